This is an optimization exercise on Yosys and OpenROAD, whose aim is small area, not a production implementation.
RTL that was checked went through simulation tests only; none was proved equivalent to the original.
The runs stand in the order in which they began. Some may have run side by side, so a run need not build on the results above it, and the first need not be the original design.
Not every run is shown, and edits may drop behaviour that the tests do not exercise.
Only the layout flow was run in runs 5 to 7; the RTL was not checked for function there.

### config.mk
export PLATFORM = sky130hd
export DESIGN_NAME = top
export DESIGN_NICKNAME = top
export VERILOG_FILES = /design/flow/design.v
export SDC_FILE = /design/flow/constraint.sdc
export NUM_CORES = 4
export LEC_CHECK = 0
export CAP_MARGIN = 20
export CORE_MARGIN = 2
export CORE_UTILIZATION = 40
export SLEW_MARGIN = 20
### constraint.sdc
create_clock -name core_clock -period 10.0 [get_ports {CLK}]
set_input_delay 2.0000 -clock core_clock [delete_from_list [all_inputs] [get_ports {CLK}]]
set_output_delay 2.0000 -clock core_clock [all_outputs]
set_load 0.01 [all_outputs]
### design.v
`timescale 1ns / 1ps
module top(
    input CLK               ,
    input RST_N             ,
    input  SCL              ,
    input  SDA              ,
    output SDA_OUT          ,
    output OUT_EN           ,
    input [7:0] RO_ONE      ,
    input [7:0] RO_TWO      ,
    output [31:0] EFUSE_OUT ,
    output [7:0] CTRL_ONE       ,
    output [7:0] CTRL_TWO       ,
    output [7:0] CTRL_THREE     ,
    output VDD5V                , 
    input  Q                    ,
    output PGENB                ,
    output STROBE               ,
    output NR                   ,
    output [31:0] WE                    
    );
    assign VDD5V = 1'b1;
    wire efuse_bypass     ;
    wire efuse_write      ;
	wire efuse_multiple_en ;
    wire [31:0] efuse_in  ;
    wire write              ;
    wire read               ;
    wire ack                ;
    wire wr_done            ;
    wire rd_done            ;
    wire [31:0] data_in     ;
    wire [31:0] data_out    ;
    wire rst_n_s            ;
    wire clk_div_r          ;
    clk_div  #(.DIV_CLK(1)) 
        u_clk_div(
        .clk        (CLK        ),
        .rst_n      (rst_n_s    ),
        .clk_div_r  (clk_div_r  )
        );
    sync_async_reset u_sync_async_reset(
        .clk    (CLK    ),
        .rst_n  (RST_N  ),
        .rst_n_s(rst_n_s)
   );
    main_state_machine u_main_state_machine(
        .clk            (CLK        )  ,
        .rst_n          (rst_n_s    )  ,
        .efuse_write    (efuse_write)  ,
        .efuse_in       (efuse_in   )  ,
        .efuse_out      (EFUSE_OUT  )  ,
        .efuse_bypass   (efuse_bypass) ,
        .efuse_multiple_en (efuse_multiple_en),  
        .write          (write      )  ,
        .read           (read       )  ,
        .ack            (ack        )  ,
        .data_write     (data_in    )  ,
        .data_read      (data_out   )  ,
        .wr_done        (wr_done    )  ,
        .rd_done        (rd_done    )
    );
    efuse_controller u_efuse_controller(
        .clk_div2   (CLK        ),
        .ce         (~clk_div_r ),
        .rst_n      (rst_n_s    ),
        .wr         (write      ),
        .rd         (read       ),
        .ack        (ack        ),
        .data_in    (data_in    ),
        .data_out   (data_out   ),
        .wr_done    (wr_done    ),
        .rd_done    (rd_done    ),
        .pgenb      (PGENB      ),
        .strobe     (STROBE     ),
        .nr         (NR         ),
        .q          (Q          ),
        .we         (WE         )
    );
    i2c u_i2c(
        .clk           (CLK                 ),
        .reset_n       (rst_n_s             ),
        .efuse_write    (efuse_write        ),
        .efuse_bypass   (efuse_bypass       ),
		.efuse_multiple_en (efuse_multiple_en) ,  
        .efuse_out      (EFUSE_OUT          ),
        .efuse_in       (efuse_in           ),
        .RO_ONE         (RO_ONE             ),
        .RO_TWO         (RO_TWO             ),
        .CTRL_ONE      (CTRL_ONE             ),
        .CTRL_TWO      (CTRL_TWO             ),
        .CTRL_THREE    (CTRL_THREE           ),
        .scl            (SCL                ),
        .sda            (SDA                ),
        .sda_out        (SDA_OUT            ),
        .sda_out_en     (OUT_EN             )
    );
endmodule
`timescale 1ns / 1ps
module clk_div #(parameter DIV_CLK = 1)(
    input clk           ,
    input rst_n         ,
    output reg clk_div_r
    );
    reg [2:0] cnt;
    always @(posedge clk or negedge rst_n) begin
        if(!rst_n)
            cnt <= 3'd0;
        else if(cnt==DIV_CLK-1 )
            cnt <= 3'd0;
        else
            cnt <= cnt + 3'b1;
    end
    always @(posedge clk or negedge rst_n) begin
        if(!rst_n)
            clk_div_r <= 1'b1;
        else if(cnt==DIV_CLK-1 )
            clk_div_r <= ~clk_div_r;
    end
endmodule
`timescale 1ns / 1ps
module sync_async_reset(
    input clk           ,
    input rst_n         ,
    output reg rst_n_s
    );
    reg mid_rst;
    always @(posedge clk or negedge rst_n) begin
        if(!rst_n) begin
            rst_n_s <= 1'b0     ;
            mid_rst <= 1'b0     ;
        end
        else begin
            mid_rst <= 1'b1     ;
            rst_n_s <= mid_rst  ;
        end        
    end
endmodule
`timescale 1ns / 1ps
module main_state_machine(
    input clk           ,
    input rst_n         , 
    input efuse_bypass        ,
    output reg [31:0] efuse_out,
    input efuse_write       ,
	input efuse_multiple_en ,   
    input [31:0] efuse_in   ,
    output reg [31:0] data_write,
    output reg ack              ,
    output reg write            ,
    output reg read             ,
    input wr_done               ,
    input rd_done               ,
    input [31:0] data_read    
    );
    localparam READ = 2'b00;
    localparam WAIT = 2'b01;
    localparam PGM  = 2'b10;
    reg [1:0] state_c;
    reg [1:0] state_n;
    reg efuse_write_d0;
    wire efuse_write_up;
    always @(posedge clk or negedge rst_n) begin
        if(!rst_n)
            state_c <= READ;
        else 
            state_c <= state_n;
    end
    always @(*) begin
        case(state_c)
            READ:   if(rd_done)
                        state_n = WAIT;
                    else    
                        state_n = state_c;
            WAIT:   if((efuse_write_up)&&((efuse_out==32'd0) || efuse_multiple_en))  
                        state_n = PGM;
                    else    
                        state_n = state_c;
            PGM:    if(wr_done)
                        state_n = READ;
                    else    
                        state_n = state_c;
            default:state_n = READ;
        endcase
    end
    always @(posedge clk or negedge rst_n) begin
        if(!rst_n)
            efuse_write_d0 <= 1'b0;
        else 
            efuse_write_d0 <= efuse_write;
    end
    assign efuse_write_up = (efuse_write)&&(!efuse_write_d0);
    always @(posedge clk or negedge rst_n) begin
        if(!rst_n)
            read <= 1'b0;
        else if(rd_done)
            read <= 1'b0;
        else if(state_c == READ)
            read <= 1'b1;
        else 
            read <= 1'b0;
    end
    always @(posedge clk or negedge rst_n) begin
        if(!rst_n)
            write <= 1'b0;
        else if(state_n == PGM)begin
                write <= 1'b1;
        end
        else if(wr_done)
            write <= 1'b0;
        else 
            write <= 1'b0; 
    end
    always @(posedge clk or negedge rst_n) begin
        if(!rst_n)
            efuse_out <= 32'd0;
        else if (efuse_bypass)
            efuse_out <= efuse_in;
        else if(rd_done) begin       
            efuse_out <= data_read;
        end
        else    
            efuse_out <= efuse_out;
    end
    always @(posedge clk or negedge rst_n)begin
        if(!rst_n)
            ack <= 1'b0;
        else if(rd_done)
            ack <= 1'b1;
        else if(wr_done)
            ack <= 1'b1;
        else 
            ack <= 1'b0; 
    end
    always @(posedge clk or negedge rst_n) begin
        if(!rst_n)
            data_write <= 32'd0;
        else if(efuse_write)
            data_write <= (efuse_in & (~ efuse_out)) ;  
        else 
            data_write <= data_write; 
    end
endmodule
`timescale 1ns / 1ps
module efuse_controller #(parameter M=32) (
    input rst_n ,
    input clk_div2,
    input ce    ,    
    input wr    ,
    input rd    ,
    input ack   ,
    input [M-1:0] data_in       ,
    output  reg [M-1:0] data_out,
    input  q,
    output reg pgenb,
    output reg nr,
    output reg strobe,
    output reg [M-1:0] we,
    output reg rd_done,
    output reg wr_done
    );
    reg [M-1:0] temp            ;
    reg [M-1:0] we_d0           ;
    reg [M-1:0] data_out_temp   ;
    reg [1:0] state_c           ;
    reg [1:0] state_n           ;
    reg [4:0] cnt_t_pgm         ;  
    reg [4:0] cnt_pgm           ;
    reg [4:0] cnt_read          ;
    reg strobe_d0   ;
    wire we_rise    ;
    wire strobe_fall;
    localparam WAIT = 2'b00 ;
    localparam READ = 2'b01 ;
    localparam PGM  = 2'b10 ;
    always @(posedge clk_div2 or negedge rst_n) begin
        if(!rst_n)
            state_c <= WAIT   ;
        else if(!ce) begin end  
        else
            state_c <= state_n;
    end
    always @(*) begin
        case(state_c)
            WAIT:begin
                if(rd)
                    state_n = READ;
                else if(wr)
                    state_n = PGM;
                else
                    state_n = state_c;
            end
            READ:begin
                if(rd_done)
                    state_n = WAIT;
                else
                    state_n = state_c;
            end
            PGM:begin
                if(wr_done)
                    state_n = WAIT;
                else 
                    state_n = state_c;
            end
            default:state_n = WAIT;
        endcase
    end
    always @(*) begin
        case(state_c)
            WAIT:begin
                pgenb = 1'b1;
                nr    = 1'b0;
            end
            READ:begin
                pgenb = 1'b1;
                nr    = 1'b1;
            end
            PGM:begin
                pgenb = 1'b0;
                nr    = 1'b0;
            end
            default:begin
                pgenb = 1'b1;               
                nr    = 1'b0;           
            end
        endcase
    end
    always @(posedge clk_div2 or negedge rst_n) begin
        if(!rst_n)
            strobe <= 1'b0;
        else if(!ce) begin end  
        else if(state_c==READ)begin
            if(cnt_t_pgm=='d0&&we!='d0)
                strobe <= 1'b1;
            else if(cnt_t_pgm=='d1)
                strobe <= 1'b1;
            else 
                strobe <= 1'b0; 
        end
        else if(state_c==PGM)begin
            if(we_rise)
                strobe <= 1'b1;
            else if(cnt_t_pgm =='d19)
                strobe <= 1'b0;            
        end
        else
            strobe <= 1'b0;
    end
    always @(posedge clk_div2 or negedge rst_n) begin
        if(!rst_n)begin
            data_out <= 'd0;
        end
        else if(!ce) begin end  
        else if((cnt_read == 'd31)&&(strobe_fall))
            data_out <= data_out_temp;
        else 
            data_out <= data_out;
    end
    always @(posedge clk_div2 or negedge rst_n) begin
        if(!rst_n)begin
            strobe_d0 <= 1'b0;
        end
        else if(!ce) begin end  
        else begin
            strobe_d0 <= strobe;
        end
    end
    always @(posedge clk_div2 or negedge rst_n) begin
        if(!rst_n)begin
            we_d0 <= 'd0;
        end
        else if(!ce) begin end  
        else
            we_d0 <= we;
    end
    assign we_rise = (we!='d0&&we_d0 =='d0);
    assign strobe_fall = (!strobe && strobe_d0);
    always @(posedge clk_div2 or negedge rst_n) begin
        if(!rst_n)begin
            cnt_pgm <=0;
        end
        else if(!ce) begin end  
        else if(state_c == PGM) begin
            if(cnt_pgm == 5'd31) begin
                if(strobe_fall)
                    cnt_pgm <=0;
                else if(data_in[cnt_pgm]==0)
                    cnt_pgm <=0;
            end 
            else if(state_n == WAIT)
                cnt_pgm <=0;
            else if(data_in[cnt_pgm]==0)
                cnt_pgm <= cnt_pgm +1;
            else if(strobe_fall)
                cnt_pgm <= cnt_pgm +1;
            else 
                cnt_pgm <= cnt_pgm;
        end
    end
    wire sign_cnt_t_pgm;
    assign sign_cnt_t_pgm = (cnt_t_pgm==5'd4)?1'b1:1'b0;
    always @(posedge clk_div2 or negedge rst_n) begin
        if(!rst_n)
            cnt_t_pgm <=0;
        else if(!ce) begin end  
        else if(state_c == PGM&&we!='d0)
            if(cnt_t_pgm=='d19)
                cnt_t_pgm <= 'd0;
            else if(strobe)
                cnt_t_pgm <= cnt_t_pgm+1;
            else
                cnt_t_pgm<=0;
        else if(state_c == READ)begin
            if(sign_cnt_t_pgm)
                cnt_t_pgm <= 'd0;
            else
                cnt_t_pgm <= cnt_t_pgm + 'd1;
        end
        else 
            cnt_t_pgm <= 'd0;
    end
    always @(posedge clk_div2 or negedge rst_n) begin
        if(!rst_n)begin
            wr_done <= 0;
        end
        else if(!ce) begin end  
        else if(cnt_pgm == 5'd31)begin
            if(strobe_fall)
                wr_done <= 1'b1;
            else if(data_in[cnt_pgm]==1'b0)
                wr_done <= 1'b1; 
            else
                wr_done <= 0 ;
        end        
        else if(ack)begin
            wr_done <= 0;
        end
        else 
            wr_done <= 0;
    end
      always @(posedge clk_div2 or negedge rst_n) begin
        if(!rst_n)
            rd_done <= 0;
        else if(!ce) begin end  
        else if(state_c == READ)begin
            if(cnt_read == 5'd31&&strobe_fall)
                rd_done <= 1'b1; 
            else 
                rd_done <= 1'b0;
        end
        else if(ack)begin
             rd_done <= 0;
        end
    end
    always @(posedge clk_div2 or negedge rst_n) begin
        if(!rst_n)
            data_out_temp<= 'd0;
        else if(!ce) begin end  
        else if(state_c == WAIT)
            data_out_temp<= 'd0;
        else if(state_c==READ&&cnt_t_pgm=='d2)
            data_out_temp[cnt_read] <= q;
        else
            data_out_temp <= data_out_temp;
    end
    always @(posedge clk_div2 or negedge rst_n) begin
        if(!rst_n)begin
            cnt_read <= 0;
        end
        else if(!ce) begin end  
        else if(state_c==READ)begin
            if((cnt_read == 5'd31)&&(strobe_fall))
                cnt_read <= 'd0;
            else if(cnt_t_pgm=='d3)
                cnt_read <= cnt_read +1;
            else 
                cnt_read <= cnt_read;
        end
    end
    always @(posedge clk_div2 or negedge rst_n) begin
        if(!rst_n)
            we <= 'd0;
        else if(!ce) begin end  
        else if(state_n == READ && we == 'd0)   
            we <= temp;        
        else if(state_c == READ)begin
            if(cnt_t_pgm=='d3)
                we <= 'd0;
            else if(cnt_t_pgm == 'd4)
                we <= temp;
            else 
                we <= we;
        end
        else if(state_c==PGM)begin
            if(strobe_fall)
                we <= 'd0;
            else
                we <= temp & data_in; 
        end
    end
    always @(posedge clk_div2 or negedge rst_n) begin
        if(!rst_n)
            temp <= 'd1;
        else if(!ce) begin end  
        else if( state_c==READ&&cnt_t_pgm=='d3)
            temp <= temp<<1;                    
        else if(cnt_t_pgm=='d19) 
            temp <= temp<<1;
        else if(state_c == PGM && !data_in[cnt_pgm])
            temp <= temp<<1;
        else if(state_c == WAIT)
            temp <= 'd1;
        else
            temp <= temp;
    end
endmodule
`timescale 1ns/1ps
module i2c  (
    input clk                   ,       
    input reset_n               ,
    input  [31:0] efuse_out     ,
    output [31:0] efuse_in      ,
    output efuse_bypass         ,
    output efuse_write          ,
    output  efuse_multiple_en ,   
    input [7:0] RO_ONE         ,
    input [7:0] RO_TWO         ,
    output [7:0] CTRL_ONE       ,
    output [7:0] CTRL_TWO       ,
    output [7:0] CTRL_THREE     ,
    input scl                   ,
    input sda                   ,
    output reg sda_out          ,
    output reg sda_out_en
    );
    parameter I2C_IDLE = 0      ;
    parameter I2C_WORK = 1      ;
    parameter MAX_REGS = 14     ;
    parameter  [6:0] i2c_slave_addr = 7'b1010101; 
    parameter  [7:0] in_reg6    = 8'b0 ;
    parameter  [7:0] in_reg7    = 8'b0 ;
    parameter  [7:0] in_reg8    = 8'b0 ;
    parameter  [7:0] in_reg9    = 8'hff ;
    parameter  [7:0] in_reg10   = 8'b0 ;
    parameter  [7:0] in_reg11   = 8'b0 ;
    parameter  [7:0] in_reg12   = 8'b0 ;
    parameter  [7:0] in_reg13   = 8'b0 ;
    wire  [7:0] EFUSE_IN_ONE  ;
    wire  [7:0] EFUSE_IN_TWO  ;
    wire  [7:0] EFUSE_IN_THREE;
    wire  [7:0] EFUSE_IN_FOUR ;
    wire  [7:0] EFUSE_CTRL    ;
    wire [7:0] read_data            ;        
    reg [7:0] myregs[0:MAX_REGS-1]  ; 
    reg [7:0] addr                  ;                 
    reg [4:0] i                     ;
    reg [7:0] j                     ;
    reg [7:0] slave_addr            ;
    reg [7:0] data                  ;
    reg state                       ;
    reg n_state                     ;
    reg i2c_start       ;
    reg i2c_stop        ;
    reg scl_rise        ;
    reg scl_fall        ;
    reg i2c_set         ;
    reg i2c_get         ;
    reg slave_addr_match;
    reg scl_in, sda_in  ;
    reg scl_old, sda_old; 
    wire time_out       ;
    assign EFUSE_IN_ONE     = myregs[2] ;
    assign EFUSE_IN_TWO     = myregs[3] ;
    assign EFUSE_IN_THREE   = myregs[4];
    assign EFUSE_IN_FOUR    = myregs[5];
    assign EFUSE_CTRL       = myregs[6];
    assign CTRL_ONE         = myregs[7];
    assign CTRL_TWO         = myregs[8];
    assign CTRL_THREE       = myregs[9];
    assign read_data = (addr < MAX_REGS) ? myregs[addr[3:0]] : 8'd0;    
    assign time_out = (j >= 8'd250) ? 1'b1 : 1'b0;     
    assign efuse_in = {EFUSE_IN_FOUR,EFUSE_IN_THREE,EFUSE_IN_TWO,EFUSE_IN_ONE};
    assign efuse_write  = EFUSE_CTRL[0];
    assign efuse_bypass = EFUSE_CTRL[1];
	assign efuse_multiple_en = EFUSE_CTRL[2];  
    always @(posedge clk or negedge reset_n)begin
        if(!reset_n) begin
            state <= I2C_IDLE;
        end
        else begin
            state <= n_state;
        end
    end
    always @(*) begin
        n_state = state;
        case(state)
            I2C_IDLE:begin
                if(i2c_start == 1'b1)
                    n_state = I2C_WORK;
                else
                    n_state = state;
            end
            I2C_WORK:begin
                if(i2c_stop == 1'b1)
                    n_state = I2C_IDLE;
                else if ((scl_fall == 1'b1)&&(i==5'd17 && slave_addr_match && i2c_get))
                    n_state = I2C_IDLE;
                else if ((scl_fall == 1'b1)&&(i==5'd27 && slave_addr_match && i2c_get))
                    n_state = I2C_IDLE;
                else
                    n_state = state ;
            end        
            default: n_state = I2C_IDLE;
        endcase
    end
    always @(posedge clk or negedge reset_n) begin
        if (!reset_n) begin
                myregs[0]  <= 8'd0     ;
                myregs[1]  <= 8'd0     ;
                myregs[2]  <= 8'd0     ;
                myregs[3]  <= 8'd0     ;
                myregs[4]  <= 8'd0     ;
                myregs[5]  <= 8'd0     ;
                myregs[6]  <= in_reg6  ;
                myregs[7]  <= in_reg7  ;
                myregs[8]  <= in_reg8  ;
                myregs[9]  <= in_reg9  ;
                myregs[10] <= in_reg10 ;
                myregs[11] <= in_reg11 ;
                myregs[12] <= in_reg12 ;
                myregs[13] <= in_reg13 ;
        end
        else begin
            myregs[0] <= RO_ONE             ;
            myregs[1] <= RO_TWO             ;            
            myregs[10] <= efuse_out[7:0]     ;
            myregs[11] <= efuse_out[15:8]    ;            
            myregs[12] <= efuse_out[23:16]   ;
            myregs[13] <= efuse_out[31:24]   ;
           if((state==I2C_WORK)&&(scl_fall == 1'b1)&&(i==5'd26) && (i2c_set))begin        
                case(addr) 
                    8'd2 :  myregs[2]  <= data;
                    8'd3 :  myregs[3]  <= data;
                    8'd4 :  myregs[4]  <= data;
                    8'd5 :  myregs[5]  <= data;
                    8'd6 :  myregs[6]  <= data;
                    8'd7 :  myregs[7]  <= data;
                    8'd8 :  myregs[8]  <= data;
                    8'd9 :  myregs[9]  <= data;
                endcase				    
           end        
        end  
    end
    always @(posedge clk or negedge reset_n)begin
        if (reset_n == 1'b0) begin
            scl_in <= 1'b0; 
            sda_in <= 1'b0;
        end
        else begin
            scl_in <= scl;
            sda_in <= sda;
        end
    end
    always @(posedge clk or negedge reset_n)begin
        if (reset_n == 1'b0) begin
            scl_old <= 1'b0; 
            sda_old <= 1'b0;
        end
        else begin
            scl_old <= scl_in; 
            sda_old <= sda_in;
        end
    end
    always @(*) begin
        if(scl_old==1'b1 && scl_in ==1'b1 && sda_old ==1'b1 && sda_in == 1'b0) 
            i2c_start = 1'b1; 
        else 
            i2c_start = 1'b0;
        if(scl_old==1'b1 && scl_in ==1'b1 && sda_old ==1'b0 && sda_in == 1'b1) 
            i2c_stop = 1'b1; 
        else 
            i2c_stop = 1'b0;
        if(scl_old == 1'b0 && scl_in == 1'b1) 
            scl_rise = 1'b1; 
        else 
            scl_rise = 1'b0;
        if(scl_old == 1'b1 && scl_in == 1'b0) 
            scl_fall = 1'b1; 
        else 
            scl_fall = 1'b0;
    end
    always @(*) begin
        if (slave_addr[7:1] == i2c_slave_addr) 
            slave_addr_match = 1'b1; 
        else 
            slave_addr_match = 1'b0;
        if (slave_addr_match && slave_addr[0] == 1'b1)  
            i2c_get = 1'b1; 
        else 
            i2c_get = 1'b0;
        if (slave_addr_match && slave_addr[0] == 1'b0)  
            i2c_set = 1'b1; 
        else 
            i2c_set = 1'b0;
    end
    always @(posedge clk or negedge reset_n)begin
        if(!reset_n)begin
            i <= 5'd0;
        end
        else begin
            if(state==I2C_WORK)begin
                if (i2c_stop == 1'b1)
                    i <= 5'd0;
                else if(i2c_start == 1'b1)
                    i <= 5'd0;
                else if (scl_rise == 1'b1)begin
                    if ( i<5'd30 )
                        i <= i + 5'd1;
                end
                else if ((scl_fall == 1'b1)&&(i==5'd17 && slave_addr_match && i2c_get)) 
                    i <= 5'd0;
                else if ((scl_fall == 1'b1)&&(i==5'd27 && slave_addr_match && i2c_get)) 
                    i <= 5'd0;
            end
            else if(state==I2C_IDLE)begin
                i <= 5'd0;
                if (i2c_start == 1'b1)
                    i <= 5'd0;
            end
        end
    end
    always @(posedge clk or negedge reset_n)begin
        if(!reset_n) begin
            j <= 8'd0;
        end
        else begin
            if( state==I2C_IDLE)
                j <= 8'd0;
            else if( state==I2C_WORK)begin
                if (i2c_start == 1'b1)
                    j <= 8'd0;
                else if (scl_fall == 1'b1)
                    j <= 8'd0;
                else
                    j <= j+8'd1;
            end
        end
    end
    always @(posedge clk or negedge reset_n) begin
        if(!reset_n)begin
            sda_out <= 1'b0;
        end
        else begin
            if(state==I2C_IDLE)
                sda_out <= 1'b1;
            else if( state==I2C_WORK)begin
                if (i2c_stop == 1'b1)
                    sda_out <= 1'b1;
                else if (i2c_start == 1'b1)
                    sda_out <= 1'b1;
                else if (scl_fall == 1'b1)begin
                    if (i==5'd8 && slave_addr_match)
                        sda_out <= 1'b0;
                    else if (i==5'd17 && slave_addr_match && i2c_set)
                        sda_out <= 1'b0;
                    else if (i==5'd26 && slave_addr_match && i2c_set)
                        sda_out <= 1'b0;
                    else if (i==5'd9 && i2c_get)
                        sda_out    <= read_data[7];
                    else if (i==5'd10 && i2c_get)
                        sda_out    <= read_data[6];
                    else if (i==5'd11 && i2c_get)
                        sda_out    <= read_data[5];
                    else if (i==5'd12 && i2c_get)
                        sda_out    <= read_data[4];
                    else if (i==5'd13 && i2c_get)
                        sda_out    <= read_data[3];
                    else if (i==5'd14 && i2c_get)
                        sda_out    <= read_data[2];
                    else if (i==5'd15 && i2c_get)
                        sda_out    <= read_data[1];
                    else if (i==5'd16 && i2c_get)
                        sda_out    <= read_data[0];
                    else if (i==5'd17 && slave_addr_match && i2c_get)
                        sda_out <= 1'b1;
                    else if (i==5'd27 && slave_addr_match && i2c_set)
                        sda_out <= 1'b1;
                end              
            end      
        end
    end
    always @(posedge clk or negedge reset_n) begin
        if(!reset_n)begin
            data <= 8'd0;    
        end
        else begin
            if(state==I2C_WORK)begin
                if ((scl_rise == 1'b1)&&(i>5'd17) && (i<5'd26)&&(i2c_get==0) )
                    data <= {data[6:0], sda_in};   
            end
        end
    end
    always @(posedge clk or negedge reset_n) begin
        if(!reset_n)begin
            addr <= 8'd0;    
        end
        else begin
            if(state==I2C_WORK)begin
                if ((scl_rise == 1'b1)&&(i>5'd8) && (i<5'd17)&&(i2c_get==0) )
                    addr <= {addr[6:0], sda_in};   
            end    
        end
    end
    always @(posedge clk or negedge reset_n) begin
        if(!reset_n)begin
            slave_addr <= 8'd0;  
        end
        else begin
            if(state==I2C_WORK)begin
                if (i2c_stop == 1'b1) 
                    slave_addr <= 8'd0;
                else if (i2c_start == 1'b1)
                    slave_addr <= 8'd0;
                else if (scl_rise == 1'b1)begin
                    if(i<5'd8)begin
                        slave_addr <= {slave_addr[6:0], sda_in};
                    end
                end
                else if (scl_fall == 1'b1)begin
                    if (i==5'd17 && slave_addr_match && i2c_get)
                        slave_addr <= 8'd0;
                    else if (i==5'd27 && slave_addr_match && i2c_set)
                        slave_addr <= 8'd0;        
                end  
            end
        end
    end
    always @(posedge clk or negedge reset_n) begin
        if(!reset_n)begin
            sda_out_en <= 1'b0;
        end
        else begin
            if( state==I2C_WORK)begin           
                if (i2c_stop == 1'b1)
                    sda_out_en <= 1'b0;
                else if (i2c_start == 1'b1)
                    sda_out_en <= 1'b0;
                else if (scl_fall == 1'b1)begin
                    if (i==5'd8 && slave_addr_match)
                        sda_out_en <= 1'b1;
                    else if (i==5'd17 && slave_addr_match && i2c_set)
                        sda_out_en <= 1'b1;
                    else if (i==5'd26 && slave_addr_match && i2c_set)
                        sda_out_en <= 1'b1;
                    else if (i==5'd9 && i2c_get)
                        sda_out_en <= 1'b1;
                    else if (i==5'd10 && i2c_get)
                        sda_out_en <= 1'b1;
                    else if (i==5'd11 && i2c_get)
                        sda_out_en <= 1'b1;
                    else if (i==5'd12 && i2c_get)
                        sda_out_en <= 1'b1;
                    else if (i==5'd13 && i2c_get)
                        sda_out_en <= 1'b1;
                    else if (i==5'd14 && i2c_get)
                        sda_out_en <= 1'b1;
                    else if (i==5'd15 && i2c_get)
                        sda_out_en <= 1'b1;
                    else if (i==5'd16 && i2c_get)
                        sda_out_en <= 1'b1;
                    else if (i==5'd17 && slave_addr_match && i2c_get)
                        sda_out_en <= 1'b0;
                    else if (i==5'd27 && slave_addr_match && i2c_set)
                        sda_out_en <= 1'b0;
                    else 
                        sda_out_en <= 1'b0;
                end
                else if (sda_out_en && time_out)  
                    sda_out_en <= 1'b0;     
            end
        end
    end
endmodule
### run.sh
#!/bin/bash
# synth_recipe.tcl (not shown) runs the flow's synth.tcl, then flattens the netlist and writes it again
# the make line also repeats each setting of config.mk as NAME=value (left out here)
make -C /OpenROAD-flow-scripts/flow DESIGN_CONFIG=/design/flow/config.mk WORK_HOME=/design/flow/orfs CLKGATE_MAP_FILE= SYNTH_SCRIPT=/design/flow/synth_recipe.tcl finish
==> results of run 1 <==
[per-layer routing]
metal	vias up	share of wire [%]	track usage, %
met4	2	2.4	5.928
met1	6876	47	31.93
met5	-	0.021	0
met2	386	46	33.27
li1	6234	-	-
met3	81	5.0	3.821
[final timing paths]
kind / endpoint / slack (ps) / cells after the start
max: NR / 5890 / 3
max in group asynchronous: u_i2c.myregs[3][2]$_DFFE_PN0P_ / 7370 / 2
min reg2reg: u_sync_async_reset.rst_n_s$_DFF_PN0_ / 350 / 0
min in group asynchronous: u_i2c.myregs[1][2]$_DFF_PN0_ / 440 / 0
max reg2reg: u_i2c.myregs[4][7]$_DFFE_PN0P_ / 6610 / 6
min: u_sync_async_reset.rst_n_s$_DFF_PN0_ / 350 / 0
[worst max-delay path: stages, from the launching register on]
cell and delay (ps):
dfrtp_1 480, nand2b_1 190, clkinv_1 280, clkdlybuf4s50_1 590
[registers in the layout, indices dropped and copies added, names as in the netlist, 8 cells and up]
name	count
u_efuse_controller.data_out	32
u_efuse_controller.data_out_temp	32
u_efuse_controller.temp	32
u_efuse_controller.we	32
u_efuse_controller.we_d0	32
u_i2c.addr	8
u_i2c.data	8
u_i2c.j	8
u_i2c.myregs	112
u_i2c.slave_addr	8
u_main_state_machine.data_write	32
u_main_state_machine.efuse_out	32
[cell type report]
class	count	share of cell area, %
flip-flops and latches	413	47.11
multi-input cells	1073	34.74
repair buffers	132	5.869
clock buffers	60	5.659
well taps	607	3.456
inverters	99	1.691
clock inverters	21	1.480
[per-stage QoR]
stage / setup WS (ps) / area [um^2] / hold slack (ps) / utilization [%]
6_report: 5888 / 21980 / 347.2 / 47.41
5_1_grt: 5758 / 21980 / 356.8 / 47.41
4_1_cts: 5888 / 21970 / 350.9 / 47.40
3_5_place_dp: 6438 / 20400 / 337.0 / 44.02
3_3_place_gp: 6452 / 20390 / 336.3 / 43.99
2_1_floorplan: 3273 / 18710 / 331.1 / -
[cell families (layout without fill, tap and decap cells)]
group | count (synthesis) | count (layout) | share of synthesized area (%)
mux | 212 | 212 | 13.03
compound gates | 422 | 422 | 14.26
buf+inv | 196 | 312 | 4.074
other cells | 1 | 2 | 0.02005
fa+ha+maj | 23 | 23 | 1.539
flops | 413 | 413 | 55.33
xor+xnor | 17 | 17 | 0.7961
simple gates | 397 | 397 | 10.95
[synthesized netlist by cell type (all sizes together) (10+ instances only)]
master	count	area share (%)
dfstp	10	1.4
o21ai	167	4.5
clkbuf	70	1.4
nor3	16	0.54
inv	98	2.0
nand2b	19	0.64
a31oi	28	0.94
nand4	14	0.47
nor2b	11	0.37
nor4	33	1.1
a22o	35	1.6
nand3b	35	1.4
mux4	10	1.2
nand2	138	2.8
mux2	152	9.2
nor2	61	1.3
ha	23	1.5
o31ai	39	1.6
nand3	32	0.86
dfrtp	403	54
buf	27	0.68
a21oi	69	1.8
mux2i	50	2.7
==> summary.txt, run 1 <==
Placement
  • Cells after DPL: ~2300
  • Port Buffers: 113
  • RePlAce Congestion: 0.8694
  • DPL Wire Length: about 36 mm

STA
  • Final hold violation count: 0
  • Fin crit share: between 40% and 50%
  • Final setup vio count: 0
  • Rel. slew slack: 27.66%
  • Clock skew: 30.59 ps
  • Fmax: 243.2 MHz
  • Max-slew violations: 0
  • RSZ-0062 raised after global routing: false
  • Total Neg Setup Slack: 0 ps
  • Final worst path period need: slightly above 4000 ps
  • Worst-Margin Slew: between 1000 and 1500 ps

Drt
  • Wire per inst: approximately 22 um
  • Drt pass-1 iters: 5
  • Vias per cell: 5.646
  • Final ANT Viol Nets: 0
  • # DRC: 0
  • Initial DRC count: 1297
  • Post-Route WL: 52.11 mm
  • DR vias: 13580

Logic synthesis
  • Mapped Area: roughly 19000 um^2
  • Seq/Total Area, Yosys: 55.33%
  • Ys flop type: dfrtp_1
  • EDFF count, synth: 0
  • Synth Area per Inst: about 11 um^2
  • Async SR Flop Fraction: 100.0%
  • Synth warn: 6
  • Post-synthesis cell type count: 74
  • #FFs+latches synth: around 410
  • Syn Inst Count: 1681

Run
  • Max Cap Viol: 0

Setup path
  • R2r startpoint: u_i2c.slave_addr[4]$_DFFE_PN0P_
  • CP Class: flip-flop to output port
  • Critical Path Source: u_efuse_controller.state_c[1]$_DFFE_PN0N_
  • CP Data Required Time: 8000 ps
  • CP Launch Type: flip-flop
  • Worst-path fanout max: 9
  • CP arrival: 2110 ps
  • Crit. End Element: output port

Final layout
  • Layout fillers: 4245
  • Area grow syn2layout: 17.51%
  • Most common cell after layout, fill and taps aside: dfrtp_1
  • Share of layout cells above drive strength 1: between 15 and 20%
  • Antenna cell count: 0
  • Fin nets: 1809
  • Layout Cells excl Fill: 2405
  • Multi-input logic area: around 7600 um^2
  • Most frequent cells in the layout: dfrtp_1 (400), o21ai_0 (166), mux2_2 (152)
  • Storage cell area: 10350 um^2

Die
  • Die Span Y: 220.2 um
  • Die area: 48500 um^2
  • Core Rows: 79
  • # IOs: between 100 and 150
  • Chip Width: 220.2 um
  • Starting Density: 40.34%
  • Core region area: 46360 um^2

Status
  • Run status: complete, no violations

Clocking
  • Worst-case clock buffer depth: 3
  • CTS root buffer: clkbuf_16
  • CTS tree: done
  • Clk sinks: 413
  • Postcts setup bufs: 0
  • CTS Buf Count: 46
  • # resized after CTS: 0
  • Max H-tree Level: 2
  • Clock transition at path regs: approximately 60 ps
  • Hold-fix buffers at CTS: 0
  • Clock latency (worst-skew pair): 580 ps

Worst hold path
  • HP Start: u_sync_async_reset.mid_rst$_DFF_PN0_
  • Min-Delay Path Class: flip-flop to flip-flop

Global route
  • Tot GR Track Use: 21.77%
  • Antenna violations before repair: 1
  • Grt ovf: 0
  • Vias in the first global route: 13170
  • First-pass GRT wire length: around 80 mm
  • Pin count of the biggest net entering global routing: around 140
Power of run 1 is not shown: the default activity estimate is doubtful for this run.
==> inputs of run 2 (changes only) <==
==> design.v (replaced) <==
`timescale 1ns / 1ps
module top(
    input CLK               ,
    input RST_N             ,
    input  SCL              ,
    input  SDA              ,
    output SDA_OUT          ,
    output OUT_EN           ,
    input [7:0] RO_ONE      ,
    input [7:0] RO_TWO      ,
    output [31:0] EFUSE_OUT ,
    output [7:0] CTRL_ONE       ,
    output [7:0] CTRL_TWO       ,
    output [7:0] CTRL_THREE     ,
    output VDD5V                ,
    input  Q                    ,
    output PGENB                ,
    output STROBE               ,
    output NR                   ,
    output [31:0] WE
    );
    assign VDD5V = 1'b1;
    wire efuse_bypass     ;
    wire efuse_write      ;
    wire efuse_multiple_en ;
    wire [31:0] efuse_in  ;
    wire write              ;
    wire read               ;
    wire wr_done            ;
    wire rd_done            ;
    wire dshift             ;
    wire [31:0] data_in     ;
    wire rst_n_s            ;
    wire clk_div_r          ;
    clk_div u_clk_div(
        .clk        (CLK        ),
        .rst_n      (rst_n_s    ),
        .clk_div_r  (clk_div_r  )
        );
    sync_async_reset u_sync_async_reset(
        .clk    (CLK    ),
        .rst_n  (RST_N  ),
        .rst_n_s(rst_n_s)
   );
    main_state_machine u_main_state_machine(
        .clk            (CLK        )  ,
        .rst_n          (rst_n_s    )  ,
        .efuse_write    (efuse_write)  ,
        .efuse_in       (efuse_in   )  ,
        .efuse_out      (EFUSE_OUT  )  ,
        .efuse_bypass   (efuse_bypass) ,
        .efuse_multiple_en (efuse_multiple_en),
        .write          (write      )  ,
        .read           (read       )  ,
        .data_write     (data_in    )  ,
        .dshift         (dshift     )  ,
        .q              (Q          )  ,
        .wr_done        (wr_done    )  ,
        .rd_done        (rd_done    )
    );
    efuse_controller u_efuse_controller(
        .clk        (CLK        ),
        .ce         (~clk_div_r ),
        .rst_n      (rst_n_s    ),
        .wr         (write      ),
        .rd         (read       ),
        .data_in    (data_in    ),
        .dshift     (dshift     ),
        .wr_done    (wr_done    ),
        .rd_done    (rd_done    ),
        .pgenb      (PGENB      ),
        .strobe     (STROBE     ),
        .nr         (NR         ),
        .we         (WE         )
    );
    i2c u_i2c(
        .clk           (CLK                 ),
        .reset_n       (rst_n_s             ),
        .efuse_write    (efuse_write        ),
        .efuse_bypass   (efuse_bypass       ),
        .efuse_multiple_en (efuse_multiple_en) ,
        .efuse_out      (EFUSE_OUT          ),
        .efuse_in       (efuse_in           ),
        .RO_ONE         (RO_ONE             ),
        .RO_TWO         (RO_TWO             ),
        .CTRL_ONE      (CTRL_ONE             ),
        .CTRL_TWO      (CTRL_TWO             ),
        .CTRL_THREE    (CTRL_THREE           ),
        .scl            (SCL                ),
        .sda            (SDA                ),
        .sda_out        (SDA_OUT            ),
        .sda_out_en     (OUT_EN             )
    );
endmodule
`timescale 1ns / 1ps
module clk_div (
    input clk           ,
    input rst_n         ,
    output reg clk_div_r
    );
    always @(posedge clk or negedge rst_n) begin
        if(!rst_n)
            clk_div_r <= 1'b1;
        else
            clk_div_r <= ~clk_div_r;
    end
endmodule
`timescale 1ns / 1ps
module sync_async_reset(
    input clk           ,
    input rst_n         ,
    output reg rst_n_s
    );
    reg mid_rst;
    always @(posedge clk or negedge rst_n) begin
        if(!rst_n) begin
            rst_n_s <= 1'b0     ;
            mid_rst <= 1'b0     ;
        end
        else begin
            mid_rst <= 1'b1     ;
            rst_n_s <= mid_rst  ;
        end
    end
endmodule
`timescale 1ns / 1ps
module main_state_machine(
    input clk           ,
    input rst_n         ,
    input efuse_bypass        ,
    output reg [31:0] efuse_out,
    input efuse_write       ,
    input efuse_multiple_en ,
    input [31:0] efuse_in   ,
    output reg [31:0] data_write,
    output reg write            ,
    output reg read             ,
    input  dshift               ,
    input  q                    ,
    input wr_done               ,
    input rd_done
    );
    localparam READ = 2'b00;
    localparam WAIT = 2'b01;
    localparam PGM  = 2'b10;
    reg [1:0] state_c;
    reg [1:0] state_n;
    reg efuse_write_d0;
    wire efuse_write_up = efuse_write & ~efuse_write_d0;
    always @(posedge clk or negedge rst_n) begin
        if(!rst_n)
            state_c <= READ;
        else
            state_c <= state_n;
    end
    always @(*) begin
        case(state_c)
            READ:   state_n = rd_done ? WAIT : READ;
            WAIT:   state_n = (efuse_write_up && ((efuse_out==32'd0) || efuse_multiple_en)) ? PGM : WAIT;
            PGM:    state_n = wr_done ? READ : PGM;
            default:state_n = READ;
        endcase
    end
    always @(posedge clk or negedge rst_n) begin
        if(!rst_n) begin
            efuse_write_d0 <= 1'b0;
            read  <= 1'b0;
            write <= 1'b0;
        end else begin
            efuse_write_d0 <= efuse_write;
            read  <= !rd_done && (state_c == READ);
            write <= (state_n == PGM);
        end
    end
    always @(posedge clk or negedge rst_n) begin
        if(!rst_n)
            efuse_out <= 32'd0;
        else if (efuse_bypass)
            efuse_out <= efuse_in;
        else if(rd_done)
            efuse_out <= data_write;
    end
    always @(posedge clk or negedge rst_n) begin
        if(!rst_n)
            data_write <= 32'd0;
        else if(dshift)
            data_write <= {q, data_write[31:1]};
        else if(efuse_write && state_c != READ)
            data_write <= efuse_in & ~efuse_out;
    end
endmodule
`timescale 1ns / 1ps
module efuse_controller (
    input rst_n ,
    input clk   ,
    input ce    ,
    input wr    ,
    input rd    ,
    input [31:0] data_in,
    output dshift,           
    output reg pgenb,
    output reg nr,
    output reg strobe,
    output [31:0] we,
    output reg rd_done,
    output reg wr_done
    );
    localparam WAIT = 2'b00 ;
    localparam READ = 2'b01 ;
    localparam PGM  = 2'b10 ;
    localparam [5:0] ZERO = 6'd32;
    reg [1:0] state_c   ;
    reg [1:0] state_n   ;
    reg [5:0] temp      ;
    reg [5:0] we_i      ;
    reg we_nz_d0        ;
    reg strobe_d0       ;
    reg [4:0] cnt_t_pgm ;
    reg [4:0] cnt_pgm   ;
    reg [4:0] cnt_read  ;
    wire we_nz       = ~we_i[5];
    wire we_rise     = we_nz & ~we_nz_d0;
    wire strobe_fall = ~strobe & strobe_d0;
    wire din_p       = data_in[cnt_pgm];
    wire din_t       = ~temp[5] & data_in[temp[4:0]];
    wire [5:0] temp_sh = temp[5] ? temp : temp + 6'd1;
    wire st_wait = (state_c == WAIT);
    wire st_read = (state_c == READ);
    wire st_pgm  = (state_c == PGM);
    genvar k;
    generate for (k = 0; k < 32; k = k + 1) begin : g_we
        assign we[k] = (we_i == k);
    end endgenerate
    assign dshift = ce & st_read & (cnt_t_pgm == 5'd2);
    always @(posedge clk or negedge rst_n) begin
        if(!rst_n)
            state_c <= WAIT;
        else if(ce)
            state_c <= state_n;
    end
    always @(*) begin
        case(state_c)
            WAIT:    state_n = rd ? READ : (wr ? PGM : WAIT);
            READ:    state_n = rd_done ? WAIT : READ;
            PGM:     state_n = wr_done ? WAIT : PGM;
            default: state_n = WAIT;
        endcase
    end
    always @(*) begin
        case(state_c)
            READ:    begin pgenb = 1'b1; nr = 1'b1; end
            PGM:     begin pgenb = 1'b0; nr = 1'b0; end
            default: begin pgenb = 1'b1; nr = 1'b0; end
        endcase
    end
    always @(posedge clk or negedge rst_n) begin
        if(!rst_n)
            strobe <= 1'b0;
        else if(ce) begin
            if(st_read)
                strobe <= (cnt_t_pgm == 5'd0 && we_nz) || (cnt_t_pgm == 5'd1);
            else if(st_pgm) begin
                if(we_rise)
                    strobe <= 1'b1;
                else if(cnt_t_pgm == 5'd19)
                    strobe <= 1'b0;
            end
            else
                strobe <= 1'b0;
        end
    end
    always @(posedge clk or negedge rst_n) begin
        if(!rst_n) begin
            strobe_d0 <= 1'b0;
            we_nz_d0  <= 1'b0;
        end
        else if(ce) begin
            strobe_d0 <= strobe;
            we_nz_d0  <= we_nz;
        end
    end
    always @(posedge clk or negedge rst_n) begin
        if(!rst_n)
            cnt_pgm <= 5'd0;
        else if(ce && st_pgm) begin
            if(cnt_pgm == 5'd31) begin
                if(strobe_fall || !din_p)
                    cnt_pgm <= 5'd0;
            end
            else if(state_n == WAIT)
                cnt_pgm <= 5'd0;
            else if(!din_p || strobe_fall)
                cnt_pgm <= cnt_pgm + 5'd1;
        end
    end
    always @(posedge clk or negedge rst_n) begin
        if(!rst_n)
            cnt_t_pgm <= 5'd0;
        else if(ce) begin
            if(st_pgm && we_nz) begin
                if(cnt_t_pgm == 5'd19)
                    cnt_t_pgm <= 5'd0;
                else if(strobe)
                    cnt_t_pgm <= cnt_t_pgm + 5'd1;
                else
                    cnt_t_pgm <= 5'd0;
            end
            else if(st_read)
                cnt_t_pgm <= (cnt_t_pgm == 5'd4) ? 5'd0 : cnt_t_pgm + 5'd1;
            else
                cnt_t_pgm <= 5'd0;
        end
    end
    always @(posedge clk or negedge rst_n) begin
        if(!rst_n) begin
            wr_done <= 1'b0;
            rd_done <= 1'b0;
        end
        else if(ce) begin
            wr_done <= (cnt_pgm == 5'd31) && (strobe_fall || !din_p);
            rd_done <= st_read && (cnt_read == 5'd31) && strobe_fall;
        end
    end
    always @(posedge clk or negedge rst_n) begin
        if(!rst_n)
            cnt_read <= 5'd0;
        else if(ce && st_read) begin
            if((cnt_read == 5'd31) && strobe_fall)
                cnt_read <= 5'd0;
            else if(cnt_t_pgm == 5'd3)
                cnt_read <= cnt_read + 5'd1;
        end
    end
    always @(posedge clk or negedge rst_n) begin
        if(!rst_n)
            we_i <= ZERO;
        else if(ce) begin
            if(state_n == READ && !we_nz)
                we_i <= temp;
            else if(st_read) begin
                if(cnt_t_pgm == 5'd3)
                    we_i <= ZERO;
                else if(cnt_t_pgm == 5'd4)
                    we_i <= temp;
            end
            else if(st_pgm)
                we_i <= (strobe_fall || !din_t) ? ZERO : temp;
        end
    end
    always @(posedge clk or negedge rst_n) begin
        if(!rst_n)
            temp <= 6'd0;
        else if(ce) begin
            if(st_read && cnt_t_pgm == 5'd3)
                temp <= temp_sh;
            else if(cnt_t_pgm == 5'd19)
                temp <= temp_sh;
            else if(st_pgm && !din_p)
                temp <= temp_sh;
            else if(st_wait)
                temp <= 6'd0;
        end
    end
endmodule
`timescale 1ns/1ps
module i2c  (
    input clk                   ,
    input reset_n               ,
    input  [31:0] efuse_out     ,
    output [31:0] efuse_in      ,
    output efuse_bypass         ,
    output efuse_write          ,
    output efuse_multiple_en    ,
    input [7:0] RO_ONE          ,
    input [7:0] RO_TWO          ,
    output [7:0] CTRL_ONE       ,
    output [7:0] CTRL_TWO       ,
    output [7:0] CTRL_THREE     ,
    input scl                   ,
    input sda                   ,
    output reg sda_out          ,
    output reg sda_out_en
    );
    localparam I2C_IDLE = 1'b0;
    localparam I2C_WORK = 1'b1;
    reg [7:0] reg2, reg3, reg4, reg5, reg6, reg7, reg8, reg9;
    reg [7:0] addr      ;
    reg [7:0] data      ;
    reg [4:0] i         ;
    reg [4:0] i_n       ;
    reg [7:0] j         ;
    reg state           ;
    reg n_state         ;
    reg amatch          ;
    reg arw             ;
    reg rbit            ;
    reg scl_in, sda_in  ;
    reg scl_old, sda_old;
    wire i2c_start = scl_old & scl_in & sda_old & ~sda_in;
    wire i2c_stop  = scl_old & scl_in & ~sda_old & sda_in;
    wire scl_rise  = ~scl_old & scl_in;
    wire scl_fall  = scl_old & ~scl_in;
    wire work      = (state == I2C_WORK);
    wire i2c_get   = amatch & arw;
    wire i2c_set   = amatch & ~arw;
    wire time_out  = (j >= 8'd250);
    wire i_rd      = (i >= 5'd9) && (i <= 5'd16);
    assign efuse_in          = {reg5, reg4, reg3, reg2};
    assign efuse_write       = reg6[0];
    assign efuse_bypass      = reg6[1];
    assign efuse_multiple_en = reg6[2];
    assign CTRL_ONE          = reg7;
    assign CTRL_TWO          = reg8;
    assign CTRL_THREE        = reg9;
    reg [7:0] rsrc;
    always @(*) begin
        case(addr)
            8'd0:  rsrc = RO_ONE;
            8'd1:  rsrc = RO_TWO;
            8'd2:  rsrc = reg2;
            8'd3:  rsrc = reg3;
            8'd4:  rsrc = reg4;
            8'd5:  rsrc = reg5;
            8'd6:  rsrc = reg6;
            8'd7:  rsrc = reg7;
            8'd8:  rsrc = reg8;
            8'd9:  rsrc = reg9;
            8'd10: rsrc = efuse_out[7:0];
            8'd11: rsrc = efuse_out[15:8];
            8'd12: rsrc = efuse_out[23:16];
            8'd13: rsrc = efuse_out[31:24];
            default: rsrc = 8'd0;
        endcase
    end
    always @(posedge clk or negedge reset_n) begin
        if(!reset_n)
            rbit <= 1'b0;
        else
            rbit <= rsrc[3'd0 - i_n[2:0]];
    end
    always @(*) begin
        n_state = state;
        if(!work) begin
            if(i2c_start) n_state = I2C_WORK;
        end
        else if(i2c_stop)
            n_state = I2C_IDLE;
        else if(scl_fall && i == 5'd17 && i2c_get)
            n_state = I2C_IDLE;
    end
    always @(*) begin
        i_n = i;
        if(!work)
            i_n = 5'd0;
        else if(i2c_stop || i2c_start)
            i_n = 5'd0;
        else if(scl_rise) begin
            if(i < 5'd30) i_n = i + 5'd1;
        end
        else if(scl_fall && i == 5'd17 && i2c_get)
            i_n = 5'd0;
    end
    always @(posedge clk or negedge reset_n) begin
        if(!reset_n) begin
            state <= I2C_IDLE;
            i     <= 5'd0;
        end else begin
            state <= n_state;
            i     <= i_n;
        end
    end
    always @(posedge clk or negedge reset_n) begin
        if (!reset_n) begin
            reg2 <= 8'd0;
            reg3 <= 8'd0;
            reg4 <= 8'd0;
            reg5 <= 8'd0;
            reg6 <= 8'd0;
            reg7 <= 8'd0;
            reg8 <= 8'd0;
            reg9 <= 8'hff;
        end
        else if(work && scl_fall && (i == 5'd26) && i2c_set) begin
            case(addr)
                8'd2 :  reg2 <= data;
                8'd3 :  reg3 <= data;
                8'd4 :  reg4 <= data;
                8'd5 :  reg5 <= data;
                8'd6 :  reg6 <= data;
                8'd7 :  reg7 <= data;
                8'd8 :  reg8 <= data;
                8'd9 :  reg9 <= data;
                default: ;
            endcase
        end
    end
    always @(posedge clk or negedge reset_n)begin
        if (reset_n == 1'b0) begin
            scl_in  <= 1'b0;
            sda_in  <= 1'b0;
            scl_old <= 1'b0;
            sda_old <= 1'b0;
        end
        else begin
            scl_in  <= scl;
            sda_in  <= sda;
            scl_old <= scl_in;
            sda_old <= sda_in;
        end
    end
    always @(posedge clk or negedge reset_n)begin
        if(!reset_n)
            j <= 8'd0;
        else if(!work || i2c_start || scl_fall)
            j <= 8'd0;
        else
            j <= j + 8'd1;
    end
    always @(posedge clk or negedge reset_n) begin
        if(!reset_n)begin
            sda_out <= 1'b0;
        end
        else if(!work || i2c_stop || i2c_start)
            sda_out <= 1'b1;
        else if(scl_fall) begin
            if (i == 5'd8 && amatch)
                sda_out <= 1'b0;
            else if ((i == 5'd17 || i == 5'd26) && i2c_set)
                sda_out <= 1'b0;
            else if (i_rd && i2c_get)
                sda_out <= rbit;
            else if (i == 5'd17 && i2c_get)
                sda_out <= 1'b1;
            else if (i == 5'd27 && i2c_set)
                sda_out <= 1'b1;
        end
    end
    always @(posedge clk or negedge reset_n) begin
        if(!reset_n)
            data <= 8'd0;
        else if(work && scl_rise && (i > 5'd17) && (i < 5'd26) && !i2c_get)
            data <= {data[6:0], sda_in};
    end
    always @(posedge clk or negedge reset_n) begin
        if(!reset_n)
            addr <= 8'd0;
        else if(work && scl_rise && i_rd && !i2c_get)
            addr <= {addr[6:0], sda_in};
    end
    always @(posedge clk or negedge reset_n) begin
        if(!reset_n) begin
            amatch <= 1'b1;
            arw    <= 1'b0;
        end
        else if(work) begin
            if (i2c_stop || i2c_start)
                amatch <= 1'b1;
            else if (scl_rise) begin
                if (i < 5'd7)
                    amatch <= amatch & (sda_in == ~i[0]);
                else if (i == 5'd7)
                    arw <= sda_in;
            end
            else if (scl_fall) begin
                if (i == 5'd17 && i2c_get)
                    amatch <= 1'b1;
                else if (i == 5'd27 && i2c_set)
                    amatch <= 1'b0;
            end
        end
    end
    always @(posedge clk or negedge reset_n) begin
        if(!reset_n)
            sda_out_en <= 1'b0;
        else if(work) begin
            if (i2c_stop || i2c_start)
                sda_out_en <= 1'b0;
            else if (scl_fall)
                sda_out_en <= (i == 5'd8 && amatch) ||
                              ((i == 5'd17 || i == 5'd26) && i2c_set) ||
                              (i_rd && i2c_get);
            else if (sda_out_en && time_out)
                sda_out_en <= 1'b0;
        end
    end
endmodule
==> run 2 against run 1 <==
  * Synthesized cell count down 30%
  * Clock skew up 0.84 ps
  * Wire length down 34%
  * First-iteration DRC count down 37%
==> summary.txt, run 2 <==
STA
  • Fin worst setup slack: 5970 ps (was 5888 ps)
  • Total Neg Setup Slack: 0 ps (unchanged)
  • Hold Slack: 347.9 ps (was 347.2 ps)
  • Rel. slew slack: 35.39% (was 27.66%)
  • Clock skew: 31.43 ps (was 30.59 ps)
  • Final setup vio count: 0 (unchanged)
  • Max-slew violations: 0 (unchanged)
  • Final hold violation count: 0 (unchanged)
  • Fin crit share: 40.30% (was 41.12%)
  • RSZ-0062 raised after global routing: false (unchanged)
  • Final worst path period need: 4030 ps (was 4112 ps)
  • Fmax: 248.2 MHz (was 243.2 MHz)
  • Worst-Margin Slew: 969.2 ps (was 1081 ps)

Setup path
  • CP Launch Type: flip-flop (unchanged)
  • Max stage delay cell, worst path: clkdlybuf4s50_1 (unchanged)
  • Worst-path fanout max: 13 (was 9)
  • Cell family with most CP delay: buffers and inverters (unchanged)
  • CP cell instances: nand2b_1 > inv_1 > clkdlybuf4s50_1 (was nand2b_1 > clkinv_1 > clkdlybuf4s50_1)
  • CP Class: flip-flop to output port (unchanged)
  • CP Data Required Time: 8000 ps (about the same)
  • Crit. End Element: output port (unchanged)
  • Worst path bufs/invs: 2 (unchanged)
  • CP peak stage delay: 550 ps (was 590 ps)
  • CP arrival: 2030 ps (was 2110 ps)

Die
  • Core region area: 28630 um^2 (was 46360 um^2)
  • Core Rows: 62 (was 79)
  • Chip Width: 174.1 um (was 220.2 um)
  • # IOs: 115 (unchanged)
  • Die area: 30320 um^2 (was 48500 um^2)
  • Starting Density: 40.44% (was 40.34%)
  • Die Span Y: 174.1 um (was 220.2 um)

Placement
  • Cells after DPL: 1614 (was 2324)
  • Pre-CTS WS: 6275 ps (was 6438 ps)
  • RePlAce Congestion: 0.8919 (was 0.8694)
  • DPL Wire Length: 23.78 mm (was 36.35 mm)
  • Port Buffers: 113 (unchanged)

Final layout
  • Fin nets: 1293 (was 1809)
  • Most common cell after layout, fill and taps aside: dfrtp_1 (unchanged)
  • Layout Cells excl Fill: 1660 (was 2405)
  • Area grow syn2layout: 19.31% (was 17.51%)
  • Most frequent cells in the layout: dfrtp_1 (196), nand2_1 (143), clkdlybuf4s50_1 (113) (was dfrtp_1 (400), o21ai_0 (166), mux2_2 (152))
  • Antenna cell count: 0 (unchanged)
  • Share of layout cells above drive strength 1: 14.73% (was 16.02%)
  • Regs by FF count: u_main_state_machine.data_write x32, u_main_state_machine.efuse_out x32

Global route
  • Pin count of the biggest net entering global routing: 149 (was 139)
  • Vias in the first global route: 9250 (was 13170)
  • Tot GR Track Use: 22.56% (was 21.77%)
  • Antenna violations before repair: 0 (was 1)
  • Grt ovf: 0 (unchanged)
  • First-pass GRT wire length: 54.03 mm (was 80.72 mm)

Logic synthesis
  • Synth Area per Inst: 9.802 um^2 (was 11.13 um^2)
  • Post-synthesis mux area share: 16.75% (was 13.03%)
  • Leading area contributor after synthesis: dfrtp_1 (unchanged)
  • Most numerous cell in the Yosys netlist: dfrtp_1 (unchanged)
  • Syn Inst Count: 1181 (was 1681)
  • Ys flop type: dfrtp_1 (unchanged)
  • Largest family of logic cells by synthesized area: simple AND/OR/NAND/NOR gates (was compound AO/OA/AOI/OAI gates)
  • Post-synthesis cell type count: 84 (was 74)
  • Seq/Total Area, Yosys: 45.30% (was 55.33%)
  • Synth warn: 5 (was 6)
  • Mapped Area: 11580 um^2 (was 18700 um^2)
  • Async SR Flop Fraction: 100.0% (unchanged)
  • #FFs+latches synth: 209 (was 413)
  • Post-synth top area share: 42.80% (was 53.92%)
  • Top area cells in the synthesized netlist: dfrtp_1 (43%), mux2_2 (9.1%), mux2i_1 (5.3%) (was dfrtp_1 (54%), mux2_2 (9.2%), o21ai_0 (4.4%))
  • Synth cell count leaders: dfrtp_1 (198), nand2_1 (143), o21ai_0 (103) (was dfrtp_1 (403), o21ai_0 (166), mux2_2 (152))
  • Synth Area in Compound Gates: 14.08% (was 14.26%)
  • EDFF count, synth: 0 (unchanged)
  • Adder-cell share of the synthesized area: 1.621% (was 1.539%)
  • Xor/xnor cell area share of the yosys netlist: 0.8323% (was 0.7961%)
  • Post-Synth Simple-Gate Area: 17.77% (was 10.95%)

Clocking
  • CTS tree: done (unchanged)
  • Hold-fix buffers at CTS: 0 (unchanged)
  • Clk sinks: 209 (was 413)
  • Max H-tree Level: 1 (was 2)
  • Clock transition at path regs: 60 ps (about the same)
  • # resized after CTS: 0 (unchanged)
  • Clock latency (worst-skew pair): 540 ps (was 580 ps)
  • Postcts setup bufs: 0 (unchanged)
  • Worst-case clock buffer depth: 3 (unchanged)
  • CTS Buf Count: 25 (was 46)
  • CTS root buffer: clkbuf_16 (unchanged)

Drt
  • Post-Route WL: 34.45 mm (was 52.11 mm)
  • Final ANT Viol Nets: 0 (unchanged)
  • DR vias: 9504 (was 13580)
  • Wire per inst: 20.75 um (was 21.67 um)
  • Initial DRC count: 811 (was 1297)
  • Drt pass-1 iters: 7 (was 5)
  • # DRC: 0 (unchanged)
  • Vias per cell: 5.725 (was 5.646)

Status
  • Run status: complete, no violations (unchanged)

Worst hold path
  • Min-Delay Path Class: flip-flop to flip-flop (unchanged)

Run
  • Max Cap Viol: 0 (unchanged)
[run 2: final timing paths]
path | start | end | slack (ps) | cells after the start
max | u_efuse_controller.state_c[0]$_DFFE_PN0N_ | NR | 5970 | 3
min | u_sync_async_reset.mid_rst$_DFF_PN0_ | u_sync_async_reset.rst_n_s$_DFF_PN0_ | 350 | 0
max reg2reg | u_i2c.i[1]$_DFF_PN0_ | u_i2c.rbit$_DFF_PN0_ | 6760 | 14
min reg2reg | u_sync_async_reset.mid_rst$_DFF_PN0_ | u_sync_async_reset.rst_n_s$_DFF_PN0_ | 350 | 0
max in group asynchronous | RST_N | u_sync_async_reset.rst_n_s$_DFF_PN0_ | 8220 | 1
min in group asynchronous | u_sync_async_reset.rst_n_s$_DFF_PN0_ | u_main_state_machine.data_write[30]$_DFFE_PN0P_ | 430 | 0
[run 2: cells by family (layout without fill, tap and decap cells)]
group / Yosys count / count (layout)
buffers and inverters: 98 / 192
multiplexers: 168 / 168
XOR/XNOR: 11 / 11
AO/OA/AOI/OAI: 262 / 262
flip-flops: 209 / 209
other: 1 / 2
adder cells (fa/ha/maj): 15 / 15
AND/OR/NAND/NOR: 417 / 417
[run 2: final cells by class]
cell class	count	area, um^2
Fill cell	2710	14810
Multi-Input combinational cell	875	5927
Sequential cell	209	5249
Timing Repair Buffer	124	1226
Clock buffer	38	724.4
Tap cell	384	480.5
Clock inverter	8	122.6
Inverter	22	82.58
[run 2: metrics by stage]
stage          area, um^2  utilization [%]
6_report            13810            48.25
2_1_floorplan       11580                -
5_1_grt             13810            48.25
4_1_cts             13810            48.25
3_3_place_gp        12960            45.29
3_5_place_dp        12960            45.29
[run 2: metal layers]
metal,share of wire [%],global-route usage [%],vias to the layer above
li1,-,-,4449
met1,47,32.44,4666
met2,44,34.31,315
met3,6.2,3.784,74
met4,3.2,8.193,0
met5,0,0,-
Power of run 2 is not shown: the default activity estimate is doubtful for this run.
==> inputs of run 3 (changes only) <==
--- a/config.mk
+++ b/config.mk
@@ -5,7 +5,9 @@
 export SDC_FILE = /design/flow/constraint.sdc
 export NUM_CORES = 4
 export LEC_CHECK = 0
+export ABC_AREA = 1
 export CAP_MARGIN = 20
 export CORE_MARGIN = 2
 export CORE_UTILIZATION = 40
+export CTS_BUF_LIST = sky130_fd_sc_hd__clkbuf_4
 export SLEW_MARGIN = 20
==> run 3 against run 2 <==
  * Non-clock buffer count down 5
  * Still clean
  * Setup slack got worse by 300 ps
  * Wire length rose by 4.3%
==> summary.txt, run 3 <==
Status
  • Run status: complete, no violations (unchanged)

Logic synthesis
  • Syn Inst Count: 1500 (was 1181)
  • Top area cells in the synthesized netlist: dfrtp_1 (44%), nand2_1 (11%), nand3_1 (7.6%) (was dfrtp_1 (43%), mux2_2 (9.1%), mux2i_1 (5.3%))
  • Leading area contributor after synthesis: dfrtp_1 (unchanged)
  • EDFF count, synth: 0 (unchanged)
  • Synth cell count leaders: nand2_1 (330), dfrtp_1 (198), nor2_1 (188) (was dfrtp_1 (198), nand2_1 (143), o21ai_0 (103))
  • Synth Area per Inst: 7.518 um^2 (was 9.802 um^2)
  • Most numerous cell in the Yosys netlist: nand2_1 (was dfrtp_1)
  • Synth warn: 5 (unchanged)
  • Post-synth top area share: 43.94% (was 42.80%)
  • Post-synthesis cell type count: 39 (was 84)
  • Seq/Total Area, Yosys: 46.50% (was 45.30%)
  • #FFs+latches synth: 209 (unchanged)
  • Mapped Area: 11280 um^2 (was 11580 um^2)
  • Async SR Flop Fraction: 100.0% (unchanged)
  • Ys flop type: dfrtp_1 (unchanged)

Setup path
  • CP peak stage delay: 580 ps (was 550 ps)
  • CP cell instances: inv_1 > nand2_1 > nor2_1 > clkdlybuf4s50_1 (was nand2b_1 > inv_1 > clkdlybuf4s50_1)
  • CP Class: flip-flop to output port (unchanged)
  • Worst-path fanout max: 16 (was 13)
  • Max stage delay cell, worst path: dfstp_2 (was clkdlybuf4s50_1)
  • CP arrival: 2330 ps (was 2030 ps)
  • Crit. End Element: output port (unchanged)
  • CP Launch Type: flip-flop (unchanged)
  • CP Data Required Time: 8000 ps (about the same)

STA
  • Final setup vio count: 0 (unchanged)
  • Rel. slew slack: 31.84% (was 35.39%)
  • Max-slew violations: 0 (unchanged)
  • Fin crit share: 43.27% (was 40.30%)
  • Final hold violation count: 0 (unchanged)
  • Total Neg Setup Slack: 0 ps (unchanged)
  • Fmax: 231.1 MHz (was 248.2 MHz)
  • Worst-Margin Slew: 1022 ps (was 969.2 ps)
  • RSZ-0062 raised after global routing: false (unchanged)
  • Final worst path period need: 4327 ps (was 4030 ps)
  • Clock skew: 53.41 ps (was 31.43 ps)

Final layout
  • Area grow syn2layout: 19.28% (was 19.31%)
  • Most frequent cells in the layout: nand2_1 (330), dfrtp_1 (197), nor2_1 (186) (was dfrtp_1 (196), nand2_1 (143), clkdlybuf4s50_1 (113))
  • Share of layout cells above drive strength 1: 7.323% (was 14.73%)
  • Regs by FF count: u_main_state_machine.data_write x32, u_main_state_machine.efuse_out x32 (unchanged)
  • Fin nets: 1656 (was 1293)
  • Most common cell after layout, fill and taps aside: nand2_1 (was dfrtp_1)

Global route
  • Tot GR Track Use: 24.46% (was 22.56%)
  • Vias in the first global route: 10010 (was 9250)
  • Grt ovf: 0 (unchanged)
  • First-pass GRT wire length: 56.02 mm (was 54.03 mm)
  • Pin count of the biggest net entering global routing: 177 (was 149)
  • Antenna violations before repair: 1 (was 0)

Clocking
  • CTS tree: done (unchanged)
  • CTS root buffer: clkbuf_4 (was clkbuf_16)
  • Hold-fix buffers at CTS: 0 (unchanged)
  • Max H-tree Level: 2 (was 1)
  • Postcts setup bufs: 0 (unchanged)
  • # resized after CTS: 0 (unchanged)
  • Clk sinks: 209 (unchanged)
  • Clock latency (worst-skew pair): 700 ps (was 540 ps)
  • CTS Buf Count: 58 (was 25)
  • Worst-case clock buffer depth: 3 (unchanged)
  • Clock transition at path regs: 60 ps (about the same)

Placement
  • DPL Wire Length: 25.74 mm (was 23.78 mm)
  • RePlAce Congestion: 0.9073 (was 0.8919)
  • Port Buffers: 113 (unchanged)

Drt
  • Final ANT Viol Nets: 0 (unchanged)
  • Vias per cell: 5.403 (was 5.725)
  • Metal3 WL: 2.957 mm (was 2.137 mm)
  • Detail Route met2 WL: 15.00 mm (was 15.10 mm)
  • Wire per inst: 17.57 um (was 20.75 um)
  • # DRC: 0 (unchanged)
  • Met1 wire length: 17.29 mm (was 16.09 mm)
  • DR top layer: met4 (unchanged)
  • Drt pass-1 iters: 6 (was 7)
  • DR vias: 11050 (was 9504)
  • Initial DRC count: 1066 (was 811)
  • Post-Route WL: 35.94 mm (was 34.45 mm)

Die
  • # IOs: 115 (unchanged)
  • Core Rows: 61 (was 62)
  • Die Span Y: 171.9 um (was 174.1 um)
  • Die area: 29550 um^2 (was 30320 um^2)
  • Starting Density: 40.59% (was 40.44%)
  • Chip Width: 171.9 um (was 174.1 um)
  • Core region area: 27780 um^2 (was 28630 um^2)

Worst hold path
  • Min-Delay Path Class: flip-flop to asynchronous set/reset pin (was flip-flop to flip-flop)

Run
  • Max Cap Viol: 0 (unchanged)
## run 3: cell types whose count changed in the layout (fill, tap and decap cells not counted), sizes merged, moves of 53 or more
| cell | before | now |
|---|---|---|
| nand2 | 147 | 330 |
| inv | 23 | 163 |
| nand3 | 32 | 171 |
| nor2 | 91 | 188 |
| mux2 | 96 | 0 |
| mux2i | 61 | 2 |
| o21ai | 103 | 161 |
| clkbuf | 38 | 91 |
## run 3: logic make-up after synthesis
logic type | after synthesis | share of synthesized area (%)
AO/OA/AOI/OAI | 290 | 14.95
XOR/XNOR | 8 | 0.6213
adder cells (fa/ha/maj) | 15 | 1.664
buffers and inverters | 223 | 7.733
flip-flops | 209 | 46.50
multiplexers | 2 | 0.1775
other | 1 | 0.03325
AND/OR/NAND/NOR | 752 | 28.33
## run 3: critical path: cells and delay by family, from the launching register on
family / cells / cell delay [ps]
DFF: 1 / 580
buffers and inverters: 2 / 590
and+or+nand+nor: 2 / 490
## run 3: final timing paths
check	start	endpoint	slack, ps	cells after the start
max reg2reg	u_efuse_controller.cnt_pgm[0]$_DFFE_PN0P_	u_efuse_controller.temp[0]$_DFFE_PN0P_	7100	14
min	u_sync_async_reset.rst_n_s$_DFF_PN0_	u_main_state_machine.state_c[0]$_DFF_PN0_	280	0
max	u_efuse_controller.we_i[5]$_DFFE_PN1P_	WE[24]	5670	4
min in group core_clock	u_sync_async_reset.mid_rst$_DFF_PN0_	u_sync_async_reset.rst_n_s$_DFF_PN0_	350	0
min reg2reg	u_sync_async_reset.rst_n_s$_DFF_PN0_	u_main_state_machine.state_c[0]$_DFF_PN0_	280	0
max in group asynchronous	RST_N	u_sync_async_reset.rst_n_s$_DFF_PN0_	8360	1
## run 3: final cells by class
class / instances / area, um^2
diodes: 1 / 2.502
clock buffers: 91 / 683.2
clock inverters: 15 / 62.56
fillers: 2838 / 14330
inverters: 163 / 611.8
multi-input cells: 1069 / 5182
flip-flops and latches: 209 / 5248
well taps: 378 / 473.0
repair buffers: 119 / 1189
## run 3: metal layers
| layer | global-route usage [%] | up-vias |
|---|---|---|
| met1 | 37.64 | 5251 |
| met2 | 34.26 | 429 |
| met4 | 7.600 | 0 |
| li1 | - | 5316 |
| met3 | 4.921 | 54 |
| met5 | 0 | - |
## run 3: through the flow
step           utilization, %  instance area (um^2)  std cells  hold slack [ps]  setup slack (ps)
4_1_cts                 48.41                 13450       2044            305.7              5622
3_3_place_gp            45.73                 12700       1938            285.9              6417
5_1_grt                 48.42                 13450       2045            324.3              5519
6_report                48.42                 13450       2045            275.9              5673
3_5_place_dp            45.73                 12700       1938            295.4              6343
2_1_floorplan               -                 11280       1501            331.2              3764
Power of run 3 is not shown: the default activity estimate is doubtful for this run.
==> inputs of run 4 (changes only) <==
--- a/config.mk
+++ b/config.mk
@@ -9,5 +9,6 @@
 export CAP_MARGIN = 20
 export CORE_MARGIN = 2
 export CORE_UTILIZATION = 40
-export CTS_BUF_LIST = sky130_fd_sc_hd__clkbuf_4
+export CTS_BUF_LIST = sky130_fd_sc_hd__clkbuf_8
+export CTS_CLUSTER_SIZE = 30
 export SLEW_MARGIN = 20
==> run 4 against run 3 <==
  * First-iteration DRC count rose by 12%
  * Sequential cell count did not move
  * Maximum frequency rose by 3.4%
  * Clock skew fell by 20 ps
  * Critical path type unchanged
  * Final area barely moved
  * Register-to-register slack improved by 40 ps
  * Synthesized area did not move
==> summary.txt, run 4 <==
Status
  • Run status: complete, no violations (unchanged)

Setup path
  • Max stage delay cell, worst path: dfstp_2 (unchanged)
  • Crit. End Element: output port (unchanged)
  • Worst-path fanout max: 16 (unchanged)
  • Register-to-register setup slack: 7140 ps (was 7100 ps)
  • Cell family with most CP delay: buffers and inverters (unchanged)
  • Worst path bufs/invs: 2 (unchanged)
  • Capture point of the worst reg-to-reg path: u_efuse_controller.temp[0]$_DFFE_PN0P_ (unchanged)
  • CP Launch Type: flip-flop (unchanged)
  • FF-to-FF path depth: 14 (unchanged)
  • CP arrival: 2190 ps (was 2330 ps)
  • R2r startpoint: u_efuse_controller.cnt_pgm[0]$_DFFE_PN0P_ (unchanged)
  • CP Class: flip-flop to output port (unchanged)
  • CP peak stage delay: 580 ps (about the same)
  • CP Data Required Time: 8000 ps (about the same)
  • CP cell instances: inv_1 > nand2_1 > nor2_1 > clkdlybuf4s50_1 (unchanged)

Clocking
  • # resized after CTS: 0 (unchanged)
  • Clk sinks: 209 (unchanged)
  • Hold-fix buffers at CTS: 0 (unchanged)
  • Max H-tree Level: 2 (unchanged)
  • Postcts setup bufs: 0 (unchanged)
  • Worst-case clock buffer depth: 3 (unchanged)
  • CTS root buffer: clkbuf_8 (was clkbuf_4)
  • Clock transition at path regs: 50 ps (was 60 ps)
  • CTS tree: done (unchanged)
  • Clock latency (worst-skew pair): 550 ps (was 700 ps)
  • CTS Buf Count: 39 (was 58)

Global route
  • Antenna violations before repair: 0 (was 1)
  • Grt ovf: 0 (unchanged)
  • First-pass GRT wire length: 55.39 mm (was 56.02 mm)
  • Tot GR Track Use: 24.23% (was 24.46%)
  • Pin count of the biggest net entering global routing: 177 (unchanged)
  • Vias in the first global route: 9810 (was 10010)

Logic synthesis
  • Post-Synth Simple-Gate Area: 28.33% (unchanged)
  • Mapped Area: 11280 um^2 (unchanged)
  • Most numerous cell in the Yosys netlist: nand2_1 (unchanged)
  • Seq/Total Area, Yosys: 46.50% (unchanged)
  • EDFF count, synth: 0 (unchanged)
  • Post-synthesis cell type count: 39 (unchanged)
  • Synth Area in Compound Gates: 14.95% (unchanged)
  • Syn Inst Count: 1500 (unchanged)
  • Leading area contributor after synthesis: dfrtp_1 (unchanged)
  • Top area cells in the synthesized netlist: dfrtp_1 (44%), nand2_1 (11%), nand3_1 (7.6%) (unchanged)
  • Synth cell count leaders: nand2_1 (330), dfrtp_1 (198), nor2_1 (188) (unchanged)
  • Largest family of logic cells by synthesized area: simple AND/OR/NAND/NOR gates (unchanged)
  • #FFs+latches synth: 209 (unchanged)
  • Post-synthesis mux area share: 0.1775% (unchanged)
  • Synth Area per Inst: 7.518 um^2 (unchanged)
  • Post-synth top area share: 43.94% (unchanged)
  • Adder-cell share of the synthesized area: 1.664% (unchanged)
  • Async SR Flop Fraction: 100.0% (unchanged)
  • Synth warn: 5 (unchanged)
  • Xor/xnor cell area share of the yosys netlist: 0.6213% (unchanged)
  • Ys flop type: dfrtp_1 (unchanged)

Worst hold path
  • Min-Delay Path Class: flip-flop to asynchronous set/reset pin (unchanged)

Drt
  • # DRC: 0 (unchanged)
  • Initial DRC count: 1191 (was 1066)
  • Final ANT Viol Nets: 0 (unchanged)
  • Vias per cell: 5.439 (was 5.403)
  • Post-Route WL: 35.64 mm (was 35.94 mm)
  • Wire per inst: 17.78 um (was 17.57 um)
  • Drt pass-1 iters: 6 (unchanged)
  • DR vias: 10910 (was 11050)

STA
  • Final worst path period need: 4186 ps (was 4327 ps)
  • Final hold violation count: 0 (unchanged)
  • Fmax: 238.9 MHz (was 231.1 MHz)
  • Worst-Margin Slew: 1036 ps (was 1022 ps)
  • Max-slew violations: 0 (unchanged)
  • RSZ-0062 raised after global routing: false (unchanged)
  • Fin crit share: 41.86% (was 43.27%)
  • Total Neg Setup Slack: 0 ps (unchanged)
  • Clock skew: 33.87 ps (was 53.41 ps)
  • Rel. slew slack: 30.96% (was 31.84%)
  • Final setup vio count: 0 (unchanged)

Die
  • Die Span Y: 171.9 um (unchanged)
  • Die area: 29550 um^2 (unchanged)
  • Core Rows: 61 (unchanged)
  • Starting Density: 40.59% (unchanged)
  • Chip Width: 171.9 um (unchanged)
  • # IOs: 115 (unchanged)
  • Core region area: 27780 um^2 (unchanged)

Run
  • Max Cap Viol: 0 (unchanged)

Placement
  • Port Buffers: 113 (unchanged)
  • RePlAce Congestion: 0.9073 (unchanged)
  • DPL Wire Length: 25.74 mm (unchanged)

Final layout
  • Layout fillers: 2806 (was 2838)
  • Area grow syn2layout: 19.39% (was 19.28%)
  • Fin nets: 1637 (was 1656)
  • Antenna cell count: 0 (was 1)
  • Multi-input logic area: 5182 um^2 (unchanged)
  • Most common cell after layout, fill and taps aside: nand2_1 (unchanged)
  • Storage cell area: 5248 um^2 (unchanged)
  • Share of layout cells above drive strength 1: 4.856% (was 7.323%)
  • Most frequent cells in the layout: nand2_1 (330), dfrtp_1 (197), nor2_1 (186) (unchanged)
  • Regs by FF count: u_main_state_machine.data_write x32, u_main_state_machine.efuse_out x32 (unchanged)
## run 4: stage by stage
stage	worst slack (ps)	utilization [%]	instances	area, um^2	hold slack [ps]
after floorplan	3764	-	1501	11280	331.2
after global placement	6417	45.73	1938	12700	285.9
after detailed placement	6343	45.73	1938	12700	295.4
after CTS	5774	48.46	2005	13460	294.6
after global routing	5665	48.46	2005	13460	320.0
final	5814	48.46	2005	13460	269.9
## run 4: worst max-delay path by stage
stage / endpoint / cells past startpoint / slack (ps) / start
6_report: WE[24] / 4 / 5810 / u_efuse_controller.we_i[5]$_DFFE_PN1P_
5_1_grt: WE[23] / 4 / 5670 / u_efuse_controller.we_i[5]$_DFFE_PN1P_
4_1_cts: WE[24] / 4 / 5770 / u_efuse_controller.we_i[5]$_DFFE_PN1P_
3_5_place_dp: WE[24] / 4 / 6340 / u_efuse_controller.we_i[5]$_DFFE_PN1P_
3_3_place_gp: WE[30] / 4 / 6420 / u_efuse_controller.we_i[5]$_DFFE_PN1P_
2_1_floorplan: u_efuse_controller.cnt_pgm[0]$_DFFE_PN0P_ / 0 / 3760 / u_sync_async_reset.rst_n_s$_DFF_PN0_
## run 4: per-layer routing
layer | routed length, um | part of all wire [%] | global-route usage (%)
met5 | 0 | 0 | 0
met4 | 673 | 1.9 | 6.102
met3 | 3322 | 9.3 | 5.402
met2 | 14750 | 41 | 33.94
met1 | 16890 | 47 | 37.53
## run 4: cell type report
type                       count  area share (%)
clock buffer                  47           4.804
tap                          378           3.513
multi-input combinational   1069           38.49
inverter                     163           4.544
clock inverter                20          0.8456
sequential                   209           38.97
timing repair buffer         119           8.828
## run 4: logic make-up (layout without fill, tap and decap cells)
logic type / Yosys count / after routing
and+or+nand+nor: 752 / 752
AOI/OAI and AO/OA: 290 / 290
buffers and inverters: 223 / 349
DFF: 209 / 209
adders and majority gates: 15 / 15
xor gates and xnor gates: 8 / 8
muxes: 2 / 2
other: 1 / 2
Power of run 4 is not shown: the default activity estimate is doubtful for this run.
==> inputs of run 5 (changes only) <==
--- a/design.v
+++ b/design.v
@@ -133,8 +133,8 @@
     input efuse_multiple_en ,
     input [31:0] efuse_in   ,
     output reg [31:0] data_write,
-    output reg write            ,
-    output reg read             ,
+    output write                ,
+    output read                 ,
     input  dshift               ,
     input  q                    ,
     input wr_done               ,
@@ -162,16 +162,13 @@
         endcase
     end
     always @(posedge clk or negedge rst_n) begin
-        if(!rst_n) begin
+        if(!rst_n)
             efuse_write_d0 <= 1'b0;
-            read  <= 1'b0;
-            write <= 1'b0;
-        end else begin
+        else
             efuse_write_d0 <= efuse_write;
-            read  <= !rd_done && (state_c == READ);
-            write <= (state_n == PGM);
-        end
     end
+    assign write = (state_c == PGM);
+    assign read  = (state_c == READ) && !wr_done;
     always @(posedge clk or negedge rst_n) begin
         if(!rst_n)
             efuse_out <= 32'd0;
@@ -552,21 +549,13 @@
             amatch <= 1'b1;
             arw    <= 1'b0;
         end
-        else if(work) begin
-            if (i2c_stop || i2c_start)
-                amatch <= 1'b1;
-            else if (scl_rise) begin
-                if (i < 5'd7)
-                    amatch <= amatch & (sda_in == ~i[0]);
-                else if (i == 5'd7)
-                    arw <= sda_in;
-            end
-            else if (scl_fall) begin
-                if (i == 5'd17 && i2c_get)
-                    amatch <= 1'b1;
-                else if (i == 5'd27 && i2c_set)
-                    amatch <= 1'b0;
-            end
+        else if (!work || i2c_stop || i2c_start)
+            amatch <= 1'b1;
+        else if (scl_rise) begin
+            if (i < 5'd7)
+                amatch <= amatch & (sda_in == ~i[0]);
+            else if (i == 5'd7)
+                arw <= sda_in;
         end
     end
     always @(posedge clk or negedge reset_n) begin
==> flow/run.sh (new file) <==
#!/bin/bash
# Standard ORFS layout with smaller port buffers and a clock tree without
# dummy loads; everything else (synthesis included) is standard.sh.
set -euo pipefail
export BUFFER_PORTS_ARGS="-buffer_cell sky130_fd_sc_hd__buf_1"
export CTS_ARGS="-sink_clustering_enable -repair_clock_nets -buf_list {sky130_fd_sc_hd__clkbuf_4 sky130_fd_sc_hd__clkbuf_8} -dont_use_dummy_load"
bash standard.sh > standard.log 2>&1
==> standard.sh (new file) <==
#!/bin/bash
# synth_recipe.tcl (not shown) runs the flow's synth.tcl, then flattens the netlist and writes it again
# the make line also repeats each setting of config.mk as NAME=value (left out here)
make -C /OpenROAD-flow-scripts/flow DESIGN_CONFIG=/design/flow/config.mk WORK_HOME=/design/flow/orfs CLKGATE_MAP_FILE= SYNTH_SCRIPT=/design/flow/synth_recipe.tcl "${@:-finish}"
--- a/config.mk
+++ b/config.mk
@@ -9,6 +9,4 @@
 export CAP_MARGIN = 20
 export CORE_MARGIN = 2
 export CORE_UTILIZATION = 40
-export CTS_BUF_LIST = sky130_fd_sc_hd__clkbuf_8
-export CTS_CLUSTER_SIZE = 30
 export SLEW_MARGIN = 20
removed: run.sh
==> run 5 against run 4 <==
  * Still clean on timing, DRC and antenna
  * Sequential share of layout area grew 2.3 points
  * Utilization down 3.4 points
  * Clock-buffer cell count down 7
  * Setup slack gained 400 ps
  * Sequential cell count decreased by 2
  * Maximum frequency up 11%
  * First-iteration DRC count shrank 4.6%
  * Highest routed layer unchanged
==> summary.txt, run 5 <==
Status
  • Run status: complete, no violations (unchanged)

Clocking
  • Worst-case clock buffer depth: 3 (unchanged)
  • Clk sinks: 207 (was 209)
  • Postcts setup bufs: 0 (unchanged)
  • Hold-fix buffers at CTS: 0 (unchanged)
  • Clock transition at path regs: 50 ps (about the same)
  • CTS tree: done (unchanged)
  • Clock latency (worst-skew pair): 540 ps (was 550 ps)
  • CTS Buf Count: 40 (was 39)
  • # resized after CTS: 0 (unchanged)
  • Max H-tree Level: 2 (unchanged)
  • CTS root buffer: clkbuf_8 (unchanged)

STA
  • Worst-Margin Slew: 1106 ps (was 1036 ps)
  • Rel. slew slack: 26.20% (was 30.96%)
  • Final worst path period need: 3785 ps (was 4186 ps)
  • Hold Slack: 344.2 ps (was 269.9 ps)
  • Fmax: 264.2 MHz (was 238.9 MHz)
  • Fin crit share: 37.85% (was 41.86%)
  • RSZ-0062 raised after global routing: false (unchanged)
  • Final setup vio count: 0 (unchanged)
  • Max-slew violations: 0 (unchanged)
  • Clock skew: 37.60 ps (was 33.87 ps)
  • Total Neg Setup Slack: 0 ps (unchanged)
  • Final hold violation count: 0 (unchanged)

Worst hold path
  • Hold Path Stages: 0
  • Min-Delay Path Class: flip-flop to flip-flop (was flip-flop to asynchronous set/reset pin)
  • Worst Hold End: u_sync_async_reset.rst_n_s$_DFF_PN0_
  • HP Start: u_sync_async_reset.mid_rst$_DFF_PN0_

Logic synthesis
  • Mapped Area: 11390 um^2 (was 11280 um^2)
  • Leading area contributor after synthesis: dfrtp_1 (unchanged)
  • Top area cells in the synthesized netlist: dfrtp_1 (43%), nand2_1 (11%), nand3_1 (7.7%) (was dfrtp_1 (44%), nand2_1 (11%), nand3_1 (7.6%))
  • Post-synthesis cell type count: 49 (was 39)
  • Ys flop type: dfrtp_1 (unchanged)
  • Syn Inst Count: 1478 (was 1500)
  • Synth cell count leaders: nand2_1 (347), dfrtp_1 (196), nand3_1 (176) (was nand2_1 (330), dfrtp_1 (198), nor2_1 (188))
  • Post-synth top area share: 43.06% (was 43.94%)
  • Most numerous cell in the Yosys netlist: nand2_1 (unchanged)
  • Synth Area per Inst: 7.706 um^2 (was 7.518 um^2)
  • Synth warn: 5 (unchanged)
  • Seq/Total Area, Yosys: 45.60% (was 46.50%)
  • #FFs+latches synth: 207 (was 209)
  • Async SR Flop Fraction: 100.0% (unchanged)
  • EDFF count, synth: 0 (unchanged)

Final layout
  • Most common cell after layout, fill and taps aside: nand2_1 (unchanged)
  • Final Cell Area: 12590 um^2 (was 13460 um^2)
  • Regs by FF count: u_main_state_machine.data_write x32, u_main_state_machine.efuse_out x32 (unchanged)
  • Share of layout cells above drive strength 1: 6.139% (was 4.856%)
  • Most frequent cells in the layout: nand2_1 (347), dfrtp_1 (195), nand3_1 (176) (was nand2_1 (330), dfrtp_1 (197), nor2_1 (186))
  • Fin nets: 1618 (was 1637)
  • Area grow syn2layout: 10.57% (was 19.39%)
  • Antenna cell count: 0 (unchanged)
  • Layout Cells excl Fill: 1958 (was 2005)

Global route
  • First-pass GRT wire length: 55.22 mm (was 55.39 mm)
  • Vias in the first global route: 9932 (was 9810)
  • Grt ovf: 0 (unchanged)
  • Pin count of the biggest net entering global routing: 139 (was 177)
  • Tot GR Track Use: 22.89% (was 24.23%)
  • Antenna violations before repair: 0 (unchanged)

Drt
  • Drt pass-1 iters: 5 (was 6)
  • Post-Route WL: 34.76 mm (was 35.64 mm)
  • DR top layer: met4 (unchanged)
  • Vias per cell: 5.491 (was 5.439)
  • Initial DRC count: 1136 (was 1191)
  • # DRC: 0 (unchanged)
  • Final ANT Viol Nets: 0 (unchanged)
  • Wire per inst: 17.75 um (was 17.78 um)
  • Metal3 WL: 2.550 mm (was 3.322 mm)
  • Detail Route met2 WL: 14.81 mm (was 14.75 mm)
  • Met1 wire length: 16.58 mm (was 16.89 mm)
  • DR vias: 10750 (was 10910)

Placement
  • DPL Wire Length: 24.69 mm (was 25.74 mm)
  • RePlAce Congestion: 0.9053 (was 0.9073)
  • Port Buffers: 113 (unchanged)
  • Cells after DPL: 1918 (was 1938)
  • DP Area: 12040 um^2 (was 12700 um^2)

Die
  • Die area: 29840 um^2 (was 29550 um^2)
  • Chip Width: 172.7 um (was 171.9 um)
  • # IOs: 115 (unchanged)
  • Core Rows: 61 (unchanged)
  • Core region area: 27930 um^2 (was 27780 um^2)
  • Starting Density: 40.77% (was 40.59%)
  • Die Span Y: 172.7 um (was 171.9 um)

Setup path
  • Critical Path Source: u_efuse_controller.we_i[5]$_DFFE_PN1P_ (unchanged)
  • CP cell instances: inv_1 > nand2_1 > nor2_1 > buf_1 (was inv_1 > nand2_1 > nor2_1 > clkdlybuf4s50_1)
  • CP Data Required Time: 8000 ps (about the same)
  • CP Launch Type: flip-flop (unchanged)
  • CP peak stage delay: 590 ps (was 580 ps)
  • Worst-path fanout max: 16 (unchanged)
  • Register-to-register setup slack: 7210 ps (was 7140 ps)
  • Capture point of the worst reg-to-reg path: u_main_state_machine.data_write[23]$_DFFE_PN0P_ (was u_efuse_controller.temp[0]$_DFFE_PN0P_)
  • CP Class: flip-flop to output port (unchanged)
  • R2r startpoint: u_i2c.reg6[0]$_DFFE_PN0P_ (was u_efuse_controller.cnt_pgm[0]$_DFFE_PN0P_)
  • Max stage delay cell, worst path: dfstp_2 (unchanged)
  • FF-to-FF path depth: 5 (was 14)
  • CP arrival: 1780 ps (was 2190 ps)
  • Crit. End Element: output port (unchanged)

Run
  • Max Cap Viol: 0 (unchanged)
## run 5: cell types whose count changed after synthesis, moves of 9 or more
cell	previous run	this run
a21oi_1	37	26
a31oi_1	30	7
buf_6	0	9
nand2_1	330	347
nand4_1	42	60
nor2_1	188	164
o211ai_1	11	1
o21ai_0	160	88
o21ai_1	1	24
o221ai_1	0	29
## run 5: metrics by stage
stage / worst slack (ps) / utilization (%)
floorplan: 3824 / -
global placement: 6805 / 43.11
detailed placement: 6765 / 43.11
CTS: 6215 / 45.08
global route: 6080 / 45.08
finish: 6215 / 45.08
## run 5: layout make-up
cell class                 count  area [um^2]
clock buffer                  40        550.5
timing repair buffer         119        481.7
tap                          378        473.0
inverter                     176        660.6
fill                        2868        15340
multi-input combinational   1038         5230
sequential                   207         5197
## run 5: worst max-delay path by stage
stage,to,slack (ps),depth (start not counted)
finish,WE[21],6220,4
global route,WE[31],6080,4
CTS,WE[30],6220,4
detailed placement,WE[30],6770,4
global placement,WE[16],6810,4
floorplan,u_efuse_controller.cnt_pgm[0]$_DFFE_PN0P_,3820,0
## run 5: layer usage
metal / track usage, % / vias to the layer above
li1: - / 5174
met1: 34.97 / 5102
met2: 33.43 / 416
met3: 3.716 / 59
met4: 6.285 / 0
met5: 0 / -
## run 5: logic make-up (layout without fill, tap and decap cells)
family	after synthesis	in the layout	share of synthesized area, %
flip-flops	207	207	45.60
buffers and inverters	234	335	8.558
adder cells (fa/ha/maj)	15	15	1.648
AND/OR/NAND/NOR	784	784	30.66
XOR/XNOR	4	4	0.3076
other	1	2	0.03292
AO/OA/AOI/OAI	232	232	13.11
multiplexers	1	1	0.08789
## run 5: critical path, delay by kind of cell, from the launching register on
family	cells	cell delay (ps)
flip-flops	1	590
AND/OR/NAND/NOR	2	480
buffers and inverters	2	210
Power of run 5 is not shown: the default activity estimate is doubtful for this run.
==> inputs of run 6 (changes only) <==
==> flow/run.sh (replaced) <==
#!/bin/bash
# The standard layout (standard.sh) with three changes:
#  - synthesis maps logic with an area-only ABC script (flow/abc_area2.script);
#    everything else in synthesis, flip-flop mapping included, is unchanged
#  - port buffers use buf_1
#  - the clock tree uses clkbuf_8 with larger sink clusters and no dummy loads
set -euo pipefail
here=$(pwd)
export MY_ABC_SCRIPT=$here/flow/abc_area2.script
export BUFFER_PORTS_ARGS="-buffer_cell sky130_fd_sc_hd__buf_1"
export CTS_ARGS="-sink_clustering_enable -repair_clock_nets -buf_list {sky130_fd_sc_hd__clkbuf_8} -sink_clustering_size 12 -sink_clustering_max_diameter 50 -dont_use_dummy_load"
sed "s|SYNTH_SCRIPT=[^ ]*|SYNTH_SCRIPT=$here/flow/my_synth.tcl|" standard.sh > my_standard.sh
grep -q "SYNTH_SCRIPT=$here/flow/my_synth.tcl" my_standard.sh
bash my_standard.sh > standard.log 2>&1
==> flow/abc_area2.script (new file) <==
strash
dch
map -a
strash
dch
map -a
topo
==> flow/my_synth.tcl (new file) <==
proc synth {args} { yosys synth -nofsm -noshare {*}$args }
proc abc {args} {
  if {[info exists ::env(MY_ABC_SCRIPT)]} {
    set i [lsearch -exact $args -script]
    if {$i >= 0} { set args [lreplace $args $i [expr {$i+1}] -script $::env(MY_ABC_SCRIPT)] }
  }
  puts "abc args: $args"
  yosys abc {*}$args
}
source $::env(SCRIPTS_DIR)/synth.tcl
# left out here: clear keep_hierarchy, flatten, clean up, hide names made inside functions, write 1_2_yosys.v
--- a/config.mk
+++ b/config.mk
@@ -8,5 +8,6 @@
 export ABC_AREA = 1
 export CAP_MARGIN = 20
 export CORE_MARGIN = 2
-export CORE_UTILIZATION = 40
+export CORE_UTILIZATION = 55
+export PLACE_DENSITY = 0.7
 export SLEW_MARGIN = 20
==> run 6 against run 5 <==
  * Non-clock buffer count rose by 2
  * Via count shrank 8.9%
  * Hold slack lost 90 ps
==> summary.txt, run 6 <==
Drt
  • Initial DRC count: 1002 (was 1136)
  • Drt pass-1 iters: 6 (was 5)
  • DR vias: 9794 (was 10750)
  • # DRC: 0 (unchanged)
  • Final ANT Viol Nets: 0 (unchanged)
  • Vias per cell: 6.270 (was 5.491)
  • Post-Route WL: 31.98 mm (was 34.76 mm)
  • Wire per inst: 20.47 um (was 17.75 um)

Setup path
  • Max stage delay cell, worst path: dfstp_2 (unchanged)
  • Cell family with most CP delay: flip-flops (unchanged)
  • Register-to-register setup slack: 6530 ps (was 7210 ps)
  • CP Class: flip-flop to output port (unchanged)
  • CP Data Required Time: 8000 ps (about the same)
  • CP peak stage delay: 560 ps (was 590 ps)
  • Crit. End Element: output port (unchanged)
  • Worst-path fanout max: 16 (unchanged)
  • CP arrival: 1940 ps (was 1780 ps)
  • CP Launch Type: flip-flop (unchanged)
  • Worst path bufs/invs: 2 (unchanged)
  • CP cell instances: clkinv_1 > nand2_1 > nor2_1 > buf_1 (was inv_1 > nand2_1 > nor2_1 > buf_1)

STA
  • Final hold violation count: 0 (unchanged)
  • Worst-Margin Slew: 918.4 ps (was 1106 ps)
  • Rel. slew slack: 38.78% (was 26.20%)
  • Final worst path period need: 3939 ps (was 3785 ps)
  • Max-slew violations: 0 (unchanged)
  • Clock skew: 60.59 ps (was 37.60 ps)
  • Final setup vio count: 0 (unchanged)
  • Total Neg Setup Slack: 0 ps (unchanged)
  • Fin crit share: 39.39% (was 37.85%)
  • RSZ-0062 raised after global routing: false (unchanged)
  • Fmax: 253.9 MHz (was 264.2 MHz)

Logic synthesis
  • #FFs+latches synth: 207 (unchanged)
  • Most numerous cell in the Yosys netlist: dfrtp_1 (was nand2_1)
  • Synth Area per Inst: 8.561 um^2 (was 7.706 um^2)
  • Synth cell count leaders: dfrtp_1 (196), nand2_1 (167), clkinv_1 (163) (was nand2_1 (347), dfrtp_1 (196), nand3_1 (176))
  • Post-synthesis cell type count: 37 (was 49)
  • Mapped Area: 10160 um^2 (was 11390 um^2)
  • Seq/Total Area, Yosys: 51.11% (was 45.60%)
  • EDFF count, synth: 0 (unchanged)
  • Post-synth top area share: 48.26% (was 43.06%)
  • Synth warn: 5 (unchanged)
  • Ys flop type: dfrtp_1 (unchanged)
  • Syn Inst Count: 1187 (was 1478)
  • Top area cells in the synthesized netlist: dfrtp_1 (48%), o21ai_0 (6.7%), nand2_1 (6.2%) (was dfrtp_1 (43%), nand2_1 (11%), nand3_1 (7.7%))
  • Leading area contributor after synthesis: dfrtp_1 (unchanged)
  • Async SR Flop Fraction: 100.0% (unchanged)

Die
  • Die Span Y: 139.9 um (was 172.7 um)
  • Core Rows: 49 (was 61)
  • Chip Width: 139.9 um (was 172.7 um)
  • Core region area: 18020 um^2 (was 27930 um^2)
  • Starting Density: 56.38% (was 40.77%)
  • # IOs: 115 (unchanged)
  • Die area: 19580 um^2 (was 29840 um^2)

Clocking
  • Clk sinks: 207 (unchanged)
  • Clock latency (worst-skew pair): 560 ps (was 540 ps)
  • Clock transition at path regs: 80 ps (was 50 ps)
  • CTS tree: done (unchanged)
  • Hold-fix buffers at CTS: 0 (unchanged)
  • Max H-tree Level: 1 (was 2)
  • Worst-case clock buffer depth: 3 (unchanged)
  • CTS Buf Count: 25 (was 40)
  • Postcts setup bufs: 0 (unchanged)
  • CTS root buffer: clkbuf_8 (unchanged)
  • # resized after CTS: 0 (unchanged)

Global route
  • Pin count of the biggest net entering global routing: 73 (was 139)
  • First-pass GRT wire length: 50.98 mm (was 55.22 mm)
  • Grt ovf: 0 (unchanged)
  • Antenna violations before repair: 0 (unchanged)
  • Vias in the first global route: 9064 (was 9932)
  • Tot GR Track Use: 32.93% (was 22.89%)

Final layout
  • Regs by FF count: u_main_state_machine.data_write x32, u_main_state_machine.efuse_out x32 (unchanged)
  • Area grow syn2layout: 11.06% (was 10.57%)
  • Antenna cell count: 0 (unchanged)
  • Share of layout cells above drive strength 1: 3.901% (was 6.139%)
  • Most common cell after layout, fill and taps aside: dfrtp_1 (was nand2_1)
  • Fin nets: 1371 (was 1618)
  • Most frequent cells in the layout: dfrtp_1 (195), nand2_1 (166), clkinv_1 (162) (was nand2_1 (347), dfrtp_1 (195), nand3_1 (176))

Placement
  • DPL Wire Length: 23.61 mm (was 24.69 mm)
  • Port Buffers: 113 (unchanged)
  • RePlAce Congestion: 1.013 (was 0.9053)

Status
  • Run status: complete, no violations (unchanged)

Worst hold path
  • Min-Delay Path Class: flip-flop to asynchronous set/reset pin (was flip-flop to flip-flop)

Run
  • Max Cap Viol: 0 (unchanged)
==> run 6: cells by family (layout without fill, tap and decap cells) <==
logic type	Yosys count	after routing	synth area share (%)
other	1	2	0.03690
buffers and inverters	164	309	6.095
DFF	207	207	51.11
xor gates and xnor gates	5	5	0.4309
adders and majority gates	15	15	1.847
and+or+nand+nor	406	406	16.84
AOI/OAI and AO/OA	389	389	23.64
==> run 6: worst register-to-register path: stages (launching register included) <==
cell      delay [ps]
dfrtp_1          400
clkinv_1         140
ha_1             240
clkinv_1          50
nor2_1            30
nand3_1           80
buf_4            340
clkinv_1         270
nor2_1           440
clkinv_1         860
o221ai_1         500
==> run 6: through the flow <==
stage          util (%)  setup WS (ps)  cells  hold slack (ps)  area, um^2
6_report          62.61           6061   1562            254.0       11290
5_1_grt           62.61           5912   1562            295.8       11290
4_1_cts           62.60           6066   1562            268.0       11280
3_5_place_dp      60.69           6664   1537            260.3       10940
3_3_place_gp      60.69           6646   1537            258.1       10940
2_1_floorplan         -           3824   1188            331.2       10170
==> run 6: final timing paths <==
| check | from | end | cells past startpoint |
|---|---|---|---|
| max | u_efuse_controller.we_i[5]$_DFFE_PN1P_ | WE[18] | 4 |
| min | u_sync_async_reset.rst_n_s$_DFF_PN0_ | u_main_state_machine.efuse_out[2]$_DFFE_PN0P_ | 0 |
| max reg2reg | u_efuse_controller.cnt_t_pgm[0]$_DFFE_PN0N_ | u_main_state_machine.data_write[3]$_DFFE_PN0P_ | 10 |
| min reg2reg | u_sync_async_reset.rst_n_s$_DFF_PN0_ | u_main_state_machine.efuse_out[2]$_DFFE_PN0P_ | 0 |
| max in group asynchronous | u_sync_async_reset.rst_n_s$_DFF_PN0_ | u_i2c.addr[2]$_DFFE_PN0P_ | 2 |
| min in group core_clock | u_sync_async_reset.mid_rst$_DFF_PN0_ | u_sync_async_reset.rst_n_s$_DFF_PN0_ | 0 |
==> run 6: final cells by class <==
| type | instances | area (um^2) |
|---|---|---|
| Clock buffer | 25 | 344.1 |
| Fill cell | 1616 | 6739 |
| Inverter | 163 | 611.8 |
| Multi-Input combinational cell | 817 | 4362 |
| Sequential cell | 207 | 5197 |
| Tap cell | 229 | 286.5 |
| Timing Repair Buffer | 121 | 484.2 |
==> run 6: metal layers <==
layer  share of wire, %  up-vias  track usage [%]
met3                9.5      100            5.299
met1                 44     4610            49.30
met4                5.1        0            15.32
met5                  0        -                0
li1                   -     4547                -
met2                 42      537            47.24
Power of run 6 is not shown: the default activity estimate is doubtful for this run.
==> inputs of run 7 (changes only) <==
--- a/flow/run.sh
+++ b/flow/run.sh
@@ -8,7 +8,7 @@
 here=$(pwd)
 export MY_ABC_SCRIPT=$here/flow/abc_area2.script
 export BUFFER_PORTS_ARGS="-buffer_cell sky130_fd_sc_hd__buf_1"
-export CTS_ARGS="-sink_clustering_enable -repair_clock_nets -buf_list {sky130_fd_sc_hd__clkbuf_8} -sink_clustering_size 12 -sink_clustering_max_diameter 50 -dont_use_dummy_load"
+export CTS_ARGS="-sink_clustering_enable -repair_clock_nets -buf_list {sky130_fd_sc_hd__clkbuf_8} -sink_clustering_size 12 -sink_clustering_max_diameter 60 -dont_use_dummy_load"
 sed "s|SYNTH_SCRIPT=[^ ]*|SYNTH_SCRIPT=$here/flow/my_synth.tcl|" standard.sh > my_standard.sh
 grep -q "SYNTH_SCRIPT=$here/flow/my_synth.tcl" my_standard.sh
 bash my_standard.sh > standard.log 2>&1
--- a/config.mk
+++ b/config.mk
@@ -8,6 +8,5 @@
 export ABC_AREA = 1
 export CAP_MARGIN = 20
 export CORE_MARGIN = 2
-export CORE_UTILIZATION = 55
-export PLACE_DENSITY = 0.7
+export CORE_UTILIZATION = 40
 export SLEW_MARGIN = 20
==> run 7 against run 6 <==
  * Non-clock buffer count shrank 1
  * Hold slack better by 100 ps
  * Final cell count is 6.3% higher
  * First-iteration DRC count fell by 15%
  * Register-to-register slack is essentially flat
  * Global-route usage decreased by 7.8 points
  * Synthesized cell count did not move
  * Highest routed layer unchanged
  * Utilization decreased by 17 points
==> summary.txt, run 7 <==
Status
  • Run status: complete, no violations (unchanged)

Drt
  • Post-Route WL: 33.53 mm (was 31.98 mm)
  • # DRC: 0 (unchanged)
  • Final ANT Viol Nets: 0 (unchanged)
  • Wire per inst: 20.20 um (was 20.47 um)
  • Vias per cell: 5.798 (was 6.270)
  • DR vias: 9624 (was 9794)
  • Initial DRC count: 852 (was 1002)
  • Drt pass-1 iters: 5 (was 6)

Run
  • Max Cap Viol: 0 (unchanged)

Setup path
  • Capture point of the worst reg-to-reg path: u_main_state_machine.data_write[5]$_DFFE_PN0P_ (was u_main_state_machine.data_write[3]$_DFFE_PN0P_)
  • CP Data Required Time: 8000 ps (about the same)
  • Worst setup path end: WE[26] (was WE[18])
  • Critical Path Source: u_efuse_controller.we_i[5]$_DFFE_PN1P_ (unchanged)
  • CP Class: flip-flop to output port (unchanged)
  • CP arrival: 1950 ps (was 1940 ps)
  • Register-to-register setup slack: 6540 ps (was 6530 ps)
  • Worst path bufs/invs: 2 (unchanged)
  • Worst-path fanout max: 16 (unchanged)
  • CP Launch Type: flip-flop (unchanged)
  • Crit. End Element: output port (unchanged)
  • R2r startpoint: u_efuse_controller.cnt_t_pgm[0]$_DFFE_PN0N_ (unchanged)
  • Crit path depth: 4 (unchanged)
  • Max stage delay cell, worst path: dfstp_2 (unchanged)
  • CP cell instances: clkinv_1 > nand2_1 > nor2_1 > buf_1 (unchanged)
  • CP peak stage delay: 560 ps (about the same)
  • Cell family with most CP delay: flip-flops (unchanged)
  • FF-to-FF path depth: 10 (unchanged)

Logic synthesis
  • Syn Inst Count: 1187 (unchanged)
  • Seq/Total Area, Yosys: 51.11% (unchanged)
  • Post-synth top area share: 48.26% (unchanged)
  • Async SR Flop Fraction: 100.0% (unchanged)
  • Top area cells in the synthesized netlist: dfrtp_1 (48%), o21ai_0 (6.7%), nand2_1 (6.2%) (unchanged)
  • Most numerous cell in the Yosys netlist: dfrtp_1 (unchanged)
  • Post-synthesis cell type count: 37 (unchanged)
  • Mapped Area: 10160 um^2 (unchanged)
  • Synth cell count leaders: dfrtp_1 (196), nand2_1 (167), clkinv_1 (163) (unchanged)
  • Synth Area per Inst: 8.561 um^2 (unchanged)
  • Ys flop type: dfrtp_1 (unchanged)
  • #FFs+latches synth: 207 (unchanged)
  • Leading area contributor after synthesis: dfrtp_1 (unchanged)
  • EDFF count, synth: 0 (unchanged)
  • Synth warn: 5 (unchanged)

Global route
  • Antenna violations before repair: 0 (unchanged)
  • Pin count of the biggest net entering global routing: 80 (was 73)
  • Tot GR Track Use: 25.09% (was 32.93%)
  • First-pass GRT wire length: 52.13 mm (was 50.98 mm)
  • Vias in the first global route: 9038 (was 9064)
  • Grt ovf: 0 (unchanged)

Final layout
  • Most frequent cells in the layout: dfrtp_1 (195), nand2_1 (167), clkinv_1 (163) (was dfrtp_1 (195), nand2_1 (166), clkinv_1 (162))
  • Layout fillers: 2540 (was 1616)
  • Share of layout cells above drive strength 1: 3.609% (was 3.901%)
  • Antenna cell count: 0 (unchanged)
  • Fin nets: 1368 (was 1371)
  • Most common cell after layout, fill and taps aside: dfrtp_1 (unchanged)
  • Area grow syn2layout: 12.13% (was 11.06%)
  • Regs by FF count: u_main_state_machine.data_write x32, u_main_state_machine.efuse_out x32 (unchanged)

STA
  • Clock skew: 32.87 ps (was 60.59 ps)
  • Worst-Margin Slew: 1078 ps (was 918.4 ps)
  • Fin crit share: 39.50% (was 39.39%)
  • Fmax: 253.2 MHz (was 253.9 MHz)
  • Rel. slew slack: 27.97% (was 38.78%)
  • Max-slew violations: 0 (unchanged)
  • Final setup vio count: 0 (unchanged)
  • Final hold violation count: 0 (unchanged)
  • Final worst path period need: 3950 ps (was 3939 ps)
  • Total Neg Setup Slack: 0 ps (unchanged)
  • RSZ-0062 raised after global routing: false (unchanged)
  • Fin worst setup slack: 6050 ps (was 6061 ps)

Clocking
  • Max H-tree Level: 1 (unchanged)
  • CTS root buffer: clkbuf_8 (unchanged)
  • Postcts setup bufs: 0 (unchanged)
  • CTS tree: done (unchanged)
  • CTS Buf Count: 23 (was 25)
  • Clk sinks: 207 (unchanged)
  • Worst-case clock buffer depth: 3 (unchanged)
  • Hold-fix buffers at CTS: 0 (unchanged)
  • # resized after CTS: 0 (unchanged)
  • Clock transition at path regs: 80 ps (about the same)
  • Clock latency (worst-skew pair): 560 ps (about the same)

Die
  • Core Rows: 58 (was 49)
  • Starting Density: 40.59% (was 56.38%)
  • # IOs: 115 (unchanged)
  • Core region area: 25040 um^2 (was 18020 um^2)
  • Die area: 26700 um^2 (was 19580 um^2)
  • Die Span Y: 163.4 um (was 139.9 um)
  • Chip Width: 163.4 um (was 139.9 um)

Placement
  • DPL Wire Length: 24.71 mm (was 23.61 mm)
  • Port Buffers: 113 (unchanged)
  • RePlAce Congestion: 0.9748 (was 1.013)
  • Pre-CTS WS: 6615 ps (was 6664 ps)

Worst hold path
  • Min-Delay Path Class: flip-flop to flip-flop (was flip-flop to asynchronous set/reset pin)
## run 7: stage by stage
stage          instance area (um^2)  util (%)  hold WS [ps]  instances
4_1_cts                       11370     45.43         360.5       1659
3_3_place_gp                  11050     44.15         333.8       1636
2_1_floorplan                 10170         -         331.2       1188
6_report                      11390     45.51         357.2       1660
5_1_grt                       11390     45.51         373.7       1660
3_5_place_dp                  11060     44.17         342.6       1636
## run 7: area by class of cell
cell class              instances  area, um^2  share of cell area, %
repair buffers                120       489.2                  4.293
well taps                     330       412.9                  3.624
flip-flops and latches        207        5197                  45.61
clock buffers                  23       316.6                  2.778
multi-input cells             817        4367                  38.32
inverters                     163       611.8                  5.369
## run 7: how the worst min path moves through the flow
| stage | cells after the start | start | end |
|---|---|---|---|
| after floorplan | 0 | u_sync_async_reset.mid_rst$_DFF_PN0_ | u_sync_async_reset.rst_n_s$_DFF_PN0_ |
| after global placement | 0 | u_sync_async_reset.mid_rst$_DFF_PN0_ | u_sync_async_reset.rst_n_s$_DFF_PN0_ |
| after detailed placement | 0 | u_sync_async_reset.mid_rst$_DFF_PN0_ | u_sync_async_reset.rst_n_s$_DFF_PN0_ |
| after CTS | 0 | u_sync_async_reset.mid_rst$_DFF_PN0_ | u_sync_async_reset.rst_n_s$_DFF_PN0_ |
| after global routing | 0 | u_sync_async_reset.mid_rst$_DFF_PN0_ | u_sync_async_reset.rst_n_s$_DFF_PN0_ |
| final | 0 | u_sync_async_reset.mid_rst$_DFF_PN0_ | u_sync_async_reset.rst_n_s$_DFF_PN0_ |
## run 7: cells by family after synthesis
kind of cell,Yosys count,synth area share [%]
AOI/OAI and AO/OA,389,23.64
xor gates and xnor gates,5,0.4309
adders and majority gates,15,1.847
buffers and inverters,164,6.095
DFF,207,51.11
other,1,0.03690
and+or+nand+nor,406,16.84
## run 7: layer usage
metal	global-route usage [%]	wire [um]	vias up
met3	4.749	2567	70
met4	9.453	1189	0
li1	-	-	4537
met1	36.67	15430	4608
met2	36.88	14340	409
met5	0	0	-
Power of run 7 is not shown: the default activity estimate is doubtful for this run.
==> inputs of run 8 (changes only) <==
--- a/design.v
+++ b/design.v
@@ -213,12 +213,11 @@
     reg we_nz_d0        ;
     reg strobe_d0       ;
     reg [4:0] cnt_t_pgm ;
-    reg [4:0] cnt_pgm   ;
-    reg [4:0] cnt_read  ;
+    reg [4:0] cnt_bit   ;
     wire we_nz       = ~we_i[5];
     wire we_rise     = we_nz & ~we_nz_d0;
     wire strobe_fall = ~strobe & strobe_d0;
-    wire din_p       = data_in[cnt_pgm];
+    wire din_p       = data_in[cnt_bit];
     wire din_t       = ~temp[5] & data_in[temp[4:0]];
     wire [5:0] temp_sh = temp[5] ? temp : temp + 6'd1;
     wire st_wait = (state_c == WAIT);
@@ -278,16 +277,22 @@
     end
     always @(posedge clk or negedge rst_n) begin
         if(!rst_n)
-            cnt_pgm <= 5'd0;
+            cnt_bit <= 5'd0;
         else if(ce && st_pgm) begin
-            if(cnt_pgm == 5'd31) begin
+            if(cnt_bit == 5'd31) begin
                 if(strobe_fall || !din_p)
-                    cnt_pgm <= 5'd0;
+                    cnt_bit <= 5'd0;
             end
             else if(state_n == WAIT)
-                cnt_pgm <= 5'd0;
+                cnt_bit <= 5'd0;
             else if(!din_p || strobe_fall)
-                cnt_pgm <= cnt_pgm + 5'd1;
+                cnt_bit <= cnt_bit + 5'd1;
+        end
+        else if(ce && st_read) begin
+            if((cnt_bit == 5'd31) && strobe_fall)
+                cnt_bit <= 5'd0;
+            else if(cnt_t_pgm == 5'd3)
+                cnt_bit <= cnt_bit + 5'd1;
         end
     end
     always @(posedge clk or negedge rst_n) begin
@@ -314,18 +319,8 @@
             rd_done <= 1'b0;
         end
         else if(ce) begin
-            wr_done <= (cnt_pgm == 5'd31) && (strobe_fall || !din_p);
-            rd_done <= st_read && (cnt_read == 5'd31) && strobe_fall;
-        end
-    end
-    always @(posedge clk or negedge rst_n) begin
-        if(!rst_n)
-            cnt_read <= 5'd0;
-        else if(ce && st_read) begin
-            if((cnt_read == 5'd31) && strobe_fall)
-                cnt_read <= 5'd0;
-            else if(cnt_t_pgm == 5'd3)
-                cnt_read <= cnt_read + 5'd1;
+            wr_done <= st_pgm && (cnt_bit == 5'd31) && (strobe_fall || !din_p);
+            rd_done <= st_read && (cnt_bit == 5'd31) && strobe_fall;
         end
     end
     always @(posedge clk or negedge rst_n) begin
@@ -382,10 +377,9 @@
     localparam I2C_WORK = 1'b1;
     reg [7:0] reg2, reg3, reg4, reg5, reg6, reg7, reg8, reg9;
     reg [7:0] addr      ;
-    reg [7:0] data      ;
+    reg [7:0] tj        ;
     reg [4:0] i         ;
     reg [4:0] i_n       ;
-    reg [7:0] j         ;
     reg state           ;
     reg n_state         ;
     reg amatch          ;
@@ -400,7 +394,7 @@
     wire work      = (state == I2C_WORK);
     wire i2c_get   = amatch & arw;
     wire i2c_set   = amatch & ~arw;
-    wire time_out  = (j >= 8'd250);
+    wire time_out  = (tj >= 8'd250);
     wire i_rd      = (i >= 5'd9) && (i <= 5'd16);
     assign efuse_in          = {reg5, reg4, reg3, reg2};
     assign efuse_write       = reg6[0];
@@ -479,14 +473,14 @@
         end
         else if(work && scl_fall && (i == 5'd26) && i2c_set) begin
             case(addr)
-                8'd2 :  reg2 <= data;
-                8'd3 :  reg3 <= data;
-                8'd4 :  reg4 <= data;
-                8'd5 :  reg5 <= data;
-                8'd6 :  reg6 <= data;
-                8'd7 :  reg7 <= data;
-                8'd8 :  reg8 <= data;
-                8'd9 :  reg9 <= data;
+                8'd2 :  reg2 <= tj;
+                8'd3 :  reg3 <= tj;
+                8'd4 :  reg4 <= tj;
+                8'd5 :  reg5 <= tj;
+                8'd6 :  reg6 <= tj;
+                8'd7 :  reg7 <= tj;
+                8'd8 :  reg8 <= tj;
+                8'd9 :  reg9 <= tj;
                 default: ;
             endcase
         end
@@ -505,13 +499,20 @@
             sda_old <= sda_in;
         end
     end
+    wire en_set = (i == 5'd8 && amatch) ||
+                  ((i == 5'd17 || i == 5'd26) && i2c_set) ||
+                  (i_rd && i2c_get);
     always @(posedge clk or negedge reset_n)begin
         if(!reset_n)
-            j <= 8'd0;
-        else if(!work || i2c_start || scl_fall)
-            j <= 8'd0;
-        else
-            j <= j + 8'd1;
+            tj <= 8'd0;
+        else if(work && scl_fall) begin
+            if(en_set)
+                tj <= 8'd0;
+        end
+        else if(sda_out_en)
+            tj <= tj + 8'd1;
+        else if(work && scl_rise && (i > 5'd17) && (i < 5'd26) && !i2c_get)
+            tj <= {tj[6:0], sda_in};
     end
     always @(posedge clk or negedge reset_n) begin
         if(!reset_n)begin
@@ -534,12 +535,6 @@
     end
     always @(posedge clk or negedge reset_n) begin
         if(!reset_n)
-            data <= 8'd0;
-        else if(work && scl_rise && (i > 5'd17) && (i < 5'd26) && !i2c_get)
-            data <= {data[6:0], sda_in};
-    end
-    always @(posedge clk or negedge reset_n) begin
-        if(!reset_n)
             addr <= 8'd0;
         else if(work && scl_rise && i_rd && !i2c_get)
             addr <= {addr[6:0], sda_in};
@@ -565,9 +560,7 @@
             if (i2c_stop || i2c_start)
                 sda_out_en <= 1'b0;
             else if (scl_fall)
-                sda_out_en <= (i == 5'd8 && amatch) ||
-                              ((i == 5'd17 || i == 5'd26) && i2c_set) ||
-                              (i_rd && i2c_get);
+                sda_out_en <= en_set;
             else if (sda_out_en && time_out)
                 sda_out_en <= 1'b0;
         end
--- a/flow/run.sh
+++ b/flow/run.sh
@@ -8,7 +8,7 @@
 here=$(pwd)
 export MY_ABC_SCRIPT=$here/flow/abc_area2.script
 export BUFFER_PORTS_ARGS="-buffer_cell sky130_fd_sc_hd__buf_1"
-export CTS_ARGS="-sink_clustering_enable -repair_clock_nets -buf_list {sky130_fd_sc_hd__clkbuf_8} -sink_clustering_size 12 -sink_clustering_max_diameter 60 -dont_use_dummy_load"
+export CTS_ARGS="-sink_clustering_enable -repair_clock_nets -buf_list {sky130_fd_sc_hd__clkbuf_8} -sink_clustering_size 20 -sink_clustering_max_diameter 45 -dont_use_dummy_load"
 sed "s|SYNTH_SCRIPT=[^ ]*|SYNTH_SCRIPT=$here/flow/my_synth.tcl|" standard.sh > my_standard.sh
 grep -q "SYNTH_SCRIPT=$here/flow/my_synth.tcl" my_standard.sh
 bash my_standard.sh > standard.log 2>&1
==> run 8 against run 7 <==
  * Global-route usage is 1.0 points higher
  * Via count is 0.50% lower
  * Final cell count is 1.1% lower
  * Die area is 3.8% lower
  * Utilization is 0.45 points lower
  * Synthesized area is 3.9% lower
  * Clock-buffer cell count is 6 lower
  * Final area is 4.4% lower
  * Critical path type unchanged
  * Wire length is 1.7% lower
  * Still clean on timing, DRC and antenna
  * Critical endpoint is now WE[4]
  * Highest routed layer unchanged
==> summary.txt, run 8 <==
Status
  • Run status: complete, no violations (unchanged)

Global route
  • Tot GR Track Use: 26.10% (was 25.09%)
  • First-pass GRT wire length: 52.01 mm (was 52.13 mm)
  • Antenna violations before repair: 0 (unchanged)
  • Grt ovf: 0 (unchanged)
  • Vias in the first global route: 8875 (was 9038)
  • Pin count of the biggest net entering global routing: 70 (was 80)

Setup path
  • Max stage delay cell, worst path: dfstp_2 (unchanged)
  • CP Class: flip-flop to output port (unchanged)
  • CP peak stage delay: 560 ps (about the same)
  • Cell family with most CP delay: flip-flops (unchanged)
  • FF-to-FF path depth: 8 (was 10)
  • Crit. End Element: output port (unchanged)
  • CP Launch Type: flip-flop (unchanged)
  • Worst path bufs/invs: 2 (unchanged)
  • R2r startpoint: u_efuse_controller.state_c[0]$_DFFE_PN0N_ (was u_efuse_controller.cnt_t_pgm[0]$_DFFE_PN0N_)
  • CP Data Required Time: 8000 ps (about the same)
  • CP cell instances: clkinv_1 > nand2_1 > nor2_1 > buf_1 (unchanged)
  • Worst-path fanout max: 16 (unchanged)
  • CP arrival: 1860 ps (was 1950 ps)
  • Capture point of the worst reg-to-reg path: u_main_state_machine.data_write[1]$_DFFE_PN0P_ (was u_main_state_machine.data_write[5]$_DFFE_PN0P_)
  • Register-to-register setup slack: 6320 ps (was 6540 ps)

Logic synthesis
  • Most numerous cell in the Yosys netlist: nand2_1 (was dfrtp_1)
  • Mapped Area: 9769 um^2 (was 10160 um^2)
  • #FFs+latches synth: 194 (was 207)
  • Ys flop type: dfrtp_1 (unchanged)
  • EDFF count, synth: 0 (unchanged)
  • Syn Inst Count: 1181 (was 1187)
  • Top area cells in the synthesized netlist: dfrtp_1 (47%), nand2_1 (7.5%), o21ai_0 (6.8%) (was dfrtp_1 (48%), o21ai_0 (6.7%), nand2_1 (6.2%))
  • Post-synth top area share: 46.88% (was 48.26%)
  • Seq/Total Area, Yosys: 49.83% (was 51.11%)
  • Synth cell count leaders: nand2_1 (196), dfrtp_1 (183), clkinv_1 (141) (was dfrtp_1 (196), nand2_1 (167), clkinv_1 (163))
  • Async SR Flop Fraction: 100.0% (unchanged)
  • Synth warn: 5 (unchanged)
  • Synth Area per Inst: 8.272 um^2 (was 8.561 um^2)
  • Post-synthesis cell type count: 37 (unchanged)
  • Leading area contributor after synthesis: dfrtp_1 (unchanged)

STA
  • Worst-Margin Slew: 1051 ps (was 1078 ps)
  • Rel. slew slack: 29.77% (was 27.97%)
  • Max-slew violations: 0 (unchanged)
  • Fin crit share: 38.59% (was 39.50%)
  • Total Neg Setup Slack: 0 ps (unchanged)
  • Clock skew: 34.80 ps (was 32.87 ps)
  • Final hold violation count: 0 (unchanged)
  • RSZ-0062 raised after global routing: false (unchanged)
  • Final worst path period need: 3859 ps (was 3950 ps)
  • Final setup vio count: 0 (unchanged)
  • Hold Slack: 350.0 ps (was 357.2 ps)
  • Fmax: 259.2 MHz (was 253.2 MHz)

Final layout
  • Most frequent cells in the layout: nand2_1 (196), dfrtp_1 (182), clkinv_1 (141) (was dfrtp_1 (195), nand2_1 (167), clkinv_1 (163))
  • Layout Cells excl Fill: 1642 (was 1660)
  • Antenna cell count: 0 (unchanged)
  • Most common cell after layout, fill and taps aside: nand2_1 (was dfrtp_1)
  • Share of layout cells above drive strength 1: 3.414% (was 3.609%)
  • Regs by FF count: u_main_state_machine.data_write x32, u_main_state_machine.efuse_out x32 (unchanged)
  • Layout fillers: 2422 (was 2540)
  • Area grow syn2layout: 11.53% (was 12.13%)
  • Fin nets: 1354 (was 1368)

Placement
  • DPL Wire Length: 24.20 mm (was 24.71 mm)
  • Port Buffers: 113 (unchanged)
  • RePlAce Congestion: 0.9380 (was 0.9748)
  • Cells after DPL: 1625 (was 1636)

Clocking
  • Hold-fix buffers at CTS: 0 (unchanged)
  • CTS tree: done (unchanged)
  • Max H-tree Level: 4 (was 1)
  • CTS root buffer: clkbuf_8 (unchanged)
  • Postcts setup bufs: 0 (unchanged)
  • Clock latency (worst-skew pair): 480 ps (was 560 ps)
  • Clock transition at path regs: 90 ps (was 80 ps)
  • CTS Buf Count: 17 (was 23)
  • # resized after CTS: 0 (unchanged)
  • Clk sinks: 194 (was 207)
  • Worst-case clock buffer depth: 2 (was 3)

Die
  • # IOs: 115 (unchanged)
  • Starting Density: 40.41% (was 40.59%)
  • Die Span Y: 160.3 um (was 163.4 um)
  • Chip Width: 160.3 um (was 163.4 um)
  • Die area: 25690 um^2 (was 26700 um^2)
  • Core Rows: 57 (was 58)
  • Core region area: 24180 um^2 (was 25040 um^2)

Drt
  • Wire per inst: 20.07 um (was 20.20 um)
  • Final ANT Viol Nets: 0 (unchanged)
  • Vias per cell: 5.832 (was 5.798)
  • Initial DRC count: 1009 (was 852)
  • Drt pass-1 iters: 8 (was 5)
  • Post-Route WL: 32.95 mm (was 33.53 mm)
  • DR vias: 9576 (was 9624)
  • # DRC: 0 (unchanged)

Worst hold path
  • HP Start: u_sync_async_reset.mid_rst$_DFF_PN0_ (unchanged)
  • Min-Delay Path Class: flip-flop to flip-flop (unchanged)
  • Worst Hold End: u_sync_async_reset.rst_n_s$_DFF_PN0_ (unchanged)
  • Hold Path Stages: 0 (unchanged)

Run
  • Max Cap Viol: 0 (unchanged)
## run 8: cell types whose count changed in the layout (fill, tap and decap cells not counted), moves of 6 or more
cell,before,now
clkinv_1,163,141
o221ai_1,30,2
a21oi_1,82,105
nand2_1,167,196
o22ai_1,49,77
o2111ai_1,6,0
nor3_1,27,20
nand3_1,54,46
clkbuf_8,23,17
dfrtp_1,195,182
## run 8: kinds of logic (layout without fill, tap and decap cells)
family / count (synthesis) / in the layout / synth area share (%)
compound gates: 406 / 406 / 24.56
xor+xnor: 4 / 4 / 0.3587
fa+ha+maj: 13 / 13 / 1.665
buf+inv: 142 / 278 / 5.494
flops: 194 / 194 / 49.83
mux: 3 / 3 / 0.3458
other cells: 1 / 2 / 0.03839
simple gates: 418 / 418 / 17.70
## run 8: worst max path at each step
stage	endpoint	slack, ps	start	depth (start not counted)
2_1_floorplan	u_efuse_controller.cnt_bit[0]$_DFFE_PN0P_	4210	u_sync_async_reset.rst_n_s$_DFF_PN0_	0
3_3_place_gp	u_main_state_machine.data_write[1]$_DFFE_PN0P_	6150	u_efuse_controller.state_c[0]$_DFFE_PN0N_	8
4_1_cts	u_main_state_machine.data_write[29]$_DFFE_PN0P_	5920	u_efuse_controller.state_c[0]$_DFFE_PN0N_	8
6_report	WE[4]	6140	u_efuse_controller.we_i[5]$_DFFE_PN1P_	4
5_1_grt	WE[1]	5930	u_efuse_controller.we_i[5]$_DFFE_PN1P_	4
3_5_place_dp	u_main_state_machine.data_write[1]$_DFFE_PN0P_	5970	u_efuse_controller.state_c[0]$_DFFE_PN0N_	8
## run 8: routing by layer
layer | GRT usage [%] | share of wire, %
met5 | 0 | 0
met4 | 9.009 | 2.7
met3 | 4.649 | 8.2
met2 | 39.63 | 44
met1 | 37.71 | 45
## run 8: cell type report
| class | count | area (um^2) | share of cell area [%] |
|---|---|---|---|
| multi-input cells | 846 | 4378 | 40.18 |
| flip-flops and latches | 194 | 4872 | 44.72 |
| clock buffers | 17 | 234.0 | 2.147 |
| repair buffers | 120 | 476.7 | 4.375 |
| well taps | 324 | 405.4 | 3.721 |
| inverters | 141 | 529.3 | 4.858 |
## run 8: per-stage QoR
step	util (%)	instance area (um^2)	setup WS, ps
after detailed placement	44.07	10650	5967
final	45.07	10900	6141
after global routing	45.07	10900	5931
after floorplan	-	9773	4213
after global placement	44.07	10650	6154
after CTS	45.03	10890	5920
Power of run 8 is not shown: the default activity estimate is doubtful for this run.
==> inputs of run 9 (changes only) <==
--- a/flow/run.sh
+++ b/flow/run.sh
@@ -8,7 +8,7 @@
 here=$(pwd)
 export MY_ABC_SCRIPT=$here/flow/abc_area2.script
 export BUFFER_PORTS_ARGS="-buffer_cell sky130_fd_sc_hd__buf_1"
-export CTS_ARGS="-sink_clustering_enable -repair_clock_nets -buf_list {sky130_fd_sc_hd__clkbuf_8} -sink_clustering_size 20 -sink_clustering_max_diameter 45 -dont_use_dummy_load"
+export CTS_ARGS="-sink_clustering_enable -repair_clock_nets -buf_list {sky130_fd_sc_hd__clkbuf_8} -sink_clustering_size 16 -sink_clustering_max_diameter 60 -dont_use_dummy_load"
 sed "s|SYNTH_SCRIPT=[^ ]*|SYNTH_SCRIPT=$here/flow/my_synth.tcl|" standard.sh > my_standard.sh
 grep -q "SYNTH_SCRIPT=$here/flow/my_synth.tcl" my_standard.sh
 bash my_standard.sh > standard.log 2>&1
==> run 9 against run 8 <==
  * Still clean
  * Global-route usage is the same
  * Hold slack unchanged
  * Non-clock buffer count did not move
  * Die area is the same
  * Setup slack stayed put
  * Utilization did not move
  * Via count is the same
  * Critical path depth is the same
  * Critical path type unchanged
  * Highest routed layer unchanged
==> summary.txt, run 9 <==
Final layout
  • Regs by FF count: u_main_state_machine.data_write x32, u_main_state_machine.efuse_out x32 (unchanged)
  • Share of layout cells above drive strength 1: 3.414% (unchanged)
  • Layout fillers: 2422 (unchanged)
  • Most frequent cells in the layout: nand2_1 (196), dfrtp_1 (182), clkinv_1 (141) (unchanged)
  • Antenna cell count: 0 (unchanged)
  • Area grow syn2layout: 11.53% (unchanged)
  • Most common cell after layout, fill and taps aside: nand2_1 (unchanged)
  • Final Cell Area: 10900 um^2 (unchanged)
  • Fin nets: 1354 (unchanged)

STA
  • Fin crit share: 38.59% (unchanged)
  • Clock skew: 34.80 ps (unchanged)
  • Fmax: 259.2 MHz (unchanged)
  • Max-slew violations: 0 (unchanged)
  • Worst-Margin Slew: 1051 ps (unchanged)
  • Final worst path period need: 3859 ps (unchanged)
  • Rel. slew slack: 29.77% (unchanged)
  • Final hold violation count: 0 (unchanged)
  • Total Neg Setup Slack: 0 ps (unchanged)
  • Final setup vio count: 0 (unchanged)
  • RSZ-0062 raised after global routing: false (unchanged)

Setup path
  • CP arrival: 1860 ps (about the same)
  • CP Data Required Time: 8000 ps (about the same)
  • Worst-path fanout max: 16 (unchanged)
  • Crit. End Element: output port (unchanged)
  • CP Launch Type: flip-flop (unchanged)
  • CP Class: flip-flop to output port (unchanged)

Clocking
  • Worst-case clock buffer depth: 2 (unchanged)
  • Clock transition at path regs: 90 ps (about the same)
  • Hold-fix buffers at CTS: 0 (unchanged)
  • Postcts setup bufs: 0 (unchanged)
  • # resized after CTS: 0 (unchanged)
  • CTS Buf Count: 17 (unchanged)
  • Max H-tree Level: 4 (unchanged)
  • CTS tree: done (unchanged)
  • Clock latency (worst-skew pair): 480 ps (about the same)
  • Clk sinks: 194 (unchanged)
  • CTS root buffer: clkbuf_8 (unchanged)

Die
  • Core region area: 24180 um^2 (unchanged)
  • Core Rows: 57 (unchanged)
  • # IOs: 115 (unchanged)
  • Starting Density: 40.41% (unchanged)
  • Chip Width: 160.3 um (unchanged)
  • Die Span Y: 160.3 um (unchanged)
  • Die area: 25690 um^2 (unchanged)

Logic synthesis
  • Leading area contributor after synthesis: dfrtp_1 (unchanged)
  • EDFF count, synth: 0 (unchanged)
  • Seq/Total Area, Yosys: 49.83% (unchanged)
  • Top area cells in the synthesized netlist: dfrtp_1 (47%), nand2_1 (7.5%), o21ai_0 (6.8%) (unchanged)
  • Ys flop type: dfrtp_1 (unchanged)
  • Synth cell count leaders: nand2_1 (196), dfrtp_1 (183), clkinv_1 (141) (unchanged)
  • Post-synth top area share: 46.88% (unchanged)
  • Synth Area per Inst: 8.272 um^2 (unchanged)
  • Async SR Flop Fraction: 100.0% (unchanged)
  • Most numerous cell in the Yosys netlist: nand2_1 (unchanged)
  • Syn Inst Count: 1181 (unchanged)
  • Mapped Area: 9769 um^2 (unchanged)
  • #FFs+latches synth: 194 (unchanged)
  • Post-synthesis cell type count: 37 (unchanged)
  • Synth warn: 5 (unchanged)

Global route
  • Vias in the first global route: 8875 (unchanged)
  • Antenna violations before repair: 0 (unchanged)
  • Tot GR Track Use: 26.10% (unchanged)
  • First-pass GRT wire length: 52.01 mm (unchanged)
  • Pin count of the biggest net entering global routing: 70 (unchanged)
  • Grt ovf: 0 (unchanged)

Drt
  • Drt pass-1 iters: 8 (unchanged)
  • Final ANT Viol Nets: 0 (unchanged)
  • Initial DRC count: 1009 (unchanged)
  • Post-Route WL: 32.95 mm (unchanged)
  • Vias per cell: 5.832 (unchanged)
  • DR vias: 9576 (unchanged)
  • Wire per inst: 20.07 um (unchanged)
  • # DRC: 0 (unchanged)

Placement
  • RePlAce Congestion: 0.9380 (unchanged)
  • DPL Wire Length: 24.20 mm (unchanged)
  • Port Buffers: 113 (unchanged)
  • DP Area: 10650 um^2 (unchanged)

Status
  • Run status: complete, no violations (unchanged)

Run
  • Max Cap Viol: 0 (unchanged)

Worst hold path
  • Min-Delay Path Class: flip-flop to flip-flop (unchanged)
## run 9: cell counts after synthesis
No cell type changed its count.
## run 9: final timing paths
check                                                          start                                              to  slack (ps)  depth (start not counted)
min in group asynchronous       u_sync_async_reset.rst_n_s$_DFF_PN0_   u_main_state_machine.efuse_out[9]$_DFFE_PN0P_         390                          0
max in group asynchronous       u_sync_async_reset.rst_n_s$_DFF_PN0_                            u_i2c.rbit$_DFF_PN0_        7320                          2
setup reg to reg           u_efuse_controller.state_c[0]$_DFFE_PN0N_  u_main_state_machine.data_write[1]$_DFFE_PN0P_        6320                          8
hold / removal                  u_sync_async_reset.mid_rst$_DFF_PN0_            u_sync_async_reset.rst_n_s$_DFF_PN0_         350                          0
hold reg to reg                 u_sync_async_reset.mid_rst$_DFF_PN0_            u_sync_async_reset.rst_n_s$_DFF_PN0_         350                          0
setup / recovery              u_efuse_controller.we_i[5]$_DFFE_PN1P_                                           WE[4]        6140                          4
## run 9: layer usage
| metal | GRT usage (%) | vias to the layer above | part of all wire (%) |
|---|---|---|---|
| li1 | - | 4504 | - |
| met1 | 37.71 | 4564 | 45 |
| met2 | 39.63 | 458 | 44 |
| met3 | 4.649 | 50 | 8.2 |
| met4 | 9.009 | 0 | 2.7 |
| met5 | 0 | - | 0 |
## run 9: logic make-up (layout without fill, tap and decap cells)
logic type / count (synthesis) / in the layout / synth area share [%]
compound gates: 406 / 406 / 24.56
fa+ha+maj: 13 / 13 / 1.665
mux: 3 / 3 / 0.3458
buf+inv: 142 / 278 / 5.494
flops: 194 / 194 / 49.83
simple gates: 418 / 418 / 17.70
other cells: 1 / 2 / 0.03839
xor+xnor: 4 / 4 / 0.3587
## run 9: per-stage QoR
step	std cells	utilization (%)	setup slack (ps)	hold slack, ps
5_1_grt	1642	45.07	5931	376.2
6_report	1642	45.07	6141	350.0
3_5_place_dp	1625	44.07	5967	334.7
3_3_place_gp	1625	44.07	6154	333.8
4_1_cts	1642	45.03	5920	351.0
2_1_floorplan	1182	-	4213	331.2
## run 9: worst max-delay path: stages, from the launching register on
cell and delay, ps:
dfstp_2 560, clkinv_1 160, nand2_1 410, nor2_1 110
buf_1 140
## run 9: final cells by class
type | count | area (um^2) | area share, %
clock buffer | 17 | 234.0 | 2.147
inverter | 141 | 529.3 | 4.858
multi-input combinational | 846 | 4378 | 40.18
sequential | 194 | 4872 | 44.72
tap | 324 | 405.4 | 3.721
timing repair buffer | 120 | 476.7 | 4.375
Power of run 9 is not shown: the default activity estimate is doubtful for this run.
==> inputs of run 10 (changes only) <==
--- a/flow/run.sh
+++ b/flow/run.sh
@@ -8,7 +8,7 @@
 here=$(pwd)
 export MY_ABC_SCRIPT=$here/flow/abc_area2.script
 export BUFFER_PORTS_ARGS="-buffer_cell sky130_fd_sc_hd__buf_1"
-export CTS_ARGS="-sink_clustering_enable -repair_clock_nets -buf_list {sky130_fd_sc_hd__clkbuf_8} -sink_clustering_size 16 -sink_clustering_max_diameter 60 -dont_use_dummy_load"
+export CTS_ARGS="-sink_clustering_enable -repair_clock_nets -buf_list {sky130_fd_sc_hd__clkbuf_16} -sink_clustering_size 40 -sink_clustering_max_diameter 60 -dont_use_dummy_load"
 sed "s|SYNTH_SCRIPT=[^ ]*|SYNTH_SCRIPT=$here/flow/my_synth.tcl|" standard.sh > my_standard.sh
 grep -q "SYNTH_SCRIPT=$here/flow/my_synth.tcl" my_standard.sh
 bash my_standard.sh > standard.log 2>&1
==> run 10 against run 9 <==
  * Clock-buffer cell count unchanged
  * Utilization is 0.79 points higher
  * Non-clock buffer count unchanged
  * Global-route usage is 0.056 points higher
  * Critical path depth is the same
  * Final cell count unchanged
  * First-iteration DRC count rose by 11%
  * Synthesized area is the same
  * Critical path type unchanged
==> summary.txt, run 10 <==
Status
  • Run status: complete, no violations (unchanged)

Clocking
  • # resized after CTS: 0 (unchanged)
  • Worst-case clock buffer depth: 2 (unchanged)
  • Clk sinks: 194 (unchanged)
  • Clock latency (worst-skew pair): 450 ps (was 480 ps)
  • Max H-tree Level: 4 (unchanged)
  • Hold-fix buffers at CTS: 0 (unchanged)
  • CTS tree: done (unchanged)
  • Postcts setup bufs: 0 (unchanged)
  • CTS Buf Count: 17 (unchanged)
  • Clock transition at path regs: 70 ps (was 90 ps)
  • CTS root buffer: clkbuf_16 (was clkbuf_8)

Logic synthesis
  • Synth Area in Compound Gates: 24.56% (unchanged)
  • Post-synthesis mux area share: 0.3458% (unchanged)
  • Adder-cell share of the synthesized area: 1.665% (unchanged)
  • Ys flop type: dfrtp_1 (unchanged)
  • Top area cells in the synthesized netlist: dfrtp_1 (47%), nand2_1 (7.5%), o21ai_0 (6.8%) (unchanged)
  • Mapped Area: 9769 um^2 (unchanged)
  • Synth Area per Inst: 8.272 um^2 (unchanged)
  • Xor/xnor cell area share of the yosys netlist: 0.3586% (unchanged)
  • Most numerous cell in the Yosys netlist: nand2_1 (unchanged)
  • Post-synthesis cell type count: 37 (unchanged)
  • Syn Inst Count: 1181 (unchanged)
  • Post-synth top area share: 46.88% (unchanged)
  • Seq/Total Area, Yosys: 49.83% (unchanged)
  • Synth cell count leaders: nand2_1 (196), dfrtp_1 (183), clkinv_1 (141) (unchanged)
  • Post-Synth Simple-Gate Area: 17.70% (unchanged)
  • Synth warn: 5 (unchanged)
  • Largest family of logic cells by synthesized area: compound AO/OA/AOI/OAI gates (unchanged)
  • #FFs+latches synth: 194 (unchanged)
  • Leading area contributor after synthesis: dfrtp_1 (unchanged)
  • Async SR Flop Fraction: 100.0% (unchanged)
  • EDFF count, synth: 0 (unchanged)

Drt
  • Wire per inst: 20.10 um (was 20.07 um)
  • Drt pass-1 iters: 6 (was 8)
  • Initial DRC count: 1117 (was 1009)
  • Final ANT Viol Nets: 0 (unchanged)
  • Post-Route WL: 33.01 mm (was 32.95 mm)
  • Vias per cell: 5.872 (was 5.832)
  • # DRC: 0 (unchanged)
  • DR vias: 9642 (was 9576)

STA
  • Final setup vio count: 0 (unchanged)
  • Final hold violation count: 0 (unchanged)
  • Clock skew: 24.54 ps (was 34.80 ps)
  • Fmax: 262.1 MHz (was 259.2 MHz)
  • RSZ-0062 raised after global routing: false (unchanged)
  • Max-slew violations: 0 (unchanged)
  • Fin crit share: 38.15% (was 38.59%)
  • Rel. slew slack: 30.19% (was 29.77%)
  • Total Neg Setup Slack: 0 ps (unchanged)
  • Final worst path period need: 3815 ps (was 3859 ps)
  • Worst-Margin Slew: 1045 ps (was 1051 ps)

Die
  • Die Span Y: 160.3 um (unchanged)
  • Starting Density: 40.41% (unchanged)
  • Chip Width: 160.3 um (unchanged)
  • Die area: 25690 um^2 (unchanged)
  • Core Rows: 57 (unchanged)
  • Core region area: 24180 um^2 (unchanged)
  • # IOs: 115 (unchanged)

Worst hold path
  • Min-Delay Path Class: flip-flop to flip-flop (unchanged)

Final layout
  • Area grow syn2layout: 13.49% (was 11.53%)
  • Most common cell after layout, fill and taps aside: nand2_1 (unchanged)
  • Antenna cell count: 0 (unchanged)
  • Most frequent cells in the layout: nand2_1 (196), dfrtp_1 (182), clkinv_1 (141) (unchanged)
  • Fin nets: 1354 (unchanged)
  • Regs by FF count: u_main_state_machine.data_write x32, u_main_state_machine.efuse_out x32 (unchanged)
  • Share of layout cells above drive strength 1: 3.414% (unchanged)

Placement
  • Port Buffers: 113 (unchanged)
  • RePlAce Congestion: 0.9380 (unchanged)
  • DPL Wire Length: 24.20 mm (unchanged)

Setup path
  • Worst-path fanout max: 16 (unchanged)
  • CP Launch Type: flip-flop (unchanged)
  • CP Data Required Time: 8000 ps (about the same)
  • CP Class: flip-flop to output port (unchanged)
  • CP cell instances: clkinv_1 > nand2_1 > nor2_1 > buf_1 (unchanged)
  • Max stage delay cell, worst path: dfstp_2 (unchanged)
  • Worst path bufs/invs: 2 (unchanged)
  • Crit. End Element: output port (unchanged)
  • Cell family with most CP delay: flip-flops (unchanged)
  • CP peak stage delay: 550 ps (was 560 ps)
  • CP arrival: 1810 ps (was 1860 ps)

Global route
  • First-pass GRT wire length: 52.03 mm (was 52.01 mm)
  • Pin count of the biggest net entering global routing: 70 (unchanged)
  • Vias in the first global route: 8878 (was 8875)
  • Tot GR Track Use: 26.16% (was 26.10%)
  • Antenna violations before repair: 0 (unchanged)
  • Grt ovf: 0 (unchanged)

Run
  • Max Cap Viol: 0 (unchanged)
run 10: cells by family after synthesis:
kind of cell / count (synthesis)
DFF: 194
other: 1
AOI/OAI and AO/OA: 406
buffers and inverters: 142
muxes: 3
xor gates and xnor gates: 4
and+or+nand+nor: 418
adders and majority gates: 13
run 10: path summary, 6_finish.rpt:
check | start | end | slack [ps] | depth (start not counted)
setup / recovery | u_efuse_controller.we_i[5]$_DFFE_PN1P_ | WE[4] | 6190 | 4
hold / removal | u_sync_async_reset.mid_rst$_DFF_PN0_ | u_sync_async_reset.rst_n_s$_DFF_PN0_ | 350 | 0
setup reg to reg | u_efuse_controller.state_c[0]$_DFFE_PN0N_ | u_main_state_machine.data_write[1]$_DFFE_PN0P_ | 6370 | 8
hold reg to reg | u_sync_async_reset.mid_rst$_DFF_PN0_ | u_sync_async_reset.rst_n_s$_DFF_PN0_ | 350 | 0
max in group asynchronous | u_sync_async_reset.rst_n_s$_DFF_PN0_ | u_i2c.rbit$_DFF_PN0_ | 7350 | 2
min in group asynchronous | u_sync_async_reset.rst_n_s$_DFF_PN0_ | u_main_state_machine.efuse_out[7]$_DFFE_PN0P_ | 390 | 0
run 10: routing by layer:
layer  track usage, %  part of all wire [%]  vias to the layer above  routed length [um]
met2            39.57                    44                      482               14660
li1                 -                     -                     4495                   -
met1            37.58                    45                     4610               14700
met4            8.681                   2.5                        0                 838
met5                0                     0                        -                   0
met3            5.403                   8.5                       55                2807
run 10: layout make-up:
cell class,count,area (um^2)
Fill cell,2386,13090
Inverter,141,529.3
Timing Repair Buffer,120,476.7
Sequential cell,194,4872
Clock buffer,17,425.4
Multi-Input combinational cell,846,4378
Tap cell,324,405.4
run 10: worst register-to-register path: cells and delay by family (launching register included):
| family | cells | cell delay (ps) |
|---|---|---|
| and+or+nand+nor | 4 | 2100 |
| DFF | 1 | 390 |
| buffers and inverters | 3 | 690 |
| AOI/OAI and AO/OA | 1 | 320 |
run 10: per-stage QoR:
| step | hold slack (ps) | cell area (um^2) | util, % | std cells | worst slack (ps) |
|---|---|---|---|---|---|
| after floorplan | 331.2 | 9773 | - | 1182 | 4213 |
| after global routing | 371.2 | 11090 | 45.86 | 1642 | 5978 |
| after global placement | 333.8 | 10650 | 44.07 | 1625 | 6154 |
| after detailed placement | 334.7 | 10650 | 44.07 | 1625 | 5967 |
| final | 346.4 | 11090 | 45.86 | 1642 | 6185 |
| after CTS | 346.7 | 11080 | 45.83 | 1642 | 5939 |
Power of run 10 is not shown: the default activity estimate is doubtful for this run.
==> inputs of run 11 (changes only) <==
--- a/design.v
+++ b/design.v
@@ -205,7 +205,20 @@
     localparam WAIT = 2'b00 ;
     localparam READ = 2'b01 ;
     localparam PGM  = 2'b10 ;
-    localparam [5:0] ZERO = 6'd32;
+    localparam [4:0] T0  = 5'b00000, T1 = 5'b00001, T2 = 5'b00011,
+                     T3  = 5'b00111, T4 = 5'b01110, T19 = 5'b11101;
+    localparam [159:0] DB = {5'd16, 5'd24, 5'd12, 5'd6, 5'd19, 5'd9, 5'd20, 5'd26,
+                             5'd13, 5'd22, 5'd27, 5'd29, 5'd30, 5'd31, 5'd15, 5'd23,
+                             5'd11, 5'd21, 5'd10, 5'd5, 5'd2, 5'd17, 5'd8, 5'd4,
+                             5'd18, 5'd25, 5'd28, 5'd14, 5'd7, 5'd3, 5'd1, 5'd0};
+    localparam [4:0] B31 = 5'd16;
+    localparam [5:0] ZERO = 6'b100000;
+    function [4:0] t_next(input [4:0] c);
+        t_next = {c[3:0], ~(c[4] ^ c[2])};
+    endfunction
+    function [4:0] b_next(input [4:0] c);
+        b_next = {c[3:0], ~(c[4] ^ c[2]) ^ (c[3:0] == 4'b1111)};
+    endfunction
     reg [1:0] state_c   ;
     reg [1:0] state_n   ;
     reg [5:0] temp      ;
@@ -217,17 +230,20 @@
     wire we_nz       = ~we_i[5];
     wire we_rise     = we_nz & ~we_nz_d0;
     wire strobe_fall = ~strobe & strobe_d0;
-    wire din_p       = data_in[cnt_bit];
-    wire din_t       = ~temp[5] & data_in[temp[4:0]];
-    wire [5:0] temp_sh = temp[5] ? temp : temp + 6'd1;
+    wire [31:0] dperm;
+    wire din_p       = dperm[cnt_bit];
+    wire din_t       = ~temp[5] & dperm[temp[4:0]];
+    wire [5:0] temp_sh = temp[5] ? temp :
+                         (temp[4:0] == B31) ? ZERO : {1'b0, b_next(temp[4:0])};
     wire st_wait = (state_c == WAIT);
     wire st_read = (state_c == READ);
     wire st_pgm  = (state_c == PGM);
     genvar k;
     generate for (k = 0; k < 32; k = k + 1) begin : g_we
-        assign we[k] = (we_i == k);
+        assign we[k]             = (we_i == {1'b0, DB[5*k +: 5]});
+        assign dperm[DB[5*k +: 5]] = data_in[k];
     end endgenerate
-    assign dshift = ce & st_read & (cnt_t_pgm == 5'd2);
+    assign dshift = ce & st_read & (cnt_t_pgm == T2);
     always @(posedge clk or negedge rst_n) begin
         if(!rst_n)
             state_c <= WAIT;
@@ -254,11 +270,11 @@
             strobe <= 1'b0;
         else if(ce) begin
             if(st_read)
-                strobe <= (cnt_t_pgm == 5'd0 && we_nz) || (cnt_t_pgm == 5'd1);
+                strobe <= (cnt_t_pgm == T0 && we_nz) || (cnt_t_pgm == T1);
             else if(st_pgm) begin
                 if(we_rise)
                     strobe <= 1'b1;
-                else if(cnt_t_pgm == 5'd19)
+                else if(cnt_t_pgm == T19)
                     strobe <= 1'b0;
             end
             else
@@ -279,20 +295,20 @@
         if(!rst_n)
             cnt_bit <= 5'd0;
         else if(ce && st_pgm) begin
-            if(cnt_bit == 5'd31) begin
+            if(cnt_bit == B31) begin
                 if(strobe_fall || !din_p)
                     cnt_bit <= 5'd0;
             end
             else if(state_n == WAIT)
                 cnt_bit <= 5'd0;
             else if(!din_p || strobe_fall)
-                cnt_bit <= cnt_bit + 5'd1;
+                cnt_bit <= b_next(cnt_bit);
         end
         else if(ce && st_read) begin
-            if((cnt_bit == 5'd31) && strobe_fall)
+            if((cnt_bit == B31) && strobe_fall)
                 cnt_bit <= 5'd0;
-            else if(cnt_t_pgm == 5'd3)
-                cnt_bit <= cnt_bit + 5'd1;
+            else if(cnt_t_pgm == T3)
+                cnt_bit <= b_next(cnt_bit);
         end
     end
     always @(posedge clk or negedge rst_n) begin
@@ -300,15 +316,15 @@
             cnt_t_pgm <= 5'd0;
         else if(ce) begin
             if(st_pgm && we_nz) begin
-                if(cnt_t_pgm == 5'd19)
-                    cnt_t_pgm <= 5'd0;
+                if(cnt_t_pgm == T19)
+                    cnt_t_pgm <= T0;
                 else if(strobe)
-                    cnt_t_pgm <= cnt_t_pgm + 5'd1;
+                    cnt_t_pgm <= t_next(cnt_t_pgm);
                 else
                     cnt_t_pgm <= 5'd0;
             end
             else if(st_read)
-                cnt_t_pgm <= (cnt_t_pgm == 5'd4) ? 5'd0 : cnt_t_pgm + 5'd1;
+                cnt_t_pgm <= (cnt_t_pgm == T4) ? T0 : t_next(cnt_t_pgm);
             else
                 cnt_t_pgm <= 5'd0;
         end
@@ -319,8 +335,8 @@
             rd_done <= 1'b0;
         end
         else if(ce) begin
-            wr_done <= st_pgm && (cnt_bit == 5'd31) && (strobe_fall || !din_p);
-            rd_done <= st_read && (cnt_bit == 5'd31) && strobe_fall;
+            wr_done <= st_pgm && (cnt_bit == B31) && (strobe_fall || !din_p);
+            rd_done <= st_read && (cnt_bit == B31) && strobe_fall;
         end
     end
     always @(posedge clk or negedge rst_n) begin
@@ -330,9 +346,9 @@
             if(state_n == READ && !we_nz)
                 we_i <= temp;
             else if(st_read) begin
-                if(cnt_t_pgm == 5'd3)
+                if(cnt_t_pgm == T3)
                     we_i <= ZERO;
-                else if(cnt_t_pgm == 5'd4)
+                else if(cnt_t_pgm == T4)
                     we_i <= temp;
             end
             else if(st_pgm)
@@ -343,9 +359,9 @@
         if(!rst_n)
             temp <= 6'd0;
         else if(ce) begin
-            if(st_read && cnt_t_pgm == 5'd3)
+            if(st_read && cnt_t_pgm == T3)
                 temp <= temp_sh;
-            else if(cnt_t_pgm == 5'd19)
+            else if(cnt_t_pgm == T19)
                 temp <= temp_sh;
             else if(st_pgm && !din_p)
                 temp <= temp_sh;
@@ -394,7 +410,8 @@
     wire work      = (state == I2C_WORK);
     wire i2c_get   = amatch & arw;
     wire i2c_set   = amatch & ~arw;
-    wire time_out  = (tj >= 8'd250);
+    wire time_out  = (tj == 8'd216);
+    wire tj_fb     = ~(tj[7] ^ tj[5] ^ tj[4] ^ tj[3]);
     wire i_rd      = (i >= 5'd9) && (i <= 5'd16);
     assign efuse_in          = {reg5, reg4, reg3, reg2};
     assign efuse_write       = reg6[0];
@@ -510,7 +527,7 @@
                 tj <= 8'd0;
         end
         else if(sda_out_en)
-            tj <= tj + 8'd1;
+            tj <= {tj[6:0], tj_fb};
         else if(work && scl_rise && (i > 5'd17) && (i < 5'd26) && !i2c_get)
             tj <= {tj[6:0], sda_in};
     end
--- a/flow/run.sh
+++ b/flow/run.sh
@@ -8,7 +8,7 @@
 here=$(pwd)
 export MY_ABC_SCRIPT=$here/flow/abc_area2.script
 export BUFFER_PORTS_ARGS="-buffer_cell sky130_fd_sc_hd__buf_1"
-export CTS_ARGS="-sink_clustering_enable -repair_clock_nets -buf_list {sky130_fd_sc_hd__clkbuf_16} -sink_clustering_size 40 -sink_clustering_max_diameter 60 -dont_use_dummy_load"
+export CTS_ARGS="-sink_clustering_enable -repair_clock_nets -buf_list {sky130_fd_sc_hd__clkbuf_8} -sink_clustering_size 16 -sink_clustering_max_diameter 60 -dont_use_dummy_load"
 sed "s|SYNTH_SCRIPT=[^ ]*|SYNTH_SCRIPT=$here/flow/my_synth.tcl|" standard.sh > my_standard.sh
 grep -q "SYNTH_SCRIPT=$here/flow/my_synth.tcl" my_standard.sh
 bash my_standard.sh > standard.log 2>&1
==> flow/abc_area2.script (replaced) <==
strash
&get -n
&deepsyn -J 10
&put
dch
map -a
strash
dch
map -a
topo
==> run 11 against run 10 <==
  * Setup slack better by 32 ps
  * Final area down 4.8%
  * Critical path depth stayed put
  * Sequential share of layout area is 2.2 points higher
  * Critical endpoint is now WE[11]
  * Utilization decreased by 0.62 points
  * Clock skew grew 33 ps
==> summary.txt, run 11 <==
Die
  • # IOs: 115 (unchanged)
  • Die area: 24810 um^2 (was 25690 um^2)
  • Chip Width: 157.5 um (was 160.3 um)
  • Core region area: 23330 um^2 (was 24180 um^2)
  • Starting Density: 40.41% (about the same)
  • Die Span Y: 157.5 um (was 160.3 um)
  • Core Rows: 56 (was 57)

Setup path
  • CP Data Required Time: 8000 ps (about the same)
  • Worst-path fanout max: 8 (was 16)
  • FF-to-FF path depth: 15 (was 8)
  • CP peak stage delay: 560 ps (was 550 ps)
  • CP Launch Type: flip-flop (unchanged)
  • Register-to-register setup slack: 6500 ps (was 6370 ps)
  • CP Class: flip-flop to output port (unchanged)
  • CP cell instances: clkinv_1 > nand3_1 > nor2_1 > buf_1 (was clkinv_1 > nand2_1 > nor2_1 > buf_1)
  • R2r startpoint: u_i2c.sda_in$_DFF_PN0_ (was u_efuse_controller.state_c[0]$_DFFE_PN0N_)
  • CP arrival: 1780 ps (was 1810 ps)
  • Max stage delay cell, worst path: dfstp_2 (unchanged)
  • Crit. End Element: output port (unchanged)
  • Capture point of the worst reg-to-reg path: u_i2c.rbit$_DFF_PN0_ (was u_main_state_machine.data_write[1]$_DFFE_PN0P_)

Global route
  • Vias in the first global route: 8942 (was 8878)
  • Grt ovf: 0 (unchanged)
  • Antenna violations before repair: 0 (unchanged)
  • First-pass GRT wire length: 53.61 mm (was 52.03 mm)
  • Pin count of the biggest net entering global routing: 71 (was 70)
  • Tot GR Track Use: 29.26% (was 26.16%)

Logic synthesis
  • Seq/Total Area, Yosys: 51.64% (was 49.83%)
  • EDFF count, synth: 0 (unchanged)
  • Most numerous cell in the Yosys netlist: clkinv_1 (was nand2_1)
  • Leading area contributor after synthesis: dfrtp_1 (unchanged)
  • Post-synth top area share: 48.57% (was 46.88%)
  • Synth Area per Inst: 8.579 um^2 (was 8.272 um^2)
  • Post-synthesis cell type count: 36 (was 37)
  • Syn Inst Count: 1099 (was 1181)
  • Synth warn: 5 (unchanged)
  • #FFs+latches synth: 194 (unchanged)
  • Ys flop type: dfrtp_1 (unchanged)
  • Synth cell count leaders: clkinv_1 (213), dfrtp_1 (183), nor2_1 (142) (was nand2_1 (196), dfrtp_1 (183), clkinv_1 (141))
  • Async SR Flop Fraction: 100.0% (unchanged)
  • Mapped Area: 9428 um^2 (was 9769 um^2)
  • Top area cells in the synthesized netlist: dfrtp_1 (49%), clkinv_1 (8.5%), nor2_1 (5.7%) (was dfrtp_1 (47%), nand2_1 (7.5%), o21ai_0 (6.8%))

Placement
  • DPL Wire Length: 26.77 mm (was 24.20 mm)
  • DP Area: 10310 um^2 (was 10650 um^2)
  • RePlAce Congestion: 0.9531 (was 0.9380)
  • Port Buffers: 113 (unchanged)

Final layout
  • Regs by FF count: u_main_state_machine.data_write x32, u_main_state_machine.efuse_out x32 (unchanged)
  • Share of layout cells above drive strength 1: 3.234% (was 3.414%)
  • Most frequent cells in the layout: clkinv_1 (213), dfrtp_1 (182), nor2_1 (141) (was nand2_1 (196), dfrtp_1 (182), clkinv_1 (141))
  • Layout fillers: 2353 (was 2386)
  • Antenna cell count: 0 (unchanged)
  • Most common cell after layout, fill and taps aside: clkinv_1 (was nand2_1)
  • Fin nets: 1264 (was 1354)
  • Area grow syn2layout: 11.94% (was 13.49%)
  • Final Cell Area: 10550 um^2 (was 11090 um^2)

Drt
  • Initial DRC count: 805 (was 1117)
  • # DRC: 0 (unchanged)
  • Post-Route WL: 35.05 mm (was 33.01 mm)
  • Vias per cell: 5.876 (was 5.872)
  • Wire per inst: 22.52 um (was 20.10 um)
  • Final ANT Viol Nets: 0 (unchanged)
  • Drt pass-1 iters: 5 (was 6)
  • DR vias: 9143 (was 9642)

Run
  • Max Cap Viol: 0 (unchanged)

STA
  • Fmax: 264.4 MHz (was 262.1 MHz)
  • Fin crit share: 37.83% (was 38.15%)
  • Worst-Margin Slew: 1125 ps (was 1045 ps)
  • Rel. slew slack: 24.74% (was 30.19%)
  • RSZ-0062 raised after global routing: false (unchanged)
  • Max-slew violations: 0 (unchanged)
  • Total Neg Setup Slack: 0 ps (unchanged)
  • Final worst path period need: 3783 ps (was 3815 ps)
  • Final setup vio count: 0 (unchanged)
  • Clock skew: 57.63 ps (was 24.54 ps)
  • Final hold violation count: 0 (unchanged)

Clocking
  • Clk sinks: 194 (unchanged)
  • CTS tree: done (unchanged)
  • # resized after CTS: 0 (unchanged)
  • Clock latency (worst-skew pair): 490 ps (was 450 ps)
  • Hold-fix buffers at CTS: 0 (unchanged)
  • CTS Buf Count: 17 (unchanged)
  • Postcts setup bufs: 0 (unchanged)
  • Clock transition at path regs: 110 ps (was 70 ps)
  • Max H-tree Level: 4 (unchanged)
  • Worst-case clock buffer depth: 2 (unchanged)
  • CTS root buffer: clkbuf_8 (was clkbuf_16)

Status
  • Run status: complete, no violations (unchanged)

Worst hold path
  • Min-Delay Path Class: flip-flop to flip-flop (unchanged)
  • Worst Hold End: u_sync_async_reset.rst_n_s$_DFF_PN0_ (unchanged)
  • HP Start: u_sync_async_reset.mid_rst$_DFF_PN0_ (unchanged)
  • Hold Path Stages: 0 (unchanged)
-- run 11: changes by cell type after synthesis, sizes merged, moves of 5 or more --
cell | before | now
o21ai | 133 | 84
clkinv | 141 | 213
a21oi | 105 | 57
o221ai | 2 | 37
a22oi | 23 | 10
nand3 | 47 | 61
nor2 | 126 | 142
a221oi | 21 | 36
ha | 13 | 4
nor3 | 20 | 15
nand2 | 196 | 98
-- run 11: worst max path at each step --
| stage | from | cells past startpoint | endpoint |
|---|---|---|---|
| after global placement | u_i2c.sda_in$_DFF_PN0_ | 15 | u_i2c.rbit$_DFF_PN0_ |
| after CTS | u_efuse_controller.we_i[5]$_DFFE_PN1P_ | 4 | WE[25] |
| after floorplan | u_sync_async_reset.rst_n_s$_DFF_PN0_ | 0 | u_efuse_controller.cnt_bit[0]$_DFFE_PN0P_ |
| after global routing | u_efuse_controller.we_i[5]$_DFFE_PN1P_ | 4 | WE[19] |
| final | u_efuse_controller.we_i[5]$_DFFE_PN1P_ | 4 | WE[11] |
| after detailed placement | u_i2c.sda_in$_DFF_PN0_ | 15 | u_i2c.rbit$_DFF_PN0_ |
-- run 11: final cells by class --
| type | instances | area, um^2 | share of cell area, % |
|---|---|---|---|
| Clock buffer | 17 | 234.0 | 2.217 |
| Inverter | 213 | 799.5 | 7.576 |
| Multi-Input combinational cell | 692 | 3765 | 35.67 |
| Sequential cell | 194 | 4872 | 46.16 |
| Tap cell | 319 | 399.1 | 3.782 |
| Timing Repair Buffer | 121 | 484.2 | 4.588 |
-- run 11: cell families after synthesis --
| family | Yosys count | share of synthesized area (%) |
|---|---|---|
| fa+ha+maj | 4 | 0.5309 |
| xor+xnor | 4 | 0.3717 |
| simple gates | 338 | 15.06 |
| flops | 194 | 51.64 |
| compound gates | 344 | 23.80 |
| buf+inv | 214 | 8.560 |
| other cells | 1 | 0.03978 |
-- run 11: layer usage --
layer | up-vias | global-route usage, % | share of wire (%)
li1 | 4194 | - | -
met2 | 435 | 46.48 | 46
met5 | - | 0 | 0
met1 | 4450 | 40.46 | 43
met3 | 64 | 4.626 | 7.4
met4 | 0 | 10.91 | 3.3
-- run 11: critical path: cells and delay by family (launching register included) --
kind                   cells  cell delay, ps
buffers and inverters      2             320
DFF                        1             560
and+or+nand+nor            2             410
-- run 11: stage by stage --
stage          std cells  hold slack, ps  utilization (%)  setup WS (ps)
2_1_floorplan       1100           331.2                -           4213
3_3_place_gp        1538           334.8            44.20           6679
3_5_place_dp        1538           342.7            44.20           6630
4_1_cts             1555           365.2            45.20           6210
5_1_grt             1556           372.1            45.23           6053
6_report            1556           359.8            45.23           6217
Power of run 11 is not shown: the default activity estimate is doubtful for this run.
==> inputs of run 12 (changes only) <==
==> flow/abc_area2.script (replaced) <==
strash
&get -n
&deepsyn -J 10
&put
strash
&get -n
&dch
&nf -R 1000 -C 32
&put
topo
==> run 12 against run 11 <==
  * Final cell count shrank 15%
  * Register-to-register slack gained 290 ps
  * Synthesized cell count shrank 19%
  * Critical path depth shrank 1
  * First-iteration DRC count grew 13%
  * Via count shrank 9.9%
  * Maximum frequency grew 2.2%
  * Critical path type unchanged
  * Synthesized area shrank 2.8%
  * Sequential cell count is the same
  * Critical endpoint is now WE[8]
  * Final area shrank 2.6%
==> summary.txt, run 12 <==
Status
  • Run status: complete, no violations (unchanged)

Global route
  • Busiest grt layer: met2 (unchanged)
  • Vias in the first global route: 7712 (was 8942)
  • Pin count of the biggest net entering global routing: 71 (unchanged)
  • Grt ovf: 0 (unchanged)
  • First-pass GRT wire length: 45.74 mm (was 53.61 mm)
  • GR Layer Usage met2: 37.82% (was 46.48%)
  • Tot GR Track Use: 24.78% (was 29.26%)
  • Met1 usage: 35.38% (was 40.46%)
  • M3 GR Usage: 5.376% (was 4.626%)
  • Antenna violations before repair: 0 (unchanged)

Drt
  • DR vias: 8242 (was 9143)
  • Wire per inst: 22.32 um (was 22.52 um)
  • Drt pass-1 iters: 5 (unchanged)
  • Initial DRC count: 910 (was 805)
  • Vias per cell: 6.268 (was 5.876)
  • Final ANT Viol Nets: 0 (unchanged)
  • # DRC: 0 (unchanged)
  • Post-Route WL: 29.35 mm (was 35.05 mm)

Logic synthesis
  • Leading area contributor after synthesis: dfrtp_1 (unchanged)
  • Mapped Area: 9163 um^2 (was 9428 um^2)
  • Seq/Total Area, Yosys: 53.13% (was 51.64%)
  • #FFs+latches synth: 194 (unchanged)
  • Synth Area per Inst: 10.32 um^2 (was 8.579 um^2)
  • Async SR Flop Fraction: 100.0% (unchanged)
  • Ys flop type: dfrtp_1 (unchanged)
  • Synth warn: 5 (unchanged)
  • Post-synth top area share: 49.98% (was 48.57%)
  • Most numerous cell in the Yosys netlist: dfrtp_1 (was clkinv_1)
  • EDFF count, synth: 0 (unchanged)
  • Synth cell count leaders: dfrtp_1 (183), nor2_1 (115), a21oi_1 (74) (was clkinv_1 (213), dfrtp_1 (183), nor2_1 (142))
  • Post-synthesis cell type count: 46 (was 36)
  • Syn Inst Count: 888 (was 1099)
  • Top area cells in the synthesized netlist: dfrtp_1 (50%), mux2_1 (5.4%), nor2_1 (4.7%) (was dfrtp_1 (49%), clkinv_1 (8.5%), nor2_1 (5.7%))

Clocking
  • CTS tree: done (unchanged)
  • Hold-fix buffers at CTS: 0 (unchanged)
  • Clock transition at path regs: 110 ps (about the same)
  • Clock latency (worst-skew pair): 480 ps (was 490 ps)
  • Postcts setup bufs: 0 (unchanged)
  • CTS root buffer: clkbuf_8 (unchanged)
  • Worst-case clock buffer depth: 2 (unchanged)
  • Max H-tree Level: 4 (unchanged)
  • Clk sinks: 194 (unchanged)
  • # resized after CTS: 0 (unchanged)
  • CTS Buf Count: 17 (unchanged)

Placement
  • Port Buffers: 113 (unchanged)
  • RePlAce Congestion: 0.9454 (was 0.9531)
  • DPL Wire Length: 21.02 mm (was 26.77 mm)

Setup path
  • Capture point of the worst reg-to-reg path: u_efuse_controller.temp[0]$_DFFE_PN0P_ (was u_i2c.rbit$_DFF_PN0_)
  • FF-to-FF path depth: 11 (was 15)
  • CP arrival: 1700 ps (was 1780 ps)
  • CP Data Required Time: 8000 ps (about the same)
  • CP Launch Type: flip-flop (unchanged)
  • CP Class: flip-flop to output port (unchanged)
  • Max stage delay cell, worst path: dfrtp_1 (was dfstp_2)
  • Crit. End Element: output port (unchanged)
  • CP cell instances: or3_1 > nor2_1 > buf_1 (was clkinv_1 > nand3_1 > nor2_1 > buf_1)
  • R2r startpoint: u_efuse_controller.cnt_bit[1]$_DFFE_PN0P_ (was u_i2c.sda_in$_DFF_PN0_)
  • CP peak stage delay: 470 ps (was 560 ps)
  • Register-to-register setup slack: 6790 ps (was 6500 ps)
  • Worst-path fanout max: 9 (was 8)

Final layout
  • Most frequent cells in the layout: dfrtp_1 (182), nor2_1 (115), buf_1 (113) (was clkinv_1 (213), dfrtp_1 (182), nor2_1 (141))
  • Regs by FF count: u_main_state_machine.data_write x32, u_main_state_machine.efuse_out x32 (unchanged)
  • Most common cell after layout, fill and taps aside: dfrtp_1 (was clkinv_1)
  • Share of layout cells above drive strength 1: 4.175% (was 3.234%)
  • Fin nets: 1057 (was 1264)
  • Antenna cell count: 0 (unchanged)
  • Finished Core Util: 45.55% (was 45.23%)
  • Area grow syn2layout: 12.22% (was 11.94%)

Die
  • Die area: 24130 um^2 (was 24810 um^2)
  • Core Rows: 55 (was 56)
  • Core region area: 22570 um^2 (was 23330 um^2)
  • Starting Density: 40.59% (was 40.41%)
  • Die Span Y: 155.4 um (was 157.5 um)
  • Chip Width: 155.4 um (was 157.5 um)
  • # IOs: 115 (unchanged)

STA
  • RSZ-0062 raised after global routing: false (unchanged)
  • Max-slew violations: 0 (unchanged)
  • Fmax: 270.1 MHz (was 264.4 MHz)
  • Worst-Margin Slew: 1113 ps (was 1125 ps)
  • Final setup vio count: 0 (unchanged)
  • Fin crit share: 37.02% (was 37.83%)
  • Total Neg Setup Slack: 0 ps (unchanged)
  • Rel. slew slack: 25.25% (was 24.74%)
  • Final worst path period need: 3702 ps (was 3783 ps)
  • Final hold violation count: 0 (unchanged)
  • Clock skew: 50.70 ps (was 57.63 ps)

Worst hold path
  • Min-Delay Path Class: flip-flop to asynchronous set/reset pin (was flip-flop to flip-flop)

Run
  • Max Cap Viol: 0 (unchanged)
[run 12: critical path, delay by kind of cell (launching register included)]
kind | cells | cell delay, ps
simple gates | 2 | 600
buf+inv | 1 | 160
flops | 1 | 470
[run 12: cell type report]
cell class | instances | area [um^2]
tap | 285 | 356.6
clock buffer | 17 | 234.0
multi-input combinational | 649 | 4139
timing repair buffer | 125 | 511.7
sequential | 194 | 4872
fill | 2206 | 12290
inverter | 45 | 168.9
[run 12: cell families after synthesis]
group                    Yosys count  synth area share [%]
adder cells (fa/ha/maj)            4                0.5462
multiplexers                      44                 5.408
XOR/XNOR                          10                0.9560
AO/OA/AOI/OAI                    291                 22.49
other                              1               0.04093
flip-flops                       194                 53.13
AND/OR/NAND/NOR                  298                 15.50
buffers and inverters             46                 1.925
[run 12: worst max path at each step]
stage / from / end / cells after the start
finish: u_efuse_controller.we_i[0]$_DFFE_PN0P_ / WE[8] / 3
global route: u_efuse_controller.we_i[5]$_DFFE_PN1P_ / WE[16] / 4
CTS: u_efuse_controller.we_i[0]$_DFFE_PN0P_ / WE[8] / 3
detailed placement: u_efuse_controller.we_i[5]$_DFFE_PN1P_ / WE[18] / 4
global placement: u_efuse_controller.we_i[5]$_DFFE_PN1P_ / WE[18] / 4
floorplan: u_sync_async_reset.rst_n_s$_DFF_PN0_ / u_efuse_controller.cnt_bit[0]$_DFFE_PN0P_ / 0
[run 12: per-layer routing]
| layer | share of wire [%] | up-vias |
|---|---|---|
| met3 | 9.1 | 54 |
| li1 | - | 3718 |
| met2 | 44 | 438 |
| met4 | 2.5 | 0 |
| met1 | 44 | 4032 |
| met5 | 0 | - |
[run 12: stage by stage]
stage / worst slack, ps / cells / cell area (um^2) / hold slack, ps
final: 6298 / 1315 / 10280 / 291.2
after global routing: 6186 / 1315 / 10280 / 334.2
after CTS: 6286 / 1315 / 10280 / 312.3
after detailed placement: 6792 / 1298 / 10050 / 299.4
after global placement: 6815 / 1297 / 10040 / 302.0
after floorplan: 4213 / 889 / 9166 / 331.2
Power of run 12 is not shown: the default activity estimate is doubtful for this run.
==> inputs of run 13 (changes only) <==
==> flow/run.sh (replaced) <==
#!/bin/bash
# The standard layout (standard.sh) with three changes:
#  - synthesis maps logic with an area-oriented ABC script
#    (flow/abc_area2.script: &deepsyn AIG optimisation, then &nf mapping with
#    relaxed delay), swapped in by flow/my_synth.tcl; everything else in
#    synthesis, flip-flop mapping included, is the standard synthesis
#  - port buffers use buf_1
#  - the clock tree uses clkbuf_8 with larger sink clusters and no dummy loads
set -euo pipefail
here=$(pwd)
export MY_ABC_SCRIPT=$here/flow/abc_area2.script
export BUFFER_PORTS_ARGS="-buffer_cell sky130_fd_sc_hd__buf_1"
export CTS_ARGS="-sink_clustering_enable -repair_clock_nets -buf_list {sky130_fd_sc_hd__clkbuf_8} -sink_clustering_size 14 -sink_clustering_max_diameter 50 -dont_use_dummy_load"
sed "s|SYNTH_SCRIPT=[^ ]*|SYNTH_SCRIPT=$here/flow/my_synth.tcl|" standard.sh > my_standard.sh
grep -q "SYNTH_SCRIPT=$here/flow/my_synth.tcl" my_standard.sh
bash my_standard.sh > standard.log 2>&1
==> run 13 against run 12 <==
  * Still clean on timing, DRC and antenna
  * Critical path depth unchanged
  * Clock skew unchanged
  * Maximum frequency unchanged
  * Sequential share of layout area unchanged
  * First-iteration DRC count unchanged
  * Die area unchanged
  * Synthesized area unchanged
  * Register-to-register slack about the same
  * Largest cell class unchanged
==> summary.txt, run 13 <==
Logic synthesis
  • Top area cells in the synthesized netlist: dfrtp_1 (50%), mux2_1 (5.4%), nor2_1 (4.7%) (unchanged)
  • Synth cell count leaders: dfrtp_1 (183), nor2_1 (115), a21oi_1 (74) (unchanged)
  • Leading area contributor after synthesis: dfrtp_1 (unchanged)
  • Synth warn: 5 (unchanged)
  • Syn Inst Count: 888 (unchanged)
  • Async SR Flop Fraction: 100.0% (unchanged)
  • Post-synthesis cell type count: 46 (unchanged)
  • Seq/Total Area, Yosys: 53.13% (unchanged)
  • EDFF count, synth: 0 (unchanged)
  • Post-synth top area share: 49.98% (unchanged)
  • Mapped Area: 9163 um^2 (unchanged)
  • Ys flop type: dfrtp_1 (unchanged)
  • Most numerous cell in the Yosys netlist: dfrtp_1 (unchanged)
  • Synth Area per Inst: 10.32 um^2 (unchanged)
  • #FFs+latches synth: 194 (unchanged)

Drt
  • Initial DRC count: 910 (unchanged)
  • Post-Route WL: 29.35 mm (unchanged)
  • Vias per cell: 6.268 (unchanged)
  • # DRC: 0 (unchanged)
  • Wire per inst: 22.32 um (unchanged)
  • DR vias: 8242 (unchanged)
  • Final ANT Viol Nets: 0 (unchanged)
  • Drt pass-1 iters: 5 (unchanged)

Final layout
  • Most common cell after layout, fill and taps aside: dfrtp_1 (unchanged)
  • Area grow syn2layout: 12.22% (unchanged)
  • Fin nets: 1057 (unchanged)
  • Most frequent cells in the layout: dfrtp_1 (182), nor2_1 (115), buf_1 (113) (unchanged)
  • Layout fillers: 2206 (unchanged)
  • Antenna cell count: 0 (unchanged)
  • Regs by FF count: u_main_state_machine.data_write x32, u_main_state_machine.efuse_out x32 (unchanged)
  • Share of layout cells above drive strength 1: 4.175% (unchanged)

Run
  • Max Cap Viol: 0 (unchanged)

Clocking
  • CTS Buf Count: 17 (unchanged)
  • Clock transition at path regs: 110 ps (about the same)
  • CTS root buffer: clkbuf_8 (unchanged)
  • Max H-tree Level: 4 (unchanged)
  • CTS tree: done (unchanged)
  • Worst-case clock buffer depth: 2 (unchanged)
  • # resized after CTS: 0 (unchanged)
  • Hold-fix buffers at CTS: 0 (unchanged)
  • Clk sinks: 194 (unchanged)
  • Clock latency (worst-skew pair): 480 ps (about the same)
  • Postcts setup bufs: 0 (unchanged)

Worst hold path
  • Min-Delay Path Class: flip-flop to asynchronous set/reset pin (unchanged)

STA
  • RSZ-0062 raised after global routing: false (unchanged)
  • Final worst path period need: 3702 ps (unchanged)
  • Total Neg Setup Slack: 0 ps (unchanged)
  • Worst-Margin Slew: 1113 ps (unchanged)
  • Fin crit share: 37.02% (unchanged)
  • Rel. slew slack: 25.25% (unchanged)
  • Clock skew: 50.70 ps (unchanged)
  • Fmax: 270.1 MHz (unchanged)
  • Max-slew violations: 0 (unchanged)
  • Final setup vio count: 0 (unchanged)
  • Final hold violation count: 0 (unchanged)
  • Hold Slack: 291.2 ps (unchanged)

Placement
  • RePlAce Congestion: 0.9454 (unchanged)
  • DPL Wire Length: 21.02 mm (unchanged)
  • Port Buffers: 113 (unchanged)

Global route
  • Tot GR Track Use: 24.78% (unchanged)
  • Grt ovf: 0 (unchanged)
  • Vias in the first global route: 7712 (unchanged)
  • Antenna violations before repair: 0 (unchanged)
  • First-pass GRT wire length: 45.74 mm (unchanged)
  • Pin count of the biggest net entering global routing: 71 (unchanged)

Die
  • Die Span Y: 155.4 um (unchanged)
  • # IOs: 115 (unchanged)
  • Chip Width: 155.4 um (unchanged)
  • Starting Density: 40.59% (unchanged)
  • Core Rows: 55 (unchanged)
  • Core region area: 22570 um^2 (unchanged)
  • Die area: 24130 um^2 (unchanged)

Setup path
  • CP cell instances: or3_1 > nor2_1 > buf_1 (unchanged)
  • CP Launch Type: flip-flop (unchanged)
  • Max stage delay cell, worst path: dfrtp_1 (unchanged)
  • Worst-path fanout max: 9 (unchanged)
  • CP Class: flip-flop to output port (unchanged)
  • Crit. End Element: output port (unchanged)
  • Cell family with most CP delay: simple AND/OR/NAND/NOR gates (unchanged)
  • Critical Path Source: u_efuse_controller.we_i[0]$_DFFE_PN0P_ (unchanged)
  • CP Data Required Time: 8000 ps (about the same)
  • R2r startpoint: u_efuse_controller.cnt_bit[1]$_DFFE_PN0P_ (unchanged)
  • Worst path bufs/invs: 1 (unchanged)
  • CP peak stage delay: 470 ps (about the same)
  • CP arrival: 1700 ps (about the same)

Status
  • Run status: complete, no violations (unchanged)
-- run 13: cell counts after synthesis --
No cell type changed its count.
-- run 13: cell type report --
class                           instances  area [um^2]  share of cell area [%]
Sequential cell                       194         4872                   47.38
Multi-Input combinational cell        649         4139                   40.25
Timing Repair Buffer                  125        511.7                   4.977
Tap cell                              285        356.6                   3.468
Clock buffer                           17        234.0                   2.275
Inverter                               45        168.9                   1.643
-- run 13: cells by family (layout without fill, tap and decap cells) --
family | Yosys count | count (layout) | share of synthesized area (%)
simple gates | 298 | 298 | 15.50
compound gates | 291 | 291 | 22.49
flops | 194 | 194 | 53.13
buf+inv | 46 | 187 | 1.925
mux | 44 | 44 | 5.408
xor+xnor | 10 | 10 | 0.9560
fa+ha+maj | 4 | 4 | 0.5462
other cells | 1 | 2 | 0.04093
-- run 13: path summary, 6_finish.rpt --
kind | cells after the start | endpoint | slack (ps)
max | 3 | WE[8] | 6300
min | 0 | u_main_state_machine.efuse_out[28]$_DFFE_PN0P_ | 290
max reg2reg | 11 | u_efuse_controller.temp[0]$_DFFE_PN0P_ | 6790
min reg2reg | 0 | u_main_state_machine.efuse_out[28]$_DFFE_PN0P_ | 290
max in group asynchronous | 2 | u_main_state_machine.data_write[0]$_DFFE_PN0P_ | 7740
min in group core_clock | 0 | u_sync_async_reset.rst_n_s$_DFF_PN0_ | 360
-- run 13: per-stage QoR --
stage	cells	worst slack, ps	cell area, um^2	utilization (%)
finish	1315	6298	10280	45.55
global route	1315	6186	10280	45.55
CTS	1315	6286	10280	45.55
detailed placement	1298	6792	10050	44.52
global placement	1297	6815	10040	44.50
floorplan	889	4213	9166	-
-- run 13: routing by layer --
metal	vias up	GRT usage [%]	share of wire [%]
met5	-	0	0
li1	3718	-	-
met4	0	7.776	2.5
met1	4032	35.38	44
met3	54	5.376	9.1
met2	438	37.82	44
Power of run 13 is not shown: the default activity estimate is doubtful for this run.
==> inputs of run 14 (changes only) <==
--- a/design.v
+++ b/design.v
@@ -389,15 +389,11 @@
     output reg sda_out          ,
     output reg sda_out_en
     );
-    localparam I2C_IDLE = 1'b0;
-    localparam I2C_WORK = 1'b1;
     reg [7:0] reg2, reg3, reg4, reg5, reg6, reg7, reg8, reg9;
     reg [7:0] addr      ;
     reg [7:0] tj        ;
-    reg [4:0] i         ;
-    reg [4:0] i_n       ;
-    reg state           ;
-    reg n_state         ;
+    reg [4:0] ic        ;
+    reg [4:0] ic_n      ;
     reg amatch          ;
     reg arw             ;
     reg rbit            ;
@@ -407,12 +403,12 @@
     wire i2c_stop  = scl_old & scl_in & ~sda_old & sda_in;
     wire scl_rise  = ~scl_old & scl_in;
     wire scl_fall  = scl_old & ~scl_in;
-    wire work      = (state == I2C_WORK);
+    wire work      = (ic != 5'd0);
     wire i2c_get   = amatch & arw;
     wire i2c_set   = amatch & ~arw;
     wire time_out  = (tj == 8'd216);
     wire tj_fb     = ~(tj[7] ^ tj[5] ^ tj[4] ^ tj[3]);
-    wire i_rd      = (i >= 5'd9) && (i <= 5'd16);
+    wire i_rd      = (ic >= 5'd10) && (ic <= 5'd17);
     assign efuse_in          = {reg5, reg4, reg3, reg2};
     assign efuse_write       = reg6[0];
     assign efuse_bypass      = reg6[1];
@@ -444,38 +440,27 @@
         if(!reset_n)
             rbit <= 1'b0;
         else
-            rbit <= rsrc[3'd0 - i_n[2:0]];
+            rbit <= rsrc[3'd1 - ic_n[2:0]];
     end
     always @(*) begin
-        n_state = state;
-        if(!work) begin
-            if(i2c_start) n_state = I2C_WORK;
-        end
+        ic_n = ic;
+        if(i2c_start)
+            ic_n = 5'd1;
+        else if(!work)
+            ic_n = 5'd0;
         else if(i2c_stop)
-            n_state = I2C_IDLE;
-        else if(scl_fall && i == 5'd17 && i2c_get)
-            n_state = I2C_IDLE;
-    end
-    always @(*) begin
-        i_n = i;
-        if(!work)
-            i_n = 5'd0;
-        else if(i2c_stop || i2c_start)
-            i_n = 5'd0;
+            ic_n = 5'd0;
         else if(scl_rise) begin
-            if(i < 5'd30) i_n = i + 5'd1;
+            if(ic != 5'd31) ic_n = ic + 5'd1;
         end
-        else if(scl_fall && i == 5'd17 && i2c_get)
-            i_n = 5'd0;
+        else if(scl_fall && ic == 5'd18 && i2c_get)
+            ic_n = 5'd0;
     end
     always @(posedge clk or negedge reset_n) begin
-        if(!reset_n) begin
-            state <= I2C_IDLE;
-            i     <= 5'd0;
-        end else begin
-            state <= n_state;
-            i     <= i_n;
-        end
+        if(!reset_n)
+            ic <= 5'd0;
+        else
+            ic <= ic_n;
     end
     always @(posedge clk or negedge reset_n) begin
         if (!reset_n) begin
@@ -488,7 +473,7 @@
             reg8 <= 8'd0;
             reg9 <= 8'hff;
         end
-        else if(work && scl_fall && (i == 5'd26) && i2c_set) begin
+        else if(work && scl_fall && (ic == 5'd27) && i2c_set) begin
             case(addr)
                 8'd2 :  reg2 <= tj;
                 8'd3 :  reg3 <= tj;
@@ -516,8 +501,8 @@
             sda_old <= sda_in;
         end
     end
-    wire en_set = (i == 5'd8 && amatch) ||
-                  ((i == 5'd17 || i == 5'd26) && i2c_set) ||
+    wire en_set = (ic == 5'd9 && amatch) ||
+                  ((ic == 5'd18 || ic == 5'd27) && i2c_set) ||
                   (i_rd && i2c_get);
     always @(posedge clk or negedge reset_n)begin
         if(!reset_n)
@@ -528,7 +513,7 @@
         end
         else if(sda_out_en)
             tj <= {tj[6:0], tj_fb};
-        else if(work && scl_rise && (i > 5'd17) && (i < 5'd26) && !i2c_get)
+        else if(work && scl_rise && (ic > 5'd18) && (ic < 5'd27) && !i2c_get)
             tj <= {tj[6:0], sda_in};
     end
     always @(posedge clk or negedge reset_n) begin
@@ -538,15 +523,15 @@
         else if(!work || i2c_stop || i2c_start)
             sda_out <= 1'b1;
         else if(scl_fall) begin
-            if (i == 5'd8 && amatch)
+            if (ic == 5'd9 && amatch)
                 sda_out <= 1'b0;
-            else if ((i == 5'd17 || i == 5'd26) && i2c_set)
+            else if ((ic == 5'd18 || ic == 5'd27) && i2c_set)
                 sda_out <= 1'b0;
             else if (i_rd && i2c_get)
                 sda_out <= rbit;
-            else if (i == 5'd17 && i2c_get)
+            else if (ic == 5'd18 && i2c_get)
                 sda_out <= 1'b1;
-            else if (i == 5'd27 && i2c_set)
+            else if (ic == 5'd28 && i2c_set)
                 sda_out <= 1'b1;
         end
     end
@@ -564,9 +549,9 @@
         else if (!work || i2c_stop || i2c_start)
             amatch <= 1'b1;
         else if (scl_rise) begin
-            if (i < 5'd7)
-                amatch <= amatch & (sda_in == ~i[0]);
-            else if (i == 5'd7)
+            if (ic < 5'd8)
+                amatch <= amatch & (sda_in == ic[0]);
+            else if (ic == 5'd8)
                 arw <= sda_in;
         end
     end
==> run 14 against run 13 <==
  * Still clean
  * Clock-buffer cell count stayed put
  * Setup slack got worse by 37 ps
  * Register-to-register slack lost 70 ps
  * Maximum frequency fell by 1.0%
  * Synthesized cell count is 1.4% lower
  * First-iteration DRC count is 0.88% lower
==> summary.txt, run 14 <==
Status
  • Run status: complete, no violations (unchanged)

Clocking
  • # resized after CTS: 0 (unchanged)
  • CTS Buf Count: 17 (unchanged)
  • Clock transition at path regs: 110 ps (about the same)
  • Clock latency (worst-skew pair): 490 ps (was 480 ps)
  • CTS root buffer: clkbuf_8 (unchanged)
  • CTS tree: done (unchanged)
  • Hold-fix buffers at CTS: 0 (unchanged)
  • Postcts setup bufs: 0 (unchanged)
  • Clk sinks: 193 (was 194)
  • Worst-case clock buffer depth: 2 (unchanged)
  • Max H-tree Level: 4 (unchanged)

Final layout
  • Area grow syn2layout: 12.02% (was 12.22%)
  • Most frequent cells in the layout: dfrtp_1 (181), buf_1 (113), nor2_1 (93) (was dfrtp_1 (182), nor2_1 (115), buf_1 (113))
  • Share of layout cells above drive strength 1: 4.134% (was 4.175%)
  • Fin nets: 1044 (was 1057)
  • Regs by FF count: u_main_state_machine.data_write x32, u_main_state_machine.efuse_out x32 (unchanged)
  • Antenna cell count: 0 (unchanged)
  • Most common cell after layout, fill and taps aside: dfrtp_1 (unchanged)

Drt
  • Final ANT Viol Nets: 0 (unchanged)
  • Wire per inst: 23.40 um (was 22.32 um)
  • Post-Route WL: 30.44 mm (was 29.35 mm)
  • # DRC: 0 (unchanged)
  • Drt pass-1 iters: 7 (was 5)
  • Initial DRC count: 902 (was 910)
  • Vias per cell: 6.427 (was 6.268)
  • DR vias: 8362 (was 8242)

Placement
  • RePlAce Congestion: 0.9508 (was 0.9454)
  • Port Buffers: 113 (unchanged)
  • DPL Wire Length: 21.35 mm (was 21.02 mm)
  • Pre-CTS WS: 6681 ps (was 6792 ps)

Setup path
  • Capture point of the worst reg-to-reg path: u_i2c.reg8[4]$_DFFE_PN0P_ (was u_efuse_controller.temp[0]$_DFFE_PN0P_)
  • CP Data Required Time: 8000 ps (about the same)
  • R2r startpoint: u_i2c.addr[5]$_DFFE_PN0P_ (was u_efuse_controller.cnt_bit[1]$_DFFE_PN0P_)
  • Worst-path fanout max: 8 (was 9)
  • Register-to-register setup slack: 6720 ps (was 6790 ps)
  • CP arrival: 1740 ps (was 1700 ps)
  • CP Launch Type: flip-flop (unchanged)
  • CP Class: flip-flop to output port (unchanged)
  • FF-to-FF path depth: 6 (was 11)
  • Crit. End Element: output port (unchanged)

Logic synthesis
  • Synth cell count leaders: dfrtp_1 (182), nor2_1 (94), a21oi_1 (62) (was dfrtp_1 (183), nor2_1 (115), a21oi_1 (74))
  • Post-synthesis cell type count: 50 (was 46)
  • Post-synth top area share: 49.90% (was 49.98%)
  • Async SR Flop Fraction: 100.0% (unchanged)
  • EDFF count, synth: 0 (unchanged)
  • Most numerous cell in the Yosys netlist: dfrtp_1 (unchanged)
  • Synth warn: 5 (unchanged)
  • Ys flop type: dfrtp_1 (unchanged)
  • #FFs+latches synth: 193 (was 194)
  • Mapped Area: 9128 um^2 (was 9163 um^2)
  • Leading area contributor after synthesis: dfrtp_1 (unchanged)
  • Top area cells in the synthesized netlist: dfrtp_1 (50%), mux2_1 (5.2%), nor2_1 (3.9%) (was dfrtp_1 (50%), mux2_1 (5.4%), nor2_1 (4.7%))
  • Seq/Total Area, Yosys: 53.06% (was 53.13%)
  • Syn Inst Count: 876 (was 888)
  • Synth Area per Inst: 10.42 um^2 (was 10.32 um^2)

STA
  • Final setup vio count: 0 (unchanged)
  • RSZ-0062 raised after global routing: false (unchanged)
  • Max-slew violations: 0 (unchanged)
  • Final hold violation count: 0 (unchanged)
  • Total Neg Setup Slack: 0 ps (unchanged)
  • Fmax: 267.4 MHz (was 270.1 MHz)
  • Fin worst setup slack: 6260 ps (was 6298 ps)
  • Worst-Margin Slew: 1096 ps (was 1113 ps)
  • Fin crit share: 37.40% (was 37.02%)
  • Clock skew: 39.16 ps (was 50.70 ps)
  • Rel. slew slack: 26.38% (was 25.25%)
  • Final worst path period need: 3740 ps (was 3702 ps)

Die
  • Chip Width: 155.1 um (was 155.4 um)
  • Core Rows: 55 (unchanged)
  • Die Span Y: 155.1 um (was 155.4 um)
  • # IOs: 115 (unchanged)
  • Starting Density: 40.56% (was 40.59%)
  • Die area: 24040 um^2 (was 24130 um^2)
  • Core region area: 22500 um^2 (was 22570 um^2)

Global route
  • GR Layer Usage met2: 39.32% (was 37.82%)
  • Busiest grt layer: met2 (unchanged)
  • Tot GR Track Use: 25.52% (was 24.78%)
  • Met1 usage: 36.55% (was 35.38%)
  • M3 GR Usage: 5.320% (was 5.376%)
  • Grt ovf: 0 (unchanged)
  • Antenna violations before repair: 0 (unchanged)
  • First-pass GRT wire length: 46.65 mm (was 45.74 mm)
  • Vias in the first global route: 7637 (was 7712)
  • Pin count of the biggest net entering global routing: 74 (was 71)

Worst hold path
  • Min-Delay Path Class: flip-flop to asynchronous set/reset pin (unchanged)

Run
  • Max Cap Viol: 0 (unchanged)
[run 14: metrics by stage]
step                cell area [um^2]  utilization, %  std cells  hold slack (ps)
detailed placement              9986           44.38       1284            343.6
global placement                9986           44.38       1284            335.5
CTS                            10220           45.42       1301            352.0
global route                   10220           45.44       1301            360.3
floorplan                       9131               -        877            331.2
finish                         10220           45.44       1301            312.1
[run 14: how the worst max path moves through the flow]
stage	from	to	slack (ps)	cells past startpoint
3_5_place_dp	RO_ONE[6]	u_i2c.rbit$_DFF_PN0_	6680	7
6_report	u_efuse_controller.we_i[5]$_DFFE_PN1P_	WE[24]	6260	4
3_3_place_gp	RO_ONE[6]	u_i2c.rbit$_DFF_PN0_	6700	7
5_1_grt	u_efuse_controller.state_c[1]$_DFFE_PN0N_	PGENB	6130	3
4_1_cts	u_efuse_controller.we_i[5]$_DFFE_PN1P_	WE[24]	6240	4
2_1_floorplan	u_sync_async_reset.rst_n_s$_DFF_PN0_	u_efuse_controller.cnt_bit[0]$_DFFE_PN0P_	4240	0
[run 14: worst max-delay path: stages, from the launching register on]
cell      delay, ps
dfstp_2         610
clkinv_1        150
nand3_1         270
nor2_1           90
buf_1           130
[run 14: kinds of logic (layout without fill, tap and decap cells)]
family,count (synthesis),after routing,share of synthesized area [%]
XOR/XNOR,9,9,0.8635
buffers and inverters,42,181,1.768
AO/OA/AOI/OAI,286,286,22.45
AND/OR/NAND/NOR,298,298,15.94
adder cells (fa/ha/maj),5,5,0.6854
flip-flops,193,193,53.06
multiplexers,42,42,5.182
other,1,2,0.04108
[run 14: routing by layer]
| metal | vias to the layer above | wire (um) |
|---|---|---|
| met4 | 0 | 716 |
| met3 | 56 | 2530 |
| met1 | 4154 | 13370 |
| met2 | 448 | 13830 |
| met5 | - | 0 |
| li1 | 3704 | - |
[run 14: cell type report]
class | instances | area (um^2)
clock buffer | 17 | 234.0
fill | 2162 | 12280
inverter | 41 | 153.9
multi-input combinational | 642 | 4134
sequential | 193 | 4847
tap | 285 | 356.6
timing repair buffer | 123 | 499.2
Power of run 14 is not shown: the default activity estimate is doubtful for this run.
==> inputs of run 15 (changes only) <==
--- a/config.mk
+++ b/config.mk
@@ -6,7 +6,7 @@
 export NUM_CORES = 4
 export LEC_CHECK = 0
 export ABC_AREA = 1
-export CAP_MARGIN = 20
+export CAP_MARGIN = 0
 export CORE_MARGIN = 2
 export CORE_UTILIZATION = 40
-export SLEW_MARGIN = 20
+export SLEW_MARGIN = 0
==> run 15 against run 14 <==
  * Wire length down 0.20%
  * Still clean
  * First-iteration DRC count down 0.67%
  * Synthesized cell count unchanged
==> summary.txt, run 15 <==
Status
  • Run status: complete, no violations (unchanged)

Clocking
  • Clock latency (worst-skew pair): 490 ps (about the same)
  • Clock transition at path regs: 110 ps (about the same)
  • CTS Buf Count: 17 (unchanged)
  • CTS tree: done (unchanged)
  • # resized after CTS: 0 (unchanged)
  • Worst-case clock buffer depth: 2 (unchanged)
  • Postcts setup bufs: 0 (unchanged)
  • Clk sinks: 193 (unchanged)
  • Max H-tree Level: 4 (unchanged)
  • CTS root buffer: clkbuf_8 (unchanged)
  • Hold-fix buffers at CTS: 0 (unchanged)

Die
  • Die area: 24040 um^2 (unchanged)
  • Die Span Y: 155.1 um (unchanged)
  • Core Rows: 55 (unchanged)
  • Core region area: 22500 um^2 (unchanged)
  • # IOs: 115 (unchanged)
  • Starting Density: 40.56% (unchanged)
  • Chip Width: 155.1 um (unchanged)

Logic synthesis
  • Synth Area per Inst: 10.42 um^2 (unchanged)
  • #FFs+latches synth: 193 (unchanged)
  • Post-synth top area share: 49.90% (unchanged)
  • Most numerous cell in the Yosys netlist: dfrtp_1 (unchanged)
  • Async SR Flop Fraction: 100.0% (unchanged)
  • Top area cells in the synthesized netlist: dfrtp_1 (50%), mux2_1 (5.2%), nor2_1 (3.9%) (unchanged)
  • Leading area contributor after synthesis: dfrtp_1 (unchanged)
  • Syn Inst Count: 876 (unchanged)
  • Synth cell count leaders: dfrtp_1 (182), nor2_1 (94), a21oi_1 (62) (unchanged)
  • Post-synthesis cell type count: 50 (unchanged)
  • Synth warn: 5 (unchanged)
  • Mapped Area: 9128 um^2 (unchanged)
  • Seq/Total Area, Yosys: 53.06% (unchanged)
  • Ys flop type: dfrtp_1 (unchanged)
  • EDFF count, synth: 0 (unchanged)

Global route
  • Antenna violations before repair: 0 (unchanged)
  • Grt ovf: 0 (unchanged)
  • Pin count of the biggest net entering global routing: 74 (unchanged)
  • Vias in the first global route: 7637 (unchanged)
  • Tot GR Track Use: 25.52% (unchanged)
  • First-pass GRT wire length: 46.65 mm (unchanged)

Setup path
  • CP cell instances: clkinv_1 > nand3_1 > nor2_1 > buf_1 (unchanged)
  • CP Class: flip-flop to output port (unchanged)
  • CP Launch Type: flip-flop (unchanged)
  • CP peak stage delay: 610 ps (about the same)
  • CP Data Required Time: 8000 ps (about the same)
  • Cell family with most CP delay: flip-flops (unchanged)
  • Max stage delay cell, worst path: dfstp_2 (unchanged)
  • Crit. End Element: output port (unchanged)
  • Worst path bufs/invs: 2 (unchanged)
  • Worst-path fanout max: 8 (unchanged)
  • CP arrival: 1740 ps (about the same)

STA
  • Total Neg Setup Slack: 0 ps (unchanged)
  • Max-slew violations: 0 (unchanged)
  • Fmax: 267.4 MHz (about the same)
  • Worst-Margin Slew: 1315 ps (was 1096 ps)
  • RSZ-0062 raised after global routing: false (unchanged)
  • Final setup vio count: 0 (unchanged)
  • Fin crit share: 37.39% (was 37.40%)
  • Final worst path period need: 3739 ps (was 3740 ps)
  • Rel. slew slack: 12.35% (was 26.38%)
  • Clock skew: 38.06 ps (was 39.16 ps)
  • Final hold violation count: 0 (unchanged)

Worst hold path
  • Min-Delay Path Class: flip-flop to asynchronous set/reset pin (unchanged)

Placement
  • DPL Wire Length: 21.35 mm (about the same)
  • RePlAce Congestion: 0.9508 (unchanged)
  • Port Buffers: 113 (unchanged)

Run
  • Max Cap Viol: 0 (unchanged)

Final layout
  • Antenna cell count: 0 (unchanged)
  • Layout fillers: 2163 (was 2162)
  • Fin nets: 1044 (unchanged)
  • Regs by FF count: u_main_state_machine.data_write x32, u_main_state_machine.efuse_out x32 (unchanged)
  • Share of layout cells above drive strength 1: 3.937% (was 4.134%)
  • Area grow syn2layout: 11.97% (was 12.02%)
  • Most frequent cells in the layout: dfrtp_1 (181), buf_1 (113), nor2_1 (93) (unchanged)
  • Most common cell after layout, fill and taps aside: dfrtp_1 (unchanged)

Drt
  • Wire per inst: 23.35 um (was 23.40 um)
  • Initial DRC count: 896 (was 902)
  • Vias per cell: 6.447 (was 6.427)
  • DR vias: 8388 (was 8362)
  • Final ANT Viol Nets: 0 (unchanged)
  • Drt pass-1 iters: 8 (was 7)
  • Post-Route WL: 30.38 mm (was 30.44 mm)
  • # DRC: 0 (unchanged)
==> run 15: cell counts after synthesis <==
Identical to the previous run, type by type.
==> run 15: worst paths after layout <==
kind,start,end,slack (ps),cells past startpoint
worst max-delay path,u_efuse_controller.we_i[5]$_DFFE_PN1P_,WE[24],6260,4
worst min-delay path,u_sync_async_reset.rst_n_s$_DFF_PN0_,u_efuse_controller.state_c[1]$_DFFE_PN0N_,310,0
worst max register to register,u_i2c.addr[5]$_DFFE_PN0P_,u_i2c.rbit$_DFF_PN0_,6680,10
worst min register to register,u_sync_async_reset.rst_n_s$_DFF_PN0_,u_efuse_controller.state_c[1]$_DFFE_PN0N_,310,0
max in group asynchronous,u_sync_async_reset.rst_n_s$_DFF_PN0_,u_i2c.reg3[5]$_DFFE_PN0P_,7420,2
min in group core_clock,u_sync_async_reset.mid_rst$_DFF_PN0_,u_sync_async_reset.rst_n_s$_DFF_PN0_,360,0
==> run 15: logic make-up (layout without fill, tap and decap cells) <==
logic type | count (synthesis) | after routing | synth area share (%)
and+or+nand+nor | 298 | 298 | 15.94
AOI/OAI and AO/OA | 286 | 286 | 22.45
DFF | 193 | 193 | 53.06
muxes | 42 | 42 | 5.182
buffers and inverters | 42 | 181 | 1.768
xor gates and xnor gates | 9 | 9 | 0.8635
adders and majority gates | 5 | 5 | 0.6854
other | 1 | 2 | 0.04108
==> run 15: metrics by stage <==
stage / area [um^2] / utilization [%] / hold WS, ps / std cells / setup slack, ps
2_1_floorplan: 9131 / - / 331.2 / 877 / 4243
3_3_place_gp: 9986 / 44.38 / 335.5 / 1284 / 6697
3_5_place_dp: 9986 / 44.38 / 343.6 / 1284 / 6681
4_1_cts: 10220 / 45.42 / 352.0 / 1301 / 6237
5_1_grt: 10220 / 45.42 / 360.3 / 1301 / 6127
6_report: 10220 / 45.42 / 312.1 / 1301 / 6261
==> run 15: per-layer routing <==
layer / track usage, % / up-vias / share of wire, %
met2: 39.32 / 472 / 45
met3: 5.320 / 56 / 8.7
li1: - / 3697 / -
met5: 0 / - / 0
met4: 7.363 / 0 / 2.4
met1: 36.55 / 4163 / 44
==> run 15: final cells by class <==
| cell class | count | area [um^2] | share of cell area [%] |
|---|---|---|---|
| flip-flops and latches | 193 | 4847 | 47.43 |
| multi-input cells | 642 | 4129 | 40.40 |
| repair buffers | 123 | 499.2 | 4.885 |
| clock buffers | 17 | 234.0 | 2.289 |
| inverters | 41 | 153.9 | 1.506 |
| well taps | 285 | 356.6 | 3.489 |
==> run 15: worst reg2reg max path, cell delays in order (launching register included) <==
cell	delay, ps
dfrtp_1	400
nor4_1	500
nor2b_1	230
nand2b_1	140
nor3_1	970
a222oi_1	260
nand3_1	200
o32ai_1	90
o21ai_0	220
a31oi_1	70
a21oi_1	150
Power of run 15 is not shown: the default activity estimate is doubtful for this run.
==> inputs of run 16 (changes only) <==
--- a/config.mk
+++ b/config.mk
@@ -6,7 +6,8 @@
 export NUM_CORES = 4
 export LEC_CHECK = 0
 export ABC_AREA = 1
-export CAP_MARGIN = 0
+export CAP_MARGIN = 20
 export CORE_MARGIN = 2
 export CORE_UTILIZATION = 40
-export SLEW_MARGIN = 0
+export PLACE_DENSITY = 0.9
+export SLEW_MARGIN = 20
==> run 16 against run 15 <==
  * Hold slack got worse by 77 ps
  * Clock-buffer cell count unchanged
  * Setup slack got worse by 32 ps
  * Register-to-register slack improved by 80 ps
  * Final cell count decreased by 0.31%
  * Via count increased by 2.3%
  * Synthesized cell count unchanged
  * Largest cell class unchanged
==> summary.txt, run 16 <==
Die
  • # IOs: 115 (unchanged)
  • Die Span Y: 155.1 um (unchanged)
  • Die area: 24040 um^2 (unchanged)
  • Starting Density: 40.56% (unchanged)
  • Core Rows: 55 (unchanged)
  • Core region area: 22500 um^2 (unchanged)
  • Chip Width: 155.1 um (unchanged)

Status
  • Run status: complete, no violations (unchanged)

Setup path
  • CP Class: flip-flop to output port (unchanged)
  • Worst path bufs/invs: 2 (unchanged)
  • Max stage delay cell, worst path: or3_1 (was dfstp_2)
  • FF-to-FF path depth: 11 (was 10)
  • Cell family with most CP delay: simple AND/OR/NAND/NOR gates (was flip-flops)
  • CP Launch Type: flip-flop (unchanged)
  • Crit. End Element: output port (unchanged)
  • CP arrival: 1770 ps (was 1740 ps)
  • Capture point of the worst reg-to-reg path: u_i2c.rbit$_DFF_PN0_ (unchanged)
  • CP Data Required Time: 8000 ps (about the same)
  • Critical Path Source: u_efuse_controller.we_i[0]$_DFFE_PN0P_ (was u_efuse_controller.we_i[5]$_DFFE_PN1P_)
  • CP peak stage delay: 460 ps (was 610 ps)
  • Worst setup path end: WE[20] (was WE[24])
  • Worst-path fanout max: 8 (unchanged)
  • CP cell instances: clkinv_1 > or3_1 > nor2_1 > buf_1 (was clkinv_1 > nand3_1 > nor2_1 > buf_1)
  • Crit path depth: 4 (unchanged)
  • Register-to-register setup slack: 6760 ps (was 6680 ps)
  • R2r startpoint: u_i2c.ic[0]$_DFF_PN0_ (was u_i2c.addr[5]$_DFFE_PN0P_)

STA
  • Worst-Margin Slew: 1198 ps (was 1315 ps)
  • RSZ-0062 raised after global routing: false (unchanged)
  • Final setup vio count: 0 (unchanged)
  • Final worst path period need: 3772 ps (was 3739 ps)
  • Rel. slew slack: 19.54% (was 12.35%)
  • Fin worst setup slack: 6228 ps (was 6261 ps)
  • Total Neg Setup Slack: 0 ps (unchanged)
  • Final hold violation count: 0 (unchanged)
  • Fin crit share: 37.72% (was 37.39%)
  • Max-slew violations: 0 (unchanged)
  • Clock skew: 40.43 ps (was 38.06 ps)
  • Fmax: 265.1 MHz (was 267.4 MHz)

Final layout
  • Regs by FF count: u_main_state_machine.data_write x32, u_main_state_machine.efuse_out x32 (unchanged)
  • Most frequent cells in the layout: dfrtp_1 (181), buf_1 (113), nor2_1 (93) (unchanged)
  • Share of layout cells above drive strength 1: 4.051% (was 3.937%)
  • Fin nets: 1040 (was 1044)
  • Final Cell Area: 10230 um^2 (was 10220 um^2)
  • Most common cell after layout, fill and taps aside: dfrtp_1 (unchanged)
  • Storage cell area: 4847 um^2 (unchanged)
  • Layout fillers: 2049 (was 2163)
  • Area grow syn2layout: 12.13% (was 11.97%)
  • Finished Core Util: 45.48% (was 45.42%)
  • Antenna cell count: 0 (unchanged)
  • Multi-input logic area: 4154 um^2 (was 4129 um^2)

Logic synthesis
  • Mapped Area: 9128 um^2 (unchanged)
  • Most numerous cell in the Yosys netlist: dfrtp_1 (unchanged)
  • Leading area contributor after synthesis: dfrtp_1 (unchanged)
  • #FFs+latches synth: 193 (unchanged)
  • Synth Area per Inst: 10.42 um^2 (unchanged)
  • Synth cell count leaders: dfrtp_1 (182), nor2_1 (94), a21oi_1 (62) (unchanged)
  • Syn Inst Count: 876 (unchanged)
  • EDFF count, synth: 0 (unchanged)
  • Post-synth top area share: 49.90% (unchanged)
  • Post-synthesis cell type count: 50 (unchanged)
  • Ys flop type: dfrtp_1 (unchanged)
  • Synth warn: 5 (unchanged)
  • Top area cells in the synthesized netlist: dfrtp_1 (50%), mux2_1 (5.2%), nor2_1 (3.9%) (unchanged)
  • Async SR Flop Fraction: 100.0% (unchanged)
  • Seq/Total Area, Yosys: 53.06% (unchanged)

Clocking
  • CTS root buffer: clkbuf_8 (unchanged)
  • Clock latency (worst-skew pair): 490 ps (about the same)
  • Worst-case clock buffer depth: 2 (unchanged)
  • CTS tree: done (unchanged)
  • CTS Buf Count: 17 (unchanged)
  • Hold-fix buffers at CTS: 0 (unchanged)
  • Max H-tree Level: 4 (unchanged)
  • # resized after CTS: 0 (unchanged)
  • Postcts setup bufs: 0 (unchanged)
  • Clk sinks: 193 (unchanged)
  • Clock transition at path regs: 100 ps (was 110 ps)

Global route
  • Grt ovf: 0 (unchanged)
  • Pin count of the biggest net entering global routing: 88 (was 74)
  • First-pass GRT wire length: 45.86 mm (was 46.65 mm)
  • Tot GR Track Use: 24.53% (was 25.52%)
  • Antenna violations before repair: 0 (unchanged)
  • Vias in the first global route: 8017 (was 7637)

Worst hold path
  • Min-Delay Path Class: flip-flop to asynchronous set/reset pin (unchanged)

Drt
  • Final ANT Viol Nets: 0 (unchanged)
  • DR vias: 8580 (was 8388)
  • Wire per inst: 22.74 um (was 23.35 um)
  • Drt pass-1 iters: 8 (unchanged)
  • # DRC: 0 (unchanged)
  • Initial DRC count: 1689 (was 896)
  • Vias per cell: 6.615 (was 6.447)
  • Post-Route WL: 29.50 mm (was 30.38 mm)

Placement
  • Port Buffers: 113 (unchanged)
  • Pre-CTS WS: 6642 ps (was 6681 ps)
  • RePlAce Congestion: 0.9571 (was 0.9508)
  • DP Area: 9958 um^2 (was 9986 um^2)
  • DPL Wire Length: 21.02 mm (was 21.35 mm)

Run
  • Max Cap Viol: 0 (unchanged)
-- run 16: cell counts after synthesis --
No cell type changed its count.
-- run 16: kinds of logic (layout without fill, tap and decap cells) --
family / Yosys count / count (layout) / share of synthesized area (%)
AOI/OAI and AO/OA: 286 / 286 / 22.45
other: 1 / 2 / 0.04108
muxes: 42 / 42 / 5.182
DFF: 193 / 193 / 53.06
buffers and inverters: 42 / 177 / 1.768
xor gates and xnor gates: 9 / 9 / 0.8635
and+or+nand+nor: 298 / 298 / 15.94
adders and majority gates: 5 / 5 / 0.6854
-- run 16: per-layer routing --
metal,track usage (%),routed length [um],vias up
met1,33.55,11630,4093
met2,37.65,13110,684
met5,0,0,-
met4,10.45,1315,0
met3,5.627,3441,116
li1,-,-,3687
-- run 16: final cells by class --
type	count	area share, %
tap	285	3.484
sequential	193	47.36
multi-input combinational	642	40.59
clock buffer	17	2.286
timing repair buffer	119	4.780
inverter	41	1.504
-- run 16: worst min-delay path by stage --
stage / from / end / slack [ps] / depth (start not counted)
3_3_place_gp: u_sync_async_reset.mid_rst$_DFF_PN0_ / u_sync_async_reset.rst_n_s$_DFF_PN0_ / 340 / 0
6_report: u_sync_async_reset.rst_n_s$_DFF_PN0_ / u_efuse_controller.cnt_t_pgm[0]$_DFFE_PN0N_ / 240 / 0
3_5_place_dp: u_sync_async_reset.mid_rst$_DFF_PN0_ / u_sync_async_reset.rst_n_s$_DFF_PN0_ / 340 / 0
2_1_floorplan: u_sync_async_reset.mid_rst$_DFF_PN0_ / u_sync_async_reset.rst_n_s$_DFF_PN0_ / 330 / 0
5_1_grt: u_sync_async_reset.rst_n_s$_DFF_PN0_ / u_efuse_controller.cnt_t_pgm[0]$_DFFE_PN0N_ / 270 / 0
4_1_cts: u_sync_async_reset.mid_rst$_DFF_PN0_ / u_sync_async_reset.rst_n_s$_DFF_PN0_ / 350 / 0
-- run 16: worst register-to-register path, delay by kind of cell, from the launching register on --
family	cells	cell delay, ps
adder cells (fa/ha/maj)	1	170
flip-flops	1	490
buffers and inverters	2	430
AND/OR/NAND/NOR	3	980
AO/OA/AOI/OAI	5	1120
-- run 16: metrics by stage --
stage	instances	hold WS, ps
floorplan	877	331.2
global placement	1279	337.9
detailed placement	1279	336.3
CTS	1296	352.0
global route	1297	270.6
finish	1297	235.3
Power of run 16 is not shown: the default activity estimate is doubtful for this run.
==> inputs of run 17 (changes only) <==
--- a/config.mk
+++ b/config.mk
@@ -8,6 +8,6 @@
 export ABC_AREA = 1
 export CAP_MARGIN = 20
 export CORE_MARGIN = 2
-export CORE_UTILIZATION = 40
-export PLACE_DENSITY = 0.9
+export CORE_UTILIZATION = 65
+export PLACE_DENSITY = 0.85
 export SLEW_MARGIN = 20
==> run 17 against run 16 <==
  * Critical endpoint is now WE[12]
  * Wire length down 3.4%
  * Hold slack better by 85 ps
  * Die area down 38%
  * Setup slack better by 8.8 ps
  * Clock skew down 9.6 ps
==> summary.txt, run 17 <==
Placement
  • Port Buffers: 113 (unchanged)
  • DPL Wire Length: 20.18 mm (was 21.02 mm)
  • RePlAce Congestion: 0.9898 (was 0.9571)

Final layout
  • Share of layout cells above drive strength 1: 3.945% (was 4.051%)
  • Fin nets: 1042 (was 1040)
  • Finished Core Util: 73.19% (was 45.48%)
  • Regs by FF count: u_main_state_machine.data_write x32, u_main_state_machine.efuse_out x32 (unchanged)
  • Area grow syn2layout: 10.45% (was 12.13%)
  • Most common cell after layout, fill and taps aside: dfrtp_1 (unchanged)
  • Most frequent cells in the layout: dfrtp_1 (181), buf_1 (113), nor2_1 (93) (unchanged)
  • Antenna cell count: 0 (unchanged)

Clocking
  • Max H-tree Level: 4 (unchanged)
  • Worst-case clock buffer depth: 2 (unchanged)
  • CTS tree: done (unchanged)
  • Clk sinks: 193 (unchanged)
  • CTS Buf Count: 17 (unchanged)
  • Hold-fix buffers at CTS: 0 (unchanged)
  • Postcts setup bufs: 0 (unchanged)
  • Clock latency (worst-skew pair): 480 ps (was 490 ps)
  • Clock transition at path regs: 100 ps (about the same)
  • CTS root buffer: clkbuf_8 (unchanged)
  • # resized after CTS: 0 (unchanged)

STA
  • Max-slew violations: 0 (unchanged)
  • Fin crit share: 37.63% (was 37.72%)
  • Clock skew: 30.84 ps (was 40.43 ps)
  • Hold Slack: 320.8 ps (was 235.3 ps)
  • Final setup vio count: 0 (unchanged)
  • Final hold violation count: 0 (unchanged)
  • Fmax: 265.8 MHz (was 265.1 MHz)
  • Worst-Margin Slew: 1080 ps (was 1198 ps)
  • Final worst path period need: 3763 ps (was 3772 ps)
  • RSZ-0062 raised after global routing: false (unchanged)
  • Rel. slew slack: 27.45% (was 19.54%)
  • Total Neg Setup Slack: 0 ps (unchanged)

Global route
  • Vias in the first global route: 7932 (was 8017)
  • Antenna violations before repair: 0 (unchanged)
  • First-pass GRT wire length: 44.10 mm (was 45.86 mm)
  • Pin count of the biggest net entering global routing: 79 (was 88)
  • Tot GR Track Use: 39.20% (was 24.53%)
  • Grt ovf: 0 (unchanged)

Logic synthesis
  • Synth warn: 5 (unchanged)
  • Ys flop type: dfrtp_1 (unchanged)
  • Mapped Area: 9128 um^2 (unchanged)
  • #FFs+latches synth: 193 (unchanged)
  • Post-synthesis cell type count: 50 (unchanged)
  • EDFF count, synth: 0 (unchanged)
  • Most numerous cell in the Yosys netlist: dfrtp_1 (unchanged)
  • Top area cells in the synthesized netlist: dfrtp_1 (50%), mux2_1 (5.2%), nor2_1 (3.9%) (unchanged)
  • Async SR Flop Fraction: 100.0% (unchanged)
  • Synth cell count leaders: dfrtp_1 (182), nor2_1 (94), a21oi_1 (62) (unchanged)
  • Post-synth top area share: 49.90% (unchanged)
  • Seq/Total Area, Yosys: 53.06% (unchanged)
  • Leading area contributor after synthesis: dfrtp_1 (unchanged)
  • Syn Inst Count: 876 (unchanged)
  • Synth Area per Inst: 10.42 um^2 (unchanged)

Drt
  • Wire per inst: 23.87 um (was 22.74 um)
  • Initial DRC count: 1533 (was 1689)
  • Drt pass-1 iters: 6 (was 8)
  • Final ANT Viol Nets: 0 (unchanged)
  • # DRC: 0 (unchanged)
  • Post-Route WL: 28.50 mm (was 29.50 mm)
  • DR vias: 8660 (was 8580)
  • Vias per cell: 7.253 (was 6.615)

Status
  • Run status: complete, no violations (unchanged)

Setup path
  • CP Class: flip-flop to output port (unchanged)
  • CP Launch Type: flip-flop (unchanged)
  • FF-to-FF path depth: 12 (was 11)
  • R2r startpoint: u_i2c.ic[0]$_DFF_PN0_ (unchanged)
  • Register-to-register setup slack: 6570 ps (was 6760 ps)
  • CP Data Required Time: 8000 ps (about the same)
  • Crit. End Element: output port (unchanged)
  • Worst-path fanout max: 8 (unchanged)
  • Capture point of the worst reg-to-reg path: u_i2c.rbit$_DFF_PN0_ (unchanged)
  • CP arrival: 1760 ps (was 1770 ps)

Die
  • Core region area: 13770 um^2 (was 22500 um^2)
  • Core Rows: 43 (was 55)
  • Die Span Y: 122.5 um (was 155.1 um)
  • Starting Density: 66.27% (was 40.56%)
  • # IOs: 115 (unchanged)
  • Die area: 15010 um^2 (was 24040 um^2)
  • Chip Width: 122.5 um (was 155.1 um)

Run
  • Max Cap Viol: 0 (unchanged)

Worst hold path
  • Min-Delay Path Class: flip-flop to asynchronous set/reset pin (unchanged)
run 17: worst max-delay path by stage:
stage / from / cells after the start / slack, ps / end
after detailed placement: RO_ONE[6] / 7 / 6610 / u_i2c.rbit$_DFF_PN0_
final: u_efuse_controller.we_i[0]$_DFFE_PN0P_ / 4 / 6240 / WE[12]
after floorplan: u_sync_async_reset.rst_n_s$_DFF_PN0_ / 0 / 4240 / u_efuse_controller.cnt_bit[0]$_DFFE_PN0P_
after global placement: RO_ONE[6] / 7 / 6670 / u_i2c.rbit$_DFF_PN0_
after global routing: u_efuse_controller.we_i[1]$_DFFE_PN0P_ / 3 / 6190 / WE[0]
after CTS: u_efuse_controller.we_i[1]$_DFFE_PN0P_ / 3 / 6250 / WE[31]
run 17: metrics by stage:
stage | instance area, um^2 | setup WS [ps] | std cells
global placement | 9839 | 6668 | 1177
floorplan | 9131 | 4243 | 877
detailed placement | 9842 | 6611 | 1177
global route | 10080 | 6188 | 1194
CTS | 10080 | 6251 | 1194
finish | 10080 | 6237 | 1194
run 17: cell families after synthesis:
kind of cell,Yosys count,synth area share [%]
xor gates and xnor gates,9,0.8635
other,1,0.04108
muxes,42,5.182
buffers and inverters,42,1.768
adders and majority gates,5,0.6854
and+or+nand+nor,298,15.94
DFF,193,53.06
AOI/OAI and AO/OA,286,22.45
run 17: worst max-delay path: stages, from the launching register on:
cell      delay, ps
dfrtp_1         400
clkinv_1         90
or3_1           450
nor2_1          180
buf_1           180
run 17: cell type report:
| cell class | count | area [um^2] |
|---|---|---|
| clock buffer | 17 | 234.0 |
| fill | 1072 | 3692 |
| inverter | 41 | 153.9 |
| multi-input combinational | 642 | 4136 |
| sequential | 193 | 4847 |
| tap | 180 | 225.2 |
| timing repair buffer | 121 | 484.2 |
run 17: routing by layer:
layer | share of wire [%] | routed length [um] | track usage, %
met1 | 39 | 11130 | 55.87
met2 | 45 | 12700 | 57.57
met3 | 11 | 3142 | 7.946
met4 | 5.3 | 1522 | 19.76
met5 | 0 | 0 | 0
Power of run 17 is not shown: the default activity estimate is doubtful for this run.
==> inputs of run 18 (changes only) <==
--- a/design.v
+++ b/design.v
@@ -199,7 +199,7 @@
     output reg nr,
     output reg strobe,
     output [31:0] we,
-    output reg rd_done,
+    output rd_done,
     output reg wr_done
     );
     localparam WAIT = 2'b00 ;
@@ -207,6 +207,7 @@
     localparam PGM  = 2'b10 ;
     localparam [4:0] T0  = 5'b00000, T1 = 5'b00001, T2 = 5'b00011,
                      T3  = 5'b00111, T4 = 5'b01110, T19 = 5'b11101;
+    localparam [4:0] TF1 = 5'b11011, TF0 = 5'b10110;
     localparam [159:0] DB = {5'd16, 5'd24, 5'd12, 5'd6, 5'd19, 5'd9, 5'd20, 5'd26,
                              5'd13, 5'd22, 5'd27, 5'd29, 5'd30, 5'd31, 5'd15, 5'd23,
                              5'd11, 5'd21, 5'd10, 5'd5, 5'd2, 5'd17, 5'd8, 5'd4,
@@ -223,21 +224,20 @@
     reg [1:0] state_n   ;
     reg [5:0] temp      ;
     reg [5:0] we_i      ;
-    reg we_nz_d0        ;
-    reg strobe_d0       ;
     reg [4:0] cnt_t_pgm ;
     reg [4:0] cnt_bit   ;
     wire we_nz       = ~we_i[5];
-    wire we_rise     = we_nz & ~we_nz_d0;
-    wire strobe_fall = ~strobe & strobe_d0;
+    wire st_wait = (state_c == WAIT);
+    wire st_read = (state_c == READ);
+    wire st_pgm  = (state_c == PGM);
+    wire tf          = (cnt_t_pgm == TF1) || (cnt_t_pgm == TF0);
+    wire we_rise     = we_nz & ~strobe & (cnt_t_pgm != TF1);
+    wire strobe_fall = st_pgm ? tf : (cnt_t_pgm == T3);
     wire [31:0] dperm;
     wire din_p       = dperm[cnt_bit];
     wire din_t       = ~temp[5] & dperm[temp[4:0]];
     wire [5:0] temp_sh = temp[5] ? temp :
                          (temp[4:0] == B31) ? ZERO : {1'b0, b_next(temp[4:0])};
-    wire st_wait = (state_c == WAIT);
-    wire st_read = (state_c == READ);
-    wire st_pgm  = (state_c == PGM);
     genvar k;
     generate for (k = 0; k < 32; k = k + 1) begin : g_we
         assign we[k]             = (we_i == {1'b0, DB[5*k +: 5]});
@@ -282,16 +282,6 @@
         end
     end
     always @(posedge clk or negedge rst_n) begin
-        if(!rst_n) begin
-            strobe_d0 <= 1'b0;
-            we_nz_d0  <= 1'b0;
-        end
-        else if(ce) begin
-            strobe_d0 <= strobe;
-            we_nz_d0  <= we_nz;
-        end
-    end
-    always @(posedge clk or negedge rst_n) begin
         if(!rst_n)
             cnt_bit <= 5'd0;
         else if(ce && st_pgm) begin
@@ -315,10 +305,10 @@
         if(!rst_n)
             cnt_t_pgm <= 5'd0;
         else if(ce) begin
-            if(st_pgm && we_nz) begin
-                if(cnt_t_pgm == T19)
-                    cnt_t_pgm <= T0;
-                else if(strobe)
+            if(st_pgm && cnt_t_pgm == T19)
+                cnt_t_pgm <= we_nz ? TF1 : TF0;
+            else if(st_pgm && we_nz) begin
+                if(strobe)
                     cnt_t_pgm <= t_next(cnt_t_pgm);
                 else
                     cnt_t_pgm <= 5'd0;
@@ -330,15 +320,12 @@
         end
     end
     always @(posedge clk or negedge rst_n) begin
-        if(!rst_n) begin
+        if(!rst_n)
             wr_done <= 1'b0;
-            rd_done <= 1'b0;
-        end
-        else if(ce) begin
+        else if(ce)
             wr_done <= st_pgm && (cnt_bit == B31) && (strobe_fall || !din_p);
-            rd_done <= st_read && (cnt_bit == B31) && strobe_fall;
-        end
     end
+    assign rd_done = st_read && (cnt_t_pgm == T4) && (cnt_bit == 5'd0);
     always @(posedge clk or negedge rst_n) begin
         if(!rst_n)
             we_i <= ZERO;
==> run 18 against run 17 <==
  * Register-to-register slack better by 70 ps
  * Clock skew decreased by 2.9 ps
  * Synthesized area shrank 0.96%
  * Setup slack improved by 47 ps
  * Final cell count rose by 0.75%
  * Synthesized cell count increased by 1.0%
  * First-iteration DRC count fell by 28%
  * Critical endpoint is now WE[21]
==> summary.txt, run 18 <==
Status
  • Run status: complete, no violations (unchanged)

Run
  • Max Cap Viol: 0 (unchanged)

Setup path
  • CP Launch Type: flip-flop (unchanged)
  • Worst-path fanout max: 8 (unchanged)
  • Capture point of the worst reg-to-reg path: u_i2c.rbit$_DFF_PN0_ (unchanged)
  • Register-to-register setup slack: 6640 ps (was 6570 ps)
  • CP Class: flip-flop to output port (unchanged)
  • CP peak stage delay: 590 ps (was 450 ps)
  • Max stage delay cell, worst path: dfstp_2 (was or3_1)
  • Crit. End Element: output port (unchanged)
  • FF-to-FF path depth: 10 (was 12)
  • CP arrival: 1720 ps (was 1760 ps)
  • R2r startpoint: u_i2c.addr[5]$_DFFE_PN0P_ (was u_i2c.ic[0]$_DFF_PN0_)
  • CP cell instances: clkinv_1 > nand3_1 > nor2_1 > buf_1 (was clkinv_1 > or3_1 > nor2_1 > buf_1)
  • CP Data Required Time: 8000 ps (about the same)

Final layout
  • Area grow syn2layout: 10.66% (was 10.45%)
  • Most frequent cells in the layout: dfrtp_1 (178), buf_1 (113), nor2_1 (111) (was dfrtp_1 (181), buf_1 (113), nor2_1 (93))
  • Fin nets: 1051 (was 1042)
  • Regs by FF count: u_main_state_machine.data_write x32, u_main_state_machine.efuse_out x32 (unchanged)
  • Storage cell area: 4772 um^2 (was 4847 um^2)
  • Antenna cell count: 0 (unchanged)
  • Layout Cells excl Fill: 1203 (was 1194)
  • Multi-input logic area: 4115 um^2 (was 4136 um^2)
  • Share of layout cells above drive strength 1: 3.910% (was 3.945%)
  • Finished Core Util: 72.91% (was 73.19%)
  • Layout fillers: 1079 (was 1072)
  • Most common cell after layout, fill and taps aside: dfrtp_1 (unchanged)

Clocking
  • CTS Buf Count: 17 (unchanged)
  • Clk sinks: 190 (was 193)
  • Hold-fix buffers at CTS: 0 (unchanged)
  • Clock latency (worst-skew pair): 480 ps (about the same)
  • CTS root buffer: clkbuf_8 (unchanged)
  • Max H-tree Level: 4 (unchanged)
  • CTS tree: done (unchanged)
  • Worst-case clock buffer depth: 2 (unchanged)
  • # resized after CTS: 0 (unchanged)
  • Clock transition at path regs: 90 ps (was 100 ps)
  • Postcts setup bufs: 0 (unchanged)

STA
  • Fmax: 269.1 MHz (was 265.8 MHz)
  • Final worst path period need: 3716 ps (was 3763 ps)
  • Total Neg Setup Slack: 0 ps (unchanged)
  • Final setup vio count: 0 (unchanged)
  • Clock skew: 27.96 ps (was 30.84 ps)
  • Max-slew violations: 0 (unchanged)
  • Worst-Margin Slew: 1090 ps (was 1080 ps)
  • Rel. slew slack: 26.74% (was 27.45%)
  • Fin crit share: 37.16% (was 37.63%)
  • Final hold violation count: 0 (unchanged)
  • RSZ-0062 raised after global routing: false (unchanged)
  • Fin worst setup slack: 6284 ps (was 6237 ps)

Logic synthesis
  • Syn Inst Count: 885 (was 876)
  • Post-synth top area share: 49.55% (was 49.90%)
  • Seq/Total Area, Yosys: 52.75% (was 53.06%)
  • Async SR Flop Fraction: 100.0% (unchanged)
  • Most numerous cell in the Yosys netlist: dfrtp_1 (unchanged)
  • Synth warn: 5 (unchanged)
  • Synth Area per Inst: 10.21 um^2 (was 10.42 um^2)
  • Synth cell count leaders: dfrtp_1 (179), nor2_1 (111), a21oi_1 (86) (was dfrtp_1 (182), nor2_1 (94), a21oi_1 (62))
  • Mapped Area: 9040 um^2 (was 9128 um^2)
  • Ys flop type: dfrtp_1 (unchanged)
  • #FFs+latches synth: 190 (was 193)
  • Top area cells in the synthesized netlist: dfrtp_1 (50%), mux2_1 (5.1%), a21oi_1 (4.8%) (was dfrtp_1 (50%), mux2_1 (5.2%), nor2_1 (3.9%))
  • EDFF count, synth: 0 (unchanged)
  • Leading area contributor after synthesis: dfrtp_1 (unchanged)
  • Post-synthesis cell type count: 48 (was 50)

Global route
  • First-pass GRT wire length: 42.64 mm (was 44.10 mm)
  • Vias in the first global route: 7680 (was 7932)
  • Antenna violations before repair: 0 (unchanged)
  • Grt ovf: 0 (unchanged)
  • Tot GR Track Use: 38.03% (was 39.20%)
  • Pin count of the biggest net entering global routing: 83 (was 79)

Die
  • Core Rows: 43 (unchanged)
  • Chip Width: 121.9 um (was 122.5 um)
  • Die area: 14870 um^2 (was 15010 um^2)
  • Core region area: 13720 um^2 (was 13770 um^2)
  • Die Span Y: 121.9 um (was 122.5 um)
  • # IOs: 115 (unchanged)
  • Starting Density: 65.89% (was 66.27%)

Drt
  • Drt pass-1 iters: 8 (was 6)
  • Initial DRC count: 1105 (was 1533)
  • # DRC: 0 (unchanged)
  • DR vias: 8498 (was 8660)
  • Wire per inst: 22.54 um (was 23.87 um)
  • Final ANT Viol Nets: 0 (unchanged)
  • Post-Route WL: 27.11 mm (was 28.50 mm)
  • Vias per cell: 7.064 (was 7.253)

Placement
  • Pre-CTS WS: 6795 ps (was 6611 ps)
  • RePlAce Congestion: 1.037 (was 0.9898)
  • DPL Wire Length: 19.18 mm (was 20.18 mm)
  • Cells after DPL: 1186 (was 1177)
  • Port Buffers: 113 (unchanged)

Worst hold path
  • Min-Delay Path Class: flip-flop to asynchronous set/reset pin (unchanged)
## run 18: cell count changes in the layout (fill, tap and decap cells not counted), moves of 6 or more
cell     change
a21oi_1     +23
a22o_1       -6
nor3_1      -14
nor2_1      +18
and2_0       -6
o21ai_0     -12
o22ai_1      -9
nand2_1     +13
## run 18: cells by family after synthesis
kind of cell,Yosys count,share of synthesized area (%)
other,1,0.04148
adder cells (fa/ha/maj),5,0.6920
XOR/XNOR,9,0.8719
AO/OA/AOI/OAI,276,21.68
flip-flops,190,52.75
AND/OR/NAND/NOR,314,16.44
multiplexers,44,5.578
buffers and inverters,46,1.952
## run 18: cell type report
cell class | count | area share (%)
clock buffers | 17 | 2.339
inverters | 45 | 1.689
multi-input cells | 650 | 41.14
flip-flops and latches | 190 | 47.71
well taps | 180 | 2.251
repair buffers | 121 | 4.878
## run 18: worst max-delay path by stage
stage	from	endpoint	slack (ps)
floorplan	u_sync_async_reset.rst_n_s$_DFF_PN0_	u_efuse_controller.cnt_bit[0]$_DFFE_PN0P_	4330
global placement	u_efuse_controller.state_c[1]$_DFFE_PN0N_	PGENB	6790
detailed placement	u_efuse_controller.we_i[5]$_DFFE_PN1P_	WE[21]	6790
CTS	u_efuse_controller.we_i[5]$_DFFE_PN1P_	WE[21]	6280
global route	u_efuse_controller.state_c[1]$_DFFE_PN0N_	PGENB	6170
finish	u_efuse_controller.we_i[5]$_DFFE_PN1P_	WE[21]	6280
## run 18: worst max-delay path, delay by kind of cell, from the launching register on
kind	cells	cell delay, ps
DFF	1	590
and+or+nand+nor	2	380
buffers and inverters	2	290
## run 18: stage by stage
stage / cell area, um^2 / hold WS (ps)
finish: 10000 / 287.4
global route: 10000 / 329.7
CTS: 10000 / 308.3
detailed placement: 9766 / 303.0
global placement: 9766 / 299.0
floorplan: 9044 / 331.2
## run 18: per-layer routing
layer  up-vias  track usage, %  share of wire, %  routed length [um]
met3       100           8.801                12                3305
met5         -               0                 0                   0
met2       654           55.73                44               12040
li1       3699               -                 -                   -
met1      4045           54.04                38               10350
met4         0           18.32               5.2                1418
Power of run 18 is not shown: the default activity estimate is doubtful for this run.

## what the ideal ports hide
In the flow no input, the clock included, has a driving cell. The finished layouts below were timed again as built, in two steps. Step 1: set_driving_cell puts a clkbuf_16 on CLK and a buf_2 on each other input, an assumption about the parent block. Step 2, shift: input delay + t, output delay - t, t = (earliest + latest rising clock arrival at the registers) / 2. This alone moves slack from input paths to output paths. Three values: ideal, step 1, step 2; two values: the first two.
run	t (ns)	setup WS [ns]	slew at the worst register clock pin (ns)	worst slew at a driven data input, ns	pins driven straight from the clock port
run 1	0.623	5.888 / 5.832 / 6.430	0.06 / 0.06	0.04	1
run 2	0.575	5.970 / 5.920 / 6.300	0.06 / 0.06	0.03	1
run 3	0.719	5.673 / 5.632 / 6.351	0.07 / 0.07	0.03	1
run 4	0.578	5.814 / 5.771 / 6.349	0.07 / 0.07	0.03	1
run 5	0.560	6.215 / 6.169 / 6.729	0.06 / 0.06	0.04	1
run 6	0.573	6.061 / 6.021 / 6.531	0.08 / 0.08	0.04	1
run 7	0.583	6.050 / 6.007 / 6.538	0.09 / 0.09	0.04	1
run 8	0.510	6.141 / 6.097 / 6.321	0.11 / 0.11	0.03	1
run 9	0.510	6.141 / 6.097 / 6.321	0.11 / 0.11	0.03	1
run 10	0.483	6.185 / 6.136 / 6.370	0.08 / 0.08	0.03	1
run 11	0.504	6.217 / 6.176 / 6.496	0.12 / 0.12	0.04	1
run 12	0.503	6.298 / 6.253 / 6.756	0.12 / 0.12	0.04	1
run 13	0.503	6.298 / 6.253 / 6.756	0.12 / 0.12	0.04	1
run 14	0.514	6.260 / 6.215 / 6.607	0.11 / 0.11	0.04	1
run 15	0.512	6.261 / 6.216 / 6.611	0.11 / 0.11	0.04	1
run 16	0.514	6.228 / 6.186 / 6.563	0.11 / 0.11	0.04	1
run 17	0.506	6.237 / 6.200 / 6.543	0.10 / 0.10	0.03	1
run 18	0.500	6.284 / 6.245 / 6.642	0.10 / 0.10	0.03	1
After both steps every run listed still meets setup and hold.
